From an optimization exercise on the open Yosys and OpenROAD flow, aimed at small area; shortcuts taken in it are not production practice. RTL that was checked went through simulation tests only; none was proved equivalent to the original. Runs are listed by start time; runs that overlapped did not see each other's results, and the first one shown may already differ from the original design. The series may have gaps, and a smaller design here may also do less where the tests do not look. No functional check of the RTL was part of runs 3, 4, 7, 8 and 12. In runs 7 to 14 and 16 to 20 the design's own scripts or RTL, not TritonCTS, make the clock network. The clock input has no modelled driver; a real chip could not lean on it and would need a root buffer or a full tree. Power and IR drop assume default switching activity.

$ cat flow/run.sh
#!/bin/bash
# synth_recipe.tcl (not shown) runs the flow's synth.tcl, then flattens the netlist and writes it again
# the make line also repeats each setting of config.mk as NAME=value (left out here)
make -C /OpenROAD-flow-scripts/flow DESIGN_CONFIG=/design/flow/config.mk WORK_HOME=/design/flow/orfs CLKGATE_MAP_FILE= SYNTH_SCRIPT=/design/flow/synth_recipe.tcl finish
$ cat flow/config.mk
export PLATFORM = sky130hd
export DESIGN_NAME = top_led_controller
export DESIGN_NICKNAME = top_led_controller
export VERILOG_FILES = /design/flow/design.v
export SDC_FILE = /design/flow/constraint.sdc
export NUM_CORES = 4
export LEC_CHECK = 0
export CAP_MARGIN = 20
export CORE_MARGIN = 2
export CORE_UTILIZATION = 40
export PLACE_DENSITY = 0.6
export SLEW_MARGIN = 20
$ cat flow/constraint.sdc
create_clock -name core_clock -period 10.0 [get_ports {clk}]
set_input_delay 2.0000 -clock core_clock [delete_from_list [all_inputs] [get_ports {clk}]]
set_output_delay 2.0000 -clock core_clock [all_outputs]
set_load 0.01 [all_outputs]
$ cat flow/design.v
module pattern_controller #(
    parameter NUM_LED = 8
)(
    input  wire clk,
    input  wire reset,
    input  wire [1:0] pattern_type,   
    input  wire [2:0] color,  
    input  wire [2:0] speed,  
    output reg  start,
    output reg  [NUM_LED*24-1:0] rgb_data
);
    reg [1:0] type_reg;
    reg [2:0] color_reg;
    reg [2:0] speed_reg;
    reg [26:0] timer;
    reg [26:0] speed_timer;
    reg timer_enable;
    reg [2:0] pattern_state;
    reg [2:0] led_position;
    reg direction;  
    reg flash_state;
    localparam IDLE = 0, UPDATE = 1, RUNNING = 2;
    function [26:0] speed_value;
        input [2:0] sel;
        begin
            case (sel)
                3'd0: speed_value = 27'd50_000;    
                3'd1: speed_value = 27'd62_500;    
                3'd2: speed_value = 27'd75_000;    
                3'd3: speed_value = 27'd87_500;    
                3'd4: speed_value = 27'd100_000;   
                3'd5: speed_value = 27'd112_500;   
                3'd6: speed_value = 27'd125_000;   
                default: speed_value = 27'd137_500;  
            endcase
        end
    endfunction
    function [23:0] color_value;
        input [2:0] sel;
        begin
            case (sel)
                3'd0: color_value = 24'h00FF00;   
                3'd1: color_value = 24'hFF0000;   
                3'd2: color_value = 24'h0000FF;   
                3'd3: color_value = 24'hFFFF00;   
                3'd4: color_value = 24'hFF00FF;   
                3'd5: color_value = 24'h00FFFF;   
                3'd6: color_value = 24'hFFFFFF;   
                default: color_value = 24'h000000;   
            endcase
        end
    endfunction
    always @(posedge clk or posedge reset) begin
        if (reset) begin
            type_reg <= 2'b00;
            color_reg <= 3'b000;
            speed_reg <= 3'b000;
            rgb_data <= 0;
            start <= 0;
            timer <= 0;
            speed_timer <= 0;
            timer_enable <= 0;
            pattern_state <= IDLE;
            led_position <= 0;
            direction <= 0;
            flash_state <= 0;
        end else begin
            start <= 0;
            if ((pattern_type != type_reg) || (color != color_reg) || (speed != speed_reg)) begin
                type_reg <= pattern_type;
                color_reg <= color;
                speed_reg <= speed;
                pattern_state <= UPDATE;
                timer_enable <= 0;
                speed_timer <= 0;
            end
            case (pattern_state)
                IDLE: begin
                    timer_enable <= 0;
                    speed_timer <= 0;
                end
                UPDATE: begin
                    generate_pattern();
                    start <= 1;
                    pattern_state <= RUNNING;
                    timer_enable <= 1;
                    speed_timer <= speed_value(speed_reg);
                end
                RUNNING: begin
                    if (timer_enable) begin
                        if (speed_timer > 0) begin
                            speed_timer <= speed_timer - 1;
                        end else begin
                            update_pattern();
                            start <= 1;
                            speed_timer <= speed_value(speed_reg);
                        end
                    end
                end
            endcase
        end
    end
    task generate_pattern;
        integer i;
        begin
            case (type_reg)
                2'b00: begin  
                    for (i = 0; i < NUM_LED; i = i + 1) begin
                        rgb_data[i*24 +: 24] <= color_value(color_reg);
                    end
                    timer_enable <= 0;  
                end
                2'b01: begin  
                    for (i = 0; i < NUM_LED; i = i + 1) begin
                        if (i == 0) begin
                            rgb_data[i*24 +: 24] <= color_value(color_reg);
                        end else begin
                            rgb_data[i*24 +: 24] <= 24'h000000;
                        end
                    end
                    led_position <= 0;
                    direction <= 0;
                end
                2'b10: begin  
                    for (i = 0; i < NUM_LED; i = i + 1) begin
                        if (i == 0) begin
                            rgb_data[i*24 +: 24] <= color_value(color_reg);
                        end else begin
                            rgb_data[i*24 +: 24] <= 24'h000000;
                        end
                    end
                    led_position <= 0;
                    direction <= 0;
                end
                2'b11: begin  
                    for (i = 0; i < NUM_LED; i = i + 1) begin
                        rgb_data[i*24 +: 24] <= color_value(color_reg);
                    end
                    flash_state <= 1;
                end
            endcase
        end
    endtask
    task update_pattern;
        integer i;
        begin
            case (type_reg)
                2'b01: begin  
                    for (i = 0; i < NUM_LED; i = i + 1) begin
                        rgb_data[i*24 +: 24] <= 24'h000000;
                    end
                    led_position <= led_position + 1;
                    if (led_position >= NUM_LED) begin
                        led_position <= 0;
                    end
                    rgb_data[led_position*24 +: 24] <= color_value(color_reg);
                end
                2'b10: begin  
                    for (i = 0; i < NUM_LED; i = i + 1) begin
                        rgb_data[i*24 +: 24] <= 24'h000000;
                    end
                    if (direction == 0) begin
                        led_position <= led_position + 1;
                        if (led_position >= NUM_LED - 2) begin
                            direction <= 1;
                        end
                    end else begin
                        led_position <= led_position - 1;
                        if (led_position <= 1) begin
                            direction <= 0;
                        end
                    end
                    rgb_data[led_position*24 +: 24] <= color_value(color_reg);
                end
                2'b11: begin  
                    flash_state <= ~flash_state;
                    for (i = 0; i < NUM_LED; i = i + 1) begin
                        rgb_data[i*24 +: 24] <= flash_state ? color_value(color_reg) : 24'h000000;
                    end
                end
            endcase
        end
    endtask
endmodule
module ws2812_driver #(
    parameter NUM_LED = 8
)(
    input  wire clk,
    input  wire reset,
    input  wire start,
    input  wire [NUM_LED*24-1:0] rgb_data,
    output reg  led_data
);
    localparam T0H = 35, T0L = 80;       
    localparam T1H = 70, T1L = 60;       
    localparam RES = 6000;               
    reg [12:0] timer;
    reg [5:0] bit_cnt;
    reg [5:0] led_idx;
    reg [23:0] shift_reg;
    reg state;
    reg bit_state;
    localparam IDLE = 0, SEND = 1;
    localparam BIT_HIGH = 0, BIT_LOW = 1;
    always @(posedge clk or posedge reset) begin
        if (reset) begin
            timer <= 0;
            bit_cnt <= 0;
            led_idx <= 0;
            shift_reg <= 0;
            led_data <= 0;
            state <= IDLE;
            bit_state <= BIT_HIGH;
        end else begin
            case (state)
                IDLE: begin
                    if (start) begin
                        state <= SEND;
                        shift_reg <= rgb_data[23:0];
                        led_idx <= 0;
                        bit_cnt <= 0;
                        timer <= 0;
                        bit_state <= BIT_HIGH;
                    end
                end
                SEND: begin
                    if (bit_cnt < 24) begin
                        case (bit_state)
                            BIT_HIGH: begin
                                if (timer == 0) begin
                                    led_data <= 1;
                                    timer <= shift_reg[23] ? T1H : T0H;
                                end else if (timer == 1) begin
                                    led_data <= 0;
                                    timer <= shift_reg[23] ? T1L : T0L;
                                    bit_state <= BIT_LOW;
                                end else begin
                                    timer <= timer - 1;
                                end
                            end
                            BIT_LOW: begin
                                if (timer == 1) begin
                                    shift_reg <= {shift_reg[22:0], 1'b0};
                                    bit_cnt <= bit_cnt + 1;
                                    bit_state <= BIT_HIGH;
                                    timer <= 0;
                                end else begin
                                    timer <= timer - 1;
                                end
                            end
                        endcase
                    end else begin
                        if (led_idx < NUM_LED - 1) begin
                            led_idx <= led_idx + 1;
                            shift_reg <= rgb_data[(led_idx + 1)*24 +: 24];
                            bit_cnt <= 0;
                            timer <= 0;
                            bit_state <= BIT_HIGH;
                        end else begin
                            if (timer < RES) begin
                                led_data <= 0;
                                timer <= timer + 1;
                            end else begin
                                state <= IDLE;
                            end
                        end
                    end
                end
            endcase
        end
    end
endmodule
module top_led_controller #(
    parameter NUM_LED = 8
)(
    input  wire clk,
    input  wire reset_n,
    input  wire [1:0] pattern_type,   
    input  wire [2:0] color,  
    input  wire [2:0] speed,  
    output wire led_data
);
    wire start;
    wire [NUM_LED*24-1:0] rgb_data;
    wire reset;
    assign reset = ~reset_n;
    pattern_controller #(
        .NUM_LED(NUM_LED)
    ) u_pattern_controller (
        .clk(clk),
        .reset(reset),
        .pattern_type(pattern_type),
        .color(color),
        .speed(speed),
        .start(start),
        .rgb_data(rgb_data)
    );
    ws2812_driver #(
        .NUM_LED(NUM_LED)
    ) u_ws2812_driver (
        .clk(clk),
        .reset(reset),
        .start(start),
        .rgb_data(rgb_data),
        .led_data(led_data)
    );
endmodule
==> results_dict.tcl, run 1 <==
set metrics [dict create \
    die_y_um 149 \
    wl_per_cell_um 16.8 \
    largest_reg_flops 27 \
    async_flop_share_pct 100 \
    hpwl_mm 14.7 \
    max_freq_mhz 211 \
    overflow 0 \
    holdPathStages 1 \
    nNetsFinal 1001 \
    ioPinCount 11 \
    synthAdderAreaFrac_pct 4.82 \
    globalplace.congestion 0.920 \
    cts_tree "done" \
    max_stage_delay_ns 1.01 \
    finalPower_mw 1.56 \
    final_max_slew_viol_count 0 \
    start_util_pct 40.5 \
    cp.arrival_ns 5.08 \
    yosys.area_share.simple_pct 21.2 \
    insertion_delay_ns 0.43 \
    hold_viol_final 0 \
    synth_cells 986 \
    synthXorXnorAreaFrac_pct 3.42 \
    io_buffers 10 \
    cellPowerDensity_nw_per_um2 169 \
    worstHoldPathType "flip-flop to flip-flop" \
    rsz0062_at_grt "false" \
    clk_pin_slew_ns 0.06 \
    relSlewSlack_pct 31.9 \
    gr-usage-all-layers_pct 19.7 \
    cp-endpoint "u_ws2812_driver.shift_reg[14]$_DFFE_PN0P_" \
    synth_nets 1028 \
    antenna-diode-count 0 \
    skew_ns 0.0126 \
    critical_path_class "flip-flop to flip-flop" \
    ir_drop_uv 114 \
    die-area_um2 22300 \
    viasPerCell 5.94 \
    fp.dieW_um 149 \
    cts_buffers 17 \
    grt_first_pass_wirelength_mm 35.5 \
    num_rows 53 \
    critPathLaunch "u_ws2812_driver.led_idx[0]$_DFFE_PN0P_" \
    drt-initial-drc-count 626 \
    area_delta_synth_final_pct 9.45 \
    setup_tns_ns 0 \
    fin_crit_sh_pct 47.4 \
    crit_path_end_kind "flip-flop" \
    synth_compound_area_share_pct 24.9 \
    min_period_ns 4.74 \
    postCtsSetupRepairBufs 0 \
    first_pass_iters 5 \
    worst_hold_slack_ns 0.491 \
    status "complete, no violations" \
    fillCellCount 2051 \
    drc 0 \
    critPathRequiredTime_ns 10.34 \
    ys.flop_type "dfrtp_1" \
    vias 7409 \
    pre_cts_slack_ns 5.31 \
    ff2ff_path_depth 11 \
    grt_max_degree 72 \
    p_leak_nw 3.94 \
    post_cts_resized 0 \
    r2r-end "u_ws2812_driver.shift_reg[14]$_DFFE_PN0P_" \
    synth_area_per_cell_um2 8.58 \
    drtAntennaViolNets 0 \
    drive_above_1_share_pct 7.82 \
    cap_violations 0 \
    worstPathMaxFanout 25 \
    synth_cell_types 84 \
    grt_pass1_vias 6897 \
    ys_seq_area_share_pct 35.5 \
    setup_ws_ns 5.26 \
    ys_ff_latch 120 \
    start_kind "flip-flop" \
    core_um2 20900 \
    r2r_slack_ns 5.26 \
    tightestPinTransition_ns 1.02 \
    clockBufferDepth 2 \
    cts_hold_buffers 0 \
    synth-edff-count 0 \
    path_cells "inv_1, ha_1, inv_1, ha_1, a21oi_1, xnor2_1, nor2_1, a311o_1, a2111oi_1, nor3_2, a21oi_1" \
    reg2reg_from "u_ws2812_driver.led_idx[0]$_DFFE_PN0P_" \
    synth_top_family_by_area "compound AO/OA/AOI/OAI gates" \
    crit_slowest_cell "ha_1" \
    htree_num_levels 4 \
    drt_wl_total_mm 20.9 \
    cts_sinks 120 \
    synth_mux_area_share_pct 5.40 \
    synth_area_um2 8460 \
    cts-root-buf "clkbuf_16" \
    setup_viol 0 \
    grt_antenna_before_repair 0 \
    yosysWarnings 2 \
]
-- worst max-delay path, delay by kind of cell (launching register included) --
family | cells | cell delay [ns]
simple gates | 2 | 0.31
flops | 1 | 0.85
compound gates | 4 | 1.21
fa+ha+maj | 2 | 1.35
buf+inv | 2 | 0.41
xor+xnor | 1 | 0.52
-- placed cells by master (no fill, tap or decap), types with 9 or more instances in the layout --
cell,n
nor2b_1,11
nand3_1,29
o22ai_1,12
clkdlybuf4s50_1,9
ha_1,31
o211ai_1,15
nor2_1,107
nand2_1,101
xor2_1,11
a31oi_1,23
nor4_1,10
inv_1,33
o21ai_0,70
dfrtp_1,120
xnor2_1,22
mux4_1,9
o31ai_1,12
o21a_1,16
nor3_1,32
a21oi_1,78
nand4_1,11
clkbuf_16,17
and3_1,9
-- how the worst min path moves through the flow --
stage	from	end	slack, ns
after floorplan	u_pattern_controller.speed_timer[26]$_DFF_PN0_	u_pattern_controller.speed_timer[26]$_DFF_PN0_	0.44
after global placement	u_pattern_controller.speed_timer[4]$_DFF_PN0_	u_pattern_controller.speed_timer[4]$_DFF_PN0_	0.48
after detailed placement	u_pattern_controller.speed_timer[4]$_DFF_PN0_	u_pattern_controller.speed_timer[4]$_DFF_PN0_	0.48
after CTS	u_pattern_controller.speed_timer[4]$_DFF_PN0_	u_pattern_controller.speed_timer[4]$_DFF_PN0_	0.49
after global routing	u_pattern_controller.speed_timer[4]$_DFF_PN0_	u_pattern_controller.speed_timer[4]$_DFF_PN0_	0.51
final	u_pattern_controller.speed_timer[4]$_DFF_PN0_	u_pattern_controller.speed_timer[4]$_DFF_PN0_	0.49
-- cells by family after synthesis --
group / count (synthesis)
and+or+nand+nor: 366
adders and majority gates: 32
DFF: 120
xor gates and xnor gates: 33
buffers and inverters: 94
muxes: 22
AOI/OAI and AO/OA: 319
-- report_power, final --
group / leakage, nW / total, mW / switching (mW) / internal [mW]
Combinational: 2.14 / 0.280 / 0.146 / 0.134
Sequential: 1.49 / 0.658 / 0.103 / 0.554
Clock: 0.303 / 0.627 / 0.234 / 0.393
-- synth_stat cells, types with 6 or more instances --
| library cell | number | area share (%) |
|---|---|---|
| ha_1 | 31 | 4.6 |
| nand4_1 | 11 | 0.81 |
| or2_2 | 8 | 0.59 |
| o21ai_0 | 70 | 4.1 |
| clkbuf_1 | 40 | 1.8 |
| o31ai_1 | 12 | 1.1 |
| dfrtp_1 | 120 | 35 |
| nor2_1 | 109 | 4.8 |
| o21a_1 | 16 | 1.4 |
| xnor2_1 | 22 | 2.3 |
| a21oi_1 | 78 | 4.6 |
| inv_1 | 33 | 1.5 |
| o22ai_1 | 12 | 0.89 |
| or3_1 | 6 | 0.44 |
| or4_1 | 6 | 0.53 |
| and3_1 | 9 | 0.67 |
| mux4_2 | 7 | 1.9 |
| a22oi_1 | 8 | 0.71 |
| xor2_1 | 11 | 1.1 |
| a21o_1 | 6 | 0.53 |
| mux4_1 | 9 | 2.8 |
| nor3_1 | 32 | 1.9 |
| buf_2 | 14 | 0.83 |
| nand2b_1 | 8 | 0.59 |
| nand2_1 | 101 | 4.5 |
| o211ai_1 | 15 | 1.3 |
| nor2b_1 | 11 | 0.81 |
| a31oi_1 | 23 | 1.7 |
| nand3_1 | 29 | 1.7 |
| nor4_1 | 10 | 0.74 |
-- area by class of cell --
class	instances	area (um2)	area share [%]
clock buffer	21	480	5.19
clock inverter	11	120	1.30
inverter	33	124	1.34
multi-input combinational	772	5060	54.6
sequential	120	3000	32.4
tap	275	344	3.71
timing repair buffer	15	135	1.46
-- per-stage QoR --
stage          std cells  utilization, %  instance area [um2]
6_report            1247            44.3                 9260
5_1_grt             1247            44.3                 9260
4_1_cts             1247            44.3                 9260
3_5_place_dp        1215            41.5                 8660
3_3_place_gp        1215            41.5                 8660
2_1_floorplan        986               -                 8460
-- routing by layer --
metal / up-vias / GRT usage (%) / part of all wire (%)
li1: 3609 / - / -
met1: 3594 / 28.4 / 49
met2: 177 / 30.1 / 45
met3: 29 / 3.75 / 4.2
met4: 0 / 5.62 / 1.3
met5: - / 0 / 0
==> run 2, diff against run 1 <==
==> flow/design.v (replaced) <==
module pattern_controller (
    input  wire       clk,
    input  wire       reset_n,
    input  wire [1:0] pattern_type,
    input  wire [2:0] color,
    input  wire [2:0] speed,
    output reg        start,
    output reg  [2:0] img_grb,
    output reg        img_all,
    output reg  [2:0] img_pos
);
    reg [1:0]  type_reg;
    reg [2:0]  color_reg;
    reg [2:0]  speed_reg;
    reg        update;         
    reg [14:0] step_lo;
    reg [3:0]  step_hi;
    reg [2:0]  led_position;
    reg        direction;
    reg        flash_state;
    localparam [14:0] LO_FIRST = 15'h7830;   
    localparam [14:0] LO_NEXT  = 15'h7060;   
    function [2:0] color_value;
        input [2:0] sel;
        case (sel)
            3'd0: color_value = 3'b010;
            3'd1: color_value = 3'b100;
            3'd2: color_value = 3'b001;
            3'd3: color_value = 3'b110;
            3'd4: color_value = 3'b101;
            3'd5: color_value = 3'b011;
            3'd6: color_value = 3'b111;
            default: color_value = 3'b000;
        endcase
    endfunction
    wire changed = (pattern_type != type_reg) || (color != color_reg) || (speed != speed_reg);
    wire lo_end  = (step_lo == 15'h1);
    wire expire  = !update && lo_end && (step_hi == 4'd13);
    wire [2:0] cv = color_value(color_reg);
    always @(posedge clk or negedge reset_n) begin
        if (!reset_n) begin
            type_reg <= 2'b00;
            color_reg <= 3'b000;
            speed_reg <= 3'b000;
            start <= 1'b0;
            update <= 1'b0;
            step_lo <= 15'h0;
            step_hi <= 4'h0;
            led_position <= 0;
            direction <= 0;
            flash_state <= 0;
            img_grb <= 3'b000;
            img_all <= 1'b1;
            img_pos <= 3'd0;
        end else begin
            start <= update | expire;
            update <= !update && changed;
            type_reg <= pattern_type;
            color_reg <= color;
            speed_reg <= speed;
            if (update | expire) begin
                step_lo <= LO_FIRST;
                step_hi <= {1'b0, speed_reg};
            end else if (lo_end) begin
                step_lo <= LO_NEXT;
                step_hi <= step_hi - 1'b1;
            end else begin
                step_lo <= {step_lo[13:0], step_lo[14] ^ step_lo[13]};
            end
            if (update) begin
                img_grb <= cv;
                case (type_reg)
                    2'b00: img_all <= 1'b1;
                    2'b01, 2'b10: begin
                        img_all <= 1'b0;
                        img_pos <= 3'd0;
                        led_position <= 3'd0;
                        direction <= 1'b0;
                    end
                    2'b11: begin
                        img_all <= 1'b1;
                        flash_state <= 1'b1;
                    end
                endcase
            end else if (expire) begin
                case (type_reg)
                    2'b01: begin
                        img_grb <= cv;
                        img_all <= 1'b0;
                        img_pos <= led_position;
                        led_position <= led_position + 1'b1;
                    end
                    2'b10: begin
                        img_grb <= cv;
                        img_all <= 1'b0;
                        img_pos <= led_position;
                        if (direction == 1'b0) begin
                            led_position <= led_position + 1'b1;
                            if (led_position >= 3'd6) direction <= 1'b1;
                        end else begin
                            led_position <= led_position - 1'b1;
                            if (led_position <= 3'd1) direction <= 1'b0;
                        end
                    end
                    2'b11: begin
                        flash_state <= ~flash_state;
                        img_grb <= flash_state ? cv : 3'b000;
                        img_all <= 1'b1;
                    end
                    default: ;
                endcase
            end
        end
    end
endmodule
module ws2812_driver (
    input  wire       clk,
    input  wire       reset_n,
    input  wire       start,
    input  wire [2:0] img_grb,
    input  wire       img_all,
    input  wire [2:0] img_pos,
    output reg        led_data
);
    reg [12:0] cnt;
    reg [3:0]  sr;
    reg [2:0]  bit_cnt;
    reg [2:0]  led_idx;    
    localparam [12:0] HIGH0 = 13'h1220;   
    localparam [12:0] HIGH1 = 13'h0650;   
    localparam [12:0] LOW0  = 13'h1a68;   
    localparam [12:0] LOW1  = 13'h0068;   
    localparam [12:0] GAP   = 13'h0211;   
    localparam [12:0] TERM  = 13'h0001;
    wire term     = (cnt == TERM);
    wire led_done = (sr[2:0] == 3'b000);
    wire [2:0] word = (img_all || img_pos == led_idx) ? img_grb : 3'b000;
    always @(posedge clk or negedge reset_n) begin
        if (!reset_n) begin
            cnt <= TERM;
            sr <= 4'b0000;
            bit_cnt <= 3'd0;
            led_idx <= 3'd0;
            led_data <= 1'b0;
        end else if (!term) begin
            cnt <= {cnt[11:0], cnt[12] ^ cnt[2]};
        end else if (led_data) begin
            led_data <= 1'b0;
            cnt <= sr[3] ? LOW1 : LOW0;
            bit_cnt <= bit_cnt + 1'b1;
            if (bit_cnt == 3'd7)
                sr <= {sr[2:0], 1'b0};
        end else if (!led_done) begin
            led_data <= 1'b1;
            cnt <= sr[3] ? HIGH1 : HIGH0;
        end else if (sr[3] ? (led_idx != 3'd0) : start) begin
            sr <= {word, 1'b1};
            led_idx <= led_idx + 1'b1;
        end else if (sr[3]) begin
            sr <= 4'b0000;
            cnt <= GAP;
        end
    end
endmodule
module top_led_controller #(
    parameter NUM_LED = 8
)(
    input  wire clk,
    input  wire reset_n,
    input  wire [1:0] pattern_type,
    input  wire [2:0] color,
    input  wire [2:0] speed,
    output wire led_data
);
    wire       start;
    wire [2:0] img_grb;
    wire       img_all;
    wire [2:0] img_pos;
    pattern_controller u_pattern_controller (
        .clk(clk), .reset_n(reset_n),
        .pattern_type(pattern_type), .color(color), .speed(speed),
        .start(start), .img_grb(img_grb), .img_all(img_all), .img_pos(img_pos)
    );
    ws2812_driver u_ws2812_driver (
        .clk(clk), .reset_n(reset_n), .start(start),
        .img_grb(img_grb), .img_all(img_all), .img_pos(img_pos),
        .led_data(led_data)
    );
endmodule
==> results_dict.tcl, run 2 <==
set metrics [dict create \
    crit_slowest_cell "dfrtp_1" \
    htree_num_levels 3 \
    critPathRequiredTime_ns 8.00 \
    max_stage_delay_ns 0.64 \
    grt_pass1_vias 1870 \
    ioPinCount 11 \
    synth_top_cell_by_area "dfrtp_1" \
    io_buffers 10 \
    start_kind "flip-flop" \
    area_delta_synth_final_pct 12.0 \
    grt_first_pass_wirelength_mm 9.52 \
    grt.met3_usage_pct 3.73 \
    drive_above_1_share_pct 13.2 \
    setup_ws_ns 6.39 \
    holdPathStages 0 \
    postCtsSetupRepairBufs 0 \
    path_cells "clkdlybuf4s50_1" \
    cp.arrival_ns 1.61 \
    reg2reg_from "u_pattern_controller.step_lo[5]$_DFF_PN0_" \
    viasPerCell 5.21 \
    mostFrequentLayoutCells "dfrtp_1, inv_1, nor2_1" \
    synth-edff-count 0 \
    fp.dieW_um 91.0 \
    overflow 0 \
    skew_ns 0.0101 \
    cap_violations 0 \
    critPathLaunch "u_ws2812_driver.led_data$_DFFE_PN0P_" \
    wl_per_cell_um 14.4 \
    worst-path-stages 1 \
    use_met1_pct 22.8 \
    synth_nets 290 \
    insertion_delay_ns 0.35 \
    worstHoldPathType "flip-flop to flip-flop" \
    busiest_layer "met1" \
    largest_reg_flops 15 \
    synth_area_per_cell_um2 11.2 \
    grt_antenna_before_repair 0 \
    drc 0 \
    tightestPinTransition_ns 0.897 \
    cts-root-buf "clkbuf_8" \
    worstPathMaxFanout 17 \
    globalplace.congestion 0.750 \
    nNetsFinal 297 \
    r2r-end "u_pattern_controller.step_hi[2]$_DFFE_PN0P_" \
    max_freq_mhz 277 \
    drt_wl_total_mm 5.46 \
    cp_num_buf_inv 1 \
    fin_crit_sh_pct 36.1 \
    rsz0062_at_grt "false" \
    start_util_pct 41.5 \
    r2r_slack_ns 7.68 \
    hpwl_mm 3.54 \
    finalPower_mw 0.565 \
    synth_cells 269 \
    async_flop_share_pct 100 \
    cellPowerDensity_nw_per_um2 167 \
    cts_buffers 9 \
    met2_usage_pct 19.2 \
    ys_ff_latch 65 \
    yosys-top-cells-area "dfrtp_1, ha_1, mux2_2" \
    clk_pin_slew_ns 0.07 \
    core_um2 7290 \
    ys_seq_area_share_pct 53.8 \
    yosysWarnings 2 \
    min_period_ns 3.61 \
    setup_tns_ns 0 \
    cts_sinks 65 \
    synth_area_um2 3030 \
    grt_max_degree 66 \
    critPathTopFamily "flip-flops" \
    drt-initial-drc-count 183 \
    clockBufferDepth 2 \
    ir_drop_uv 79.5 \
    status "complete, no violations" \
    vias 1978 \
    netlist.area_leader.share_pct 52.1 \
    die-area_um2 8280 \
    pre_cts_slack_ns 6.76 \
    synth_cell_types 57 \
    drtAntennaViolNets 0 \
    cp-endpoint "led_data" \
    relSlewSlack_pct 40.2 \
    synth_most_common_cell "dfrtp_1" \
    gr-usage-all-layers_pct 14.9 \
    setup_viol 0 \
    ys.flop_type "dfrtp_1" \
    regMostFlops "u_pattern_controller.step_lo" \
    worst_hold_slack_ns 0.382 \
    die_y_um 91.0 \
    synth_common_cells "dfrtp_1, inv_1, nor2_1, clkbuf_1, ha_1" \
    p_leak_nw 1.54 \
    ff2ff_path_depth 5 \
    first_pass_iters 4 \
    post_cts_resized 0 \
    num_rows 31 \
    cts_hold_buffers 0 \
    hold_viol_final 0 \
    cts_tree "done" \
    critical_path_class "flip-flop to primary output" \
    antenna-diode-count 0 \
    crit_path_end_kind "primary output" \
    layout_commonest_cell "dfrtp_1" \
    final_max_slew_viol_count 0 \
]
==> run 2: cell count changes in the layout (fill, tap and decap cells not counted), sizes merged, moves of 13 or more <==
cell	before	now
xnor2	22	9
mux4	16	0
ha	31	11
nand3	29	4
a21oi	79	7
a31oi	23	1
o21a	16	2
nand2	101	8
nor2	109	19
o21ai	74	2
inv	34	18
nor3	34	10
dfrtp	120	63
==> run 2: worst min-delay path by stage <==
stage                                              startpoint                                   to  slack [ns]
after detailed placement   u_ws2812_driver.cnt[6]$_DFFE_PN0P_   u_ws2812_driver.cnt[7]$_DFFE_PN0P_        0.37
after global placement     u_ws2812_driver.cnt[7]$_DFFE_PN0P_   u_ws2812_driver.cnt[8]$_DFFE_PN0P_        0.37
after CTS                  u_ws2812_driver.cnt[7]$_DFFE_PN0P_   u_ws2812_driver.cnt[8]$_DFFE_PN0P_        0.39
final                      u_ws2812_driver.cnt[1]$_DFFE_PN0P_   u_ws2812_driver.cnt[2]$_DFFE_PN0P_        0.38
after global routing       u_ws2812_driver.cnt[7]$_DFFE_PN0P_   u_ws2812_driver.cnt[8]$_DFFE_PN0P_        0.40
after floorplan           u_ws2812_driver.cnt[11]$_DFFE_PN0P_  u_ws2812_driver.cnt[12]$_DFFE_PN0P_        0.43
==> run 2: cells by family after synthesis <==
logic type / after synthesis / synth area share [%]
AOI/OAI and AO/OA: 44 / 11.1
DFF: 65 / 53.8
muxes: 12 / 4.38
xor gates and xnor gates: 19 / 5.50
and+or+nand+nor: 85 / 16.4
buffers and inverters: 33 / 4.22
adders and majority gates: 11 / 4.55
==> run 2: power breakdown <==
group / internal [mW] / total, mW / switching [mW] / leakage (nW)
logic: 0.0243 / 0.0506 / 0.0263 / 0.608
clock network: 0.121 / 0.223 / 0.102 / 0.0953
registers: 0.277 / 0.292 / 0.0143 / 0.834
total: 0.423 / 0.565 / 0.142 / 1.54
==> run 2: layout make-up <==
cell class / instances / area, um2
inverters: 18 / 67.6
multi-input cells: 171 / 1270
flip-flops and latches: 65 / 1630
fillers: 707 / 3900
clock buffers: 11 / 141
well taps: 99 / 124
clock inverters: 5 / 55.1
repair buffers: 11 / 103
==> run 2: per-layer routing <==
metal / part of all wire (%) / vias up
met2: 42 / 28
met1: 52 / 961
met4: 2.7 / 0
met5: 0 / -
li1: - / 978
met3: 3.3 / 11
==> run 2: stage by stage <==
step	instance area [um2]	std cells	util [%]
floorplan	3030	269	-
global placement	3190	364	43.8
finish	3390	380	46.5
detailed placement	3190	364	43.8
global route	3390	380	46.5
CTS	3390	380	46.5
==> run 3, diff against run 2 <==
--- a/flow/design.v
+++ b/flow/design.v
@@ -124,14 +124,16 @@
 );
-    reg [12:0] cnt;
-    reg [3:0]  sr;
-    reg [2:0]  bit_cnt;
-    reg [2:0]  led_idx;    
-    localparam [12:0] HIGH0 = 13'h1220;   
-    localparam [12:0] HIGH1 = 13'h0650;   
-    localparam [12:0] LOW0  = 13'h1a68;   
-    localparam [12:0] LOW1  = 13'h0068;   
-    localparam [12:0] GAP   = 13'h0211;   
-    localparam [12:0] TERM  = 13'h0001;
+    reg [6:0] cnt;
+    reg [3:0] sr;
+    reg [2:0] bit_cnt;
+    reg [2:0] led_idx;    
+    localparam [6:0] HIGH0 = 7'b1101001;   
+    localparam [6:0] HIGH1 = 7'b0011100;   
+    localparam [6:0] LOW0  = 7'b0011111;   
+    localparam [6:0] LOW1  = 7'b0010011;   
+    localparam [6:0] GAP0  = 7'b1101111;   
+    localparam [6:0] GAPN  = 7'b0010110;   
+    localparam [6:0] TERM  = 7'h01;
     wire term     = (cnt == TERM);
     wire led_done = (sr[2:0] == 3'b000);
+    wire blk_zero = (bit_cnt == 3'd0) && (led_idx == 3'd0);
     wire [2:0] word = (img_all || img_pos == led_idx) ? img_grb : 3'b000;
@@ -145,3 +147,3 @@
         end else if (!term) begin
-            cnt <= {cnt[11:0], cnt[12] ^ cnt[2]};
+            cnt <= {cnt[5:0], cnt[6] ^ cnt[5]};
         end else if (led_data) begin
@@ -155,8 +157,19 @@
             cnt <= sr[3] ? HIGH1 : HIGH0;
-        end else if (sr[3] ? (led_idx != 3'd0) : start) begin
+        end else if (sr[3]) begin
+            if (led_idx != 3'd0) begin
+                sr <= {word, 1'b1};
+                led_idx <= led_idx + 1'b1;
+            end else begin
+                sr <= 4'b0000;
+                bit_cnt <= bit_cnt + 1'b1;
+                cnt <= GAP0;
+            end
+        end else if (!blk_zero) begin
+            bit_cnt <= bit_cnt + 1'b1;
+            if (bit_cnt == 3'd7)
+                led_idx <= led_idx + 1'b1;
+            cnt <= (bit_cnt == 3'd7 && led_idx == 3'd7) ? TERM : GAPN;
+        end else if (start) begin
             sr <= {word, 1'b1};
             led_idx <= led_idx + 1'b1;
-        end else if (sr[3]) begin
-            sr <= 4'b0000;
-            cnt <= GAP;
         end
--- a/flow/config.mk
+++ b/flow/config.mk
@@ -10,2 +10,5 @@
 export CORE_UTILIZATION = 40
+export CTS_BUF_LIST = sky130_fd_sc_hd__clkbuf_4
+export CTS_CLUSTER_DIAMETER = 200
+export CTS_CLUSTER_SIZE = 40
 export PLACE_DENSITY = 0.6
==> results_dict.tcl, run 3 <==
set metrics [dict create \
    status "complete, no violations" \
    area_delta_synth_final_pct 10.9 \
    critical_path_class "flip-flop to primary output" \
    drc 0 \
    drtAntennaViolNets 0 \
    mostFrequentLayoutCells "dfrtp_1, inv_1, nand2_1, ha_1, nor2_1" \
    postCtsSetupRepairBufs 0 \
    max_freq_mhz 275 \
    core_um2 7140 \
    fillCellCount 708 \
    cts_buffers 9 \
    grt_antenna_before_repair 0 \
    num_rows 31 \
    cp.arrival_ns 1.63 \
    htree_num_levels 3 \
    wl_per_cell_um 13.4 \
    finalPower_mw 0.483 \
    critPathRequiredTime_ns 8.00 \
    reg2reg_from "u_ws2812_driver.cnt[0]$_DFFE_PN1P_" \
    cts_hold_buffers 0 \
    drive_above_1_share_pct 10.7 \
    globalplace.congestion 0.792 \
    worstPathMaxFanout 16 \
    relSlewSlack_pct 44.2 \
    ioPinCount 11 \
    cap_violations 0 \
    synth-edff-count 0 \
    ys.flop_type "dfrtp_1" \
    max_stage_delay_ns 0.62 \
    ff2ff_path_depth 5 \
    critPathTopFamily "flip-flops" \
    async_flop_share_pct 100 \
    die-area_um2 7970 \
    nNetsFinal 300 \
    insertion_delay_ns 0.39 \
    post_cts_resized 0 \
    drt-initial-drc-count 80 \
    path_cells "clkdlybuf4s50_1" \
    rsz0062_at_grt "false" \
    synth_common_cells "dfrtp_1, inv_1, ha_1, nand2_1, nor2_1" \
    die_y_um 89.3 \
    r2r-end "u_ws2812_driver.led_idx[2]$_DFFE_PN0P_" \
    crit_slowest_cell "dfrtp_1" \
    first_pass_iters 4 \
    vias 1948 \
    overflow 0 \
    grt_max_degree 60 \
    synth_area_um2 2910 \
    worst-path-stages 1 \
    cts_sinks 59 \
    ys_seq_area_share_pct 50.8 \
    utilization_pct 45.2 \
    cts-root-buf "clkbuf_4" \
    final_max_slew_viol_count 0 \
    drt_wl_total_mm 5.09 \
    synth_nets 287 \
    clk_pin_slew_ns 0.10 \
    synth_area_per_cell_um2 11.1 \
    viasPerCell 5.13 \
    grt_pass1_vias 1898 \
    setup_tns_ns 0 \
    layout_commonest_cell "dfrtp_1" \
    cp_num_buf_inv 1 \
    io_buffers 10 \
    critPathLaunch "u_ws2812_driver.led_data$_DFFE_PN0N_" \
    grt_first_pass_wirelength_mm 8.80 \
    start_kind "flip-flop" \
    clockBufferDepth 2 \
    yosys-top-cells-area "dfrtp_1, ha_1, xor2_1" \
    tightestPinTransition_ns 0.837 \
    gr-usage-all-layers_pct 14.5 \
    min_period_ns 3.63 \
    synth_cells 263 \
    ir_drop_uv 73.5 \
    holdPathStages 1 \
    netlist.area_leader.share_pct 49.0 \
    antenna-diode-count 0 \
    start_util_pct 40.8 \
    hpwl_mm 3.47 \
    cellPowerDensity_nw_per_um2 150 \
    worstHoldPathType "flip-flop to flip-flop" \
    fp.dieW_um 89.3 \
    r2r_slack_ns 7.53 \
    regMostFlops "u_pattern_controller.step_lo" \
    cts_tree "done" \
    p_leak_nw 1.48 \
    yosysWarnings 2 \
    cp-endpoint "led_data" \
    worst_hold_slack_ns 0.471 \
    crit_path_end_kind "primary output" \
    synth_top_cell_by_area "dfrtp_1" \
    hold_viol_final 0 \
    synth_cell_types 51 \
    fin_crit_sh_pct 36.3 \
    skew_ns 0.0205 \
    synth_most_common_cell "dfrtp_1" \
    largest_reg_flops 15 \
    setup_viol 0 \
    ys_ff_latch 59 \
]
-- run 3: worst min-delay path by stage --
| stage | start | to |
|---|---|---|
| after floorplan | u_pattern_controller.step_lo[12]$_DFF_PN0_ | u_pattern_controller.step_lo[13]$_DFF_PN0_ |
| after global placement | u_pattern_controller.step_lo[12]$_DFF_PN0_ | u_pattern_controller.step_lo[13]$_DFF_PN0_ |
| after detailed placement | u_pattern_controller.step_lo[12]$_DFF_PN0_ | u_pattern_controller.step_lo[13]$_DFF_PN0_ |
| after CTS | u_pattern_controller.step_lo[12]$_DFF_PN0_ | u_pattern_controller.step_lo[13]$_DFF_PN0_ |
| after global routing | u_pattern_controller.step_lo[12]$_DFF_PN0_ | u_pattern_controller.step_lo[13]$_DFF_PN0_ |
| final | u_pattern_controller.step_lo[12]$_DFF_PN0_ | u_pattern_controller.step_lo[13]$_DFF_PN0_ |
-- run 3: metrics by stage --
| step | worst slack (ns) | cells | instance area (um2) |
|---|---|---|---|
| 6_report | 6.37 | 380 | 3230 |
| 3_3_place_gp | 6.81 | 364 | 3090 |
| 4_1_cts | 6.34 | 380 | 3230 |
| 3_5_place_dp | 6.79 | 364 | 3090 |
| 2_1_floorplan | 7.40 | 263 | 2910 |
| 5_1_grt | 6.27 | 380 | 3230 |
-- run 3: kinds of logic after synthesis --
logic type,Yosys count,share of synthesized area [%]
mux,14,5.25
buf+inv,26,3.66
flops,59,50.8
fa+ha+maj,14,6.02
simple gates,75,15.4
xor+xnor,19,5.72
compound gates,56,13.2
-- run 3: final cells by class --
type	count	area, um2	area share (%)
well taps	99	124	3.84
inverters	17	63.8	1.98
flip-flops and latches	59	1480	45.8
clock inverters	4	42.5	1.32
clock buffers	12	90.1	2.79
repair buffers	11	103	3.18
multi-input cells	178	1320	41.0
-- run 3: worst register-to-register path: cells and delay by family (launching register included) --
kind	cells	cell delay, ns
and+or+nand+nor	2	0.95
muxes	1	0.36
AOI/OAI and AO/OA	2	0.50
DFF	1	0.54
-- run 3: routing by layer --
metal / vias to the layer above / GRT usage [%] / routed length, um
met3: 6 / 3.97 / 172
met2: 27 / 22.8 / 2410
met1: 946 / 18.8 / 2430
met5: - / 0 / 0
li1: 969 / - / -
met4: 0 / 6.11 / 73
-- run 3: power by group --
part	switching [mW]	internal, mW
Clock	0.0832	0.0830
Sequential	0.0143	0.254
Combinational	0.0257	0.0231
Total	0.123	0.360
==> run 4, diff against run 3 <==
==> flow/flow/run.sh (new file) <==
#!/bin/bash
# Own layout flow:
#  1. the standard synthesis (bash standard.sh synth), unchanged;
#  2. its combinational logic re-mapped by ABC for area, flip-flop cells and
#     their names untouched; a candidate is used only if a SAT proof shows its
#     logic between flip-flops and ports equals the standard synthesis's;
#  3. the standard layout steps with single-drive port buffers and a clock
#     tree of small buffers without dummy loads.
# Each tool's output goes to a log_*.txt file in the work folder.
set -uo pipefail
W=$(pwd)
F=$W/flow
R=$W/orfs/results/$FLOW_PLATFORM/top_led_controller/base
L=$W/orfs/logs/$FLOW_PLATFORM/top_led_controller/base
LIB=$FLOW_HOME/platforms/$FLOW_PLATFORM/lib/sky130_fd_sc_hd__tt_025C_1v80.lib

bash standard.sh synth > $W/log_synth.txt 2>&1 || exit 1
cp $R/1_2_yosys.v $W/std_synth.v

python3 $F/splitlib.py $LIB $W/comb.lib $W/seq.lib > $W/log_splitlib.txt 2>&1 || exit 1
DU=$(grep -o -- "-dont_use [A-Za-z0-9_]*" $L/1_2_yosys.log | sort -u | tr '\n' ' ')
python3 $F/cutff.py $W/seq.lib $W/std_synth.v $W/eq_gold.v gold 2> $W/log_cut_gold.txt

best=""
best_area=""
for s in $F/abc_*.script; do
    n=$(basename $s .script)
    yosys -p "read_liberty -lib $W/seq.lib; read_liberty $W/comb.lib; read_verilog $W/std_synth.v; hierarchy -top $FLOW_TOP; flatten; opt_clean; abc -script $s -liberty $LIB $DU; opt_clean -purge; hilomap -singleton -hicell sky130_fd_sc_hd__conb_1 HI -locell sky130_fd_sc_hd__conb_1 LO; splitnets; opt_clean -purge; rename -enumerate; tee -o $W/${n}.stat stat -liberty $LIB; write_verilog -noattr -nohex -nodec $W/${n}.v" > $W/log_${n}.txt 2>&1 || continue
    python3 $F/cutff.py $W/seq.lib $W/${n}.v $W/eq_${n}.v gate 2> $W/log_cut_${n}.txt || continue
    yosys -p "read_liberty $W/comb.lib; read_verilog $W/eq_gold.v $W/eq_${n}.v; hierarchy -check; flatten gold gate; miter -equiv -flatten -make_outputs gold gate miter; hierarchy -top miter; sat -verify -prove trigger 0 miter" > $W/log_eq_${n}.txt 2>&1 || continue
    a=$(grep -o "Chip area for module .*: [0-9.]*" $W/${n}.stat | grep -o "[0-9.]*$")
    echo "$n $a" >> $W/log_candidates.txt
    if [ -z "$best" ] || python3 -c "import sys; sys.exit(0 if float('$a') < float('$best_area') else 1)"; then
        best=$n; best_area=$a
    fi
done
echo "chosen: ${best:-standard}" >> $W/log_candidates.txt
if [ -n "$best" ]; then
    cp $W/${best}.v $R/1_2_yosys.v
    rm -f $R/1_synth.odb $R/1_synth.sdc
fi

bash standard.sh \
    BUFFER_PORTS_ARGS="-buffer_cell sky130_fd_sc_hd__buf_1" \
    CTS_ARGS="-sink_clustering_enable -repair_clock_nets -dont_use_dummy_load -buf_list sky130_fd_sc_hd__clkbuf_4 -sink_clustering_size 30 -sink_clustering_max_diameter 400" \
    finish > $W/log_layout.txt 2>&1 || exit 1
==> flow/flow/abc_c2amap.script (new file) <==
strash
&get -n
&fraig -x
&put
scorr
dc2
balance -l
resub -K 6 -l
rewrite -l
resub -K 6 -N 2 -l
refactor -l
resub -K 8 -l
balance -l
resub -K 8 -N 2 -l
rewrite -l
resub -K 10 -l
rewrite -z -l
resub -K 10 -N 2 -l
balance -l
resub -K 12 -l
refactor -z -l
resub -K 12 -N 2 -l
rewrite -z -l
balance -l
balance -l
resub -K 6 -l
rewrite -l
resub -K 6 -N 2 -l
refactor -l
resub -K 8 -l
balance -l
resub -K 8 -N 2 -l
rewrite -l
resub -K 10 -l
rewrite -z -l
resub -K 10 -N 2 -l
balance -l
resub -K 12 -l
refactor -z -l
resub -K 12 -N 2 -l
rewrite -z -l
balance -l
dch -f
amap
==> flow/flow/abc_c2nf.script (new file) <==
strash
&get -n
&fraig -x
&put
scorr
dc2
balance -l
resub -K 6 -l
rewrite -l
resub -K 6 -N 2 -l
refactor -l
resub -K 8 -l
balance -l
resub -K 8 -N 2 -l
rewrite -l
resub -K 10 -l
rewrite -z -l
resub -K 10 -N 2 -l
balance -l
resub -K 12 -l
refactor -z -l
resub -K 12 -N 2 -l
rewrite -z -l
balance -l
balance -l
resub -K 6 -l
rewrite -l
resub -K 6 -N 2 -l
refactor -l
resub -K 8 -l
balance -l
resub -K 8 -N 2 -l
rewrite -l
resub -K 10 -l
rewrite -z -l
resub -K 10 -N 2 -l
balance -l
resub -K 12 -l
refactor -z -l
resub -K 12 -N 2 -l
rewrite -z -l
balance -l
&get -n
&dch -f
&nf -R 1000
&put
==> flow/flow/abc_nf.script (new file) <==
strash
&get -n
&fraig -x
&put
scorr
dc2
strash
&get -n
&dch -f
&nf -R 1000
&put
==> flow/flow/abc_r2map.script (new file) <==
strash
&get -n
&fraig -x
&put
scorr
dc2
balance
rewrite
refactor
balance
rewrite
rewrite -z
balance
refactor -z
rewrite -z
balance
balance
rewrite
refactor
balance
rewrite
rewrite -z
balance
refactor -z
rewrite -z
balance
dch -f
map -a
==> flow/flow/cutff.py (new file) <==
#!/usr/bin/env python3
# Make a combinational model of a gate netlist: every flip-flop instance (cell
# type given by the seq liberty) is removed; its output nets become inputs
# ff_q_<i>, its input pins become outputs ff_<pin>_<i>, numbered by instance name.
import sys, re
seqlib, src, dst, modname = sys.argv[1:5]
seqcells = set(re.findall(r'\n\s*cell\s*\(\s*"?(\w+)"?\s*\)', open(seqlib).read()))
t = open(src).read()
m = re.search(r'module\s+(\S+)\s*\((.*?)\);(.*)endmodule', t, re.S)
ports, body = m.group(2), m.group(3)
ident = r'(?:\\\S+\s|[A-Za-z_][\w$]*)'
inst_re = re.compile(r'(\b[A-Za-z_]\w*)\s+(' + ident + r')\s*\((\s*\..*?)\);', re.S)
ffs = []
def repl(mm):
    if mm.group(1) in seqcells:
        pins = dict((p, n.strip()) for p, n in re.findall(r'\.(\w+)\s*\((.*?)\)\s*(?:,|$)', mm.group(3), re.S))
        ffs.append((mm.group(2).strip(), pins))
        return ''
    return mm.group(0)
body2 = inst_re.sub(repl, body)
ffs.sort()
extra_ports, decls, assigns = [], [], []
for i, (name, pins) in enumerate(ffs):
    for p, n in sorted(pins.items()):
        if p in ('Q', 'Q_N'):
            if n:
                pn = f'ff_{p}_{i}'
                extra_ports.append(pn); decls.append(f'  input {pn};')
                assigns.append(f'  assign {n} = {pn};')
        elif p in ('CLK', 'CLK_N'):
            continue
        else:
            pn = f'ff_{p}_{i}'
            extra_ports.append(pn); decls.append(f'  output {pn};')
            assigns.append(f'  assign {pn} = {n};')
out = f'module {modname}({ports}, {", ".join(extra_ports)});\n' + '\n'.join(decls) + '\n' + body2 + '\n'.join(assigns) + '\nendmodule\n'
open(dst, 'w').write(out)
print(len(ffs), 'flops cut', file=sys.stderr)
==> flow/flow/splitlib.py (new file) <==
#!/usr/bin/env python3
# Split a liberty file into combinational cells and the rest (sequential cells).
import sys, re
src, comb_out, seq_out = sys.argv[1:4]
t = open(src).read()
# find top-level cell groups by brace matching
cells = []
i = 0
for m in re.finditer(r'\n\s*cell\s*\(', t):
    start = m.start()
    if cells and start < cells[-1][1]:
        continue
    j = t.index('{', m.end())
    depth = 0
    k = j
    while True:
        if t[k] == '{': depth += 1
        elif t[k] == '}':
            depth -= 1
            if depth == 0: break
        k += 1
    cells.append((start, k + 1))
head = t[:cells[0][0]]
tail = t[cells[-1][1]:]
comb, seq = [], []
for s, e in cells:
    body = t[s:e]
    if re.search(r'\b(ff|latch|statetable)\s*\(', body) or 'three_state' in body:
        seq.append(body)
    else:
        comb.append(body)
open(comb_out, 'w').write(head + ''.join(comb) + tail)
open(seq_out, 'w').write(head + ''.join(seq) + tail)
print(len(comb), 'comb', len(seq), 'seq')
==> flow/standard.sh (new file) <==
#!/bin/bash
# synth_recipe.tcl (not shown) runs the flow's synth.tcl, then flattens the netlist and writes it again
# the make line also repeats each setting of config.mk as NAME=value (left out here)
make -C /OpenROAD-flow-scripts/flow DESIGN_CONFIG=/design/flow/config.mk WORK_HOME=/design/flow/orfs CLKGATE_MAP_FILE= SYNTH_SCRIPT=/design/flow/synth_recipe.tcl "${@:-finish}"
--- a/flow/config.mk
+++ b/flow/config.mk
@@ -10,5 +10,2 @@
 export CORE_UTILIZATION = 40
-export CTS_BUF_LIST = sky130_fd_sc_hd__clkbuf_4
-export CTS_CLUSTER_DIAMETER = 200
-export CTS_CLUSTER_SIZE = 40
 export PLACE_DENSITY = 0.6
removed: flow/run.sh
==> results_dict.tcl, run 4 <==
set metrics [dict create \
    status "complete, no violations" \
    die-area_um2 6970 \
    globalplace.congestion 0.822 \
    core_um2 6030 \
    crit_path_end_kind "flip-flop" \
    final_max_slew_viol_count 0 \
    drt-initial-drc-count 84 \
    grt_max_degree 60 \
    max_freq_mhz 312 \
    num_rows 28 \
    yosysWarnings 2 \
    worstHoldPathType "flip-flop to flip-flop" \
    antenna-diode-count 0 \
    cellPowerDensity_nw_per_um2 155 \
    hpwl_mm 3.40 \
    htree_num_levels 3 \
    clk_pin_slew_ns 0.08 \
    pre_cts_slack_ns 6.81 \
    ir_drop_uv 87.5 \
    tightestPinTransition_ns 0.729 \
    mostFrequentLayoutCells "nor2_1, dfrtp_1, clkinv_1" \
    hold_end "u_pattern_controller.step_lo[0]$_DFF_PN0_" \
    overflow 0 \
    drt_wl_total_mm 4.70 \
    holdPathStages 1 \
    layout_commonest_cell "nor2_1" \
    cts-root-buf "clkbuf_4" \
    critPathLaunch "u_pattern_controller.step_lo[11]$_DFF_PN0_" \
    synth_area_um2 2530 \
    p_leak_nw 1.17 \
    min_period_ns 3.21 \
    cts_hold_buffers 0 \
    worstPathMaxFanout 11 \
    worstHoldStart "u_pattern_controller.step_lo[14]$_DFF_PN0_" \
    r2r_slack_ns 6.79 \
    synth_cells 270 \
    r2r-end "u_pattern_controller.img_all$_DFFE_PN1P_" \
    relSlewSlack_pct 51.4 \
    die_y_um 83.5 \
    critical_path_class "flip-flop to flip-flop" \
    wl_per_cell_um 12.9 \
    io_buffers 10 \
    start_util_pct 41.9 \
    clockBufferDepth 2 \
    drive_above_1_share_pct 4.48 \
    largest_reg_flops 15 \
    cap_violations 0 \
    area_delta_synth_final_pct 8.22 \
    setup_tns_ns 0 \
    grt_antenna_before_repair 0 \
    hold_viol_final 0 \
    cts_tree "done" \
    cts_sinks 59 \
    postCtsSetupRepairBufs 0 \
    grt_pass1_vias 1900 \
    fin_crit_sh_pct 32.1 \
    cts_buffers 9 \
    setup_viol 0 \
    rsz0062_at_grt "false" \
    setup_ws_ns 6.79 \
    first_pass_iters 4 \
    start_kind "flip-flop" \
    viasPerCell 5.36 \
    insertion_delay_ns 0.40 \
    nNetsFinal 302 \
    regMostFlops "u_pattern_controller.step_lo" \
    skew_ns 0.0268 \
    vias 1958 \
    gr-usage-all-layers_pct 15.7 \
    drtAntennaViolNets 0 \
    drc 0 \
    ioPinCount 11 \
    reg2reg_from "u_pattern_controller.step_lo[11]$_DFF_PN0_" \
    fp.dieW_um 83.5 \
    ff2ff_path_depth 8 \
    synth_area_per_cell_um2 9.36 \
    cp.arrival_ns 3.52 \
    synth_nets 280 \
    post_cts_resized 0 \
    critPathRequiredTime_ns 10.31 \
    worst_hold_slack_ns 0.455 \
    grt_first_pass_wirelength_mm 8.65 \
]
-- run 4: worst max path at each step --
stage	endpoint	slack, ns	cells past startpoint
5_1_grt	u_pattern_controller.led_position[2]$_DFFE_PN0P_	6.41	8
4_1_cts	u_pattern_controller.img_all$_DFFE_PN1P_	6.78	8
2_1_floorplan	u_pattern_controller.update$_DFF_PN0_	7.13	5
6_report	u_pattern_controller.img_all$_DFFE_PN1P_	6.79	8
3_5_place_dp	u_pattern_controller.direction$_DFFE_PN0P_	6.81	8
3_3_place_gp	u_pattern_controller.img_all$_DFFE_PN1P_	6.96	8
-- run 4: layout make-up --
type	count	area (um2)
fill	581	3290
clock buffer	9	67.6
inverter	37	139
timing repair buffer	11	46.3
tap	75	93.8
multi-input combinational	174	910
sequential	59	1480
-- run 4: where the power goes --
group	switching, mW	internal [mW]	total [mW]	leakage (nW)
combinational	0.0268	0.0164	0.0432	0.384
sequential	0.0108	0.254	0.265	0.748
clock	0.0732	0.0417	0.115	0.0414
-- run 4: stage by stage --
step	power (mW)	utilization, %	area, um2	instances
2_1_floorplan	0.297	-	2530	270
3_3_place_gp	0.313	44.3	2670	356
3_5_place_dp	0.314	44.3	2670	356
4_1_cts	0.429	45.4	2740	365
5_1_grt	0.447	45.4	2740	365
6_report	0.423	45.4	2740	365
-- run 4: worst max-delay path, stage by stage, from the launching register on --
cell and delay (ns):
dfrtp_1 0.37, or4_1 0.51, nor3_1 0.50, clkinv_1 0.40, nor2_1 0.38, clkinv_1 0.24
o21ai_0 0.45, clkinv_1 0.13, o22ai_1 0.14
-- run 4: layer usage --
layer	up-vias	GRT usage (%)	part of all wire (%)
met1	902	20.7	51
met4	0	8.06	2.1
met5	-	0	0
met3	14	4.45	3.9
li1	1006	-	-
met2	36	23.7	43
==> run 5, diff against run 4 <==
--- a/flow/design.v
+++ b/flow/design.v
@@ -128,9 +128,9 @@
     reg [2:0] led_idx;    
-    localparam [6:0] HIGH0 = 7'b1101001;   
-    localparam [6:0] HIGH1 = 7'b0011100;   
-    localparam [6:0] LOW0  = 7'b0011111;   
-    localparam [6:0] LOW1  = 7'b0010011;   
-    localparam [6:0] GAP0  = 7'b1101111;   
-    localparam [6:0] GAPN  = 7'b0010110;   
-    localparam [6:0] TERM  = 7'h01;
+    localparam [6:0] HIGH0 = 7'b0011100;   
+    localparam [6:0] HIGH1 = 7'b0111100;   
+    localparam [6:0] LOW0  = 7'b1100001;   
+    localparam [6:0] LOW1  = 7'b0010110;   
+    localparam [6:0] GAP0  = 7'b0100111;   
+    localparam [6:0] GAPN  = 7'b1110000;   
+    localparam [6:0] TERM  = 7'b0110100;
     wire term     = (cnt == TERM);
--- a/flow/flow/run.sh
+++ b/flow/flow/run.sh
@@ -23,15 +23,16 @@
 
-best=""
-best_area=""
+cand() {
+    local s=$1 n
+    n=$(basename $s .script)
+    yosys -p "read_liberty -lib $W/seq.lib; read_liberty $W/comb.lib; read_verilog $W/std_synth.v; hierarchy -top $FLOW_TOP; flatten; opt_clean; abc -script $s -liberty $LIB $DU; opt_clean -purge; hilomap -singleton -hicell sky130_fd_sc_hd__conb_1 HI -locell sky130_fd_sc_hd__conb_1 LO; splitnets; opt_clean -purge; rename -enumerate; tee -o $W/${n}.stat stat -liberty $LIB; write_verilog -noattr -nohex -nodec $W/${n}.v" > $W/log_${n}.txt 2>&1 || return
+    python3 $F/cutff.py $W/seq.lib $W/${n}.v $W/eq_${n}.v gate 2> $W/log_cut_${n}.txt || return
+    yosys -p "read_liberty $W/comb.lib; read_verilog $W/eq_gold.v $W/eq_${n}.v; hierarchy -check; flatten gold gate; miter -equiv -flatten -make_outputs gold gate miter; hierarchy -top miter; sat -verify -prove trigger 0 miter" > $W/log_eq_${n}.txt 2>&1 || return
+    echo "$n $(grep -o "Chip area for module .*: [0-9.]*" $W/${n}.stat | grep -o "[0-9.]*$")" > $W/ok_${n}.txt
+}
 for s in $F/abc_*.script; do
-    n=$(basename $s .script)
-    yosys -p "read_liberty -lib $W/seq.lib; read_liberty $W/comb.lib; read_verilog $W/std_synth.v; hierarchy -top $FLOW_TOP; flatten; opt_clean; abc -script $s -liberty $LIB $DU; opt_clean -purge; hilomap -singleton -hicell sky130_fd_sc_hd__conb_1 HI -locell sky130_fd_sc_hd__conb_1 LO; splitnets; opt_clean -purge; rename -enumerate; tee -o $W/${n}.stat stat -liberty $LIB; write_verilog -noattr -nohex -nodec $W/${n}.v" > $W/log_${n}.txt 2>&1 || continue
-    python3 $F/cutff.py $W/seq.lib $W/${n}.v $W/eq_${n}.v gate 2> $W/log_cut_${n}.txt || continue
-    yosys -p "read_liberty $W/comb.lib; read_verilog $W/eq_gold.v $W/eq_${n}.v; hierarchy -check; flatten gold gate; miter -equiv -flatten -make_outputs gold gate miter; hierarchy -top miter; sat -verify -prove trigger 0 miter" > $W/log_eq_${n}.txt 2>&1 || continue
-    a=$(grep -o "Chip area for module .*: [0-9.]*" $W/${n}.stat | grep -o "[0-9.]*$")
-    echo "$n $a" >> $W/log_candidates.txt
-    if [ -z "$best" ] || python3 -c "import sys; sys.exit(0 if float('$a') < float('$best_area') else 1)"; then
-        best=$n; best_area=$a
-    fi
+    cand $s &
 done
+wait
+cat $W/ok_*.txt > $W/log_candidates.txt 2>/dev/null
+best=$(sort -k2 -g $W/log_candidates.txt | head -1 | cut -d' ' -f1)
 echo "chosen: ${best:-standard}" >> $W/log_candidates.txt
==> flow/flow/abc_ds_amap.script (new file) <==
strash
&get -n
&fraig -x
&put
scorr
dc2
&get -n
&deepsyn -T 150
&put
dch -f
amap
==> flow/flow/abc_ds_nf.script (new file) <==
strash
&get -n
&fraig -x
&put
scorr
dc2
&get -n
&deepsyn -T 150 -S 5
&put
&get -n
&dch -f
&nf -R 1000
&put
removed: flow/flow/abc_nf.script
removed: flow/flow/abc_r2map.script
==> results_dict.tcl, run 5 <==
set metrics [dict create \
    async_flop_share_pct 100 \
    fp.dieW_um 89.4 \
    io_buffers 10 \
    die-area_um2 7990 \
    critical_path_class "flip-flop to primary output" \
    layout_commonest_cell "dfrtp_1" \
    skew_ns 0.0327 \
    grt_antenna_before_repair 0 \
    cp_num_buf_inv 1 \
    cp.arrival_ns 1.15 \
    wl_per_cell_um 13.9 \
    p_leak_nw 1.40 \
    cellPowerDensity_nw_per_um2 138 \
    synth_common_cells "dfrtp_1, inv_1, nand2_1, ha_1" \
    cts_sinks 59 \
    cts_buffers 9 \
    post_dp_cell_area_um2 3060 \
    setup_tns_ns 0 \
    start_kind "flip-flop" \
    overflow 0 \
    netlist.area_leader.share_pct 47.2 \
    synth_cell_types 49 \
    crit_slowest_cell "dfrtp_1" \
    path_cells "buf_1" \
    fin_crit_sh_pct 31.5 \
    die_y_um 89.4 \
    critPathRequiredTime_ns 8.00 \
    synth-edff-count 0 \
    hold_viol_final 0 \
    cts_tree "done" \
    ys_ff_latch 59 \
    max_freq_mhz 317 \
    cts_hold_buffers 0 \
    synth_top_cell_by_area "dfrtp_1" \
    gr-usage-all-layers_pct 14.2 \
    post_cts_resized 0 \
    hpwl_mm 3.63 \
    viasPerCell 5.17 \
    core_um2 7140 \
    relSlewSlack_pct 52.0 \
    min_period_ns 3.15 \
    synth_most_common_cell "dfrtp_1" \
    drt-initial-drc-count 81 \
    vias 1907 \
    grt_pass1_vias 1862 \
    grt_first_pass_wirelength_mm 8.58 \
    synth_area_um2 2920 \
    insertion_delay_ns 0.40 \
    status "complete, no violations" \
    drc 0 \
    yosys-top-cells-area "dfrtp_1, ha_1, dfstp_2" \
    worstHoldPathType "flip-flop to flip-flop" \
    crit_path_end_kind "primary output" \
    postCtsSetupRepairBufs 0 \
    max_stage_delay_ns 0.57 \
    num_rows 31 \
    tightestPinTransition_ns 0.721 \
    cts-root-buf "clkbuf_4" \
    worstPathMaxFanout 12 \
    first_pass_iters 4 \
    design_area_um2 3130 \
    synth_cells 257 \
    drt_wl_total_mm 5.11 \
    rsz0062_at_grt "false" \
    drtAntennaViolNets 0 \
    ys_seq_area_share_pct 50.8 \
    area_delta_synth_final_pct 7.21 \
    clk_pin_slew_ns 0.10 \
    antenna-diode-count 0 \
    ioPinCount 11 \
    htree_num_levels 3 \
    final_max_slew_viol_count 0 \
    synth_nets 280 \
    setup_viol 0 \
    cap_violations 0 \
    grt_max_degree 60 \
    mostFrequentLayoutCells "dfrtp_1, inv_1, nand2_1" \
    yosysWarnings 2 \
    ir_drop_uv 66.9 \
    regMostFlops "u_pattern_controller.step_lo" \
    largest_reg_flops 15 \
    drive_above_1_share_pct 15.2 \
    clockBufferDepth 2 \
    critPathTopFamily "flip-flops" \
    synth_area_per_cell_um2 11.3 \
    start_util_pct 40.9 \
    nNetsFinal 295 \
    globalplace.congestion 0.812 \
    ys.flop_type "dfrtp_1" \
]
==> run 5: cell count changes in the layout (fill, tap and decap cells not counted), moves of 7 or more <==
cell,delta
xor2_1,+9
o21ai_0,-7
o22ai_1,-17
clkinv_1,-37
ha_1,+13
nor2_1,-47
inv_1,+16
nand2b_1,+8
xnor2_1,+9
mux2_2,+7
==> run 5: power by group <==
group / total [mW] / switching [mW] / internal, mW
Combinational: 0.0502 / 0.0291 / 0.0210
Sequential: 0.265 / 0.0117 / 0.254
Clock: 0.116 / 0.0745 / 0.0417
==> run 5: layout make-up <==
| cell class | instances | area (um2) |
|---|---|---|
| Tap cell | 99 | 124 |
| Fill cell | 721 | 4010 |
| Sequential cell | 59 | 1480 |
| Timing Repair Buffer | 12 | 53.8 |
| Inverter | 16 | 60.1 |
| Multi-Input combinational cell | 174 | 1340 |
| Clock buffer | 9 | 67.6 |
==> run 5: per-layer routing <==
layer  track usage (%)  vias to the layer above  wire length [um]  share of wire, %
met1              18.5                      925              2470                48
met3              3.60                        7               183               3.6
met2              21.9                       36              2390                47
met4              7.60                        0                66               1.3
li1                  -                      939                 -                 -
met5                 0                        -                 0                 0
==> run 5: logic make-up after synthesis <==
| kind of cell | Yosys count | synth area share [%] |
|---|---|---|
| compound gates | 54 | 13.5 |
| flops | 59 | 50.8 |
| simple gates | 78 | 17.2 |
| xor+xnor | 18 | 5.41 |
| buf+inv | 24 | 3.26 |
| mux | 11 | 4.25 |
| fa+ha+maj | 13 | 5.58 |
==> run 5: final timing paths <==
kind	start	end	slack [ns]	depth (start not counted)
worst max-delay path	u_ws2812_driver.led_data$_DFFE_PN0N_	led_data	6.85	1
min in group asynchronous	reset_n	u_pattern_controller.direction$_DFFE_PN0P_	1.75	2
worst min-delay path	u_pattern_controller.step_lo[12]$_DFF_PN0_	u_pattern_controller.step_lo[13]$_DFF_PN0_	0.46	1
max in group asynchronous	reset_n	u_pattern_controller.step_hi[2]$_DFFE_PN0P_	7.76	2
worst max register to register	u_pattern_controller.step_lo[6]$_DFF_PN0_	u_pattern_controller.led_position[0]$_DFFE_PN0P_	7.96	5
worst min register to register	u_pattern_controller.step_lo[12]$_DFF_PN0_	u_pattern_controller.step_lo[13]$_DFF_PN0_	0.46	1
==> run 5: stage by stage <==
stage	power (mW)	hold WS (ns)	util (%)	instances	setup slack, ns
6_report	0.432	0.462	43.8	369	6.85
5_1_grt	0.457	0.496	43.8	369	6.77
4_1_cts	0.439	0.470	43.8	369	6.83
3_5_place_dp	0.322	0.448	42.9	360	7.26
3_3_place_gp	0.320	0.442	42.9	360	7.26
2_1_floorplan	0.303	0.436	-	257	7.40
==> run 6, diff against run 5 <==
--- a/flow/flow/cutff.py
+++ b/flow/flow/cutff.py
@@ -22,4 +22,8 @@
 extra_ports, decls, assigns = [], [], []
+def esc(n):
+    # an escaped identifier ends at white space
+    return n + ' ' if n.startswith('\\') else n
 for i, (name, pins) in enumerate(ffs):
     for p, n in sorted(pins.items()):
+        n = esc(n)
         if p in ('Q', 'Q_N'):
==> results_dict.tcl, run 6 <==
set metrics [dict create \
    cts_tree "done" \
    nNetsFinal 252 \
    crit_path_end_kind "primary output" \
    reg2reg_from "u_ws2812_driver.cnt[5]$_DFFE_PN1P_" \
    io_buffers 10 \
    drc 0 \
    mostFrequentLayoutCells "dfrtp_1, nor2_1, a21oi_1" \
    setup_tns_ns 0 \
    clockBufferDepth 2 \
    skew_ns 0.0190 \
    critical_path_class "flip-flop to primary output" \
    grt_first_pass_wirelength_mm 7.25 \
    cts_sinks 59 \
    grt_max_degree 60 \
    relSlewSlack_pct 49.7 \
    hold_end "u_pattern_controller.step_lo[13]$_DFF_PN0_" \
    worstPathMaxFanout 10 \
    worstHoldPathType "flip-flop to flip-flop" \
    tightestPinTransition_ns 0.747 \
    fp.dieW_um 82 \
    grt_antenna_before_repair 0 \
    status "complete, no violations" \
    cp_num_buf_inv 1 \
    ir_drop_uv 86.4 \
    layout_commonest_cell "dfrtp_1" \
    cts_hold_buffers 0 \
    utilization_pct 44.9 \
    start_util_pct 41.3 \
    drt-initial-drc-count 99 \
    largest_reg_flops 15 \
    regMostFlops "u_pattern_controller.step_lo" \
    cts_buffers 9 \
    start_kind "flip-flop" \
    vias 1640 \
    die-area_um2 6720 \
    synth_area_per_cell_um2 11.1 \
    ff2ff_path_depth 8 \
    htree_num_levels 3 \
    cp.arrival_ns 1.06 \
    hold_viol_final 0 \
    critPathTopFamily "flip-flops" \
    antenna-diode-count 0 \
    fin_cells 315 \
    drt_wl_total_mm 4.09 \
    die_y_um 82 \
    setup_viol 0 \
    max_freq_mhz 326 \
    rsz0062_at_grt "false" \
    drtAntennaViolNets 0 \
    synth_cells 220 \
    synth_nets 230 \
    grt_pass1_vias 1581 \
    viasPerCell 5.21 \
    post_dp_cell_area_um2 2570 \
    path_cells "buf_1" \
    drive_above_1_share_pct 6.25 \
    min_period_ns 3.06 \
    num_rows 28 \
    worstHoldStart "u_pattern_controller.step_lo[12]$_DFF_PN0_" \
    ioPinCount 11 \
    wl_per_cell_um 13.0 \
    design_area_um2 2640 \
    fin_crit_sh_pct 30.6 \
    cts-root-buf "clkbuf_4" \
    clk_pin_slew_ns 0.08 \
    area_delta_synth_final_pct 8.53 \
    final_max_slew_viol_count 0 \
    core_um2 5890 \
    yosysWarnings 2 \
    dp_cells 306 \
    max_stage_delay_ns 0.51 \
    p_leak_nw 1.13 \
    first_pass_iters 4 \
    gr-usage-all-layers_pct 14.5 \
    post_cts_resized 0 \
    cap_violations 0 \
    crit_slowest_cell "dfrtp_1" \
    cellPowerDensity_nw_per_um2 172 \
    globalplace.congestion 0.758 \
    critPathRequiredTime_ns 8.00 \
    r2r-end "u_ws2812_driver.cnt[2]$_DFFE_PN1P_" \
    holdPathStages 1 \
    synth_area_um2 2430 \
    overflow 0 \
    r2r_slack_ns 7.08 \
    hpwl_mm 2.83 \
    postCtsSetupRepairBufs 0 \
    finalPower_mw 0.453 \
    insertion_delay_ns 0.39 \
]
==> run 6: changes by cell type in the layout (fill, tap and decap cells not counted), sizes merged, moves of 4 or more <==
cell | previous run | this run
inv | 16 | 0
clkinv | 0 | 11
a31oi | 5 | 1
mux2 | 8 | 0
nor2b | 7 | 12
a22oi | 5 | 0
ha | 13 | 0
o31ai | 5 | 1
nor2 | 11 | 18
==> run 6: stage by stage <==
step	hold WS, ns	setup slack (ns)
2_1_floorplan	0.428	7.13
3_3_place_gp	0.447	6.96
3_5_place_dp	0.445	6.92
4_1_cts	0.465	6.92
5_1_grt	0.502	6.77
6_report	0.466	6.94
==> run 6: area by class of cell <==
class	instances	area [um2]
inverters	11	41.3
clock buffers	9	67.6
repair buffers	11	46.3
well taps	75	93.8
multi-input cells	150	911
flip-flops and latches	59	1480
fillers	571	3240
==> run 6: where the power goes <==
part / switching, mW / internal (mW)
clock: 0.0738 / 0.0418
combinational: 0.0279 / 0.0252
sequential: 0.0222 / 0.263
total: 0.124 / 0.329
==> run 6: worst max-delay path by stage <==
stage / startpoint / endpoint / slack (ns) / depth (start not counted)
floorplan: speed[0] / u_pattern_controller.update$_DFF_PN0_ / 7.13 / 4
global placement: speed[0] / u_pattern_controller.update$_DFF_PN0_ / 6.96 / 5
detailed placement: speed[0] / u_pattern_controller.update$_DFF_PN0_ / 6.92 / 5
CTS: u_ws2812_driver.led_data$_DFFE_PN0N_ / led_data / 6.92 / 1
global route: u_ws2812_driver.cnt[5]$_DFFE_PN1P_ / u_ws2812_driver.cnt[2]$_DFFE_PN1P_ / 6.77 / 8
finish: u_ws2812_driver.led_data$_DFFE_PN0N_ / led_data / 6.94 / 1
==> run 6: per-layer routing <==
metal | vias up | wire, um | track usage [%] | part of all wire, %
met5 | - | 0 | 0 | 0
met4 | 0 | 82 | 6.50 | 2.0
met3 | 11 | 159 | 4.95 | 3.9
met2 | 26 | 1830 | 20.8 | 45
met1 | 784 | 2020 | 20.0 | 49
li1 | 819 | - | - | -
==> run 6: worst reg2reg max path, stage by stage (launching register included) <==
cell and delay, ns:
dfstp_2 0.56, nand4b_1 0.09, nor4_1 0.58, o21ai_0 0.45, nor4_1 0.43, o21a_1 0.23, nand3_1 0.11, a21boi_0 0.25
or2_0 0.15
==> run 7, diff against run 6 <==
--- a/flow/design.v
+++ b/flow/design.v
@@ -15,9 +15,10 @@
     reg        update;         
-    reg [14:0] step_lo;
-    reg [3:0]  step_hi;
-    reg [2:0]  led_position;
+    reg [12:0] step_lo;
+    reg [4:0]  step_hi;
+    reg [1:0]  pos_delta;      
     reg        direction;
     reg        flash_state;
-    localparam [14:0] LO_FIRST = 15'h7830;   
-    localparam [14:0] LO_NEXT  = 15'h7060;   
+    localparam [12:0] LO_FIRST = 13'h05a3;   
+    localparam [12:0] LO_NEXT  = 13'h0b46;   
+    localparam [12:0] LO_TERM  = 13'h0dbe;
     function [2:0] color_value;
@@ -36,5 +37,6 @@
     wire changed = (pattern_type != type_reg) || (color != color_reg) || (speed != speed_reg);
-    wire lo_end  = (step_lo == 15'h1);
-    wire expire  = !update && lo_end && (step_hi == 4'd13);
+    wire lo_end  = (step_lo == LO_TERM);
+    wire expire  = !update && lo_end && (step_hi == 5'd25);
     wire [2:0] cv = color_value(color_reg);
+    wire [2:0] led_position = img_pos + {pos_delta[1], pos_delta};
     always @(posedge clk or negedge reset_n) begin
@@ -46,5 +48,5 @@
             update <= 1'b0;
-            step_lo <= 15'h0;
-            step_hi <= 4'h0;
-            led_position <= 0;
+            step_lo <= 13'h0;
+            step_hi <= 5'h0;
+            pos_delta <= 2'b00;
             direction <= 0;
@@ -62,3 +64,3 @@
                 step_lo <= LO_FIRST;
-                step_hi <= {1'b0, speed_reg};
+                step_hi <= {1'b0, speed_reg, 1'b0};
             end else if (lo_end) begin
@@ -67,3 +69,3 @@
             end else begin
-                step_lo <= {step_lo[13:0], step_lo[14] ^ step_lo[13]};
+                step_lo <= {step_lo[11:0], step_lo[12] ^ step_lo[9]};
             end
@@ -76,3 +78,3 @@
                         img_pos <= 3'd0;
-                        led_position <= 3'd0;
+                        pos_delta <= 2'b00;
                         direction <= 1'b0;
@@ -90,3 +92,3 @@
                         img_pos <= led_position;
-                        led_position <= led_position + 1'b1;
+                        pos_delta <= 2'b01;
                     end
@@ -97,6 +99,6 @@
                         if (direction == 1'b0) begin
-                            led_position <= led_position + 1'b1;
+                            pos_delta <= 2'b01;
                             if (led_position >= 3'd6) direction <= 1'b1;
                         end else begin
-                            led_position <= led_position - 1'b1;
+                            pos_delta <= 2'b11;
                             if (led_position <= 3'd1) direction <= 1'b0;
--- a/flow/flow/run.sh
+++ b/flow/flow/run.sh
@@ -43,4 +43,22 @@
 
-bash standard.sh \
-    BUFFER_PORTS_ARGS="-buffer_cell sky130_fd_sc_hd__buf_1" \
+PORTBUF="BUFFER_PORTS_ARGS=-buffer_cell sky130_fd_sc_hd__buf_1"
+bash standard.sh "$PORTBUF" place > $W/log_place.txt 2>&1 || exit 1
+
+# Clock tree: a few clock buffers straight from the clock port, one per group
+# of nearby flip-flops; the first configuration (smallest area first) whose
+# estimated clock-pin slew stays under 0.1 ns is used, else TritonCTS.
+for cfg in "3 sky130_fd_sc_hd__clkbuf_8" "4 sky130_fd_sc_hd__clkbuf_8" "2 sky130_fd_sc_hd__clkbuf_16" "3 sky130_fd_sc_hd__clkbuf_16"; do
+    set -- $cfg
+    if LIB=$LIB PLATFORM_DIR=$FLOW_HOME/platforms/$FLOW_PLATFORM IN_ODB=$R/3_place.odb IN_SDC=$R/3_place.sdc \
+       NBUF=$1 BUFCELL=$2 MAX_SLEW=0.1 OUT_ODB=$R/4_1_cts.odb OUT_SDC=$W/cts_out.sdc \
+       openroad -no_init -exit $F/mcts.tcl > $W/log_cts_$1_$2.txt 2>&1; then
+        cp $R/4_1_cts.odb $R/4_cts.odb
+        cp $W/cts_out.sdc $R/4_cts.sdc
+        echo "clock tree: $cfg" > $W/log_cts_chosen.txt
+        break
+    fi
+    rm -f $R/4_1_cts.odb
+done
+
+bash standard.sh "$PORTBUF" \
     CTS_ARGS="-sink_clustering_enable -repair_clock_nets -dont_use_dummy_load -buf_list sky130_fd_sc_hd__clkbuf_4 -sink_clustering_size 30 -sink_clustering_max_diameter 400" \
==> flow/flow/abc_ds1_nf.script (new file) <==
strash
&get -n
&fraig -x
&put
scorr
dc2
&get -n
&deepsyn -T 120 -S 1
&put
&get -n
&dch -f
&nf -R 1000
&put
==> flow/flow/abc_ds2_nf.script (new file) <==
strash
&get -n
&fraig -x
&put
scorr
dc2
&get -n
&deepsyn -T 120 -S 2
&put
&get -n
&dch -f
&nf -R 1000
&put
==> flow/flow/abc_ds3_nf.script (new file) <==
strash
&get -n
&fraig -x
&put
scorr
dc2
&get -n
&deepsyn -T 120 -S 3
&put
&get -n
&dch -f
&nf -R 1000
&put
==> flow/flow/abc_ds4_nf.script (new file) <==
strash
&get -n
&fraig -x
&put
scorr
dc2
&get -n
&deepsyn -T 120 -S 4
&put
&get -n
&dch -f
&nf -R 1000
&put
==> flow/flow/abc_ds5_amap.script (new file) <==
strash
&get -n
&fraig -x
&put
scorr
dc2
&get -n
&deepsyn -T 120 -S 5
&put
dch -f
amap
==> flow/flow/abc_ds6_amap.script (new file) <==
strash
&get -n
&fraig -x
&put
scorr
dc2
&get -n
&deepsyn -T 120 -S 6
&put
dch -f
amap
==> flow/flow/mcts.tcl (new file) <==
# Manual clock tree: the flip-flops' clock pins are split into NBUF groups by
# position (k-means on x, y); each group gets one clock buffer at its centre,
# driven straight from the clock port.
read_liberty $::env(LIB)
read_db $::env(IN_ODB)
read_sdc $::env(IN_SDC)
source $::env(PLATFORM_DIR)/setRC.tcl
set nbuf $::env(NBUF)
set bufcell $::env(BUFCELL)
set block [ord::get_db_block]
set db [ord::get_db]
set clkname [get_name [lindex [get_property [lindex [all_clocks] 0] sources] 0]]
set clknet [$block findNet $clkname]
set sinks {}
foreach it [$clknet getITerms] {
  set inst [$it getInst]
  set bb [$inst getBBox]
  lappend sinks [list $it [expr {([$bb xMin] + [$bb xMax]) / 2.0}] [expr {([$bb yMin] + [$bb yMax]) / 2.0}]]
}
set n [llength $sinks]
# k-means, seeded by sorting on x
set sorted [lsort -real -index 1 $sinks]
set cent {}
for {set k 0} {$k < $nbuf} {incr k} {
  set s [lindex $sorted [expr {int(($k + 0.5) * $n / $nbuf)}]]
  lappend cent [list [lindex $s 1] [lindex $s 2]]
}
for {set iter 0} {$iter < 50} {incr iter} {
  set groups {}
  for {set k 0} {$k < $nbuf} {incr k} { lappend groups {} }
  foreach s $sinks {
    set best 0; set bd 1e30
    for {set k 0} {$k < $nbuf} {incr k} {
      set c [lindex $cent $k]
      set d [expr {abs([lindex $s 1] - [lindex $c 0]) + abs([lindex $s 2] - [lindex $c 1])}]
      if {$d < $bd} { set bd $d; set best $k }
    }
    lset groups $best [concat [lindex $groups $best] [list $s]]
  }
  set cent {}
  foreach g $groups {
    set sx 0; set sy 0; set m [llength $g]
    if {$m == 0} { lappend cent [list 0 0]; continue }
    foreach s $g { set sx [expr {$sx + [lindex $s 1]}]; set sy [expr {$sy + [lindex $s 2]}] }
    lappend cent [list [expr {$sx / $m}] [expr {$sy / $m}]]
  }
}
set master [$db findMaster $bufcell]
for {set k 0} {$k < $nbuf} {incr k} {
  set g [lindex $groups $k]
  if {[llength $g] == 0} continue
  set inst [odb::dbInst_create $block $master "clkbuf_leaf_$k"]
  set c [lindex $cent $k]
  $inst setLocation [expr {int([lindex $c 0])}] [expr {int([lindex $c 1])}]
  $inst setPlacementStatus PLACED
  set net [odb::dbNet_create $block "clknet_leaf_$k"]
  $net setSigType CLOCK
  foreach s $g {
    set it [lindex $s 0]
    $it disconnect
    $it connect $net
  }
  [$inst findITerm A] connect $clknet
  [$inst findITerm X] connect $net
  puts "clock buffer $k: [llength $g] sinks"
}
set_propagated_clock [all_clocks]
detailed_placement
check_placement -verbose
estimate_parasitics -placement
set worst 0
foreach p [get_pins -hierarchical */CLK] {
  set s [get_property $p slew_max]
  if {$s > $worst} {set worst $s}
}
puts "worst flip-flop clock pin slew: $worst ns (limit $::env(MAX_SLEW))"
report_clock_skew
if {$worst > $::env(MAX_SLEW)} {
  puts "too slow, not written"
  exit 1
}
write_db $::env(OUT_ODB)
write_sdc -no_timestamp $::env(OUT_SDC)
removed: flow/flow/abc_ds_amap.script
removed: flow/flow/abc_ds_nf.script
==> results_dict.tcl, run 7 <==
set metrics [dict create \
    status "complete, no violations" \
    critical_path_class "flip-flop to primary output" \
    tightestPinTransition_ns 0.707 \
    hpwl_mm 2.80 \
    gr-usage-all-layers_pct 12.8 \
    viasPerCell 5.13 \
    finalPower_mw 0.418 \
    relSlewSlack_pct 52.9 \
    setup_ws_ns 7.22 \
    grt_pass1_vias 1568 \
    first_pass_iters 4 \
    rsz0062_at_grt "false" \
    drt_wl_total_mm 3.85 \
    drive_above_1_share_pct 4.29 \
    overflow 0 \
    max_freq_mhz 359 \
    cellPowerDensity_nw_per_um2 160 \
    hold_end "u_ws2812_driver.cnt[5]$_DFFE_PN1P_" \
    globalplace.congestion 0.767 \
    insertion_delay_ns 0.15 \
    critPathTopFamily "flip-flops" \
    mostFrequentLayoutCells "dfrtp_1, nor2_1, nand2_1" \
    wl_per_cell_um 12.5 \
    cp.arrival_ns 0.78 \
    setup_viol 0 \
    yosysWarnings 2 \
    vias 1580 \
    setup_tns_ns 0 \
    worstHoldStart "u_ws2812_driver.cnt[4]$_DFFE_PN1P_" \
    r2r_slack_ns 7.25 \
    cp_num_buf_inv 1 \
    start_util_pct 40.9 \
    start_kind "flip-flop" \
    ff2ff_path_depth 10 \
    worst_hold_slack_ns 0.458 \
    worstPathMaxFanout 8 \
    core_um2 5850 \
    grt.met3_usage_pct 1.11 \
    area_delta_synth_final_pct 9.30 \
    busiest_layer "met2" \
    io_buffers 10 \
    largest_reg_flops 13 \
    synth_area_per_cell_um2 11.0 \
    synth_cells 218 \
    layout_commonest_cell "dfrtp_1" \
    die-area_um2 6620 \
    use_met1_pct 17.4 \
    skew_ns 0.0306 \
    cap_violations 0 \
    regMostFlops "u_pattern_controller.step_lo" \
    hold_viol_final 0 \
    crit_slowest_cell "dfrtp_1" \
    met2_usage_pct 22.8 \
    drtAntennaViolNets 0 \
    fin_crit_sh_pct 27.8 \
    p_leak_nw 1.15 \
    grt_antenna_before_repair 0 \
    ir_drop_uv 146 \
    holdPathStages 1 \
    grt_first_pass_wirelength_mm 6.98 \
    path_cells "buf_1" \
    antenna-diode-count 0 \
    final_max_slew_viol_count 0 \
    critPathRequiredTime_ns 8.00 \
    pre_cts_slack_ns 7.19 \
    drt-initial-drc-count 74 \
    grt_max_degree 58 \
    nNetsFinal 245 \
    crit_path_end_kind "primary output" \
    num_rows 28 \
    reg2reg_from "u_ws2812_driver.cnt[5]$_DFFE_PN1P_" \
    min_period_ns 2.78 \
    max_stage_delay_ns 0.47 \
    drc 0 \
    clk_pin_slew_ns 0.05 \
    synth_area_um2 2390 \
    die_y_um 81.4 \
    fp.dieW_um 81.4 \
    synth_nets 228 \
    r2r-end "u_ws2812_driver.cnt[2]$_DFFE_PN1P_" \
    ioPinCount 11 \
    worstHoldPathType "flip-flop to flip-flop" \
]
==> run 7: worst max-delay path by stage <==
stage                                               startpoint                                     to  slack [ns]  depth (start not counted)
after floorplan                                       color[1]  u_pattern_controller.update$_DFF_PN0_        7.38                          3
after global placement                         pattern_type[0]  u_pattern_controller.update$_DFF_PN0_        7.23                          4
after detailed placement                       pattern_type[0]  u_pattern_controller.update$_DFF_PN0_        7.19                          4
after global routing        u_ws2812_driver.cnt[5]$_DFFE_PN1P_     u_ws2812_driver.cnt[2]$_DFFE_PN1P_        7.00                         10
final                     u_ws2812_driver.led_data$_DFFE_PN0N_                               led_data        7.22                          1
==> run 7: worst register-to-register path, delay by kind of cell (launching register included) <==
kind | cells | cell delay [ns]
flip-flops | 1 | 0.54
AND/OR/NAND/NOR | 6 | 1.24
AO/OA/AOI/OAI | 4 | 0.91
==> run 7: metal layers <==
layer / up-vias / part of all wire, %
li1: 780 / -
met1: 767 / 48
met2: 27 / 47
met3: 6 / 4.1
met4: 0 / 1.4
met5: - / 0
==> run 7: final cells by class <==
class / count / area, um2
Fill cell: 566 / 3230
Buffer: 3 / 75.1
Multi-Input combinational cell: 149 / 917
Inverter: 12 / 45.0
Sequential cell: 57 / 1430
Tap cell: 75 / 93.8
Timing Repair Buffer: 12 / 53.8
==> run 7: power breakdown <==
| part | total (mW) | leakage, nW | internal (mW) | switching, mW |
|---|---|---|---|---|
| clock | 0.109 | 0.0370 | 0.0543 | 0.0548 |
| sequential | 0.264 | 0.715 | 0.251 | 0.0136 |
| combinational | 0.0443 | 0.400 | 0.0202 | 0.0241 |
==> run 7: per-stage QoR <==
stage,instances,utilization [%],cell area [um2]
final,308,44.7,2620
after global placement,305,43.4,2540
after global routing,308,44.7,2620
after floorplan,218,-,2390
after detailed placement,305,43.4,2540
==> run 8, diff against run 7 <==
--- a/flow/flow/run.sh
+++ b/flow/flow/run.sh
@@ -48,7 +48,7 @@
 # of nearby flip-flops; the first configuration (smallest area first) whose
-# estimated clock-pin slew stays under 0.1 ns is used, else TritonCTS.
-for cfg in "3 sky130_fd_sc_hd__clkbuf_8" "4 sky130_fd_sc_hd__clkbuf_8" "2 sky130_fd_sc_hd__clkbuf_16" "3 sky130_fd_sc_hd__clkbuf_16"; do
+# estimated clock-pin slew stays under 0.115 ns is used, else TritonCTS.
+for cfg in "3 sky130_fd_sc_hd__clkbuf_8" "4 sky130_fd_sc_hd__clkbuf_8" "3 sky130_fd_sc_hd__clkbuf_16"; do
     set -- $cfg
     if LIB=$LIB PLATFORM_DIR=$FLOW_HOME/platforms/$FLOW_PLATFORM IN_ODB=$R/3_place.odb IN_SDC=$R/3_place.sdc \
-       NBUF=$1 BUFCELL=$2 MAX_SLEW=0.1 OUT_ODB=$R/4_1_cts.odb OUT_SDC=$W/cts_out.sdc \
+       NBUF=$1 BUFCELL=$2 MAX_SLEW=0.115 OUT_ODB=$R/4_1_cts.odb OUT_SDC=$W/cts_out.sdc \
        openroad -no_init -exit $F/mcts.tcl > $W/log_cts_$1_$2.txt 2>&1; then
--- a/flow/flow/mcts.tcl
+++ b/flow/flow/mcts.tcl
@@ -1,3 +1,3 @@
 # Manual clock tree: the flip-flops' clock pins are split into NBUF groups by
-# position (k-means on x, y); each group gets one clock buffer at its centre,
+# position (balanced k-means on x, y); each group gets one clock buffer at its centre,
 # driven straight from the clock port.
@@ -27,13 +27,30 @@
 }
+# balanced k-means: each group takes at most ceil(n / nbuf) sinks
+set cap [expr {($n + $nbuf - 1) / $nbuf}]
 for {set iter 0} {$iter < 50} {incr iter} {
+  set pairs {}
+  set i 0
+  foreach s $sinks {
+    for {set k 0} {$k < $nbuf} {incr k} {
+      set c [lindex $cent $k]
+      lappend pairs [list $i $k [expr {abs([lindex $s 1] - [lindex $c 0]) + abs([lindex $s 2] - [lindex $c 1])}]]
+    }
+    incr i
+  }
+  set pairs [lsort -real -index 2 $pairs]
+  set owner [lrepeat $n -1]
+  set fill [lrepeat $nbuf 0]
+  foreach p $pairs {
+    lassign $p i k d
+    if {[lindex $owner $i] >= 0 || [lindex $fill $k] >= $cap} continue
+    lset owner $i $k
+    lset fill $k [expr {[lindex $fill $k] + 1}]
+  }
   set groups {}
   for {set k 0} {$k < $nbuf} {incr k} { lappend groups {} }
+  set i 0
   foreach s $sinks {
-    set best 0; set bd 1e30
-    for {set k 0} {$k < $nbuf} {incr k} {
-      set c [lindex $cent $k]
-      set d [expr {abs([lindex $s 1] - [lindex $c 0]) + abs([lindex $s 2] - [lindex $c 1])}]
-      if {$d < $bd} { set bd $d; set best $k }
-    }
-    lset groups $best [concat [lindex $groups $best] [list $s]]
+    set k [lindex $owner $i]
+    lset groups $k [concat [lindex $groups $k] [list $s]]
+    incr i
   }
--- a/flow/config.mk
+++ b/flow/config.mk
@@ -9,4 +9,4 @@
 export CORE_MARGIN = 2
-export CORE_UTILIZATION = 40
-export PLACE_DENSITY = 0.6
+export CORE_UTILIZATION = 70
+export PLACE_DENSITY = 0.85
 export SLEW_MARGIN = 20
==> results_dict.tcl, run 8 <==
set metrics [dict create \
    pre_cts_slack_ns 6.67 \
    grt_first_pass_wirelength_mm 7.42 \
    cap_violations 0 \
    dp_cells 307 \
    regArea_um2 1430 \
    worstHoldPathType "flip-flop to flip-flop" \
    cp.arrival_ns 3.52 \
    critical_path_class "flip-flop to flip-flop" \
    first_pass_iters 4 \
    grt_max_degree 58 \
    io_buffers 10 \
    worstPathMaxFanout 6 \
    relSlewSlack_pct 55.1 \
    r2r_slack_ns 6.59 \
    p_leak_nw 1.08 \
    wl_per_cell_um 12.5 \
    p_switching_mw 0.0870 \
    largest_reg_flops 13 \
    clk_pin_slew_ns 0.11 \
    insertion_delay_ns 0.16 \
    synth_nets 260 \
    p_int_mw 0.289 \
    start_kind "flip-flop" \
    drt-initial-drc-count 97 \
    pwr-share-clk_pct 21.8 \
    setup_viol 0 \
    worstHoldStart "u_ws2812_driver.cnt[4]$_DFFE_PN1P_" \
    drc 0 \
    die-area_um2 3870 \
    rsz0062_at_grt "false" \
    p_comb_share_pct 10.2 \
    synth_area_per_cell_um2 9.49 \
    antenna-diode-count 0 \
    synth_cells 250 \
    yosysWarnings 2 \
    max_freq_mhz 293 \
    setup_tns_ns 0 \
    drive_above_1_share_pct 3.41 \
    layout_commonest_cell "dfrtp_1" \
    setup_ws_ns 6.59 \
    ir_drop_uv 144 \
    final_max_slew_viol_count 0 \
    area_delta_synth_final_pct 6.12 \
    start_util_pct 72.2 \
    worst_hold_slack_ns 0.471 \
    multi_input_comb_area_um2 776 \
    gr-usage-all-layers_pct 22.8 \
    num_rows 21 \
    die_y_um 62.2 \
    holdPathStages 1 \
    drtAntennaViolNets 0 \
    regMostFlops "u_pattern_controller.step_lo" \
    swShare_pct 23.2 \
    critPathRequiredTime_ns 10.11 \
    hpwl_mm 2.94 \
    seqPwrFrac_pct 68.1 \
    globalplace.congestion 0.874 \
    fillCellCount 257 \
    reg2reg_from "u_pattern_controller.step_lo[1]$_DFF_PN0_" \
    nNetsFinal 276 \
    skew_ns 0.00753 \
    grt_pass1_vias 1750 \
    synth_area_um2 2370 \
    viasPerCell 5.57 \
    hold_viol_final 0 \
    hold_end "u_ws2812_driver.cnt[5]$_DFFE_PN1P_" \
    fin_cells 310 \
    ff2ff_path_depth 17 \
    status "complete, no violations" \
    core_um2 3280 \
    overflow 0 \
    fin_crit_sh_pct 34.1 \
    cellPowerDensity_nw_per_um2 149 \
    ioPinCount 11 \
    drt_wl_total_mm 3.86 \
    grt_antenna_before_repair 0 \
    tightestPinTransition_ns 0.673 \
    crit_path_end_kind "flip-flop" \
    r2r-end "u_pattern_controller.direction$_DFFE_PN0P_" \
    fp.dieW_um 62.2 \
    vias 1726 \
    min_period_ns 3.41 \
    mostFrequentLayoutCells "dfrtp_1, nor2_1, clkinv_1" \
]
run 8: cell type report:
type                    instances  share of cell area (%)
flip-flops and latches         57                    56.9
multi-input cells             149                    30.8
repair buffers                 11                    1.84
inverters                      44                    6.56
well taps                      46                    2.29
plain buffers                   3                    1.64
run 8: how the worst max path moves through the flow:
stage | from | end | slack, ns | cells past startpoint
6_report | u_pattern_controller.step_lo[1]$_DFF_PN0_ | u_pattern_controller.direction$_DFFE_PN0P_ | 6.59 | 17
5_1_grt | u_pattern_controller.step_lo[1]$_DFF_PN0_ | u_pattern_controller.direction$_DFFE_PN0P_ | 6.08 | 17
2_1_floorplan | pattern_type[1] | u_pattern_controller.update$_DFF_PN0_ | 6.88 | 4
3_5_place_dp | pattern_type[1] | u_pattern_controller.update$_DFF_PN0_ | 6.67 | 5
3_3_place_gp | color[1] | u_pattern_controller.update$_DFF_PN0_ | 6.72 | 6
run 8: per-layer routing:
layer | global-route usage, % | up-vias | part of all wire [%]
met1 | 31.3 | 814 | 47
met3 | 0.906 | 4 | 2.5
li1 | - | 876 | -
met5 | 0 | - | 0
met4 | 4.17 | 0 | 0.91
met2 | 41.6 | 32 | 50
run 8: critical path: stages (launching register included):
cell,delay [ns]
dfrtp_1,0.34
clkinv_1,0.08
nor3_1,0.19
nand4_1,0.11
nor4_1,0.40
clkinv_1,0.28
nor4_1,0.37
nand3_1,0.17
clkinv_1,0.12
nand2_1,0.08
nor2_1,0.18
clkinv_1,0.13
a32oi_1,0.19
nand2_1,0.07
o21ai_0,0.11
clkinv_1,0.12
o31ai_1,0.25
o31a_1,0.16
run 8: per-stage QoR:
step	util (%)	instance area (um2)	power, mW
after global placement	75.4	2480	0.297
final	76.6	2520	0.376
after detailed placement	75.4	2480	0.299
after floorplan	-	2370	0.284
after global routing	76.6	2520	0.395
run 8: power groups by stage:
stage          sequential, mW  combinational (mW)  clock (mW)
2_1_floorplan           0.258              0.0260           0
3_5_place_dp            0.260              0.0387           0
5_1_grt                 0.257              0.0453      0.0918
6_report                0.256              0.0382      0.0818
3_3_place_gp            0.260              0.0376           0
==> run 9, diff against run 8 <==
--- a/flow/design.v
+++ b/flow/design.v
@@ -54,3 +54,3 @@
             img_grb <= 3'b000;
-            img_all <= 1'b1;
+            img_all <= 1'b0;
             img_pos <= 3'd0;
==> results_dict.tcl, run 9 <==
set metrics [dict create \
    status "complete, no violations" \
    wl_per_cell_um 14.3 \
    crit_path_end_kind "flip-flop" \
    tightestPinTransition_ns 0.677 \
    fp.dieW_um 62.5 \
    drt-initial-drc-count 96 \
    drc 0 \
    fillCellCount 229 \
    drive_above_1_share_pct 4.29 \
    io_buffers 10 \
    critPathRequiredTime_ns 10.09 \
    synth_cells 218 \
    synth_area_um2 2390 \
    globalplace.congestion 0.840 \
    grt_first_pass_wirelength_mm 7.12 \
    largest_reg_flops 13 \
    drt_wl_total_mm 3.98 \
    final_max_slew_viol_count 0 \
    gr-usage-all-layers_pct 22.0 \
    regMostFlops "u_pattern_controller.step_lo" \
    holdPathStages 1 \
    r2r-end "u_ws2812_driver.cnt[2]$_DFFE_PN1P_" \
    skew_ns 0.0112 \
    yosysWarnings 2 \
    min_period_ns 2.98 \
    grt_pass1_vias 1577 \
    ff2ff_path_depth 10 \
    drtAntennaViolNets 0 \
    finalPower_mw 0.399 \
    max_freq_mhz 335 \
    num_rows 21 \
    clk_pin_slew_ns 0.09 \
    die_y_um 62.5 \
    viasPerCell 5.65 \
    vias 1575 \
    overflow 0 \
    ioPinCount 11 \
    r2r_slack_ns 7.02 \
    setup_viol 0 \
    grt_antenna_before_repair 0 \
    area_delta_synth_final_pct 6.75 \
    setup_tns_ns 0 \
    grt_max_degree 58 \
    cp.arrival_ns 3.08 \
    insertion_delay_ns 0.15 \
    antenna-diode-count 0 \
    hold_viol_final 0 \
    core_um2 3310 \
    start_kind "flip-flop" \
    worstHoldPathType "flip-flop to flip-flop" \
    die-area_um2 3900 \
    hold_end "u_pattern_controller.step_lo[7]$_DFF_PN0_" \
    cap_violations 0 \
    synth_nets 228 \
    mostFrequentLayoutCells "dfrtp_1, nor2_1, nand2_1" \
    synth_area_per_cell_um2 11.0 \
    regArea_um2 1430 \
    relSlewSlack_pct 54.2 \
    worstHoldStart "u_pattern_controller.step_lo[6]$_DFF_PN0_" \
    p_leak_nw 1.14 \
    ir_drop_uv 120 \
    rsz0062_at_grt "false" \
    hpwl_mm 2.90 \
    fin_crit_sh_pct 29.8 \
    critical_path_class "flip-flop to flip-flop" \
    nNetsFinal 245 \
    cellPowerDensity_nw_per_um2 156 \
    multi_input_comb_area_um2 920 \
    reg2reg_from "u_ws2812_driver.cnt[5]$_DFFE_PN1P_" \
    first_pass_iters 4 \
    start_util_pct 72.3 \
    layout_commonest_cell "dfrtp_1" \
    worstPathMaxFanout 4 \
]
[run 9: routing by layer]
layer	vias to the layer above	part of all wire, %	GRT usage [%]
li1	774	-	-
met1	767	45	30.9
met2	25	50	38.8
met3	9	3.0	1.80
met4	0	1.9	3.06
met5	-	0	0
[run 9: area by class of cell]
type | count | share of cell area (%)
plain buffers | 4 | 2.16
multi-input cells | 149 | 36.0
repair buffers | 11 | 1.81
flip-flops and latches | 57 | 56.0
inverters | 12 | 1.76
well taps | 46 | 2.25
[run 9: worst max-delay path, cell delays in order, from the launching register on]
cell       delay [ns]
dfstp_2          0.55
nand4bb_1        0.10
nor4b_1          0.59
o21ai_0          0.37
a31oi_1          0.35
nand2_1          0.13
a21oi_1          0.17
and2_0           0.26
a31oi_1          0.14
nor2_1           0.14
or2_0            0.13
[run 9: worst max-delay path by stage]
stage	from	end	slack [ns]	cells past startpoint
after floorplan	color[1]	u_pattern_controller.update$_DFF_PN0_	7.38	3
after global placement	color[1]	u_pattern_controller.update$_DFF_PN0_	7.26	4
after detailed placement	pattern_type[0]	u_pattern_controller.update$_DFF_PN0_	7.16	4
after global routing	u_ws2812_driver.cnt[5]$_DFFE_PN1P_	u_ws2812_driver.cnt[2]$_DFFE_PN1P_	6.66	10
final	u_ws2812_driver.cnt[5]$_DFFE_PN1P_	u_ws2812_driver.cnt[2]$_DFFE_PN1P_	7.02	10
[run 9: through the flow]
step	instance area, um2	cells	setup WS (ns)	hold WS, ns	utilization (%)
after floorplan	2390	218	7.38	0.424	-
after global placement	2500	275	7.26	0.435	75.4
after detailed placement	2500	275	7.16	0.452	75.4
after global routing	2550	279	6.66	0.476	77.1
final	2550	279	7.02	0.457	77.1
[run 9: report_power, final]
part	internal, mW	switching, mW
clock	0.0368	0.0525
combinational	0.0195	0.0255
sequential	0.250	0.0148
==> run 10, diff against run 9 <==
--- a/flow/design.v
+++ b/flow/design.v
@@ -15,2 +15,3 @@
     reg        update;         
+    reg        running;        
     reg [12:0] step_lo;
@@ -38,5 +39,13 @@
     wire lo_end  = (step_lo == LO_TERM);
-    wire expire  = !update && lo_end && (step_hi == 5'd25);
+    wire expire  = running && !update && lo_end && (step_hi == 5'd25);
     wire [2:0] cv = color_value(color_reg);
     wire [2:0] led_position = img_pos + {pos_delta[1], pos_delta};
+    always @(posedge clk) begin
+        if (update | expire)
+            step_lo <= LO_FIRST;
+        else if (lo_end)
+            step_lo <= LO_NEXT;
+        else
+            step_lo <= {step_lo[11:0], step_lo[12] ^ step_lo[9]};
+    end
     always @(posedge clk or negedge reset_n) begin
@@ -48,3 +57,3 @@
             update <= 1'b0;
-            step_lo <= 13'h0;
+            running <= 1'b0;
             step_hi <= 5'h0;
@@ -62,11 +71,8 @@
             speed_reg <= speed;
-            if (update | expire) begin
-                step_lo <= LO_FIRST;
+            if (update)
+                running <= 1'b1;
+            if (update | expire)
                 step_hi <= {1'b0, speed_reg, 1'b0};
-            end else if (lo_end) begin
-                step_lo <= LO_NEXT;
+            else if (lo_end)
                 step_hi <= step_hi - 1'b1;
-            end else begin
-                step_lo <= {step_lo[11:0], step_lo[12] ^ step_lo[9]};
-            end
             if (update) begin
==> results_dict.tcl, run 10 <==
set metrics [dict create \
    r2r-end "u_pattern_controller.direction$_DFFE_PN0P_" \
    fillCellCount 221 \
    ir_drop_uv 145 \
    max_stage_delay_ns 0.69 \
    cp_common_cell "nand3_1" \
    synth_area_per_cell_um2 10.7 \
    die_y_um 61.6 \
    synth_cells 217 \
    cellPowerDensity_nw_per_um2 166 \
    tightestPinTransition_ns 0.941 \
    drtAntennaViolNets 0 \
    relSlewSlack_pct 37.3 \
    max_freq_mhz 308 \
    skew_ns 0.0124 \
    crit_path_end_kind "flip-flop" \
    insertion_delay_ns 0.17 \
    num_rows 20 \
    worstHoldStart "u_pattern_controller.step_lo[0]$_SDFF_PP1_" \
    overflow 0 \
    start_util_pct 74.8 \
    vias 1573 \
    final_max_slew_viol_count 0 \
    p_leak_nw 1.04 \
    wl_per_cell_um 14.0 \
    reg2reg_from "u_pattern_controller.step_lo[0]$_SDFF_PP1_" \
    yosysWarnings 2 \
    cap_violations 0 \
    fp.dieW_um 61.6 \
    globalplace.congestion 0.800 \
    holdPathStages 1 \
    io_buffers 10 \
    layout_commonest_cell "dfrtp_1" \
    antenna-diode-count 0 \
    cp_num_buf_inv 1 \
    viasPerCell 5.74 \
    ff2ff_path_depth 12 \
    die-area_um2 3790 \
    status "complete, no violations" \
    drc 0 \
    critical_path_class "flip-flop to flip-flop" \
    clk_pin_slew_ns 0.11 \
    setup_tns_ns 0 \
    r2r_slack_ns 6.75 \
    min_period_ns 3.25 \
    crit_slowest_cell "or2_0" \
    fin_crit_sh_pct 32.5 \
    critPathRequiredTime_ns 10.07 \
    start_kind "flip-flop" \
    grt_max_degree 46 \
    drt_wl_total_mm 3.84 \
    synth_area_um2 2320 \
    regMostFlops "u_pattern_controller.step_lo" \
    synth_nets 227 \
    hold_viol_final 0 \
    grt_first_pass_wirelength_mm 6.51 \
    mostFrequentLayoutCells "dfrtp_1, nor2_1, nand2_1" \
    gr-usage-all-layers_pct 22.3 \
    cp.arrival_ns 3.32 \
    nNetsFinal 242 \
    setup_viol 0 \
    worstHoldPathType "flip-flop to flip-flop" \
    drive_above_1_share_pct 3.04 \
    worstPathMaxFanout 16 \
    first_pass_iters 4 \
    finalPower_mw 0.409 \
    area_delta_synth_final_pct 5.82 \
    largest_reg_flops 13 \
    ioPinCount 11 \
    post_dp_cell_area_um2 2410 \
    critPathTopFamily "simple AND/OR/NAND/NOR gates" \
    hold_end "u_pattern_controller.step_lo[1]$_SDFF_PP1_" \
    core_um2 3100 \
    path_cells "and3b_1, nand4b_1, nor2b_1, or2_0, clkinv_1, and2_0, nand2b_1, nand3_1, nand2_1, nor2_1, nand3_1, a22oi_1" \
    grt_antenna_before_repair 0 \
    design_area_um2 2460 \
    hpwl_mm 2.88 \
    drt-initial-drc-count 123 \
    rsz0062_at_grt "false" \
    grt_pass1_vias 1521 \
]
==> run 10: through the flow <==
| step | std cells | utilization [%] | setup slack (ns) | hold slack [ns] |
|---|---|---|---|---|
| after floorplan | 217 | - | 7.39 | 0.401 |
| after global placement | 271 | 77.8 | 7.10 | 0.406 |
| after detailed placement | 271 | 77.8 | 6.81 | 0.438 |
| after global routing | 274 | 79.2 | 6.42 | 0.467 |
| final | 274 | 79.2 | 6.75 | 0.441 |
==> run 10: metal layers <==
layer	up-vias	global-route usage (%)	routed length, um
li1	776	-	-
met1	773	31.3	1730
met2	21	40.0	1980
met3	3	1.26	88
met4	0	2.13	35
met5	-	0	0
==> run 10: worst reg2reg max path: stages, from the launching register on <==
cell	delay, ns
dfxtp_1	0.33
and3b_1	0.18
nand4b_1	0.17
nor2b_1	0.28
or2_0	0.69
clkinv_1	0.32
and2_0	0.34
nand2b_1	0.24
nand3_1	0.09
nand2_1	0.06
nor2_1	0.14
nand3_1	0.10
a22oi_1	0.22
==> run 10: final cells by class <==
class                   instances  area, um2  area share (%)
flip-flops and latches         58       1390            56.6
multi-input cells             148        890            36.2
well taps                      44       55.1            2.24
plain buffers                   3       41.3            1.68
inverters                      11       41.3            1.68
repair buffers                 10       38.8            1.58
==> run 10: worst max-delay path by stage <==
stage | from | endpoint | cells past startpoint
after floorplan | color[2] | u_pattern_controller.update$_DFF_PN0_ | 3
after global placement | u_pattern_controller.step_lo[0]$_SDFF_PP1_ | u_pattern_controller.direction$_DFFE_PN0P_ | 12
after detailed placement | u_pattern_controller.step_lo[0]$_SDFF_PP1_ | u_pattern_controller.direction$_DFFE_PN0P_ | 12
after global routing | u_pattern_controller.step_lo[0]$_SDFF_PP1_ | u_pattern_controller.direction$_DFFE_PN0P_ | 12
final | u_pattern_controller.step_lo[0]$_SDFF_PP1_ | u_pattern_controller.direction$_DFFE_PN0P_ | 12
==> run 10: where the power goes <==
part	internal [mW]	switching [mW]	total, mW
registers	0.262	0.0204	0.283
logic	0.0217	0.0215	0.0431
clock network	0.0280	0.0550	0.0830
==> run 11, diff against run 10 <==
--- a/flow/flow/run.sh
+++ b/flow/flow/run.sh
@@ -4,4 +4,6 @@
 #  2. its combinational logic re-mapped by ABC for area, flip-flop cells and
-#     their names untouched; a candidate is used only if a SAT proof shows its
-#     logic between flip-flops and ports equals the standard synthesis's;
+#     their names untouched: several ABC scripts (deep synthesis with fixed
+#     seeds and stop rules) are tried, and the smallest result is used whose
+#     logic between flip-flops and ports a SAT proof shows equal to the
+#     standard synthesis's;
 #  3. the standard layout steps with single-drive port buffers and a clock
@@ -31,6 +33,5 @@
 }
-for s in $F/abc_*.script; do
-    cand $s &
-done
-wait
+export -f cand
+export W F LIB DU FLOW_TOP
+ls $F/abc_*.script | xargs -P ${NUM_CORES:-4} -I{} bash -c 'cand {}'
 cat $W/ok_*.txt > $W/log_candidates.txt 2>/dev/null
==> flow/flow/abc_ds1_amap.script (new file) <==
strash
&get -n
&fraig -x
&put
scorr
dc2
&get -n
&deepsyn -J 300 -T 400 -S 1
&put
dch -f
amap
==> flow/flow/abc_ds1_nf.script (replaced) <==
strash
&get -n
&fraig -x
&put
scorr
dc2
&get -n
&deepsyn -J 300 -T 400 -S 1
&put
&get -n
&dch -f
&nf -R 1000
&put
==> flow/flow/abc_ds2_amap.script (new file) <==
strash
&get -n
&fraig -x
&put
scorr
dc2
&get -n
&deepsyn -J 300 -T 400 -S 2
&put
dch -f
amap
==> flow/flow/abc_ds2_nf.script (replaced) <==
strash
&get -n
&fraig -x
&put
scorr
dc2
&get -n
&deepsyn -J 300 -T 400 -S 2
&put
&get -n
&dch -f
&nf -R 1000
&put
==> flow/flow/abc_ds3_amap.script (new file) <==
strash
&get -n
&fraig -x
&put
scorr
dc2
&get -n
&deepsyn -J 300 -T 400 -S 3
&put
dch -f
amap
==> flow/flow/abc_ds3_nf.script (replaced) <==
strash
&get -n
&fraig -x
&put
scorr
dc2
&get -n
&deepsyn -J 300 -T 400 -S 3
&put
&get -n
&dch -f
&nf -R 1000
&put
==> flow/flow/abc_ds4_amap.script (new file) <==
strash
&get -n
&fraig -x
&put
scorr
dc2
&get -n
&deepsyn -J 300 -T 400 -S 4
&put
dch -f
amap
==> flow/flow/abc_ds4_nf.script (replaced) <==
strash
&get -n
&fraig -x
&put
scorr
dc2
&get -n
&deepsyn -J 300 -T 400 -S 4
&put
&get -n
&dch -f
&nf -R 1000
&put
==> flow/flow/abc_ds5_amap.script (replaced) <==
strash
&get -n
&fraig -x
&put
scorr
dc2
&get -n
&deepsyn -J 300 -T 400 -S 5
&put
dch -f
amap
==> flow/flow/abc_ds5_nf.script (new file) <==
strash
&get -n
&fraig -x
&put
scorr
dc2
&get -n
&deepsyn -J 300 -T 400 -S 5
&put
&get -n
&dch -f
&nf -R 1000
&put
==> flow/flow/abc_ds6_amap.script (replaced) <==
strash
&get -n
&fraig -x
&put
scorr
dc2
&get -n
&deepsyn -J 300 -T 400 -S 6
&put
dch -f
amap
==> flow/flow/abc_ds6_nf.script (new file) <==
strash
&get -n
&fraig -x
&put
scorr
dc2
&get -n
&deepsyn -J 300 -T 400 -S 6
&put
&get -n
&dch -f
&nf -R 1000
&put
==> flow/flow/abc_ds7_amap.script (new file) <==
strash
&get -n
&fraig -x
&put
scorr
dc2
&get -n
&deepsyn -J 300 -T 400 -S 7
&put
dch -f
amap
==> flow/flow/abc_ds7_nf.script (new file) <==
strash
&get -n
&fraig -x
&put
scorr
dc2
&get -n
&deepsyn -J 300 -T 400 -S 7
&put
&get -n
&dch -f
&nf -R 1000
&put
==> flow/flow/abc_ds8_amap.script (new file) <==
strash
&get -n
&fraig -x
&put
scorr
dc2
&get -n
&deepsyn -J 300 -T 400 -S 8
&put
dch -f
amap
==> flow/flow/abc_ds8_nf.script (new file) <==
strash
&get -n
&fraig -x
&put
scorr
dc2
&get -n
&deepsyn -J 300 -T 400 -S 8
&put
&get -n
&dch -f
&nf -R 1000
&put
==> results_dict.tcl, run 11 <==
set metrics [dict create \
    status "complete, no violations" \
    setup_ws_ns 6.72 \
    vias 1582 \
    cellPowerDensity_nw_per_um2 155 \
    rsz0062_at_grt "false" \
    worstPathMaxFanout 6 \
    critPathRequiredTime_ns 10.09 \
    layout_commonest_cell "dfrtp_1" \
    drtAntennaViolNets 0 \
    setup_tns_ns 0 \
    grt_first_pass_wirelength_mm 6.73 \
    die-area_um2 3790 \
    utilization_pct 79.2 \
    wl_per_cell_um 14.6 \
    worstHoldPathType "flip-flop to flip-flop" \
    reg2reg_from "u_pattern_controller.step_lo[0]$_SDFF_PP1_" \
    fillCellCount 217 \
    crit_path_end_kind "flip-flop" \
    skew_ns 0.00861 \
    p_leak_nw 1.06 \
    multi_input_comb_area_um2 897 \
    overflow 0 \
    area_delta_synth_final_pct 5.82 \
    r2r_slack_ns 6.72 \
    fp.dieW_um 61.6 \
    r2r-end "u_pattern_controller.direction$_DFFE_PN0P_" \
    final_max_slew_viol_count 0 \
    drive_above_1_share_pct 3.04 \
    tightestPinTransition_ns 0.940 \
    min_period_ns 3.28 \
    ff2ff_path_depth 11 \
    fin_crit_sh_pct 32.8 \
    num_rows 20 \
    drt-initial-drc-count 62 \
    cp.arrival_ns 3.37 \
    synth_area_um2 2320 \
    synth_area_per_cell_um2 10.7 \
    post_dp_cell_area_um2 2410 \
    nNetsFinal 242 \
    design_area_um2 2460 \
    pre_cts_slack_ns 6.85 \
    critical_path_class "flip-flop to flip-flop" \
    drc 0 \
    ioPinCount 11 \
    mostFrequentLayoutCells "dfrtp_1, nand2_1, nor2_1" \
    gr-usage-all-layers_pct 23.3 \
    globalplace.congestion 0.863 \
    synth_nets 227 \
    synth_cells 217 \
    start_util_pct 74.8 \
    relSlewSlack_pct 37.3 \
    yosysWarnings 2 \
    largest_reg_flops 13 \
    setup_viol 0 \
    hold_end "u_ws2812_driver.cnt[1]$_DFFE_PN0P_" \
    regMostFlops "u_pattern_controller.step_lo" \
    die_y_um 61.6 \
    holdPathStages 1 \
    hpwl_mm 2.92 \
    clk_pin_slew_ns 0.11 \
    finalPower_mw 0.380 \
    antenna-diode-count 0 \
    core_um2 3100 \
    grt_antenna_before_repair 0 \
    hold_viol_final 0 \
    grt_max_degree 46 \
    worstHoldStart "u_ws2812_driver.cnt[0]$_DFFE_PN0P_" \
    regArea_um2 1390 \
    drt_wl_total_mm 3.99 \
    first_pass_iters 4 \
    insertion_delay_ns 0.16 \
    grt_pass1_vias 1574 \
    ir_drop_uv 138 \
    cap_violations 0 \
    io_buffers 10 \
    viasPerCell 5.77 \
    start_kind "flip-flop" \
    max_freq_mhz 305 \
]
run 11: worst max-delay path: stages (launching register included):
cell,delay (ns)
dfxtp_1,0.32
and4b_1,0.24
nand4_1,0.10
or4_1,0.51
nor4_1,0.55
o21ai_0,0.26
a21oi_1,0.37
and2_0,0.23
xor2_1,0.19
and2_0,0.20
nand3_1,0.09
a22oi_1,0.15
run 11: power by group:
part / internal, mW / switching [mW] / total [mW]
Combinational: 0.0147 / 0.0216 / 0.0363
Sequential: 0.251 / 0.0121 / 0.263
Clock: 0.0280 / 0.0528 / 0.0808
run 11: per-layer routing:
metal | vias up | track usage (%) | wire [um]
li1 | 779 | - | -
met1 | 766 | 29.2 | 1690
met2 | 30 | 43.9 | 2130
met3 | 7 | 1.68 | 102
met4 | 0 | 5.17 | 68
met5 | - | 0 | 0
run 11: layout make-up:
class,instances,area share [%]
flip-flops and latches,58,56.6
multi-input cells,150,36.5
well taps,44,2.24
plain buffers,3,1.68
repair buffers,10,1.58
inverters,9,1.38
run 11: worst max path at each step:
stage                                                     startpoint  slack [ns]                                         end  cells after the start
final                     u_pattern_controller.step_lo[0]$_SDFF_PP1_        6.72  u_pattern_controller.direction$_DFFE_PN0P_                     11
after floorplan           u_pattern_controller.step_lo[0]$_SDFF_PP1_        7.29  u_pattern_controller.direction$_DFFE_PN0P_                     11
after global placement    u_pattern_controller.step_lo[0]$_SDFF_PP1_        7.10  u_pattern_controller.direction$_DFFE_PN0P_                     11
after global routing      u_pattern_controller.step_lo[0]$_SDFF_PP1_        6.30  u_pattern_controller.direction$_DFFE_PN0P_                     11
after detailed placement  u_pattern_controller.step_lo[0]$_SDFF_PP1_        6.85  u_pattern_controller.direction$_DFFE_PN0P_                     11
run 11: through the flow:
step                std cells  hold slack (ns)
floorplan                 217            0.403
global placement          271            0.419
detailed placement        271            0.432
global route              274            0.476
finish                    274            0.452
==> run 12, diff against run 11 <==
--- a/flow/design.v
+++ b/flow/design.v
@@ -136,8 +136,8 @@
     reg [2:0] led_idx;    
-    localparam [6:0] HIGH0 = 7'b0011100;   
-    localparam [6:0] HIGH1 = 7'b0111100;   
-    localparam [6:0] LOW0  = 7'b1100001;   
+    localparam [6:0] HIGH0 = 7'b1001001;   
+    localparam [6:0] HIGH1 = 7'b1110111;   
+    localparam [6:0] LOW0  = 7'b1010100;   
     localparam [6:0] LOW1  = 7'b0010110;   
-    localparam [6:0] GAP0  = 7'b0100111;   
-    localparam [6:0] GAPN  = 7'b1110000;   
+    localparam [6:0] GAP0  = 7'b1110110;   
+    localparam [6:0] GAPN  = 7'b1000000;   
     localparam [6:0] TERM  = 7'b0110100;
@@ -147,5 +147,21 @@
     wire [2:0] word = (img_all || img_pos == led_idx) ? img_grb : 3'b000;
+    wire idle = (sr == 4'b0000) && blk_zero;
+    always @(posedge clk) begin
+        if (idle ? start : term) begin
+            if (idle | !led_data & led_done & sr[3] & (led_idx != 3'd0))
+                cnt <= TERM;
+            else if (led_data)
+                cnt <= sr[3] ? LOW1 : LOW0;
+            else if (!led_done)
+                cnt <= sr[3] ? HIGH1 : HIGH0;
+            else if (sr[3])
+                cnt <= GAP0;
+            else
+                cnt <= GAPN;
+        end else begin
+            cnt <= {cnt[5:0], cnt[6] ^ cnt[0]};
+        end
+    end
     always @(posedge clk or negedge reset_n) begin
         if (!reset_n) begin
-            cnt <= TERM;
             sr <= 4'b0000;
@@ -154,30 +170,28 @@
             led_data <= 1'b0;
-        end else if (!term) begin
-            cnt <= {cnt[5:0], cnt[6] ^ cnt[5]};
-        end else if (led_data) begin
-            led_data <= 1'b0;
-            cnt <= sr[3] ? LOW1 : LOW0;
-            bit_cnt <= bit_cnt + 1'b1;
-            if (bit_cnt == 3'd7)
-                sr <= {sr[2:0], 1'b0};
-        end else if (!led_done) begin
-            led_data <= 1'b1;
-            cnt <= sr[3] ? HIGH1 : HIGH0;
-        end else if (sr[3]) begin
-            if (led_idx != 3'd0) begin
+        end else if (idle) begin
+            if (start) begin
                 sr <= {word, 1'b1};
                 led_idx <= led_idx + 1'b1;
+            end
+        end else if (term) begin
+            if (led_data) begin
+                led_data <= 1'b0;
+                bit_cnt <= bit_cnt + 1'b1;
+                if (bit_cnt == 3'd7)
+                    sr <= {sr[2:0], 1'b0};
+            end else if (!led_done) begin
+                led_data <= 1'b1;
+            end else if (sr[3]) begin
+                if (led_idx != 3'd0) begin
+                    sr <= {word, 1'b1};
+                    led_idx <= led_idx + 1'b1;
+                end else begin
+                    sr <= 4'b0000;
+                    bit_cnt <= bit_cnt + 1'b1;
+                end
             end else begin
-                sr <= 4'b0000;
                 bit_cnt <= bit_cnt + 1'b1;
-                cnt <= GAP0;
+                if (bit_cnt == 3'd7)
+                    led_idx <= led_idx + 1'b1;
             end
-        end else if (!blk_zero) begin
-            bit_cnt <= bit_cnt + 1'b1;
-            if (bit_cnt == 3'd7)
-                led_idx <= led_idx + 1'b1;
-            cnt <= (bit_cnt == 3'd7 && led_idx == 3'd7) ? TERM : GAPN;
-        end else if (start) begin
-            sr <= {word, 1'b1};
-            led_idx <= led_idx + 1'b1;
         end
==> results_dict.tcl, run 12 <==
set metrics [dict create \
    final_max_slew_viol_count 0 \
    io_buffers 10 \
    relSlewSlack_pct 38.1 \
    cellPowerDensity_nw_per_um2 201 \
    num_rows 20 \
    wl_per_cell_um 14.3 \
    globalplace.congestion 0.802 \
    dp_cells 309 \
    first_pass_iters 4 \
    critPathRequiredTime_ns 10.06 \
    synth_area_per_cell_um2 9.11 \
    hold_viol_final 0 \
    utilization_pct 79.6 \
    ff2ff_path_depth 10 \
    rsz0062_at_grt "false" \
    post_dp_cell_area_um2 2420 \
    antenna-diode-count 0 \
    cp.arrival_ns 3.12 \
    yosysWarnings 2 \
    multi_input_comb_area_um2 806 \
    hpwl_mm 3.30 \
    drtAntennaViolNets 0 \
    r2r_slack_ns 6.95 \
    overflow 0 \
    ir_drop_uv 148 \
    regArea_um2 1350 \
    fin_cells 313 \
    max_freq_mhz 328 \
    area_delta_synth_final_pct 6.41 \
    worstHoldStart "u_pattern_controller.step_lo[2]$_SDFF_PP0_" \
    setup_ws_ns 6.95 \
    drt_wl_total_mm 4.46 \
    nNetsFinal 281 \
    synth_nets 265 \
    mostFrequentLayoutCells "clkinv_1, nor2_1, dfrtp_1" \
    viasPerCell 5.77 \
    p_leak_nw 0.994 \
    tightestPinTransition_ns 0.928 \
    core_um2 3100 \
    design_area_um2 2470 \
    ioPinCount 11 \
    worstHoldPathType "flip-flop to flip-flop" \
    cp-endpoint "u_pattern_controller.img_grb[2]$_DFFE_PN0P_" \
    finalPower_mw 0.497 \
    critical_path_class "flip-flop to flip-flop" \
    largest_reg_flops 13 \
    regMostFlops "u_pattern_controller.step_lo" \
    synth_cells 255 \
    synth_area_um2 2320 \
    status "complete, no violations" \
    layout_commonest_cell "clkinv_1" \
    fin_crit_sh_pct 30.5 \
    fp.dieW_um 61.6 \
    gr-usage-all-layers_pct 26.0 \
    start_kind "flip-flop" \
    cap_violations 0 \
    worst_hold_slack_ns 0.428 \
    worstPathMaxFanout 6 \
    setup_viol 0 \
    vias 1807 \
    r2r-end "u_pattern_controller.img_grb[2]$_DFFE_PN0P_" \
    grt_first_pass_wirelength_mm 7.44 \
    setup_tns_ns 0 \
    drc 0 \
    pre_cts_slack_ns 7.03 \
    grt_max_degree 39 \
    skew_ns 0.00936 \
    insertion_delay_ns 0.15 \
    drt-initial-drc-count 139 \
    reg2reg_from "u_pattern_controller.step_lo[1]$_SDFF_PP1_" \
    fillCellCount 223 \
    drive_above_1_share_pct 1.86 \
    die-area_um2 3790 \
    start_util_pct 74.8 \
    min_period_ns 3.05 \
    crit_path_end_kind "flip-flop" \
    critPathLaunch "u_pattern_controller.step_lo[1]$_SDFF_PP1_" \
    clk_pin_slew_ns 0.09 \
    grt_pass1_vias 1746 \
    grt_antenna_before_repair 0 \
    die_y_um 61.6 \
]
-- run 12: changes by cell type in the layout (fill, tap and decap cells not counted), moves of 10 or more --
cell | previous run | this run
and2_0 | 12 | 0
o22ai_1 | 2 | 12
clkinv_1 | 9 | 44
xor2_1 | 12 | 0
nor2_1 | 18 | 40
xnor2_1 | 12 | 0
-- run 12: power by group --
group	internal [mW]	switching [mW]
clock	0.0369	0.0573
combinational	0.0380	0.0584
sequential	0.278	0.0281
-- run 12: critical path: stages (launching register included) --
cell      delay (ns)
dfxtp_1         0.33
clkinv_1        0.08
nor3_1          0.19
nand4_1         0.13
nor4_1          0.45
clkinv_1        0.30
nor3_1          0.30
clkinv_1        0.16
o21ai_0         0.51
o21ai_0         0.28
o22ai_1         0.24
-- run 12: layer usage --
metal  routed length (um)  track usage (%)  vias to the layer above  part of all wire [%]
met4                   80             5.17                        0                   1.8
met5                    0                0                        -                     0
met2                 2310             48.9                       35                    52
met3                  123             1.89                       10                   2.8
met1                 1940             32.9                      855                    44
li1                     -                -                      907                     -
-- run 12: how the worst min path moves through the flow --
| stage | cells past startpoint | slack, ns | end |
|---|---|---|---|
| global placement | 2 | 0.41 | u_pattern_controller.step_lo[3]$_SDFF_PP0_ |
| floorplan | 2 | 0.40 | u_pattern_controller.step_lo[3]$_SDFF_PP0_ |
| global route | 2 | 0.43 | u_pattern_controller.step_lo[3]$_SDFF_PP0_ |
| detailed placement | 2 | 0.41 | u_pattern_controller.step_lo[3]$_SDFF_PP0_ |
| finish | 2 | 0.43 | u_pattern_controller.step_lo[3]$_SDFF_PP0_ |
-- run 12: area by class of cell --
type / count / share of cell area [%]
Multi-Input combinational cell: 153 / 32.6
Timing Repair Buffer: 10 / 1.57
Buffer: 4 / 2.23
Sequential cell: 58 / 54.7
Inverter: 44 / 6.68
Tap cell: 44 / 2.23
==> run 13, diff against run 12 <==
--- a/flow/design.v
+++ b/flow/design.v
@@ -8,3 +8,3 @@
     output reg  [2:0] img_grb,
-    output reg        img_all,
+    output wire       img_all,
     output reg  [2:0] img_pos
@@ -41,3 +41,5 @@
     wire [2:0] cv = color_value(color_reg);
-    wire [2:0] led_position = img_pos + {pos_delta[1], pos_delta};
+    wire       step_back = pos_delta[1] & pos_delta[0];
+    wire [2:0] led_position = img_pos + {step_back, step_back, pos_delta[0]};
+    assign img_all = pos_delta[1] & ~pos_delta[0];
     always @(posedge clk) begin
@@ -63,3 +65,2 @@
             img_grb <= 3'b000;
-            img_all <= 1'b0;
             img_pos <= 3'd0;
@@ -80,5 +81,3 @@
                 case (type_reg)
-                    2'b00: img_all <= 1'b1;
                     2'b01, 2'b10: begin
-                        img_all <= 1'b0;
                         img_pos <= 3'd0;
@@ -87,5 +86,7 @@
                     end
-                    2'b11: begin
-                        img_all <= 1'b1;
-                        flash_state <= 1'b1;
+                    default: begin
+                        img_pos <= led_position;
+                        pos_delta <= 2'b10;
+                        if (type_reg == 2'b11)
+                            flash_state <= 1'b1;
                     end
@@ -96,3 +97,2 @@
                         img_grb <= cv;
-                        img_all <= 1'b0;
                         img_pos <= led_position;
@@ -102,3 +102,2 @@
                         img_grb <= cv;
-                        img_all <= 1'b0;
                         img_pos <= led_position;
@@ -115,3 +114,4 @@
                         img_grb <= flash_state ? cv : 3'b000;
-                        img_all <= 1'b1;
+                        img_pos <= led_position;
+                        pos_delta <= 2'b10;
                     end
==> results_dict.tcl, run 13 <==
set metrics [dict create \
    overflow 0 \
    crit_path_end_kind "flip-flop" \
    setup_viol 0 \
    swShare_pct 27.0 \
    grt_max_degree 38 \
    cp.arrival_ns 4.21 \
    cap_violations 0 \
    pwr-share-clk_pct 19.0 \
    synth_area_per_cell_um2 9.17 \
    die_y_um 61.0 \
    tightestPinTransition_ns 0.885 \
    grt_first_pass_wirelength_mm 6.72 \
    hpwl_mm 2.89 \
    synth_cells 248 \
    cp-endpoint "u_ws2812_driver.led_idx[2]$_DFFE_PN0P_" \
    critPathLaunch "u_ws2812_driver.led_idx[2]$_DFFE_PN0P_" \
    yosysWarnings 2 \
    largest_reg_flops 13 \
    utilization_pct 78.7 \
    max_freq_mhz 242 \
    fp.dieW_um 61.0 \
    wl_per_cell_um 12.5 \
    nNetsFinal 274 \
    pre_cts_slack_ns 6.01 \
    drive_above_1_share_pct 1.91 \
    globalplace.congestion 0.782 \
    rsz0062_at_grt "false" \
    p_switching_mw 0.128 \
    layout_commonest_cell "nor2_1" \
    die-area_um2 3720 \
    holdPathStages 2 \
    worstHoldPathType "flip-flop to flip-flop" \
    seqPwrFrac_pct 63.2 \
    antenna-diode-count 0 \
    critPathRequiredTime_ns 10.08 \
    busiest_layer "met2" \
    num_rows 20 \
    viasPerCell 5.53 \
    reg2reg_from "u_ws2812_driver.led_idx[2]$_DFFE_PN0P_" \
    ff2ff_path_depth 19 \
    ir_drop_uv 99.5 \
    fin_crit_sh_pct 41.3 \
    skew_ns 0.0137 \
    use_met1_pct 31.4 \
    gr-usage-all-layers_pct 23.4 \
    final_max_slew_viol_count 0 \
    drt_wl_total_mm 3.84 \
    drc 0 \
    start_util_pct 73.9 \
    fillCellCount 210 \
    io_buffers 10 \
    start_kind "flip-flop" \
    cellPowerDensity_nw_per_um2 195 \
    synth_area_um2 2270 \
    met2_usage_pct 41.8 \
    min_period_ns 4.13 \
    ioPinCount 11 \
    status "complete, no violations" \
    relSlewSlack_pct 41.0 \
    drt-initial-drc-count 72 \
    multi_input_comb_area_um2 823 \
    clk_pin_slew_ns 0.09 \
    grt_antenna_before_repair 0 \
    mostFrequentLayoutCells "nor2_1, dfrtp_1, clkinv_1" \
    grt_pass1_vias 1634 \
    r2r_slack_ns 5.87 \
    p_int_mw 0.345 \
    critical_path_class "flip-flop to flip-flop" \
    vias 1693 \
    synth_nets 258 \
    grt.met3_usage_pct 1.92 \
    drtAntennaViolNets 0 \
    worstPathMaxFanout 6 \
    setup_tns_ns 0 \
    hold_viol_final 0 \
    area_delta_synth_final_pct 6.55 \
    core_um2 3080 \
    p_leak_nw 0.992 \
    regArea_um2 1330 \
    regMostFlops "u_pattern_controller.step_lo" \
    first_pass_iters 5 \
    r2r-end "u_ws2812_driver.led_idx[2]$_DFFE_PN0P_" \
    setup_ws_ns 5.87 \
    p_comb_share_pct 17.8 \
    insertion_delay_ns 0.15 \
]
run 13: how the worst min path moves through the flow:
stage	start	to
after floorplan	u_pattern_controller.step_lo[2]$_SDFF_PP0_	u_pattern_controller.step_lo[3]$_SDFF_PP0_
after global placement	u_pattern_controller.step_lo[8]$_SDFF_PP1_	u_pattern_controller.step_lo[9]$_SDFF_PP0_
after detailed placement	u_pattern_controller.step_lo[8]$_SDFF_PP1_	u_pattern_controller.step_lo[9]$_SDFF_PP0_
after global routing	u_pattern_controller.step_lo[8]$_SDFF_PP1_	u_pattern_controller.step_lo[9]$_SDFF_PP0_
final	u_pattern_controller.step_lo[8]$_SDFF_PP1_	u_pattern_controller.step_lo[9]$_SDFF_PP0_
run 13: power groups by stage:
stage	registers [mW]	clock network, mW	logic [mW]
2_1_floorplan	0.297	0	0.0649
3_3_place_gp	0.303	0	0.0841
3_5_place_dp	0.303	0	0.0847
5_1_grt	0.306	0.0989	0.0986
6_report	0.299	0.0896	0.0843
run 13: metal layers:
| layer | share of wire [%] | routed length (um) |
|---|---|---|
| met1 | 48 | 1830 |
| met2 | 48 | 1850 |
| met3 | 3.1 | 118 |
| met4 | 0.96 | 37 |
| met5 | 0 | 0 |
run 13: final cells by class:
class / count / area share, %
Inverter: 33 / 5.11
Timing Repair Buffer: 10 / 1.60
Multi-Input combinational cell: 158 / 34.0
Sequential cell: 57 / 54.8
Tap cell: 44 / 2.27
Buffer: 4 / 2.27
run 13: critical path, cell delays in order, from the launching register on:
cell      delay (ns)
dfrtp_1         0.43
nor3_1          0.11
nand4_1         0.14
nor2b_1         0.22
clkinv_1        0.16
o21ai_0         0.22
nor2_1          0.06
nor3_1          0.47
and2_0          0.28
and3_1          0.22
nor2_1          0.05
o31ai_1         0.43
clkinv_1        0.29
nor2_1          0.18
a21oi_1         0.13
nor2_1          0.20
clkinv_1        0.11
nor2_1          0.18
nor2_1          0.06
a21oi_1         0.11
run 13: stage by stage:
stage	power, mW	hold WS (ns)	area, um2	instances
6_report	0.473	0.424	2420	306
5_1_grt	0.503	0.445	2420	306
3_5_place_dp	0.388	0.413	2370	302
3_3_place_gp	0.387	0.409	2370	302
2_1_floorplan	0.362	0.404	2270	248
==> run 14, diff against run 13 <==
--- a/flow/flow/run.sh
+++ b/flow/flow/run.sh
@@ -50,7 +50,7 @@
 # estimated clock-pin slew stays under 0.115 ns is used, else TritonCTS.
-for cfg in "3 sky130_fd_sc_hd__clkbuf_8" "4 sky130_fd_sc_hd__clkbuf_8" "3 sky130_fd_sc_hd__clkbuf_16"; do
+for cfg in "3 sky130_fd_sc_hd__clkbuf_8 1" "3 sky130_fd_sc_hd__clkbuf_8 0" "4 sky130_fd_sc_hd__clkbuf_8 1" "4 sky130_fd_sc_hd__clkbuf_8 0" "3 sky130_fd_sc_hd__clkbuf_16 1"; do
     set -- $cfg
     if LIB=$LIB PLATFORM_DIR=$FLOW_HOME/platforms/$FLOW_PLATFORM IN_ODB=$R/3_place.odb IN_SDC=$R/3_place.sdc \
-       NBUF=$1 BUFCELL=$2 MAX_SLEW=0.115 OUT_ODB=$R/4_1_cts.odb OUT_SDC=$W/cts_out.sdc \
-       openroad -no_init -exit $F/mcts.tcl > $W/log_cts_$1_$2.txt 2>&1; then
+       NBUF=$1 BUFCELL=$2 BALANCE=$3 MAX_SLEW=0.115 OUT_ODB=$R/4_1_cts.odb OUT_SDC=$W/cts_out.sdc \
+       openroad -no_init -exit $F/mcts.tcl > $W/log_cts_$1_$2_$3.txt 2>&1; then
         cp $R/4_1_cts.odb $R/4_cts.odb
--- a/flow/flow/mcts.tcl
+++ b/flow/flow/mcts.tcl
@@ -1,3 +1,3 @@
 # Manual clock tree: the flip-flops' clock pins are split into NBUF groups by
-# position (balanced k-means on x, y); each group gets one clock buffer at its centre,
+# position (k-means on x, y, balanced or not); each group gets one clock buffer at its centre,
 # driven straight from the clock port.
@@ -27,4 +27,8 @@
 }
-# balanced k-means: each group takes at most ceil(n / nbuf) sinks
-set cap [expr {($n + $nbuf - 1) / $nbuf}]
+# k-means; balanced: each group takes at most ceil(n / nbuf) sinks
+if {$::env(BALANCE)} {
+  set cap [expr {($n + $nbuf - 1) / $nbuf}]
+} else {
+  set cap $n
+}
 for {set iter 0} {$iter < 50} {incr iter} {
==> results_dict.tcl, run 14 <==
set metrics [dict create \
    status "complete, no violations" \
    gr-usage-all-layers_pct 23.4 \
    multi_input_comb_area_um2 823 \
    worstHoldPathType "flip-flop to flip-flop" \
    path_cells "nor3_1, nand4_1, nor2b_1, clkinv_1, o21ai_0, nor2_1, nor3_1, and2_0, and3_1, nor2_1, o31ai_1, clkinv_1, nor2_1, a21oi_1, nor2_1, clkinv_1, nor2_1, nor2_1, a21oi_1" \
    synth_area_per_cell_um2 9.17 \
    dp_cells 302 \
    critical_path_class "flip-flop to flip-flop" \
    fp.dieW_um 61.0 \
    area_delta_synth_final_pct 6.55 \
    drt-initial-drc-count 72 \
    crit_path_end_kind "flip-flop" \
    synth_nets 258 \
    critPathRequiredTime_ns 10.08 \
    cap_violations 0 \
    grt_max_degree 38 \
    post_dp_cell_area_um2 2370 \
    io_buffers 10 \
    setup_viol 0 \
    fillCellCount 210 \
    min_period_ns 4.13 \
    cp_common_cell "nor2_1" \
    worst_hold_slack_ns 0.424 \
    fin_cells 306 \
    nNetsFinal 274 \
    ir_drop_uv 99.5 \
    start_util_pct 73.9 \
    max_freq_mhz 242 \
    final_max_slew_viol_count 0 \
    viasPerCell 5.53 \
    largest_reg_flops 13 \
    die-area_um2 3720 \
    yosysWarnings 2 \
    clk_pin_slew_ns 0.09 \
    hold_viol_final 0 \
    crit_slowest_cell "nor3_1" \
    antenna-diode-count 0 \
    cp_num_buf_inv 3 \
    p_leak_nw 0.992 \
    pre_cts_slack_ns 6.01 \
    synth_cells 248 \
    overflow 0 \
    die_y_um 61.0 \
    drt_wl_total_mm 3.84 \
    wl_per_cell_um 12.5 \
    insertion_delay_ns 0.15 \
    layout_commonest_cell "nor2_1" \
    drc 0 \
    regMostFlops "u_pattern_controller.step_lo" \
    core_um2 3080 \
    grt_first_pass_wirelength_mm 6.72 \
    critPathTopFamily "simple AND/OR/NAND/NOR gates" \
    first_pass_iters 5 \
    cellPowerDensity_nw_per_um2 195 \
    ioPinCount 11 \
    tightestPinTransition_ns 0.885 \
    grt_antenna_before_repair 0 \
    design_area_um2 2420 \
    regArea_um2 1330 \
    worstPathMaxFanout 6 \
    cp.arrival_ns 4.21 \
    drtAntennaViolNets 0 \
    vias 1693 \
    setup_ws_ns 5.87 \
    synth_area_um2 2270 \
    max_stage_delay_ns 0.47 \
    start_kind "flip-flop" \
    mostFrequentLayoutCells "nor2_1, dfrtp_1, clkinv_1" \
    relSlewSlack_pct 41.0 \
    grt_pass1_vias 1634 \
    skew_ns 0.0137 \
    setup_tns_ns 0 \
    num_rows 20 \
    globalplace.congestion 0.782 \
    rsz0062_at_grt "false" \
    hpwl_mm 2.89 \
    fin_crit_sh_pct 41.3 \
    drive_above_1_share_pct 1.91 \
]
run 14: where the power goes:
part           internal [mW]  switching [mW]
sequential             0.271          0.0277
clock                 0.0368          0.0528
combinational         0.0371          0.0472
total                  0.345           0.128
run 14: final timing paths:
check	cells past startpoint	start	endpoint	slack, ns
setup reg to reg	19	u_ws2812_driver.led_idx[2]$_DFFE_PN0P_	u_ws2812_driver.led_idx[2]$_DFFE_PN0P_	5.87
setup / recovery	19	u_ws2812_driver.led_idx[2]$_DFFE_PN0P_	u_ws2812_driver.led_idx[2]$_DFFE_PN0P_	5.87
max in group asynchronous	1	reset_n	u_pattern_controller.speed_reg[2]$_DFF_PN0_	7.48
min in group asynchronous	1	reset_n	u_ws2812_driver.led_data$_DFFE_PN0P_	1.96
hold / removal	2	u_pattern_controller.step_lo[8]$_SDFF_PP1_	u_pattern_controller.step_lo[9]$_SDFF_PP0_	0.42
hold reg to reg	2	u_pattern_controller.step_lo[8]$_SDFF_PP1_	u_pattern_controller.step_lo[9]$_SDFF_PP0_	0.42
run 14: per-layer routing:
layer / routed length (um) / GRT usage (%)
met1: 1830 / 31.4
met2: 1850 / 41.8
met3: 118 / 1.92
met4: 37 / 5.28
met5: 0 / 0
run 14: worst min-delay path: cells and delay by family (launching register included):
family	cells	cell delay, ns
buffers and inverters	1	0.05
and+or+nand+nor	1	0.03
DFF	1	0.31
run 14: layout make-up:
class,instances,share of cell area [%]
buffer,4,2.27
inverter,33,5.11
sequential,57,54.8
multi-input combinational,158,34.0
tap,44,2.27
timing repair buffer,10,1.60
run 14: per-stage QoR:
step           util (%)  total power, mW
2_1_floorplan         -            0.362
3_3_place_gp       76.9            0.387
3_5_place_dp       76.9            0.388
5_1_grt            78.7            0.503
6_report           78.7            0.473
==> run 15, diff against run 14 <==
--- a/flow/config.mk
+++ b/flow/config.mk
@@ -9,4 +9,4 @@
 export CORE_MARGIN = 2
-export CORE_UTILIZATION = 70
-export PLACE_DENSITY = 0.85
+export CORE_UTILIZATION = 85
+export PLACE_DENSITY = 0.95
 export SLEW_MARGIN = 20
==> results_dict.tcl, run 15 <==
set metrics [dict create \
    synth_area_um2 2270 \
    synth_nets 258 \
    start_util_pct 90.9 \
    synth_area_per_cell_um2 9.17 \
    haltStage "3_1_place_gp_skip_io" \
    fp.dieW_um 55.7 \
    num_rows 18 \
    yosysWarnings 2 \
    synth_cells 248 \
    status "did not finish" \
    stop_error "[ERROR GPL-0301] Utilization 100.812 % exceeds 100%." \
    die_y_um 55.7 \
]
==> run 16, diff against run 15 <==
--- a/flow/config.mk
+++ b/flow/config.mk
@@ -9,4 +9,4 @@
 export CORE_MARGIN = 2
-export CORE_UTILIZATION = 85
-export PLACE_DENSITY = 0.95
+export CORE_UTILIZATION = 75
+export PLACE_DENSITY = 0.9
 export SLEW_MARGIN = 20
==> results_dict.tcl, run 16 <==
set metrics [dict create \
    status "complete, no violations" \
    skew_ns 0.0103 \
    critPathRequiredTime_ns 10.07 \
    setup_viol 0 \
    clk_pin_slew_ns 0.09 \
    cellPowerDensity_nw_per_um2 199 \
    num_rows 19 \
    final_max_slew_viol_count 0 \
    insertion_delay_ns 0.15 \
    hold_viol_final 0 \
    max_freq_mhz 241 \
    design_area_um2 2410 \
    grt_first_pass_wirelength_mm 7.29 \
    ir_drop_uv 159 \
    cp.arrival_ns 4.23 \
    mostFrequentLayoutCells "nor2_1, dfrtp_1, clkinv_1" \
    drc 0 \
    swShare_pct 27.9 \
    rsz0062_at_grt "false" \
    globalplace.congestion 0.906 \
    p_comb_share_pct 18.6 \
    regMostFlops "u_pattern_controller.step_lo" \
    grt_antenna_before_repair 0 \
    synth_area_per_cell_um2 9.17 \
    nNetsFinal 274 \
    r2r_slack_ns 5.84 \
    viasPerCell 6.01 \
    hpwl_mm 3.23 \
    critical_path_class "flip-flop to flip-flop" \
    largest_reg_flops 13 \
    fp.dieW_um 59.1 \
    multi_input_comb_area_um2 823 \
    worstPathMaxFanout 6 \
    setup_tns_ns 0 \
    first_pass_iters 4 \
    crit_path_end_kind "flip-flop" \
    finalPower_mw 0.479 \
    start_kind "flip-flop" \
    post_dp_cell_area_um2 2350 \
    synth_area_um2 2270 \
    antenna-diode-count 0 \
    p_switching_mw 0.134 \
    drt_wl_total_mm 4.18 \
    die-area_um2 3490 \
    relSlewSlack_pct 41.3 \
    p_leak_nw 0.992 \
    synth_nets 258 \
    p_int_mw 0.345 \
    vias 1760 \
    cap_violations 0 \
    worstHoldPathType "flip-flop to flip-flop" \
    wl_per_cell_um 14.3 \
    layout_commonest_cell "nor2_1" \
    drt-initial-drc-count 110 \
    min_period_ns 4.16 \
    drtAntennaViolNets 0 \
    fin_crit_sh_pct 41.6 \
    grt_max_degree 38 \
    ioPinCount 11 \
    seqPwrFrac_pct 62.6 \
    die_y_um 59.1 \
    start_util_pct 80.4 \
    io_buffers 10 \
    pwr-share-clk_pct 18.8 \
    tightestPinTransition_ns 0.880 \
    regArea_um2 1330 \
    synth_cells 248 \
    gr-usage-all-layers_pct 26.6 \
    area_delta_synth_final_pct 5.83 \
    fillCellCount 179 \
    core_um2 2830 \
    grt_pass1_vias 1693 \
    drive_above_1_share_pct 1.91 \
    overflow 0 \
    yosysWarnings 2 \
]
-- run 16: final cells by class --
cell class                 instances  share of cell area (%)
sequential                        57                    55.1
inverter                          33                    5.15
multi-input combinational        158                    34.2
timing repair buffer              10                    1.61
tap                               31                    1.61
buffer                             4                    2.29
-- run 16: worst max-delay path, cell delays in order, from the launching register on --
cell and delay, ns:
dfrtp_1 0.44, nor2_1 0.09, nand4_1 0.12, nor2b_1 0.21
clkinv_1 0.17, o21ai_0 0.29, nor2_1 0.07, nor3_1 0.49
and2_0 0.28, and3_1 0.23, nor2_1 0.05, o31ai_1 0.43
clkinv_1 0.28, nor2_1 0.18, a21oi_1 0.11, nor2_1 0.18
clkinv_1 0.11, nor2_1 0.18, nor2_1 0.06, a21oi_1 0.10
-- run 16: worst paths after layout --
path | cells after the start | start | to
max in group asynchronous | 1 | reset_n | u_pattern_controller.pos_delta[0]$_DFFE_PN0P_
min in group asynchronous | 1 | reset_n | u_ws2812_driver.led_idx[0]$_DFFE_PN0P_
worst min register to register | 1 | u_pattern_controller.step_lo[7]$_SDFF_PP1_ | u_pattern_controller.step_lo[8]$_SDFF_PP1_
worst min-delay path | 1 | u_pattern_controller.step_lo[7]$_SDFF_PP1_ | u_pattern_controller.step_lo[8]$_SDFF_PP1_
worst max-delay path | 19 | u_ws2812_driver.sr[3]$_DFFE_PN0P_ | u_ws2812_driver.led_idx[2]$_DFFE_PN0P_
worst max register to register | 19 | u_ws2812_driver.sr[3]$_DFFE_PN0P_ | u_ws2812_driver.led_idx[2]$_DFFE_PN0P_
-- run 16: routing by layer --
metal | wire length [um] | GRT usage, % | up-vias
li1 | - | - | 874
met4 | 66 | 4.55 | 0
met2 | 2150 | 47.6 | 53
met5 | 0 | 0 | -
met3 | 168 | 1.97 | 9
met1 | 1800 | 36.4 | 824
-- run 16: power groups by stage --
stage / registers [mW] / logic (mW) / clock network (mW)
after detailed placement: 0.305 / 0.0886 / 0
after floorplan: 0.297 / 0.0649 / 0
after global routing: 0.306 / 0.101 / 0.0984
final: 0.300 / 0.0892 / 0.0900
after global placement: 0.303 / 0.0840 / 0
-- run 16: per-stage QoR --
step | setup WS [ns] | cells | hold WS (ns) | utilization, %
after global placement | 6.35 | 289 | 0.424 | 83.1
after floorplan | 6.68 | 248 | 0.404 | -
after global routing | 5.31 | 293 | 0.470 | 85.1
final | 5.84 | 293 | 0.444 | 85.1
after detailed placement | 5.99 | 289 | 0.431 | 83.1
==> run 17, diff against run 16 <==
--- a/flow/flow/run.sh
+++ b/flow/flow/run.sh
@@ -26,5 +26,7 @@
 cand() {
-    local s=$1 n
+    # cand SCRIPT INPUT_NETLIST: re-map INPUT_NETLIST with an ABC script; keep
+    # the result (ok_*.txt) only if it equals the standard synthesis's logic
+    local s=$1 in=$2 n
     n=$(basename $s .script)
-    yosys -p "read_liberty -lib $W/seq.lib; read_liberty $W/comb.lib; read_verilog $W/std_synth.v; hierarchy -top $FLOW_TOP; flatten; opt_clean; abc -script $s -liberty $LIB $DU; opt_clean -purge; hilomap -singleton -hicell sky130_fd_sc_hd__conb_1 HI -locell sky130_fd_sc_hd__conb_1 LO; splitnets; opt_clean -purge; rename -enumerate; tee -o $W/${n}.stat stat -liberty $LIB; write_verilog -noattr -nohex -nodec $W/${n}.v" > $W/log_${n}.txt 2>&1 || return
+    yosys -p "read_liberty -lib $W/seq.lib; read_liberty $W/comb.lib; read_verilog $in; hierarchy -top $FLOW_TOP; flatten; opt_clean; abc -script $s -liberty $LIB $DU; opt_clean -purge; hilomap -singleton -hicell sky130_fd_sc_hd__conb_1 HI -locell sky130_fd_sc_hd__conb_1 LO; splitnets; opt_clean -purge; rename -enumerate; tee -o $W/${n}.stat stat -liberty $LIB; write_verilog -noattr -nohex -nodec $W/${n}.v" > $W/log_${n}.txt 2>&1 || return
     python3 $F/cutff.py $W/seq.lib $W/${n}.v $W/eq_${n}.v gate 2> $W/log_cut_${n}.txt || return
@@ -35,3 +37,8 @@
 export W F LIB DU FLOW_TOP
-ls $F/abc_*.script | xargs -P ${NUM_CORES:-4} -I{} bash -c 'cand {}'
+# first round from the standard synthesis, second round from the best first-round result
+ls $F/abc_*.script | xargs -P ${NUM_CORES:-4} -I{} bash -c "cand {} $W/std_synth.v"
+best1=$(cat $W/ok_abc_*.txt 2>/dev/null | sort -k2 -g | head -1 | cut -d' ' -f1)
+if [ -n "$best1" ]; then
+    ls $F/round2_*.script | xargs -P ${NUM_CORES:-4} -I{} bash -c "cand {} $W/${best1}.v"
+fi
 cat $W/ok_*.txt > $W/log_candidates.txt 2>/dev/null
@@ -50,3 +57,3 @@
 # estimated clock-pin slew stays under 0.115 ns is used, else TritonCTS.
-for cfg in "3 sky130_fd_sc_hd__clkbuf_8 1" "3 sky130_fd_sc_hd__clkbuf_8 0" "4 sky130_fd_sc_hd__clkbuf_8 1" "4 sky130_fd_sc_hd__clkbuf_8 0" "3 sky130_fd_sc_hd__clkbuf_16 1"; do
+for cfg in "3 sky130_fd_sc_hd__clkbuf_8 1" "3 sky130_fd_sc_hd__clkbuf_8 0" "2 sky130_fd_sc_hd__clkbuf_16 1" "4 sky130_fd_sc_hd__clkbuf_8 1" "4 sky130_fd_sc_hd__clkbuf_8 0" "3 sky130_fd_sc_hd__clkbuf_16 1"; do
     set -- $cfg
==> flow/flow/abc_ds10_amap.script (new file) <==
strash
&get -n
&fraig -x
&put
scorr
dc2
&get -n
&deepsyn -J 300 -T 400 -S 10
&put
dch -f
amap
==> flow/flow/abc_ds10_nf.script (new file) <==
strash
&get -n
&fraig -x
&put
scorr
dc2
&get -n
&deepsyn -J 300 -T 400 -S 10
&put
&get -n
&dch -f
&nf -R 1000
&put
==> flow/flow/abc_ds11_amap.script (new file) <==
strash
&get -n
&fraig -x
&put
scorr
dc2
&get -n
&deepsyn -J 300 -T 400 -S 11
&put
dch -f
amap
==> flow/flow/abc_ds11_nf.script (new file) <==
strash
&get -n
&fraig -x
&put
scorr
dc2
&get -n
&deepsyn -J 300 -T 400 -S 11
&put
&get -n
&dch -f
&nf -R 1000
&put
==> flow/flow/abc_ds12_amap.script (new file) <==
strash
&get -n
&fraig -x
&put
scorr
dc2
&get -n
&deepsyn -J 300 -T 400 -S 12
&put
dch -f
amap
==> flow/flow/abc_ds12_nf.script (new file) <==
strash
&get -n
&fraig -x
&put
scorr
dc2
&get -n
&deepsyn -J 300 -T 400 -S 12
&put
&get -n
&dch -f
&nf -R 1000
&put
==> flow/flow/abc_ds9_amap.script (new file) <==
strash
&get -n
&fraig -x
&put
scorr
dc2
&get -n
&deepsyn -J 300 -T 400 -S 9
&put
dch -f
amap
==> flow/flow/abc_ds9_nf.script (new file) <==
strash
&get -n
&fraig -x
&put
scorr
dc2
&get -n
&deepsyn -J 300 -T 400 -S 9
&put
&get -n
&dch -f
&nf -R 1000
&put
==> flow/flow/round2_ds1_nf.script (new file) <==
strash
&get -n
&fraig -x
&put
scorr
dc2
&get -n
&deepsyn -J 300 -T 400 -S 1
&put
&get -n
&dch -f
&nf -R 1000
&put
==> flow/flow/round2_ds2_nf.script (new file) <==
strash
&get -n
&fraig -x
&put
scorr
dc2
&get -n
&deepsyn -J 300 -T 400 -S 2
&put
&get -n
&dch -f
&nf -R 1000
&put
--- a/flow/config.mk
+++ b/flow/config.mk
@@ -9,4 +9,4 @@
 export CORE_MARGIN = 2
-export CORE_UTILIZATION = 75
-export PLACE_DENSITY = 0.9
+export CORE_UTILIZATION = 70
+export PLACE_DENSITY = 0.85
 export SLEW_MARGIN = 20
removed: flow/flow/abc_c2amap.script
removed: flow/flow/abc_c2nf.script
==> results_dict.tcl, run 17 <==
set metrics [dict create \
    grt_antenna_before_repair 0 \
    cellPowerDensity_nw_per_um2 204 \
    grt_pass1_vias 1609 \
    setup_ws_ns 5.97 \
    critPathLaunch "u_ws2812_driver.cnt[0]$_DFF_P_" \
    skew_ns 0.0123 \
    grt_max_degree 38 \
    drt-initial-drc-count 160 \
    synth_area_per_cell_um2 10.3 \
    start_util_pct 73.7 \
    cap_violations 0 \
    drive_above_1_share_pct 2.14 \
    yosysWarnings 2 \
    utilization_pct 78.3 \
    drc 0 \
    reg2reg_from "u_ws2812_driver.cnt[0]$_DFF_P_" \
    status "complete, no violations" \
    insertion_delay_ns 0.17 \
    antenna-diode-count 0 \
    worstHoldStart "u_pattern_controller.step_lo[7]$_SDFF_PP1_" \
    area_delta_synth_final_pct 6.29 \
    synth_area_um2 2270 \
    start_kind "flip-flop" \
    cp.arrival_ns 4.09 \
    pre_cts_slack_ns 6.09 \
    core_um2 3080 \
    hold_viol_final 0 \
    fp.dieW_um 60.9 \
    layout_commonest_cell "dfrtp_1" \
    nNetsFinal 246 \
    min_period_ns 4.03 \
    clk_pin_slew_ns 0.11 \
    fin_crit_sh_pct 40.3 \
    tightestPinTransition_ns 0.868 \
    die-area_um2 3710 \
    p_leak_nw 0.964 \
    vias 1624 \
    largest_reg_flops 13 \
    drt_wl_total_mm 4.12 \
    setup_tns_ns 0 \
    setup_viol 0 \
    grt_first_pass_wirelength_mm 7.08 \
    overflow 0 \
    regMostFlops "u_pattern_controller.step_lo" \
    wl_per_cell_um 14.8 \
    relSlewSlack_pct 42.1 \
    drtAntennaViolNets 0 \
    hpwl_mm 3.10 \
    max_freq_mhz 248 \
    ioPinCount 11 \
    synth_cells 220 \
    critPathRequiredTime_ns 10.06 \
    die_y_um 60.9 \
    gr-usage-all-layers_pct 25.0 \
    rsz0062_at_grt "false" \
    mostFrequentLayoutCells "dfrtp_1, nand2_1, nor2_1, dfxtp_1, a21oi_1" \
    num_rows 20 \
    worstHoldPathType "flip-flop to flip-flop" \
    critical_path_class "flip-flop to flip-flop" \
    worstPathMaxFanout 8 \
    first_pass_iters 4 \
    synth_nets 230 \
    globalplace.congestion 0.922 \
    viasPerCell 5.84 \
    final_max_slew_viol_count 0 \
    io_buffers 10 \
    crit_path_end_kind "flip-flop" \
    ir_drop_uv 143 \
]
run 17: cell type report:
| type | instances | area (um2) |
|---|---|---|
| timing repair buffer | 11 | 46.3 |
| multi-input combinational | 152 | 900 |
| tap | 44 | 55.1 |
| sequential | 57 | 1330 |
| buffer | 3 | 41.3 |
| fill | 199 | 668 |
| inverter | 11 | 41.3 |
run 17: per-stage QoR:
step | hold WS, ns | total power, mW | area (um2) | instances
2_1_floorplan | 0.401 | 0.379 | 2270 | 220
3_3_place_gp | 0.419 | 0.404 | 2370 | 275
3_5_place_dp | 0.430 | 0.414 | 2370 | 275
5_1_grt | 0.482 | 0.520 | 2410 | 278
6_report | 0.460 | 0.492 | 2410 | 278
run 17: power breakdown:
group	total [mW]	leakage (nW)	switching (mW)	internal, mW
Clock	0.0814	0.0216	0.0534	0.0280
Sequential	0.323	0.615	0.0450	0.278
Combinational	0.0881	0.327	0.0464	0.0417
Total	0.492	0.964	0.145	0.347
run 17: final timing paths:
check,depth (start not counted),slack (ns),endpoint
min,1,0.46,u_pattern_controller.step_lo[8]$_SDFF_PP1_
min in group asynchronous,1,1.92,u_pattern_controller.img_pos[0]$_DFFE_PN0P_
max,14,5.97,u_ws2812_driver.led_idx[2]$_DFFE_PN0P_
min reg2reg,1,0.46,u_pattern_controller.step_lo[8]$_SDFF_PP1_
max reg2reg,14,5.97,u_ws2812_driver.led_idx[2]$_DFFE_PN0P_
max in group asynchronous,1,7.53,u_pattern_controller.step_hi[4]$_DFFE_PN0P_
run 17: critical path, stage by stage (launching register included):
cell and delay (ns):
dfxtp_1 0.34, nor2_1 0.13, nand3_1 0.09, nor4b_1 0.53, o21ai_0 0.45, clkinv_1 0.11, nand2_1 0.10, a311oi_1 0.69
nand4_1 0.23, a211oi_1 0.30, a21oi_1 0.16, or2_0 0.28, o31ai_1 0.19, nand3_1 0.19, xnor2_1 0.16
run 17: metal layers:
layer / part of all wire, % / vias up / global-route usage [%]
met2: 50 / 54 / 43.2
met5: 0 / - / 0
li1: - / 791 / -
met3: 4.3 / 8 / 1.92
met1: 44 / 771 / 35.1
met4: 1.7 / 0 / 5.90
==> run 18, diff against run 17 <==
--- a/flow/design.v
+++ b/flow/design.v
@@ -15,3 +15,2 @@
     reg        update;         
-    reg        running;        
     reg [12:0] step_lo;
@@ -39,3 +38,4 @@
     wire lo_end  = (step_lo == LO_TERM);
-    wire expire  = running && !update && lo_end && (step_hi == 5'd25);
+    wire parked  = step_hi[4] & ~step_hi[3];
+    wire expire  = !update && lo_end && (step_hi == 5'd25);
     wire [2:0] cv = color_value(color_reg);
@@ -59,4 +59,3 @@
             update <= 1'b0;
-            running <= 1'b0;
-            step_hi <= 5'h0;
+            step_hi <= 5'd16;
             pos_delta <= 2'b00;
@@ -72,7 +71,5 @@
             speed_reg <= speed;
-            if (update)
-                running <= 1'b1;
             if (update | expire)
                 step_hi <= {1'b0, speed_reg, 1'b0};
-            else if (lo_end)
+            else if (lo_end && !parked)
                 step_hi <= step_hi - 1'b1;
==> results_dict.tcl, run 18 <==
set metrics [dict create \
    pre_cts_slack_ns 6.26 \
    swShare_pct 28.4 \
    ir_drop_uv 132 \
    insertion_delay_ns 0.16 \
    wl_met2_mm 1.60 \
    hpwl_mm 2.72 \
    grt_antenna_before_repair 0 \
    viasPerCell 5.47 \
    critPathRequiredTime_ns 10.09 \
    status "complete, no violations" \
    min_period_ns 3.71 \
    clk_pin_slew_ns 0.11 \
    post_dp_cell_area_um2 2330 \
    gr-usage-all-layers_pct 21.4 \
    highest_layer "met4" \
    p_leak_nw 0.946 \
    vias 1640 \
    first_pass_iters 5 \
    design_area_um2 2370 \
    die_y_um 60.5 \
    setup_viol 0 \
    p_switching_mw 0.134 \
    pwr-share-clk_pct 17.2 \
    max_freq_mhz 269 \
    yosysWarnings 2 \
    start_util_pct 73.2 \
    fp.dieW_um 60.5 \
    drt_wl_total_mm 3.61 \
    critical_path_class "flip-flop to flip-flop" \
    crit_path_end_kind "flip-flop" \
    fin_cells 300 \
    globalplace.congestion 0.845 \
    drive_above_1_share_pct 1.95 \
    drtAntennaViolNets 0 \
    wl_per_cell_um 12.0 \
    drc 0 \
    synth_area_per_cell_um2 9.20 \
    final_max_slew_viol_count 0 \
    synth_cells 243 \
    fillCellCount 216 \
    regMostFlops "u_pattern_controller.step_lo" \
    worstHoldPathType "flip-flop to flip-flop" \
    die-area_um2 3660 \
    synth_nets 253 \
    grt_first_pass_wirelength_mm 6.12 \
    area_delta_synth_final_pct 6.04 \
    drt-initial-drc-count 126 \
    cellPowerDensity_nw_per_um2 199 \
    p_comb_share_pct 18.7 \
    mostFrequentLayoutCells "nor2_1, clkinv_1, dfrtp_1" \
    start_kind "flip-flop" \
    grt_max_degree 37 \
    setup_tns_ns 0 \
    setup_ws_ns 6.29 \
    grt_pass1_vias 1433 \
    nNetsFinal 268 \
    met3_length_um 114 \
    layout_commonest_cell "nor2_1" \
    cp.arrival_ns 3.81 \
    num_rows 20 \
    relSlewSlack_pct 44.0 \
    tightestPinTransition_ns 0.840 \
    fin_crit_sh_pct 37.1 \
    dp_cells 297 \
    cap_violations 0 \
    synth_area_um2 2240 \
    rsz0062_at_grt "false" \
    seqPwrFrac_pct 64.1 \
    p_int_mw 0.338 \
    antenna-diode-count 0 \
    ioPinCount 11 \
    skew_ns 0.00634 \
    hold_viol_final 0 \
    largest_reg_flops 13 \
    core_um2 3050 \
    overflow 0 \
    worstPathMaxFanout 5 \
    wl_met1_mm 1.84 \
    io_buffers 10 \
]
run 18: final timing paths:
check	start	slack, ns	endpoint	depth (start not counted)
worst min-delay path	u_pattern_controller.step_lo[10]$_SDFF_PP1_	0.42	u_pattern_controller.step_lo[11]$_SDFF_PP0_	2
worst max-delay path	u_pattern_controller.step_lo[10]$_SDFF_PP1_	6.29	u_pattern_controller.direction$_DFFE_PN0P_	17
worst max register to register	u_pattern_controller.step_lo[10]$_SDFF_PP1_	6.29	u_pattern_controller.direction$_DFFE_PN0P_	17
max in group asynchronous	reset_n	7.56	u_pattern_controller.step_hi[1]$_DFFE_PN0P_	1
min in group asynchronous	reset_n	1.92	u_ws2812_driver.led_data$_DFFE_PN0P_	1
worst min register to register	u_pattern_controller.step_lo[10]$_SDFF_PP1_	0.42	u_pattern_controller.step_lo[11]$_SDFF_PP0_	2
run 18: critical path, stage by stage (launching register included):
cell and delay (ns):
dfxtp_1 0.33, clkinv_1 0.06, or4_1 0.49, nor4_1 0.47, o21ai_0 0.31, nor4_1 0.49
clkinv_1 0.18, nor2_1 0.17, nor2_1 0.11, clkinv_1 0.10, nand2_1 0.07, clkinv_1 0.07
o221ai_1 0.12, o21ai_0 0.24, clkinv_1 0.12, nor2_1 0.13, nor2_1 0.05, o21ai_0 0.14
run 18: final cells by class:
cell class | instances | area (um2) | area share (%)
Timing Repair Buffer | 10 | 38.8 | 1.64
Tap cell | 44 | 55.1 | 2.32
Multi-Input combinational cell | 150 | 795 | 33.5
Buffer | 3 | 41.3 | 1.74
Sequential cell | 56 | 1300 | 54.9
Inverter | 37 | 139 | 5.86
run 18: metrics by stage:
step	power (mW)	utilization (%)	hold slack, ns
floorplan	0.368	-	0.397
global placement	0.394	76.3	0.408
detailed placement	0.396	76.3	0.413
global route	0.502	77.7	0.441
finish	0.472	77.7	0.425
run 18: routing by layer:
layer  vias to the layer above  global-route usage (%)
met5                         -                       0
met4                         0                    4.04
met3                         7                    1.71
met2                        34                    36.8
met1                       729                    30.3
li1                        870                       -
run 18: power groups by stage:
stage	sequential (mW)	combinational (mW)	clock, mW
after global routing	0.309	0.102	0.0906
after floorplan	0.300	0.0677	0
final	0.303	0.0884	0.0811
after detailed placement	0.307	0.0885	0
after global placement	0.307	0.0872	0
==> run 19, diff against run 18 <==
--- a/flow/flow/run.sh
+++ b/flow/flow/run.sh
@@ -37,7 +37,18 @@
 export W F LIB DU FLOW_TOP
+# ABC scripts: deep synthesis (&deepsyn, fixed seed, stops after 300 steps
+# without improvement) then area mapping with &nf or amap
+mkdir -p $W/scripts
+PRE="strash;&get -n;&fraig -x;&put;scorr;dc2;&get -n"
+for S in $(seq 1 16); do
+    echo "$PRE;&deepsyn -J 300 -T 400 -S $S;&put;&get -n;&dch -f;&nf -R 1000;&put" | tr ';' '\n' > $W/scripts/abc_ds${S}_nf.script
+    echo "$PRE;&deepsyn -J 300 -T 400 -S $S;&put;dch -f;amap" | tr ';' '\n' > $W/scripts/abc_ds${S}_amap.script
+done
+for S in 1 2; do
+    echo "$PRE;&deepsyn -J 300 -T 400 -S $S;&put;&get -n;&dch -f;&nf -R 1000;&put" | tr ';' '\n' > $W/scripts/round2_ds${S}_nf.script
+done
 # first round from the standard synthesis, second round from the best first-round result
-ls $F/abc_*.script | xargs -P ${NUM_CORES:-4} -I{} bash -c "cand {} $W/std_synth.v"
+ls $W/scripts/abc_*.script | xargs -P ${NUM_CORES:-4} -I{} bash -c "cand {} $W/std_synth.v"
 best1=$(cat $W/ok_abc_*.txt 2>/dev/null | sort -k2 -g | head -1 | cut -d' ' -f1)
 if [ -n "$best1" ]; then
-    ls $F/round2_*.script | xargs -P ${NUM_CORES:-4} -I{} bash -c "cand {} $W/${best1}.v"
+    ls $W/scripts/round2_*.script | xargs -P ${NUM_CORES:-4} -I{} bash -c "cand {} $W/${best1}.v"
 fi
removed: flow/flow/abc_ds10_amap.script
removed: flow/flow/abc_ds10_nf.script
removed: flow/flow/abc_ds11_amap.script
removed: flow/flow/abc_ds11_nf.script
removed: flow/flow/abc_ds12_amap.script
removed: flow/flow/abc_ds12_nf.script
removed: flow/flow/abc_ds1_amap.script
removed: flow/flow/abc_ds1_nf.script
removed: flow/flow/abc_ds2_amap.script
removed: flow/flow/abc_ds2_nf.script
removed: flow/flow/abc_ds3_amap.script
removed: flow/flow/abc_ds3_nf.script
removed: flow/flow/abc_ds4_amap.script
removed: flow/flow/abc_ds4_nf.script
removed: flow/flow/abc_ds5_amap.script
removed: flow/flow/abc_ds5_nf.script
removed: flow/flow/abc_ds6_amap.script
removed: flow/flow/abc_ds6_nf.script
removed: flow/flow/abc_ds7_amap.script
removed: flow/flow/abc_ds7_nf.script
removed: flow/flow/abc_ds8_amap.script
removed: flow/flow/abc_ds8_nf.script
removed: flow/flow/abc_ds9_amap.script
removed: flow/flow/abc_ds9_nf.script
removed: flow/flow/round2_ds1_nf.script
removed: flow/flow/round2_ds2_nf.script
==> results_dict.tcl, run 19 <==
set metrics [dict create \
    status "complete, no violations" \
    cp.arrival_ns 3.81 \
    nNetsFinal 268 \
    cap_violations 0 \
    synth_nets 253 \
    io_buffers 10 \
    grt_pass1_vias 1433 \
    synth_area_per_cell_um2 9.20 \
    start_kind "flip-flop" \
    wl_per_cell_um 12.0 \
    relSlewSlack_pct 44.0 \
    hold_end "u_pattern_controller.step_lo[11]$_SDFF_PP0_" \
    grt_max_degree 37 \
    fp.dieW_um 60.5 \
    setup_ws_ns 6.29 \
    die-area_um2 3660 \
    regMostFlops "u_pattern_controller.step_lo" \
    area_delta_synth_final_pct 6.04 \
    die_y_um 60.5 \
    r2r-end "u_pattern_controller.direction$_DFFE_PN0P_" \
    drc 0 \
    largest_reg_flops 13 \
    finalPower_mw 0.472 \
    holdPathStages 2 \
    insertion_delay_ns 0.16 \
    mostFrequentLayoutCells "nor2_1, clkinv_1, dfrtp_1" \
    hold_viol_final 0 \
    worstHoldPathType "flip-flop to flip-flop" \
    vias 1640 \
    antenna-diode-count 0 \
    min_period_ns 3.71 \
    critPathLaunch "u_pattern_controller.step_lo[10]$_SDFF_PP1_" \
    synth_area_um2 2240 \
    fin_cells 300 \
    viasPerCell 5.47 \
    yosysWarnings 2 \
    ir_drop_uv 132 \
    critPathRequiredTime_ns 10.09 \
    grt_first_pass_wirelength_mm 6.12 \
    rsz0062_at_grt "false" \
    fin_crit_sh_pct 37.1 \
    grt_antenna_before_repair 0 \
    worstPathMaxFanout 5 \
    synth_cells 243 \
    final_max_slew_viol_count 0 \
    ff2ff_path_depth 17 \
    crit_path_end_kind "flip-flop" \
    core_um2 3050 \
    max_freq_mhz 269 \
    drt-initial-drc-count 126 \
    overflow 0 \
    clk_pin_slew_ns 0.11 \
    skew_ns 0.00634 \
    layout_commonest_cell "nor2_1" \
    first_pass_iters 5 \
    dp_cells 297 \
    reg2reg_from "u_pattern_controller.step_lo[10]$_SDFF_PP1_" \
    pre_cts_slack_ns 6.26 \
    cellPowerDensity_nw_per_um2 199 \
    num_rows 20 \
    hpwl_mm 2.72 \
    drt_wl_total_mm 3.61 \
    drive_above_1_share_pct 1.95 \
    utilization_pct 77.7 \
    critical_path_class "flip-flop to flip-flop" \
    worstHoldStart "u_pattern_controller.step_lo[10]$_SDFF_PP1_" \
    globalplace.congestion 0.845 \
    p_leak_nw 0.946 \
    r2r_slack_ns 6.29 \
    setup_tns_ns 0 \
    drtAntennaViolNets 0 \
    ioPinCount 11 \
    setup_viol 0 \
    start_util_pct 73.2 \
    tightestPinTransition_ns 0.840 \
    gr-usage-all-layers_pct 21.4 \
]
## run 19: final cells by class
| class | instances | area [um2] |
|---|---|---|
| timing repair buffer | 10 | 38.8 |
| multi-input combinational | 150 | 795 |
| sequential | 56 | 1300 |
| buffer | 3 | 41.3 |
| inverter | 37 | 139 |
| tap | 44 | 55.1 |
| fill | 216 | 682 |
## run 19: report_power, final
group | switching, mW | internal, mW | total [mW]
registers | 0.0316 | 0.271 | 0.303
logic | 0.0492 | 0.0392 | 0.0884
clock network | 0.0531 | 0.0280 | 0.0811
total | 0.134 | 0.338 | 0.472
## run 19: per-layer routing
metal	track usage, %	vias up	wire length [um]
met2	36.8	34	1600
li1	-	870	-
met1	30.3	729	1840
met5	0	-	0
met3	1.71	7	114
met4	4.04	0	57
## run 19: per-stage QoR
step / cell area [um2] / hold WS (ns)
3_3_place_gp: 2330 / 0.408
3_5_place_dp: 2330 / 0.413
5_1_grt: 2370 / 0.441
6_report: 2370 / 0.425
2_1_floorplan: 2240 / 0.397
## run 19: critical path, stage by stage, from the launching register on
cell	delay, ns
dfxtp_1	0.33
clkinv_1	0.06
or4_1	0.49
nor4_1	0.47
o21ai_0	0.31
nor4_1	0.49
clkinv_1	0.18
nor2_1	0.17
nor2_1	0.11
clkinv_1	0.10
nand2_1	0.07
clkinv_1	0.07
o221ai_1	0.12
o21ai_0	0.24
clkinv_1	0.12
nor2_1	0.13
nor2_1	0.05
o21ai_0	0.14
## run 19: how the worst max path moves through the flow
stage	slack, ns	to	cells after the start
finish	6.29	u_pattern_controller.direction$_DFFE_PN0P_	17
detailed placement	6.26	u_pattern_controller.direction$_DFFE_PN0P_	17
floorplan	6.90	u_pattern_controller.direction$_DFFE_PN0P_	17
global route	5.77	u_pattern_controller.direction$_DFFE_PN0P_	17
global placement	6.34	u_pattern_controller.direction$_DFFE_PN0P_	17
==> run 20, diff against run 19 <==
--- a/flow/design.v
+++ b/flow/design.v
@@ -12,3 +12,3 @@
     reg [1:0]  type_reg;
-    reg [2:0]  color_reg;
+    reg [2:0]  color_reg;      
     reg [2:0]  speed_reg;
@@ -36,3 +36,3 @@
     endfunction
-    wire changed = (pattern_type != type_reg) || (color != color_reg) || (speed != speed_reg);
+    wire changed = (pattern_type != type_reg) || (color_value(color) != color_reg) || (speed != speed_reg);
     wire lo_end  = (step_lo == LO_TERM);
@@ -40,3 +40,3 @@
     wire expire  = !update && lo_end && (step_hi == 5'd25);
-    wire [2:0] cv = color_value(color_reg);
+    wire [2:0] cv = color_reg;
     wire       step_back = pos_delta[1] & pos_delta[0];
@@ -55,3 +55,3 @@
             type_reg <= 2'b00;
-            color_reg <= 3'b000;
+            color_reg <= 3'b010;
             speed_reg <= 3'b000;
@@ -69,3 +69,3 @@
             type_reg <= pattern_type;
-            color_reg <= color;
+            color_reg <= color_value(color);
             speed_reg <= speed;
==> results_dict.tcl, run 20 <==
set metrics [dict create \
    regMostFlops "u_pattern_controller.step_lo" \
    setup_viol 0 \
    layout_commonest_cell "nor2_1" \
    drc 0 \
    max_stage_delay_ns 0.55 \
    post_dp_cell_area_um2 2320 \
    globalplace.congestion 0.850 \
    clk_pin_slew_ns 0.11 \
    fin_crit_sh_pct 32.2 \
    setup_tns_ns 0 \
    fin_cells 301 \
    cap_violations 0 \
    num_rows 20 \
    die-area_um2 3640 \
    yosysWarnings 2 \
    highest_layer "met4" \
    final_max_slew_viol_count 0 \
    insertion_delay_ns 0.16 \
    antenna-diode-count 0 \
    max_freq_mhz 311 \
    crit_path_end_kind "flip-flop" \
    overflow 0 \
    synth_nets 254 \
    wl_met2_mm 1.95 \
    cellPowerDensity_nw_per_um2 208 \
    synth_area_per_cell_um2 9.11 \
    first_pass_iters 4 \
    cp.arrival_ns 3.27 \
    tightestPinTransition_ns 0.838 \
    drt_wl_total_mm 3.81 \
    min_period_ns 3.22 \
    path_cells "or4_1, nor3b_1, nor4b_1, o21ai_0, a21oi_1, nand2_1, nor2_1, and2_0, o21ai_0, clkinv_1, o22ai_1, o21ai_0" \
    wl_per_cell_um 12.7 \
    p_leak_nw 0.956 \
    dp_cells 298 \
    status "complete, no violations" \
    grt_first_pass_wirelength_mm 6.56 \
    hpwl_mm 2.94 \
    crit_slowest_cell "or4_1" \
    grt_max_degree 37 \
    die_y_um 60.4 \
    synth_area_um2 2220 \
    critPathRequiredTime_ns 10.05 \
    area_delta_synth_final_pct 6.08 \
    ioPinCount 11 \
    grt_pass1_vias 1489 \
    multi_input_comb_area_um2 781 \
    nNetsFinal 269 \
    worstPathMaxFanout 5 \
    start_util_pct 73.4 \
    io_buffers 10 \
    core_um2 3030 \
    grt_antenna_before_repair 0 \
    worstHoldPathType "flip-flop to flip-flop" \
    fp.dieW_um 60.4 \
    critical_path_class "flip-flop to flip-flop" \
    met3_length_um 80 \
    rsz0062_at_grt "false" \
    wl_met1_mm 1.76 \
    ir_drop_uv 131 \
    drt-initial-drc-count 78 \
    drive_above_1_share_pct 2.33 \
    gr-usage-all-layers_pct 23.4 \
    relSlewSlack_pct 44.1 \
    vias 1621 \
    regArea_um2 1300 \
    viasPerCell 5.39 \
    skew_ns 0.00389 \
    finalPower_mw 0.490 \
    cp_common_cell "o21ai_0" \
    hold_viol_final 0 \
    fillCellCount 210 \
    worst_hold_slack_ns 0.435 \
    mostFrequentLayoutCells "nor2_1, clkinv_1, dfrtp_1" \
    largest_reg_flops 13 \
    synth_cells 244 \
    drtAntennaViolNets 0 \
    start_kind "flip-flop" \
    design_area_um2 2360 \
]
==> run 20: routing by layer <==
metal,vias to the layer above,track usage [%]
met2,16,43.5
met4,0,1.27
met1,743,32.0
li1,859,-
met5,-,0
met3,3,1.49
==> run 20: final timing paths <==
kind | end | cells past startpoint | from | slack, ns
worst max-delay path | u_ws2812_driver.sr[3]$_DFFE_PN0P_ | 12 | u_ws2812_driver.bit_cnt[0]$_DFFE_PN0P_ | 6.78
worst min-delay path | u_pattern_controller.step_lo[6]$_SDFF_PP0_ | 2 | u_pattern_controller.step_lo[5]$_SDFF_PP1_ | 0.43
worst max register to register | u_ws2812_driver.sr[3]$_DFFE_PN0P_ | 12 | u_ws2812_driver.bit_cnt[0]$_DFFE_PN0P_ | 6.78
worst min register to register | u_pattern_controller.step_lo[6]$_SDFF_PP0_ | 2 | u_pattern_controller.step_lo[5]$_SDFF_PP1_ | 0.43
max in group asynchronous | u_ws2812_driver.led_data$_DFFE_PN0P_ | 1 | reset_n | 7.56
min in group asynchronous | u_pattern_controller.update$_DFF_PN0_ | 1 | reset_n | 1.92
==> run 20: area by class of cell <==
class                           count  share of cell area (%)
Multi-Input combinational cell    151                    33.1
Buffer                              3                    1.75
Timing Repair Buffer               10                    1.64
Tap cell                           44                    2.33
Inverter                           37                    5.89
Sequential cell                    56                    55.3
==> run 20: critical path: cells and delay by family, from the launching register on <==
family	cells	cell delay [ns]
AO/OA/AOI/OAI	5	1.06
buffers and inverters	1	0.22
flip-flops	1	0.41
AND/OR/NAND/NOR	6	1.41
==> run 20: stage by stage <==
step                      utilization (%)  worst slack [ns]
after global routing                 77.9              6.36
final                                77.9              6.78
after global placement               76.5              6.84
after detailed placement             76.5              6.73
after floorplan                         -              7.05
==> run 20: where the power goes <==
group	leakage (nW)	total, mW	internal (mW)	switching, mW
sequential	0.598	0.309	0.276	0.0321
combinational	0.337	0.0995	0.0423	0.0572
clock	0.0216	0.0822	0.0280	0.0541
total	0.956	0.490	0.347	0.143

## separate check: timing with driven ports
The flow's constraints put no driver on any port. The routed layouts listed below were extracted and timed again, unchanged, in two steps. Step 1, drivers: a clkbuf_16 drives clk and a buf_2 each remaining input, both assumed. Step 2 also shifts input and output timing later by t, the mid clock arrival at the registers, as if the neighbouring blocks saw the same clock. Slacks: ideal ports / drivers / drivers and shift; pairs: ideal ports / drivers.
run | shift t [ns] | slack for setup (ns) | worst setup path after step 2 | clock arrival spread, ns | worst data-port slew with drivers (ns)
run 1 | 0.466 | 5.262 / 5.262 / 5.262 | register to register | 0.014 / 0.014 | 0.03
run 2 | 0.373 | 6.386 / 6.358 / 6.731 | register to output | 0.010 / 0.010 | 0.03
run 3 | 0.411 | 6.368 / 6.339 / 6.751 | register to output | 0.021 / 0.021 | 0.04
run 4 | 0.411 | 6.790 / 6.790 / 6.790 | register to register | 0.032 / 0.031 | 0.03
run 5 | 0.407 | 6.846 / 6.820 / 7.227 | register to output | 0.033 / 0.033 | 0.03
run 6 | 0.402 | 6.936 / 6.911 / 6.912 | input to register | 0.019 / 0.019 | 0.03
run 7 | 0.195 | 7.215 / 7.157 / 7.190 | input to register | 0.031 / 0.030 | 0.03
run 8 | 0.203 | 6.589 / 6.589 / 6.589 | register to register | 0.008 / 0.008 | 0.03
run 9 | 0.193 | 7.016 / 7.017 / 7.017 | register to register | 0.011 / 0.012 | 0.04
run 10 | 0.206 | 6.754 / 6.754 / 6.754 | register to register | 0.012 / 0.012 | 0.03
run 11 | 0.206 | 6.723 / 6.723 / 6.723 | register to register | 0.009 / 0.009 | 0.03
run 12 | 0.198 | 6.948 / 6.948 / 6.948 | register to register | 0.009 / 0.010 | 0.03
run 13 | 0.196 | 5.874 / 5.874 / 5.874 | register to register | 0.013 / 0.013 | 0.03
run 14 | 0.196 | 5.874 / 5.874 / 5.874 | register to register | 0.013 / 0.013 | 0.03
run 16 | 0.195 | 5.843 / 5.843 / 5.843 | register to register | 0.010 / 0.010 | 0.03
run 17 | 0.206 | 5.970 / 5.970 / 5.970 | register to register | 0.012 / 0.013 | 0.03
run 18 | 0.205 | 6.285 / 6.285 / 6.285 | register to register | 0.007 / 0.006 | 0.03
run 19 | 0.205 | 6.285 / 6.285 / 6.285 | register to register | 0.007 / 0.006 | 0.03
run 20 | 0.205 | 6.783 / 6.783 / 6.723 | input to register | 0.004 / 0.005 | 0.03
After both steps every run listed still meets setup and hold. The setup slack of run 20, which loses most, moves by 0.000 ns with the drivers and by -0.060 ns with both steps.
